From an optimization exercise on the open Yosys and OpenROAD flow, aimed at small area; shortcuts taken in it are not production practice.
At most, simulation tests tie the RTL to the original design; equivalence was not proved.
Order is by start time. A run may have started before the one above it ended, and the first run may already hold edits.
The series may have gaps, and a smaller design here may also do less where the tests do not look.
Only the layout flow was run in run 2; the RTL was not checked for function there.
Power figures rest on the tool's default switching activity, not on a simulated workload.

==> flow/design.v <==
module edge_detect (
   clk,
   rst,
   data_in,
   pos_edge,
   neg_edge 
   );
input      clk;
input      rst;
input      data_in;
output     pos_edge;
output     neg_edge;
reg        data_in_d1;
reg        data_in_d2; 
assign pos_edge =  data_in_d1 & ~data_in_d2;
assign neg_edge =  ~data_in_d1 & data_in_d2;
always@(posedge clk or negedge rst) 
begin
  if (!rst)
  begin
    data_in_d1 <= 1'b0;
    data_in_d2 <= 1'b0;
  end
  else 
  begin
    data_in_d1 <= ~data_in;
    data_in_d2 <= data_in_d1;   
  end
end
endmodule
module state(
	clk,
	rst,
	key0,
	run_stop
);
input clk;
input rst;
input key0;
output run_stop;
reg run_stop;
always@(posedge clk or negedge rst)
begin
	if(!rst)
		run_stop<=1'b0;
	else
	begin
	if(key0)
		if(run_stop)
			run_stop<=0;
		else
			run_stop<=1;
	else
		run_stop<=run_stop;
	end
end
endmodule
module  stopwatch	(
	clk,
	rst,
	run_stop,
	min,
	sec,
	ms
);
input	clk;
input	rst;
input run_stop;
output [6:0]min;
output [6:0]sec;
output [6:0]ms;
reg	[18:0]min_counter;
reg	[12:0]sec_counter;
reg	[5:0]ms_counter;
reg	[6:0]ms;
reg	[6:0]sec;
reg	[6:0]min;
always@(posedge clk or negedge rst)
begin
	if(!rst)
		ms_counter <=6'b1;
	else 
	begin
		if(ms_counter==6'd50)
			ms_counter <=6'b0;
		else
		begin
			if(run_stop)
				ms_counter <=ms_counter+1;
			else
				ms_counter <=ms_counter;
		end			
	end
end
always@(posedge clk or negedge rst)
begin
	if(!rst)
		ms<=7'd0;
	else
	begin
		if(run_stop)
			if(ms_counter==6'd0)
				if(ms==7'd99)
					ms<=7'd0;
				else
					ms<=ms+1;
			else
				ms<=ms;
		else
			ms<=ms;
	end
end
always@(posedge clk or negedge rst)
begin
	if(!rst)
		sec_counter<=13'b1;
	else
	begin
		if(sec_counter==13'd5000)
			sec_counter <= 13'b0;
		else
		begin
			if(run_stop)
				sec_counter <=sec_counter+1;
			else
				sec_counter <=sec_counter;
		end
	end
end
always@(posedge clk or negedge rst)
begin
	if(!rst)
		sec<=7'd0;
	else
	begin
		if(run_stop)
			if(sec_counter==13'd0)
				if(sec==7'd59)
					sec<=7'd0;
				else
					sec<=sec+1;
			else
				sec<=sec;
		else
			sec<=sec;
	end
end
always@(posedge clk or negedge rst)
begin
	if(!rst)
		min_counter<=19'b1;
	else
	begin
		if(min_counter==19'd300000)
			min_counter <= 19'b0;
		else
		begin
			if(run_stop)
				min_counter <=min_counter+1;
			else
				min_counter <=min_counter;
		end
	end
end
always@(posedge clk or negedge rst)
begin
	if(!rst)
		min<=7'd0;
	else
	begin
		if(run_stop)
			if(min_counter==19'd0)
				if(min==7'd59)
					min<=7'd0;
				else
					min<=min+1;
			else
				min<=min;
		else
			min<=min;
	end
end
endmodule
module seg(
	clk,
	rst,
	number_in,
	code_out
);
input clk;
input rst;
input [3:0]number_in;
output [6:0]code_out;
reg [6:0]code_out;
always@(posedge clk or negedge rst)
begin
	if(!rst)
		code_out<=7'b1000000;
	else
		begin
			case(number_in)
			4'h0: code_out <= 7'b1000000;  
			4'h1: code_out <= 7'b1111001;  
			4'h2: code_out <= 7'b0100100;  
			4'h3: code_out <= 7'b0110000;  
			4'h4: code_out <= 7'b0011001;  
			4'h5: code_out <= 7'b0010010;  
			4'h6: code_out <= 7'b0000010;  
			4'h7: code_out <= 7'b1111000;  
			4'h8: code_out <= 7'b0000000;  
			4'h9: code_out <= 7'b0011000;  
			4'ha: code_out <= 7'b0001000;  
			4'hb: code_out <= 7'b0000011;  
			4'hc: code_out <= 7'b1000110;  
			4'hd: code_out <= 7'b0100001;  
			4'he: code_out <= 7'b0000110;  
			4'hf: code_out <= 7'b0001110;  
	     default: code_out <= 7'b0111111;  
		  endcase
		end
end
endmodule
module  Lab1	(
	clk,
	rst,
	key0_in,
	min1,
	min2,
	sec1,
	sec2,
	ms1,
	ms2
);
input clk;
input rst;
input key0_in;
output [6:0]min1;
output [6:0]min2;
output [6:0]sec1;
output [6:0]sec2;
output [6:0]ms1;
output [6:0]ms2;
wire	run_stop;
wire	[6:0]min;
wire	[6:0]sec;
wire	[6:0]ms;
wire	posed_key0;
wire	neged_key0;
wire	[3:0]min_units;
wire	[3:0]min_tens;
wire	[3:0]sec_units;
wire	[3:0]sec_tens;
wire	[3:0]ms_units;
wire	[3:0]ms_tens;
edge_detect edge_detect0(
	.clk(clk),
   .rst(rst),
   .data_in(key0_in),
   .pos_edge(posed_key0),
   .neg_edge(neged_key0) 
);
state state1(
	.clk(clk),
	.rst(rst),
	.key0(neged_key0),
	.run_stop(run_stop)
);
stopwatch stopwatch1(
	.clk(clk),
	.rst(rst),
	.run_stop(run_stop),
	.min(min),
	.sec(sec),
	.ms(ms)
);
assign min_units=min%10;
assign min_tens=min/10;
assign sec_units=sec%10;
assign sec_tens=sec/10;
assign ms_units=ms%10;
assign ms_tens=ms/10;
seg	min_uni(
	.clk(clk),
	.rst(rst),
	.number_in(min_units),
	.code_out(min1)
);
seg	min_ten(
	.clk(clk),
	.rst(rst),
	.number_in(min_tens),
	.code_out(min2)
);
seg	sec_uni(
	.clk(clk),
	.rst(rst),
	.number_in(sec_units),
	.code_out(sec1)
);
seg	sec_ten(
	.clk(clk),
	.rst(rst),
	.number_in(sec_tens),
	.code_out(sec2)
);
seg	ms_uni(
	.clk(clk),
	.rst(rst),
	.number_in(ms_units),
	.code_out(ms1)
);
seg	ms_ten(
	.clk(clk),
	.rst(rst),
	.number_in(ms_tens),
	.code_out(ms2)
);
endmodule		
==> flow/run.sh <==
#!/bin/bash
# synth_recipe.tcl (not shown) runs the flow's synth.tcl, then flattens the netlist and writes it again
# the make line also repeats each setting of config.mk as NAME=value (left out here)
make -C /OpenROAD-flow-scripts/flow DESIGN_CONFIG=/design/flow/config.mk WORK_HOME=/design/flow/orfs CLKGATE_MAP_FILE= SYNTH_SCRIPT=/design/flow/synth_recipe.tcl finish
==> flow/config.mk <==
export PLATFORM = sky130hd
export DESIGN_NAME = Lab1
export DESIGN_NICKNAME = Lab1
export VERILOG_FILES = /design/flow/design.v
export SDC_FILE = /design/flow/constraint.sdc
export NUM_CORES = 4
export LEC_CHECK = 0
export CAP_MARGIN = 20
export CORE_MARGIN = 2
export CORE_UTILIZATION = 40
export SLEW_MARGIN = 20
==> flow/constraint.sdc <==
create_clock -name core_clock -period 10.0 [get_ports {clk}]
set_input_delay 2.0000 -clock core_clock [delete_from_list [all_inputs] [get_ports {clk}]]
set_output_delay 2.0000 -clock core_clock [all_outputs]
set_load 0.01 [all_outputs]
==> run_results.csv, run 1 <==
group,metric,value,unit
grt,grt_max_degree,66,
final_layout,top_register,"stopwatch1.min_counter",
grt,grt_pass1_wl,26100,µm
final_layout,final_common_cell,"dfrtp_1",
synth,yosysUniqueCellTypes,77,
place,place_ws,5.12,ns
timing,rsz0062_at_grt,"no",
synth,syn_avg_cell_area,8.73,µm²
floorplan,die_w,140,µm
place,dp.final_hpwl,10600,µm
synth,synth_edf_count,0,
hold_path,hold_path.class,"register to register",
cts,htree_levels,3,
floorplan,fp.dieH,140,µm
final_layout,reg_top3,"stopwatch1.min_counter: 19 flops, stopwatch1.sec_counter: 13 flops",
final_layout,final_nets,917,
setup_path,cp_cell_sequence,"nor2_1 -> inv_1 -> ha_1 -> nor2b_1 -> nand2_1 -> a22oi_1 -> a21oi_1 -> o21ai_0 -> nand3_1 -> xnor2_1 -> inv_1 -> ha_1 -> mux2i_1 -> a221oi_1",
timing,min_period,4.95,ns
cts,root_buffer,"clkbuf_16",
detailed_routing,dr.pass1.iters,5,
timing,finalSetupViolCount,0,
cts,cts_buffer_depth,2,
synth,syn_area,7370,µm²
power_and_ir_drop,leakage,0.00349,µW
setup_path,slowest_delay,0.73,ns
grt,grt_pass1_vias,5497,
final_layout,fin_cells,1091,
detailed_routing,routed_wl,15000,µm
synth,ys.flop_type,"dfrtp_1",
grt,antenna_found_initial,0,
cts,cts.repair.resized,0,
place,dp_cells,1076,
cts,clock_latency,0.36,ns
setup_path,cp-start-kind,"register",
setup_path,endpoint_kind,"register",
timing,final_max_slew_viol_count,0,
detailed_routing,route.detailed.drc,0,
synth,synth-warning-count,4,
timing,finalSetupTns,0,ns
timing,clock_skew,0.00454,ns
synth,async_flop_share,100,%
floorplan,dieArea,19500,µm²
cts,cts_tree,"done",
timing,setup_slack,5.05,ns
cts,cts_sinks,104,
detailed_routing,num_vias,5938,
final_layout,diodes,0,
final_layout,drive_above_1_share,5.34,%
floorplan,start_util,40.9,%
setup_path,crit_fanout,20,
synth,synth_seq_cells,104,
floorplan,core-area,18000,µm²
cts,post_cts_buffers,0,
setup_path,crit_required,10.26,ns
synth,synth_nets,902,
cts,cts_hold_buf,0,
run_status,status,"no timing/DRC/antenna violations",
synth,netlist_instances,844,
detailed_routing,drt_iter0_markers,430,
grt,grtUsageTotal,15.8,%
final_layout,largest_reg_flops,19,
setup_path,critical_path_class,"register to register",
place,portBuffers,44,
cts,cts.clk_slew.worst_paths,0.07,ns
final_layout,final_core_util,45.5,%
final_layout,most-common-layout-cells,"dfrtp_1, nand2_1, nor2_1",
setup_path,critical_path_arrival,5.21,ns
setup_path,slowest_stage,"a22oi_1",
job,max_cap_viol_count,0,
power_and_ir_drop,power_density,232,nW/µm²
cts,cts_buffers,9,
floorplan,io_pins,45,
final_layout,nFillCells,1793,
detailed_routing,wl_per_cell,13.7,µm
timing,slew_headroom,34.4,%
floorplan,rows,49,
detailed_routing,postRouteAntennaNets,0,
timing,max_clock_freq,202,MHz
timing,hold_viol_final,0,
grt,grt_overflow,0,
detailed_routing,avgViaCountPerCell,5.44,
place,finalWeightedCongestion,0.915,
timing,worst_pin_slew,0.977,ns
timing,period_share,49.5,%
power_and_ir_drop,vdd_ir_drop_max,0.148,mV
synth,synth.yosys.seq_area_share,35.5,%
final_layout,area.growth.synth_to_final,11.2,%
## kinds of logic after synthesis
logic type	synth area share [%]
AOI/OAI and AO/OA	18.4
xor gates and xnor gates	6.40
adders and majority gates	9.62
buffers and inverters	5.09
DFF	35.5
muxes	3.38
and+or+nand+nor	21.6
## synthesized netlist by cell type (19+ instances only)
cell,number,area share (%)
nand3_1,33,2.2
nor2_1,72,3.7
inv_1,40,2.0
dfrtp_1,95,32
mux2i_1,19,2.6
nand4_1,21,1.8
nor3_1,21,1.4
ha_1,55,9.3
a21oi_1,39,2.6
xnor2_1,34,4.0
nand2_1,76,3.9
clkbuf_1,29,1.5
o21ai_0,56,3.8
## critical path: cells and delay by family (launching register included)
family                   cells  cell delay (ns)
buffers and inverters        2             0.27
adder cells (fa/ha/maj)      2             0.71
AND/OR/NAND/NOR              4             1.24
XOR/XNOR                     1             0.50
AO/OA/AOI/OAI                4             1.43
flip-flops                   1             0.58
multiplexers                 1             0.14
## cell type report
cell class              count  area (µm²)  share of cell area [%]
flip-flops and latches    104        2610                    31.9
well taps                 229         287                    3.50
clock buffers               9         225                    2.75
inverters                  45         169                    2.06
multi-input cells         652        4390                    53.5
repair buffers             47         458                    5.59
clock inverters             5        57.6                   0.702
## metal layers
layer | global-route usage [%] | routed length, µm
met5 | 0 | 0
met4 | 5.00 | 250
met3 | 3.10 | 491
met2 | 25.6 | 6990
met1 | 21.4 | 7230
## path summary, 6_finish.rpt
check / start / endpoint / depth (start not counted) / slack (ns)
setup / recovery: stopwatch1.sec[4]$_DFFE_PN0P_ / sec_uni.code_out[3]$_DFF_PN0_ / 14 / 5.05
hold / removal: edge_detect0.data_in_d1$_DFF_PN0_ / edge_detect0.data_in_d2$_DFF_PN0_ / 0 / 0.37
setup reg to reg: stopwatch1.sec[4]$_DFFE_PN0P_ / sec_uni.code_out[3]$_DFF_PN0_ / 14 / 5.05
hold reg to reg: edge_detect0.data_in_d1$_DFF_PN0_ / edge_detect0.data_in_d2$_DFF_PN0_ / 0 / 0.37
max in group asynchronous: rst / stopwatch1.ms[1]$_DFFE_PN0P_ / 2 / 7.20
min in group asynchronous: rst / ms_ten.code_out[3]$_DFF_PN0_ / 1 / 1.61
## metrics by stage
| step | area, µm² | power [µW] | hold WS [ns] |
|---|---|---|---|
| final | 8200 | 1900 | 0.369 |
| after global routing | 8200 | 2070 | 0.395 |
| after CTS | 8190 | 1920 | 0.373 |
| after detailed placement | 7910 | 1560 | 0.357 |
| after global placement | 7910 | 1550 | 0.358 |
| after floorplan | 7370 | 1330 | 0.346 |
## where the power goes
group	internal, µW	switching, µW
clock network	192	158
registers	546	141
logic	411	451
==> run 2, diff against run 1 <==
==> flow/design.v (replaced) <==
module Lab1 (
	input        clk,
	input        rst,
	input        key0_in,
	output [6:0] min1,
	output [6:0] min2,
	output [6:0] sec1,
	output [6:0] sec2,
	output [6:0] ms1,
	output [6:0] ms2
);
reg k1, k2, k3;
always @(posedge clk or negedge rst)
	if (!rst) begin
		k1 <= 1'b0;
		k2 <= 1'b0;
		k3 <= 1'b0;
	end else begin
		k1 <= ~key0_in;
		k2 <= k1;
		k3 <= k2;
	end
reg run;
always @(posedge clk or negedge rst)
	if (!rst)
		run <= 1'b0;
	else if (~k2 & k3)
		run <= ~run;
reg  [5:0] pc;
wire tc = (pc == 6'h38);
wire zc = (pc == 6'h31);
wire fc = ^(pc & 6'h30) ^ 1'b0 ^ tc;
always @(posedge clk or negedge rst)
	if (!rst)
		pc <= 6'h22;
	else if (run | tc)
		pc <= {pc[4:0], fc};
wire inc_c = run & zc;
reg  [12:0] ps;
wire ts = (ps == 13'h1c40);
wire zs = (ps == 13'h1880);
wire fs = ^(ps & 13'h1004) ^ 1'b0 ^ ts;
always @(posedge clk or negedge rst)
	if (!rst)
		ps <= 13'h1101;
	else if (run | ts)
		ps <= {ps[11:0], fs};
wire inc_s = run & zs;
reg  [18:0] pm;
wire tm = (pm == 19'h1834);
wire zm = (pm == 19'h3069);
wire fm = ^(pm & 19'h48000) ^ 1'b0 ^ tm;
always @(posedge clk or negedge rst)
	if (!rst)
		pm <= 19'h60d2;
	else if (run | tm)
		pm <= {pm[17:0], fm};
wire inc_m = run & zm;
reg [3:0] c1, c2;
reg [3:0] s1, m1;
reg [2:0] s2, m2;
always @(posedge clk or negedge rst)
	if (!rst) begin
		c1 <= 4'd0; c2 <= 4'd0;
		s1 <= 4'd0; s2 <= 3'd0;
		m1 <= 4'd0; m2 <= 3'd0;
	end else begin
		if (inc_c) begin
			if (c1 == 4'd9) begin
				c1 <= 4'd0;
				c2 <= (c2 == 4'd9) ? 4'd0 : c2 + 4'd1;
			end else
				c1 <= c1 + 4'd1;
		end
		if (inc_s) begin
			if (s1 == 4'd9) begin
				s1 <= 4'd0;
				s2 <= (s2 == 3'd5) ? 3'd0 : s2 + 3'd1;
			end else
				s1 <= s1 + 4'd1;
		end
		if (inc_m) begin
			if (m1 == 4'd9) begin
				m1 <= 4'd0;
				m2 <= (m2 == 3'd5) ? 3'd0 : m2 + 3'd1;
			end else
				m1 <= m1 + 4'd1;
		end
	end
function [6:0] seg;
	input [3:0] d;
	case (d)
	4'd0: seg = 7'b1000000;
	4'd1: seg = 7'b1111001;
	4'd2: seg = 7'b0100100;
	4'd3: seg = 7'b0110000;
	4'd4: seg = 7'b0011001;
	4'd5: seg = 7'b0010010;
	4'd6: seg = 7'b0000010;
	4'd7: seg = 7'b1111000;
	4'd8: seg = 7'b0000000;
	default: seg = 7'b0011000;
	endcase
endfunction
assign ms1  = seg(c1);
assign ms2  = seg(c2);
assign sec1 = seg(s1);
assign sec2 = seg({1'b0, s2});
assign min1 = seg(m1);
assign min2 = seg({1'b0, m2});
endmodule
==> flow/flow/run.sh (new file) <==
#!/bin/bash
# Own layout flow: the standard ORFS flow with three changes:
#  - synthesis uses an area-oriented ABC script and skips Yosys's full/half-adder
#    extraction (everything else, including register naming, is the standard flow's synthesis);
#  - ports are buffered with the smallest buffer cell;
#  - clock tree built from small clock buffers, without dummy loads.
set -euo pipefail
W=$PWD
F=$W/flow
# synthesis script: synth_recipe.tcl, with ORFS's synth.tcl patched to use flow/area.abc
sed -e "s#^source \$::env(SCRIPTS_DIR)/synth_preamble.tcl\$#&\nset abc_args [lreplace \$abc_args 1 1 $F/area.abc]#" \
  "$FLOW_HOME/scripts/synth.tcl" > "$W/synth_body.tcl"
grep -q "area.abc" "$W/synth_body.tcl"
sed -e "s#^source \$::env(SCRIPTS_DIR)/synth.tcl\$#source $W/synth_body.tcl#" "$W/synth_recipe.tcl" > "$W/own_synth.tcl"
grep -q "synth_body.tcl" "$W/own_synth.tcl"
CTS="-sink_clustering_enable -repair_clock_nets -dont_use_dummy_load -buf_list $(cat $F/cts_bufs.txt)"
bash standard.sh \
  SYNTH_SCRIPT="$W/own_synth.tcl" \
  ADDER_MAP_FILE= \
  "BUFFER_PORTS_ARGS=-buffer_cell sky130_fd_sc_hd__buf_1" \
  "CTS_ARGS=$CTS" \
  finish > "$W/orfs_make.log" 2>&1
==> flow/flow/area.abc (new file) <==
strash
refactor
rewrite
balance
dch -f
amap
topo
dnsize -c
==> flow/flow/cts_bufs.txt (new file) <==
sky130_fd_sc_hd__clkbuf_4
==> flow/standard.sh (new file) <==
#!/bin/bash
# synth_recipe.tcl (not shown) runs the flow's synth.tcl, then flattens the netlist and writes it again
# the make line also repeats each setting of config.mk as NAME=value (left out here)
make -C /OpenROAD-flow-scripts/flow DESIGN_CONFIG=/design/flow/config.mk WORK_HOME=/design/flow/orfs CLKGATE_MAP_FILE= SYNTH_SCRIPT=/design/flow/synth_recipe.tcl "${@:-finish}"
removed: flow/run.sh
==> run_results.csv, run 2 <==
group,metric,value,unit
synth,synth-warning-count,1,
timing,finalSetupViolCount,0,
timing,final_max_slew_viol_count,0,
synth,synth_nets,352,
setup_path,r2r_slack,6.83,ns
grt,grtUsageTotal,15.0,%
detailed_routing,drt_iter0_markers,135,
final_layout,nFillCells,701,
synth,syn_area,3060,µm²
grt,grt_overflow,0,
detailed_routing,route.detailed.drc,0,
timing,slew_headroom,43.6,%
cts,htree_levels,3,
synth,synth_top_area_share,43.3,%
setup_path,cp_cell_sequence,"clkinv_1 -> nor2_1 -> o21ai_0 -> o22ai_1 -> buf_1",
final_layout,top_register,"pm",
cts,cts.clk_slew.worst_paths,0.10,ns
power_and_ir_drop,p_clk_share,16.8,%
timing,rsz0062_at_grt,"no",
hold_path,min_to,"k2$_DFF_PN0_",
detailed_routing,dr.pass1.iters,5,
detailed_routing,routed_wl,5810,µm
setup_path,crit_family,"flip-flops",
floorplan,io_pins,45,
synth,synthTopCellsByCount,"nor2_1, dfrtp_1, clkinv_1, a21oi_1, nor3_1",
final_layout,final_core_util,46.9,%
setup_path,r2r_cells,10,
timing,worst_pin_slew,0.844,ns
cts,clock_latency,0.40,ns
power_and_ir_drop,power_frac_seq,59.2,%
cts,cts_buffer_depth,2,
floorplan,start_util,41.8,%
place,portBuffers,44,
place,finalWeightedCongestion,0.857,
final_layout,fin_area,3430,µm²
cts,post_cts_buffers,0,
place,place_area,3370,µm²
detailed_routing,avgViaCountPerCell,5.18,
final_layout,most-common-layout-cells,"nor2_1, dfrtp_1, clkinv_1",
setup_path,endpoint_kind,"output pin",
timing,period_share,36.8,%
floorplan,fp.dieH,91.5,µm
final_layout,drive_above_1_share,5.69,%
synth,synth.yosys.seq_area_share,52.8,%
final_layout,reg_top3,"pm: 19 flops, ps: 13 flops, pc: 6 flops",
power_and_ir_drop,net-switching-power,232,µW
detailed_routing,postRouteAntennaNets,0,
detailed_routing,num_vias,2606,
cts,root_buffer,"clkbuf_4",
setup_path,critical_path_class,"register to output pin",
timing,min_period,3.68,ns
setup_path,crit_fanout,5,
synth,netlist_instances,349,
synth,yosysUniqueCellTypes,33,
synth,yosysMostFrequentCell,"nor2_1",
cts,cts_buffers,9,
power_and_ir_drop,pwr-share-comb,24.0,%
power_and_ir_drop,leakage,0.00127,µW
final_layout,area.growth.synth_to_final,12.2,%
cts,cts_sinks,64,
power_and_ir_drop,internal-power,464,µW
final_layout,final_common_cell,"nor2_1",
setup_path,r2r-start,"ps[3]$_DFFE_PN0P_",
floorplan,core-area,7330,µm²
job,max_cap_viol_count,0,
cts,cts_hold_buf,0,
place,dp.final_hpwl,4190,µm
power_and_ir_drop,switching_share,33.3,%
hold_path,min_path_cells,0,
grt,grt_pass1_vias,2397,
synth,synth_seq_cells,64,
cts,cts.repair.resized,0,
setup_path,timing.rr.end,"s1[3]$_DFFE_PN0P_",
timing,hold_viol_final,0,
setup_path,crit_required,8.00,ns
grt,grt_max_degree,65,
synth,synth_edf_count,0,
detailed_routing,wl_per_cell,11.6,µm
final_layout,final_nets,409,
timing,finalSetupTns,0,ns
synth,synth_largest_area_cell,"dfrtp_1",
setup_path,critical_path_arrival,1.68,ns
synth,ys.flop_type,"dfrtp_1",
cts,cts_tree,"done",
final_layout,largest_reg_flops,19,
hold_path,hp-start,"k1$_DFF_PN0_",
setup_path,path_buf_inv,2,
timing,max_clock_freq,272,MHz
hold_path,hold_path.class,"register to register",
synth,ys_top_cells_by_area,"dfrtp_1, nor2_1, dfstp_2",
run_status,status,"no timing/DRC/antenna violations",
setup_path,cp-start-kind,"register",
timing,clock_skew,0.0184,ns
setup_path,slowest_stage,"dfrtp_1",
floorplan,dieArea,8370,µm²
synth,syn_avg_cell_area,8.77,µm²
grt,antenna_found_initial,0,
power_and_ir_drop,power_density,203,nW/µm²
final_layout,diodes,0,
synth,async_flop_share,100,%
power_and_ir_drop,vdd_ir_drop_max,0.0883,mV
grt,grt_pass1_wl,10400,µm
setup_path,slowest_delay,0.43,ns
floorplan,rows,31,
floorplan,die_w,91.5,µm
## run 2: logic make-up after synthesis
kind of cell / synth area share [%]
and+or+nand+nor: 22.5
AOI/OAI and AO/OA: 18.9
DFF: 52.8
buffers and inverters: 5.88
## run 2: worst max path at each step
stage                 startpoint  slack, ns       to  depth (start not counted)
4_1_cts        c2[0]$_DFFE_PN0P_       6.30   ms2[3]                          7
6_report       m1[0]$_DFFE_PN0P_       6.32  min1[3]                          5
5_1_grt        c2[0]$_DFFE_PN0P_       6.13   ms2[3]                          7
2_1_floorplan  s2[2]$_DFFE_PN0P_       6.77  sec2[3]                          4
3_3_place_gp   s1[0]$_DFFE_PN0P_       6.76  sec1[3]                          7
3_5_place_dp   c2[0]$_DFFE_PN0P_       6.75   ms2[3]                          7
## run 2: power groups by stage
stage	combinational, µW	clock, µW	sequential, µW
final	167	117	412
after global routing	193	137	425
after CTS	171	126	412
after detailed placement	170	0	417
after global placement	166	0	416
after floorplan	132	0	399
## run 2: per-layer routing
layer,vias up,part of all wire [%],GRT usage [%],wire [µm]
met2,56,44,22.7,2530
met3,11,3.6,2.82,210
met5,-,0,0,0
li1,1356,-,-,-
met1,1183,51,20.6,2950
met4,0,2.1,7.70,124
## run 2: final cells by class
type	count	area [µm²]	area share, %
sequential	64	1620	47.0
multi-input combinational	237	1270	36.9
timing repair buffer	46	181	5.28
clock buffer	9	67.6	1.97
tap	99	124	3.61
inverter	48	180	5.25
## run 2: worst register-to-register path, stage by stage (launching register included)
cell	delay [ns]
dfrtp_1	0.41
or4_1	0.54
nor3_1	0.25
nor2_1	0.24
clkinv_1	0.27
nand2_1	0.11
nor4_1	0.63
nand2_1	0.16
nor2_1	0.20
nor2_1	0.06
a211oi_1	0.20
## run 2: per-stage QoR
step	std cells	hold WS, ns	setup WS [ns]	total power, µW
finish	503	0.357	6.32	696
global route	503	0.369	6.13	756
floorplan	349	0.331	6.77	531
CTS	503	0.359	6.30	708
detailed placement	494	0.337	6.75	587
global placement	494	0.332	6.76	582
==> run 3, diff against run 2 <==
==> flow/design.v (replaced) <==
module Lab1 (
	input        clk,
	input        rst,
	input        key0_in,
	output [6:0] min1,
	output [6:0] min2,
	output [6:0] sec1,
	output [6:0] sec2,
	output [6:0] ms1,
	output [6:0] ms2
);
reg k1, k2, k3;
always @(posedge clk or negedge rst)
	if (!rst) begin
		k1 <= 1'b0;
		k2 <= 1'b0;
		k3 <= 1'b0;
	end else begin
		k1 <= ~key0_in;
		k2 <= k1;
		k3 <= k2;
	end
reg run;
always @(posedge clk or negedge rst)
	if (!rst)
		run <= 1'b0;
	else if (~k2 & k3)
		run <= ~run;
reg  [5:0] pc;
wire tc = (pc == 6'h38);
wire zc = (pc == 6'h31);
wire fc = ^(pc & 6'h30) ^ 1'b0 ^ tc;
always @(posedge clk or negedge rst)
	if (!rst)
		pc <= 6'h22;
	else if (run | tc)
		pc <= {pc[4:0], fc};
wire inc_c = run & zc;
reg  [12:0] ps;
wire ts = (ps == 13'h1c40);
wire zs = (ps == 13'h1880);
wire fs = ^(ps & 13'h1004) ^ 1'b0 ^ ts;
always @(posedge clk or negedge rst)
	if (!rst)
		ps <= 13'h1101;
	else if (run | ts)
		ps <= {ps[11:0], fs};
wire inc_s = run & zs;
reg  [18:0] pm;
wire tm = (pm == 19'h1834);
wire zm = (pm == 19'h3069);
wire fm = ^(pm & 19'h48000) ^ 1'b0 ^ tm;
always @(posedge clk or negedge rst)
	if (!rst)
		pm <= 19'h60d2;
	else if (run | tm)
		pm <= {pm[17:0], fm};
wire inc_m = run & zm;
reg [3:0] c1;
wire c1_n0 = (c1[2]) | (~c1[0]);
wire c1_n1 = (~c1[1] & c1[2]) | (c1[3]);
wire c1_n2 = (~c1[0] & c1[2]) | (c1[0] & ~c1[1] & ~c1[2]);
wire c1_n3 = (c1[0] & c1[1] & ~c1[3]) | (~c1[0] & c1[3]) | (c1[1] & c1[2]);
always @(posedge clk or negedge rst)
	if (!rst)
		c1 <= 4'd2;
	else if (inc_c)
		c1 <= {c1_n3, c1_n2, c1_n1, c1_n0};
wire c1_co = inc_c & ((c1[1] & c1[3]));
reg [3:0] c2;
wire c2_n0 = (~c2[2] & c2[3]) | (~c2[0]);
wire c2_n1 = (~c2[0] & c2[1]) | (c2[1] & ~c2[3]) | (~c2[0] & ~c2[3]);
wire c2_n2 = (~c2[0] & ~c2[1]) | (~c2[1] & c2[2]);
wire c2_n3 = (~c2[0] & ~c2[2] & ~c2[3]) | (c2[1]);
always @(posedge clk or negedge rst)
	if (!rst)
		c2 <= 4'd4;
	else if (c1_co)
		c2 <= {c2_n3, c2_n2, c2_n1, c2_n0};
reg [3:0] s1;
wire s1_n0 = (s1[2]) | (~s1[0]);
wire s1_n1 = (~s1[1] & s1[2]) | (s1[3]);
wire s1_n2 = (~s1[0] & s1[2]) | (s1[0] & ~s1[1] & ~s1[2]);
wire s1_n3 = (s1[0] & s1[1] & ~s1[3]) | (~s1[0] & s1[3]) | (s1[1] & s1[2]);
always @(posedge clk or negedge rst)
	if (!rst)
		s1 <= 4'd2;
	else if (inc_s)
		s1 <= {s1_n3, s1_n2, s1_n1, s1_n0};
wire s1_co = inc_s & ((s1[1] & s1[3]));
reg [2:0] s2;
wire s2_n0 = (~s2[2]);
wire s2_n1 = (~s2[0]);
wire s2_n2 = (~s2[1]);
always @(posedge clk or negedge rst)
	if (!rst)
		s2 <= 3'd4;
	else if (s1_co)
		s2 <= {s2_n2, s2_n1, s2_n0};
reg [3:0] m1;
wire m1_n0 = (m1[2]) | (~m1[0]);
wire m1_n1 = (~m1[1] & m1[2]) | (m1[3]);
wire m1_n2 = (~m1[0] & m1[2]) | (m1[0] & ~m1[1] & ~m1[2]);
wire m1_n3 = (m1[0] & m1[1] & ~m1[3]) | (~m1[0] & m1[3]) | (m1[1] & m1[2]);
always @(posedge clk or negedge rst)
	if (!rst)
		m1 <= 4'd2;
	else if (inc_m)
		m1 <= {m1_n3, m1_n2, m1_n1, m1_n0};
wire m1_co = inc_m & ((m1[1] & m1[3]));
reg [2:0] m2;
wire m2_n0 = (~m2[2]);
wire m2_n1 = (~m2[0]);
wire m2_n2 = (~m2[1]);
always @(posedge clk or negedge rst)
	if (!rst)
		m2 <= 3'd4;
	else if (m1_co)
		m2 <= {m2_n2, m2_n1, m2_n0};
assign ms1[0] = (c1[0] & ~c1[1] & ~c1[2]);
assign ms1[1] = (~c1[0] & c1[1] & c1[2]) | (c1[2] & c1[3]);
assign ms1[2] = (~c1[0] & ~c1[1] & ~c1[3]);
assign ms1[3] = (c1[0] & ~c1[2]);
assign ms1[4] = (c1[0] & ~c1[2]) | (c1[1] & c1[2]);
assign ms1[5] = (~c1[1] & ~c1[3]) | (c1[0] & ~c1[3]);
assign ms1[6] = (~c1[2] & ~c1[3]);
assign ms2[0] = (c2[1] & ~c2[3]) | (c2[0] & ~c2[1] & c2[3]);
assign ms2[1] = (~c2[2] & ~c2[3]);
assign ms2[2] = (~c2[0] & c2[1]);
assign ms2[3] = (c2[0] & c2[2]) | (c2[0] & ~c2[1] & c2[3]);
assign ms2[4] = (c2[0]);
assign ms2[5] = (c2[1]);
assign ms2[6] = (~c2[0] & c2[2]) | (c2[1] & c2[2]);
assign sec1[0] = (s1[0] & ~s1[1] & ~s1[2]);
assign sec1[1] = (~s1[0] & s1[1] & s1[2]) | (s1[2] & s1[3]);
assign sec1[2] = (~s1[0] & ~s1[1] & ~s1[3]);
assign sec1[3] = (s1[0] & ~s1[2]);
assign sec1[4] = (s1[0] & ~s1[2]) | (s1[1] & s1[2]);
assign sec1[5] = (~s1[1] & ~s1[3]) | (s1[0] & ~s1[3]);
assign sec1[6] = (~s1[2] & ~s1[3]);
assign sec2[0] = (~s2[1] & ~s2[2]) | (s2[1] & s2[2]);
assign sec2[1] = (s2[0] & s2[2]);
assign sec2[2] = (~s2[0] & ~s2[2]);
assign sec2[3] = (~s2[1] & ~s2[2]) | (s2[1] & s2[2]);
assign sec2[4] = (s2[1] & s2[2]) | (s2[0]);
assign sec2[5] = (s2[1]);
assign sec2[6] = (~s2[0] & s2[2]);
assign min1[0] = (m1[0] & ~m1[1] & ~m1[2]);
assign min1[1] = (~m1[0] & m1[1] & m1[2]) | (m1[2] & m1[3]);
assign min1[2] = (~m1[0] & ~m1[1] & ~m1[3]);
assign min1[3] = (m1[0] & ~m1[2]);
assign min1[4] = (m1[0] & ~m1[2]) | (m1[1] & m1[2]);
assign min1[5] = (~m1[1] & ~m1[3]) | (m1[0] & ~m1[3]);
assign min1[6] = (~m1[2] & ~m1[3]);
assign min2[0] = (~m2[1] & ~m2[2]) | (m2[1] & m2[2]);
assign min2[1] = (m2[0] & m2[2]);
assign min2[2] = (~m2[0] & ~m2[2]);
assign min2[3] = (~m2[1] & ~m2[2]) | (m2[1] & m2[2]);
assign min2[4] = (m2[1] & m2[2]) | (m2[0]);
assign min2[5] = (m2[1]);
assign min2[6] = (~m2[0] & m2[2]);
endmodule
==> flow/flow/area.abc (replaced) <==
strash
&get -n
&deepsyn -T 60
&put
dch -f
amap
topo
dnsize -c
==> run_results.csv, run 3 <==
group,metric,value,unit
run_status,status,"no timing/DRC/antenna violations",
setup_path,crit_required,8.00,ns
grt,antenna_found_initial,0,
synth,synthTopCellsByCount,"clkinv_1, nor2_1, dfrtp_1, o22ai_1, a21oi_1",
detailed_routing,postRouteAntennaNets,0,
grt,grt_pass1_vias,2070,
timing,finalSetupTns,0,ns
hold_path,hold_path.class,"register to register",
timing,rsz0062_at_grt,"no",
final_layout,multi_input_area,885,µm²
synth,ys_top_cells_by_area,"dfrtp_1, dfstp_2, clkinv_1",
cts,cts_sinks,64,
final_layout,most-common-layout-cells,"clkinv_1, nor2_1, dfrtp_1",
floorplan,fp.dieH,87.4,µm
detailed_routing,num_vias,2212,
floorplan,die_w,87.4,µm
floorplan,core-area,6760,µm²
synth,synth_nets,306,
final_layout,nFillCells,644,
final_layout,largest_reg_flops,19,
grt,grt_overflow,0,
synth,yosysUniqueCellTypes,23,
setup_path,r2r_slack,7.26,ns
cts,cts_hold_buf,0,
power_and_ir_drop,leakage,0.00116,µW
floorplan,start_util,41.2,%
setup_path,cp-start-kind,"register",
timing,finalSetupViolCount,0,
place,finalWeightedCongestion,0.781,
final_layout,final_common_cell,"clkinv_1",
cts,cts.repair.resized,0,
synth,synth_largest_area_cell,"dfrtp_1",
synth,synth-simple-area-share,14.4,%
synth,synth.yosys.seq_area_share,58.3,%
detailed_routing,route.detailed.drc,0,
synth,synth_top_area_share,42.2,%
final_layout,fin_area,3080,µm²
grt,grt_pass1_wl,8780,µm
final_layout,drive_above_1_share,7.98,%
grt,grt_max_degree,65,
floorplan,dieArea,7650,µm²
synth,synthAdderAreaFrac,0,%
timing,hold_viol_final,0,
final_layout,top_register,"pm",
place,portBuffers,44,
synth,netlist_instances,303,
synth,yosysMostFrequentCell,"clkinv_1",
cts,cts.clk_slew.worst_paths,0.08,ns
timing,final_max_slew_viol_count,0,
power_and_ir_drop,power_density,200,nW/µm²
synth,synth_top_family_by_area,"compound AO/OA/AOI/OAI gates",
final_layout,diodes,0,
final_layout,area.growth.synth_to_final,10.6,%
cts,cts_buffers,9,
setup_path,endpoint_kind,"output pin",
timing,min_period,3.60,ns
synth,synth-warning-count,1,
synth,synth_edf_count,0,
power_and_ir_drop,vdd_ir_drop_max,0.0747,mV
final_layout,final_nets,356,
synth,synthXorXnorAreaFrac,0,%
detailed_routing,routed_wl,5080,µm
grt,grtUsageTotal,14.6,%
cts,cts_tree,"done",
place,place_area,3010,µm²
synth,syn_area,2790,µm²
timing,period_share,36.0,%
detailed_routing,dr.pass1.iters,4,
place,dp_cells,422,
detailed_routing,avgViaCountPerCell,5.13,
setup_path,critical_path_arrival,1.60,ns
floorplan,io_pins,45,
timing,worst_pin_slew,0.908,ns
synth,synth_seq_cells,64,
detailed_routing,wl_per_cell,11.8,µm
setup_path,critical_path_class,"register to output pin",
cts,clock_latency,0.39,ns
cts,cts_buffer_depth,2,
synth,async_flop_share,100,%
cts,root_buffer,"clkbuf_4",
detailed_routing,drt_iter0_markers,133,
final_layout,reg_top3,"pm: 19 flops, ps: 13 flops, pc: 6 flops",
timing,clock_skew,0.0277,ns
place,dp.final_hpwl,3490,µm
timing,max_clock_freq,278,MHz
synth,synthMuxAreaShare,0,%
cts,post_cts_buffers,0,
job,max_cap_viol_count,0,
synth,syn_avg_cell_area,9.19,µm²
timing,slew_headroom,39.2,%
final_layout,fin_cells,431,
cts,htree_levels,3,
synth,ys.flop_type,"dfrtp_1",
setup_path,crit_fanout,4,
power_and_ir_drop,power,616,µW
synth,synth_compound_area_share,17.3,%
final_layout,regArea,1620,µm²
floorplan,rows,30,
==> run 3: changes by cell type after synthesis, sizes merged, moves of 4 or more <==
cell    previous run  this run
a21oi             27        19
or2                5         1
nand3              6         2
dfstp             11        17
nor3              20         3
a211oi             6         0
buf                0         6
clkinv            48        62
dfrtp             53        47
o22a              16         8
o21ai             10        16
nor2              80        56
o22ai             11        27
==> run 3: worst paths after layout <==
| kind | from | endpoint | depth (start not counted) |
|---|---|---|---|
| min in group asynchronous | rst | c2[0]$_DFFE_PN0P_ | 2 |
| max | s1[1]$_DFFE_PN1P_ | sec1[1] | 5 |
| min reg2reg | k1$_DFF_PN0_ | k2$_DFF_PN0_ | 0 |
| max reg2reg | run$_DFFE_PN0P_ | c2[1]$_DFFE_PN0P_ | 8 |
| min | k1$_DFF_PN0_ | k2$_DFF_PN0_ | 0 |
| max in group asynchronous | rst | ps[10]$_DFFE_PN0P_ | 2 |
==> run 3: cell type report <==
class | count | share of cell area [%]
Clock buffer | 9 | 2.19
Inverter | 62 | 7.55
Multi-Input combinational cell | 171 | 28.7
Sequential cell | 64 | 52.7
Tap cell | 80 | 3.25
Timing Repair Buffer | 45 | 5.64
==> run 3: stage by stage <==
step           worst slack, ns  hold slack, ns  util [%]
2_1_floorplan             6.83           0.331         -
3_3_place_gp              6.82           0.334      44.6
3_5_place_dp              6.78           0.337      44.6
4_1_cts                   6.36           0.354      45.6
5_1_grt                   6.26           0.371      45.6
6_report                  6.40           0.351      45.6
==> run 3: where the power goes <==
part	internal, µW	switching, µW	total (µW)
registers	333	46.5	379
clock network	41.8	76.7	119
logic	47.5	70.9	118
total	422	194	616
==> run 3: critical path, stage by stage, from the launching register on <==
cell,delay (ns)
dfstp_2,0.56
clkinv_1,0.07
o21ai_0,0.21
clkinv_1,0.14
nor2_1,0.10
buf_1,0.15
==> run 3: cell families (layout without fill, tap and decap cells) <==
| group | after synthesis | after routing |
|---|---|---|
| buffers and inverters | 68 | 116 |
| AND/OR/NAND/NOR | 93 | 93 |
| AO/OA/AOI/OAI | 78 | 78 |
| flip-flops | 64 | 64 |
==> run 3: per-layer routing <==
metal / up-vias / GRT usage [%] / routed length (µm)
li1: 1128 / - / -
met1: 1036 / 18.5 / 2500
met3: 10 / 3.22 / 152
met2: 38 / 23.1 / 2320
met4: 0 / 8.11 / 106
met5: - / 0 / 0
==> run 4, diff against run 3 <==
--- a/flow/design.v
+++ b/flow/design.v
@@ -21,4 +21,10 @@
 		k3 <= k2;
 	end
+reg go;
+always @(posedge clk or negedge rst)
+	if (!rst)
+		go <= 1'b0;
+	else
+		go <= 1'b1;
 reg run;
 always @(posedge clk or negedge rst)
@@ -31,6 +37,6 @@
 wire zc = (pc == 6'h31);
 wire fc = ^(pc & 6'h30) ^ 1'b0 ^ tc;
-always @(posedge clk or negedge rst)
-	if (!rst)
+always @(posedge clk)
+	if (!go)
 		pc <= 6'h22;
 	else if (run | tc)
@@ -41,6 +47,6 @@
 wire zs = (ps == 13'h1880);
 wire fs = ^(ps & 13'h1004) ^ 1'b0 ^ ts;
-always @(posedge clk or negedge rst)
-	if (!rst)
+always @(posedge clk)
+	if (!go)
 		ps <= 13'h1101;
 	else if (run | ts)
@@ -51,6 +57,6 @@
 wire zm = (pm == 19'h3069);
 wire fm = ^(pm & 19'h48000) ^ 1'b0 ^ tm;
-always @(posedge clk or negedge rst)
-	if (!rst)
+always @(posedge clk)
+	if (!go)
 		pm <= 19'h60d2;
 	else if (run | tm)
==> run_results.csv, run 4 <==
group,metric,value,unit
floorplan,io_pins,45,
synth,async_flop_share,41.5,%
setup_path,critical_path_arrival,1.64,ns
grt,grt_max_degree,28,
cts,cts_buffers,9,
timing,hold-worst-slack,0.352,ns
setup_path,worstSetupStartpoint,"c1[1]$_DFFE_PN1P_",
cts,cts_sinks,65,
job,max_cap_viol_count,0,
cts,post_cts_buffers,0,
cts,cts_tree,"done",
setup_path,r2r-start,"run$_DFFE_PN0P_",
synth,ys.flop_type,"dfxtp_1",
grt,antenna_found_initial,0,
setup_path,crit_path_end,"ms1[1]",
synth,synth_seq_cells,65,
setup_path,critical_path_class,"register to output pin",
power_and_ir_drop,power,460,µW
timing,finalSetupTns,0,ns
detailed_routing,drt_iter0_markers,98,
place,dp.final_hpwl,3580,µm
power_and_ir_drop,leakage,0.00105,µW
cts,cts_hold_buf,0,
grt,grtUsageTotal,14.6,%
synth,yosysUniqueCellTypes,23,
setup_path,path_buf_inv,3,
power_and_ir_drop,pwr-share-comb,11.2,%
synth,syn_area,2640,µm²
setup_path,slowest_delay,0.56,ns
detailed_routing,postRouteAntennaNets,0,
place,finalWeightedCongestion,0.781,
synth,ys_top_cells_by_area,"dfxtp_1, dfrtp_1, clkinv_1",
timing,clock_skew,0.0316,ns
setup_path,crit_cells,5,
synth,synthTopCellsByCount,"clkinv_1, nor2_1, o22ai_1, dfxtp_1, dfrtp_1",
cts,htree_levels,3,
timing,rsz0062_at_grt,"no",
grt,grt_use_met3,4.38,%
synth,synth_largest_area_cell,"dfxtp_1",
cts,root_buffer,"clkbuf_4",
detailed_routing,routed_wl,4880,µm
timing,finalSetupViolCount,0,
power_and_ir_drop,p_clk_share,25.2,%
cts,cts.repair.resized,0,
grt,grt_util_met2,23.4,%
synth,synth-warning-count,1,
floorplan,core-area,6350,µm²
setup_path,cp_cell_sequence,"clkinv_1 -> o21ai_0 -> clkinv_1 -> nor2_1 -> buf_1",
timing,max_clock_freq,274,MHz
final_layout,top_register,"pm",
synth,yosysMostFrequentCell,"clkinv_1",
setup_path,slowest_stage,"dfstp_2",
final_layout,area.growth.synth_to_final,11.1,%
setup_path,r2r_slack,7.94,ns
detailed_routing,avgViaCountPerCell,5.04,
final_layout,final_common_cell,"clkinv_1",
timing,worst_pin_slew,0.987,ns
floorplan,dieArea,7260,µm²
detailed_routing,wl_per_cell,11.2,µm
synth,synth_nets,313,
final_layout,largest_reg_flops,19,
power_and_ir_drop,power_frac_seq,63.6,%
detailed_routing,num_vias,2192,
floorplan,start_util,41.5,%
synth,synth_edf_count,0,
final_layout,final_nets,363,
detailed_routing,dr.pass1.iters,4,
synth,synth.yosys.seq_area_share,54.8,%
grt,use_met1,17.6,%
grt,grt_overflow,0,
timing,slew_headroom,34.0,%
setup_path,timing.rr.end,"c2[0]$_DFFE_PN0P_",
setup_path,crit_top_cell,"clkinv_1",
setup_path,crit_fanout,3,
power_and_ir_drop,power_density,157,nW/µm²
floorplan,fp.dieH,85.2,µm
run_status,status,"no timing/DRC/antenna violations",
setup_path,crit_required,8.00,ns
power_and_ir_drop,internal-power,341,µW
hold_path,hold_path.class,"register to register",
cts,clock_latency,0.39,ns
final_layout,reg_top3,"pm: 19 flops, ps: 13 flops, pc: 6 flops",
synth,syn_avg_cell_area,8.50,µm²
power_and_ir_drop,switching_share,26.0,%
place,portBuffers,44,
grt,grt_pass1_vias,1969,
setup_path,cp-start-kind,"register",
final_layout,most-common-layout-cells,"clkinv_1, nor2_1, buf_1",
setup_path,crit_family,"flip-flops",
cts,cts.clk_slew.worst_paths,0.10,ns
timing,final_max_slew_viol_count,0,
power_and_ir_drop,vdd_ir_drop_max,0.0894,mV
floorplan,die_w,85.2,µm
timing,hold_viol_final,0,
grt,grt-busiest-layer,"met2",
final_layout,drive_above_1_share,4.47,%
synth,synth_top_area_share,28.9,%
cts,cts_buffer_depth,2,
setup_path,r2r_cells,8,
synth,netlist_instances,310,
timing,min_period,3.64,ns
floorplan,rows,29,
power_and_ir_drop,net-switching-power,120,µW
grt,grt_pass1_wl,8400,µm
setup_path,endpoint_kind,"output pin",
final_layout,diodes,0,
detailed_routing,route.detailed.drc,0,
timing,period_share,36.4,%
==> run 4: changes by cell type in the layout (fill, tap and decap cells not counted), sizes merged, moves of 2 or more <==
cell / delta
o22ai: +12
nor2: -5
dfrtp: -26
dfstp: -11
clkinv: +11
a22oi: -2
a21oi: -11
dfxtp: +38
nor4: -2
nand2: -2
or4: -4
o221ai: -2
o32ai: +2
nand4: +5
==> run 4: per-stage QoR <==
stage	utilization (%)	area (µm²)	setup slack [ns]	cells
final	46.1	2930	6.36	435
after detailed placement	45.0	2860	6.78	426
after CTS	46.1	2930	6.32	435
after global placement	45.0	2860	6.81	426
after floorplan	-	2640	6.83	310
after global routing	46.1	2930	6.13	435
==> run 4: final cells by class <==
cell class	count	area [µm²]
fill	655	3420
tap	77	96.3
clock buffer	9	67.6
sequential	65	1440
timing repair buffer	45	173
inverter	73	274
multi-input combinational	166	873
==> run 4: worst min path at each step <==
stage	from	endpoint	slack, ns	depth (start not counted)
2_1_floorplan	k1$_DFF_PN0_	k2$_DFF_PN0_	0.33	0
3_3_place_gp	k1$_DFF_PN0_	k2$_DFF_PN0_	0.34	0
3_5_place_dp	k1$_DFF_PN0_	k2$_DFF_PN0_	0.34	0
4_1_cts	k1$_DFF_PN0_	k2$_DFF_PN0_	0.36	0
5_1_grt	k1$_DFF_PN0_	k2$_DFF_PN0_	0.38	0
6_report	k1$_DFF_PN0_	k2$_DFF_PN0_	0.35	0
==> run 4: kinds of logic (layout without fill, tap and decap cells) <==
group,Yosys count,in the layout,synth area share (%)
flip-flops,65,65,54.8
AND/OR/NAND/NOR,86,86,14.0
other,1,1,0.142
AO/OA/AOI/OAI,79,79,18.9
buffers and inverters,79,127,12.1
==> run 4: worst register-to-register path: cells and delay by family, from the launching register on <==
family | cells | cell delay (ns)
buffers and inverters | 2 | 0.36
DFF | 1 | 0.46
AOI/OAI and AO/OA | 3 | 0.41
and+or+nand+nor | 3 | 0.70
==> run 4: power by group through the flow <==
stage	combinational, µW	sequential (µW)	clock (µW)
after floorplan	39.1	296	0
after global placement	51.8	298	0
after detailed placement	52.1	299	0
after CTS	52.3	293	122
after global routing	58.9	296	135
final	51.5	293	116
==> run 4: per-layer routing <==
layer	routed length, µm	up-vias
met1	2330	993
li1	-	1152
met3	185	11
met2	2260	36
met5	0	-
met4	102	0
==> run 5, diff against run 4 <==
--- a/flow/flow/run.sh
+++ b/flow/flow/run.sh
@@ -14,5 +14,5 @@
 sed -e "s#^source \$::env(SCRIPTS_DIR)/synth.tcl\$#source $W/synth_body.tcl#" "$W/synth_recipe.tcl" > "$W/own_synth.tcl"
 grep -q "synth_body.tcl" "$W/own_synth.tcl"
-CTS="-sink_clustering_enable -repair_clock_nets -dont_use_dummy_load -buf_list $(cat $F/cts_bufs.txt)"
+CTS="$(cat $F/cts_args.txt)"
 bash standard.sh \
   SYNTH_SCRIPT="$W/own_synth.tcl" \
==> flow/flow/cts_args.txt (new file) <==
-sink_clustering_enable -repair_clock_nets -dont_use_dummy_load -buf_list sky130_fd_sc_hd__clkbuf_8 -sink_clustering_size 35 -sink_clustering_max_diameter 300
removed: flow/flow/cts_bufs.txt
==> run_results.csv, run 5 <==
group,metric,value,unit
detailed_routing,drt_iter0_markers,133,
setup_path,r2r_cells,8,
cts,cts_tree,"done",
hold_path,hp-start,"k1$_DFF_PN0_",
cts,cts_buffer_depth,2,
floorplan,start_util,41.5,%
grt,grt_overflow,0,
final_layout,most-common-layout-cells,"clkinv_1, nor2_1, buf_1",
timing,hold_viol_final,0,
grt,grt_pass1_vias,1947,
setup_path,crit_fanout,6,
timing,min_period,3.58,ns
run_status,status,"no timing/DRC/antenna violations",
timing,finalSetupViolCount,0,
synth,synth_edf_count,0,
setup_path,crit_required,8.00,ns
setup_path,crit_top_cell,"clkinv_1",
synth,synth-warning-count,1,
setup_path,r2r_slack,7.94,ns
final_layout,final_common_cell,"clkinv_1",
setup_path,crit_cells,5,
floorplan,dieArea,7260,µm²
grt,grt_pass1_wl,8320,µm
detailed_routing,dr.pass1.iters,4,
setup_path,timing.rr.end,"c2[0]$_DFFE_PN0P_",
setup_path,path_buf_inv,3,
cts,htree_levels,3,
grt,grt_max_degree,28,
cts,clock_latency,0.34,ns
cts,root_buffer,"clkbuf_8",
synth,syn_area,2640,µm²
hold_path,min_to,"k2$_DFF_PN0_",
timing,max_clock_freq,279,MHz
detailed_routing,routed_wl,4880,µm
setup_path,r2r-start,"run$_DFFE_PN0P_",
synth,syn_avg_cell_area,8.50,µm²
synth,synth_seq_cells,65,
final_layout,diodes,0,
setup_path,cp_cell_sequence,"clkinv_1 -> nor2_1 -> clkinv_1 -> o22ai_1 -> buf_1",
detailed_routing,postRouteAntennaNets,0,
synth,netlist_instances,310,
final_layout,final_nets,363,
synth,yosysUniqueCellTypes,23,
final_layout,largest_reg_flops,19,
place,portBuffers,44,
synth,synthTopCellsByCount,"clkinv_1, nor2_1, o22ai_1, dfxtp_1, dfrtp_1",
cts,cts.clk_slew.worst_paths,0.06,ns
timing,period_share,35.8,%
timing,finalSetupTns,0,ns
cts,cts_sinks,65,
power_and_ir_drop,vdd_ir_drop_max,0.101,mV
detailed_routing,num_vias,2179,
setup_path,endpoint_kind,"output pin",
place,place_ws,6.78,ns
floorplan,rows,29,
setup_path,worstSetupStartpoint,"c2[0]$_DFFE_PN0P_",
timing,clock_skew,0.0183,ns
final_layout,top_register,"pm",
timing,rsz0062_at_grt,"no",
setup_path,critical_path_class,"register to output pin",
floorplan,die_w,85.2,µm
power_and_ir_drop,power_density,170,nW/µm²
timing,worst_pin_slew,0.969,ns
final_layout,final_core_util,47.0,%
detailed_routing,wl_per_cell,11.2,µm
final_layout,reg_top3,"pm: 19 flops, ps: 13 flops, pc: 6 flops",
place,finalWeightedCongestion,0.781,
setup_path,slowest_stage,"dfrtp_1",
synth,synth_largest_area_cell,"dfxtp_1",
hold_path,min_path_cells,0,
cts,cts.repair.resized,0,
grt,grtUsageTotal,14.5,%
setup_path,critical_path_arrival,1.58,ns
synth,yosysMostFrequentCell,"clkinv_1",
floorplan,io_pins,45,
synth,ys.flop_type,"dfxtp_1",
synth,synth_top_area_share,28.9,%
floorplan,fp.dieH,85.2,µm
setup_path,slowest_delay,0.44,ns
hold_path,hold_path.class,"register to register",
detailed_routing,avgViaCountPerCell,5.01,
cts,post_cts_buffers,0,
timing,slew_headroom,35.2,%
final_layout,drive_above_1_share,4.47,%
place,dp.final_hpwl,3580,µm
setup_path,crit_family,"flip-flops",
synth,synth.yosys.seq_area_share,54.8,%
timing,setup_slack,6.42,ns
synth,ys_top_cells_by_area,"dfxtp_1, dfrtp_1, clkinv_1",
synth,async_flop_share,41.5,%
job,max_cap_viol_count,0,
timing,final_max_slew_viol_count,0,
detailed_routing,route.detailed.drc,0,
floorplan,core-area,6350,µm²
setup_path,cp-start-kind,"register",
power_and_ir_drop,leakage,0.00107,µW
cts,cts_hold_buf,0,
final_layout,area.growth.synth_to_final,13.2,%
grt,antenna_found_initial,0,
synth,synth_nets,313,
cts,cts_buffers,9,
run 5: cell counts after synthesis:
Identical to the previous run, type by type.
run 5: where the power goes:
group | internal, µW | leakage [µW] | switching, µW
logic | 18.1 | 0.000350 | 33.3
registers | 281 | 0.000656 | 12.1
clock network | 79.9 | 0.0000647 | 82.2
total | 379 | 0.00107 | 128
run 5: final cells by class:
cell class,count,area [µm²]
Fill cell,655,3370
Sequential cell,65,1440
Multi-Input combinational cell,166,873
Inverter,73,274
Timing Repair Buffer,45,173
Clock buffer,9,124
Tap cell,77,96.3
run 5: worst max path at each step:
stage                          to  slack (ns)
final                      ms2[0]        6.42
after global routing      sec1[1]        6.21
after CTS                  ms1[1]        6.40
after detailed placement   ms1[1]        6.78
after global placement     ms1[1]        6.81
after floorplan            ms1[1]        6.83
run 5: logic make-up (layout without fill, tap and decap cells):
group	count (synthesis)	in the layout	synth area share (%)
flops	65	65	54.8
buf+inv	79	127	12.1
compound gates	79	79	18.9
other cells	1	1	0.142
simple gates	86	86	14.0
run 5: layer usage:
metal / part of all wire, % / routed length [µm] / global-route usage, % / vias up
met5: 0 / 0 / 0 / -
met4: 1.8 / 87 / 6.93 / 0
met3: 4.0 / 195 / 4.67 / 9
met2: 46 / 2230 / 22.7 / 31
met1: 49 / 2370 / 18.0 / 995
li1: - / - / - / 1144
run 5: metrics by stage:
| stage | instance area [µm²] | hold slack, ns | power (µW) | cells |
|---|---|---|---|---|
| after global routing | 2980 | 0.369 | 536 | 435 |
| after global placement | 2860 | 0.336 | 350 | 426 |
| after detailed placement | 2860 | 0.336 | 351 | 426 |
| final | 2980 | 0.346 | 507 | 435 |
| after CTS | 2980 | 0.350 | 513 | 435 |
| after floorplan | 2640 | 0.331 | 335 | 310 |
==> run 6, diff against run 5 <==
==> flow/flow/cts_args.txt (replaced) <==
-sink_clustering_enable -repair_clock_nets -dont_use_dummy_load -buf_list sky130_fd_sc_hd__clkbuf_16 -sink_clustering_size 100 -sink_clustering_max_diameter 500
==> run_results.csv, run 6 <==
group,metric,value,unit
run_status,status,"no timing/DRC/antenna violations",
timing,max_clock_freq,282,MHz
cts,cts_sinks,65,
setup_path,crit_fanout,3,
power_and_ir_drop,net-switching-power,135,µW
setup_path,cp-start-kind,"register",
detailed_routing,dr.pass1.iters,4,
final_layout,drive_above_1_share,4.47,%
final_layout,most-common-layout-cells,"clkinv_1, nor2_1, buf_1",
final_layout,area.growth.synth_to_final,17.0,%
setup_path,worstSetupStartpoint,"c1[1]$_DFFE_PN1P_",
synth,yosysUniqueCellTypes,23,
power_and_ir_drop,power_frac_seq,49.7,%
floorplan,die_w,85.2,µm
cts,cts_tree,"done",
timing,hold_viol_final,0,
detailed_routing,route.detailed.drc,0,
synth,ys_top_cells_by_area,"dfxtp_1, dfrtp_1, clkinv_1",
power_and_ir_drop,leakage,0.00112,µW
floorplan,rows,29,
cts,cts_buffer_depth,2,
final_layout,top_register,"pm",
synth,syn_avg_cell_area,8.50,µm²
timing,finalSetupTns,0,ns
power_and_ir_drop,switching_share,22.9,%
timing,finalSetupViolCount,0,
place,portBuffers,44,
cts,cts_buffers,9,
cts,cts_hold_buf,0,
setup_path,cp_cell_sequence,"clkinv_1 -> o21ai_0 -> clkinv_1 -> nor2_1 -> buf_1",
grt,antenna_found_initial,0,
detailed_routing,avgViaCountPerCell,5.03,
cts,root_buffer,"clkbuf_16",
grt,grt_pass1_wl,8420,µm
setup_path,slowest_delay,0.54,ns
synth,netlist_instances,310,
power_and_ir_drop,vdd_ir_drop_max,0.114,mV
timing,min_period,3.55,ns
timing,worst_pin_slew,0.983,ns
detailed_routing,routed_wl,4870,µm
final_layout,diodes,0,
power_and_ir_drop,p_clk_share,41.6,%
timing,period_share,35.5,%
place,finalWeightedCongestion,0.781,
detailed_routing,wl_per_cell,11.2,µm
synth,ys.flop_type,"dfxtp_1",
cts,cts.clk_slew.worst_paths,0.05,ns
setup_path,crit_top_cell,"clkinv_1",
setup_path,crit_required,8.00,ns
final_layout,final_common_cell,"clkinv_1",
cts,cts.repair.resized,0,
synth,synth_edf_count,0,
setup_path,slowest_stage,"dfstp_2",
floorplan,dieArea,7260,µm²
hold_path,hold_path.class,"register to register",
synth,synthTopCellsByCount,"clkinv_1, nor2_1, o22ai_1, dfxtp_1, dfrtp_1",
synth,async_flop_share,41.5,%
final_layout,fin_area,3090,µm²
detailed_routing,num_vias,2186,
synth,yosysMostFrequentCell,"clkinv_1",
place,place_ws,6.78,ns
synth,synth.yosys.seq_area_share,54.8,%
grt,grtUsageTotal,14.5,%
cts,post_cts_buffers,0,
place,dp.final_hpwl,3580,µm
floorplan,start_util,41.5,%
floorplan,core-area,6350,µm²
synth,synth_seq_cells,65,
timing,final_max_slew_viol_count,0,
job,max_cap_viol_count,0,
setup_path,critical_path_arrival,1.55,ns
timing,clock_skew,0.0134,ns
floorplan,io_pins,45,
place,place_area,2860,µm²
timing,rsz0062_at_grt,"no",
detailed_routing,postRouteAntennaNets,0,
final_layout,final_nets,363,
power_and_ir_drop,power,592,µW
grt,grt_pass1_vias,1960,
cts,htree_levels,3,
synth,synth-warning-count,1,
timing,slew_headroom,34.2,%
floorplan,fp.dieH,85.2,µm
synth,synth_top_area_share,28.9,%
timing,hold-worst-slack,0.343,ns
timing,setup_slack,6.45,ns
setup_path,critical_path_class,"register to output pin",
setup_path,r2r-start,"run$_DFFE_PN0P_",
power_and_ir_drop,pwr-share-comb,8.7,%
final_layout,largest_reg_flops,19,
setup_path,r2r_slack,7.94,ns
synth,synth_nets,313,
grt,grt_overflow,0,
synth,syn_area,2640,µm²
final_layout,reg_top3,"pm: 19 flops, ps: 13 flops, pc: 6 flops",
hold_path,hp-start,"k1$_DFF_PN0_",
cts,clock_latency,0.32,ns
synth,synth_largest_area_cell,"dfxtp_1",
detailed_routing,drt_iter0_markers,89,
setup_path,endpoint_kind,"output pin",
power_and_ir_drop,power_density,192,nW/µm²
power_and_ir_drop,internal-power,456,µW
grt,grt_max_degree,28,
==> run 6: stage by stage <==
| step | utilization, % | std cells |
|---|---|---|
| 6_report | 48.6 | 435 |
| 5_1_grt | 48.6 | 435 |
| 4_1_cts | 48.6 | 435 |
| 3_5_place_dp | 45.0 | 426 |
| 3_3_place_gp | 45.0 | 426 |
| 2_1_floorplan | - | 310 |
==> run 6: path summary, 6_finish.rpt <==
kind | end | cells after the start
worst max-delay path | ms1[1] | 5
worst min-delay path | k2$_DFF_PN0_ | 0
worst max register to register | c2[0]$_DFFE_PN0P_ | 8
worst min register to register | k2$_DFF_PN0_ | 0
max in group asynchronous | c2[2]$_DFFE_PN1P_ | 2
min in group asynchronous | s1[2]$_DFFE_PN0P_ | 2
==> run 6: cell type report <==
| type | instances | area [µm²] |
|---|---|---|
| multi-input combinational | 166 | 873 |
| fill | 638 | 3260 |
| sequential | 65 | 1440 |
| clock buffer | 9 | 225 |
| timing repair buffer | 45 | 173 |
| inverter | 73 | 274 |
| tap | 77 | 96.3 |
==> run 6: worst max-delay path: cells and delay by family (launching register included) <==
| kind | cells | cell delay [ns] |
|---|---|---|
| simple gates | 1 | 0.10 |
| compound gates | 1 | 0.22 |
| flops | 1 | 0.54 |
| buf+inv | 3 | 0.37 |
==> run 6: layer usage <==
layer  wire, µm  vias to the layer above  GRT usage (%)
met2       2290                       36           23.2
met5          0                        -              0
li1           -                     1153              -
met3        188                        7           4.67
met1       2320                      990           17.9
met4         71                        0           6.49
==> run 6: power by group through the flow <==
stage / registers [µW] / logic (µW) / clock network (µW)
2_1_floorplan: 296 / 39.1 / 0
3_3_place_gp: 298 / 51.8 / 0
3_5_place_dp: 299 / 52.1 / 0
4_1_cts: 294 / 52.2 / 254
5_1_grt: 297 / 58.8 / 269
6_report: 294 / 51.5 / 246
==> run 6: cell families after synthesis <==
logic type	count (synthesis)	synth area share, %
other cells	1	0.142
buf+inv	79	12.1
simple gates	86	14.0
flops	65	54.8
compound gates	79	18.9
==> run 7, diff against run 6 <==
==> flow/flow/cts_args.txt (replaced) <==
-repair_clock_nets -dont_use_dummy_load -buf_list sky130_fd_sc_hd__clkbuf_4
==> run_results.csv, run 7 <==
group,metric,value,unit
run_status,status,"no timing/DRC/antenna violations",
place,finalWeightedCongestion,0.781,
final_layout,fin_area,2930,µm²
setup_path,crit_required,8.00,ns
setup_path,crit_fanout,3,
synth,synth-warning-count,1,
grt,grt_overflow,0,
floorplan,start_util,41.5,%
setup_path,critical_path_class,"register to output pin",
floorplan,fp.dieH,85.2,µm
final_layout,diodes,0,
setup_path,critical_path_arrival,1.64,ns
detailed_routing,postRouteAntennaNets,0,
synth,synth_edf_count,0,
final_layout,nFillCells,655,
detailed_routing,avgViaCountPerCell,5.04,
place,place_area,2860,µm²
cts,clock_latency,0.39,ns
detailed_routing,route.detailed.drc,0,
grt,antenna_found_initial,0,
cts,cts_hold_buf,0,
synth,ys_top_cells_by_area,"dfxtp_1, dfrtp_1, clkinv_1",
synth,syn_avg_cell_area,8.50,µm²
final_layout,top_register,"pm",
cts,cts_buffer_depth,2,
grt,grt_pass1_vias,1969,
place,dp.final_hpwl,3580,µm
timing,period_share,36.4,%
floorplan,core-area,6350,µm²
detailed_routing,routed_wl,4880,µm
detailed_routing,wl_per_cell,11.2,µm
synth,syn_area,2640,µm²
timing,slew_headroom,34.0,%
cts,cts_tree,"done",
timing,rsz0062_at_grt,"no",
synth,synthTopCellsByCount,"clkinv_1, nor2_1, o22ai_1, dfxtp_1, dfrtp_1",
final_layout,drive_above_1_share,4.47,%
synth,synth_top_area_share,28.9,%
grt,grt_pass1_wl,8400,µm
power_and_ir_drop,leakage,0.00105,µW
timing,finalSetupViolCount,0,
detailed_routing,num_vias,2192,
detailed_routing,dr.pass1.iters,4,
cts,cts.clk_slew.worst_paths,0.10,ns
timing,finalSetupTns,0,ns
power_and_ir_drop,vdd_ir_drop_max,0.0894,mV
synth,yosysMostFrequentCell,"clkinv_1",
synth,ys.flop_type,"dfxtp_1",
timing,hold-worst-slack,0.352,ns
grt,grt_max_degree,28,
final_layout,area.growth.synth_to_final,11.1,%
final_layout,final_nets,363,
timing,min_period,3.64,ns
cts,htree_levels,3,
synth,yosysUniqueCellTypes,23,
floorplan,die_w,85.2,µm
final_layout,final_common_cell,"clkinv_1",
power_and_ir_drop,power_density,157,nW/µm²
grt,grtUsageTotal,14.6,%
floorplan,rows,29,
power_and_ir_drop,power,460,µW
timing,max_clock_freq,274,MHz
final_layout,reg_top3,"pm: 19 flops, ps: 13 flops, pc: 6 flops",
timing,final_max_slew_viol_count,0,
synth,synth_nets,313,
timing,hold_viol_final,0,
cts,post_cts_buffers,0,
final_layout,most-common-layout-cells,"clkinv_1, nor2_1, buf_1",
synth,netlist_instances,310,
cts,cts_sinks,65,
synth,synth_largest_area_cell,"dfxtp_1",
place,portBuffers,44,
cts,cts.repair.resized,0,
synth,synth.yosys.seq_area_share,54.8,%
floorplan,dieArea,7260,µm²
synth,async_flop_share,41.5,%
cts,root_buffer,"clkbuf_4",
timing,clock_skew,0.0316,ns
timing,worst_pin_slew,0.987,ns
job,max_cap_viol_count,0,
cts,cts_buffers,9,
hold_path,hold_path.class,"register to register",
synth,synth_seq_cells,65,
setup_path,endpoint_kind,"output pin",
detailed_routing,drt_iter0_markers,98,
floorplan,io_pins,45,
setup_path,cp-start-kind,"register",
final_layout,largest_reg_flops,19,
-- run 7: worst max-delay path, cell delays in order (launching register included) --
cell	delay, ns
dfstp_2	0.56
clkinv_1	0.08
o21ai_0	0.22
clkinv_1	0.14
nor2_1	0.10
buf_1	0.15
-- run 7: final timing paths --
path	startpoint	to	slack, ns	cells past startpoint
max	c1[1]$_DFFE_PN1P_	ms1[1]	6.36	5
min	k1$_DFF_PN0_	k2$_DFF_PN0_	0.35	0
max reg2reg	run$_DFFE_PN0P_	c2[0]$_DFFE_PN0P_	7.94	8
min reg2reg	k1$_DFF_PN0_	k2$_DFF_PN0_	0.35	0
max in group asynchronous	rst	s2[2]$_DFFE_PN1P_	8.09	2
min in group asynchronous	rst	s1[2]$_DFFE_PN0P_	1.58	2
-- run 7: where the power goes --
part           switching, µW  leakage [µW]  internal, µW
Combinational           33.4      0.000350          18.1
Clock                   74.3     0.0000414          41.8
Sequential              12.2      0.000656           281
-- run 7: cell type report --
type	count	area, µm²	area share (%)
sequential	65	1440	49.3
clock buffer	9	67.6	2.31
timing repair buffer	45	173	5.90
inverter	73	274	9.36
multi-input combinational	166	873	29.8
tap	77	96.3	3.29
-- run 7: per-stage QoR --
stage               instances  utilization [%]  worst slack (ns)
finish                    435             46.1              6.36
global route              435             46.1              6.13
detailed placement        426             45.0              6.78
CTS                       435             46.1              6.32
floorplan                 310                -              6.83
global placement          426             45.0              6.81
-- run 7: layer usage --
metal / vias up / wire length, µm / global-route usage, %
li1: 1152 / - / -
met1: 993 / 2330 / 17.6
met4: 0 / 102 / 8.23
met3: 11 / 185 / 4.38
met2: 36 / 2260 / 23.4
met5: - / 0 / 0
-- run 7: kinds of logic (layout without fill, tap and decap cells) --
family,Yosys count,in the layout,synth area share (%)
AND/OR/NAND/NOR,86,86,14.0
other,1,1,0.142
buffers and inverters,79,127,12.1
AO/OA/AOI/OAI,79,79,18.9
flip-flops,65,65,54.8
==> run 8, diff against run 7 <==
==> flow/flow/cts_args.txt (replaced) <==
-sink_clustering_enable -repair_clock_nets -dont_use_dummy_load -buf_list sky130_fd_sc_hd__clkbuf_4 -sink_buffer_max_cap_derate 0.1
==> run_results.csv, run 8 <==
group,metric,value,unit
run_status,status,"no timing/DRC/antenna violations",
synth,yosysUniqueCellTypes,23,
place,place_area,2860,µm²
place,dp_cells,426,
floorplan,core-area,6350,µm²
cts,cts_sinks,65,
floorplan,dieArea,7260,µm²
timing,finalSetupViolCount,0,
timing,finalSetupTns,0,ns
cts,clock_latency,0.39,ns
synth,synth_edf_count,0,
synth,synth_top_area_share,28.9,%
setup_path,cp_cell_sequence,"clkinv_1 -> o21ai_0 -> clkinv_1 -> nor2_1 -> buf_1",
setup_path,critical_path_class,"register to output pin",
detailed_routing,postRouteAntennaNets,0,
timing,final_max_slew_viol_count,0,
floorplan,die_w,85.2,µm
final_layout,fin_area,2930,µm²
setup_path,crit_top_cell,"clkinv_1",
synth,ys.flop_type,"dfxtp_1",
job,max_cap_viol_count,0,
power_and_ir_drop,power,460,µW
synth,syn_area,2640,µm²
power_and_ir_drop,power_density,157,nW/µm²
timing,min_period,3.64,ns
detailed_routing,avgViaCountPerCell,5.04,
grt,grt_max_degree,28,
final_layout,final_nets,363,
grt,grtUsageTotal,14.6,%
final_layout,top_register,"pm",
setup_path,slowest_stage,"dfstp_2",
synth,synth_seq_cells,65,
grt,antenna_found_initial,0,
hold_path,hold_path.class,"register to register",
detailed_routing,num_vias,2192,
detailed_routing,dr.pass1.iters,4,
power_and_ir_drop,leakage,0.00105,µW
synth,synthTopCellsByCount,"clkinv_1, nor2_1, o22ai_1, dfxtp_1, dfrtp_1",
floorplan,start_util,41.5,%
power_and_ir_drop,vdd_ir_drop_max,0.0894,mV
cts,cts_buffers,9,
timing,clock_skew,0.0316,ns
final_layout,fin_cells,435,
setup_path,crit_required,8.00,ns
cts,cts_hold_buf,0,
synth,async_flop_share,41.5,%
place,portBuffers,44,
setup_path,endpoint_kind,"output pin",
synth,synth_nets,313,
final_layout,area.growth.synth_to_final,11.1,%
detailed_routing,wl_per_cell,11.2,µm
synth,netlist_instances,310,
cts,htree_levels,3,
detailed_routing,route.detailed.drc,0,
synth,synth_largest_area_cell,"dfxtp_1",
cts,cts_tree,"done",
setup_path,slowest_delay,0.56,ns
setup_path,cp-start-kind,"register",
timing,rsz0062_at_grt,"no",
grt,grt_overflow,0,
floorplan,rows,29,
detailed_routing,routed_wl,4880,µm
cts,cts_buffer_depth,2,
final_layout,diodes,0,
cts,cts.repair.resized,0,
timing,worst_pin_slew,0.987,ns
final_layout,final_common_cell,"clkinv_1",
floorplan,io_pins,45,
grt,grt_pass1_wl,8400,µm
timing,hold_viol_final,0,
detailed_routing,drt_iter0_markers,98,
place,dp.final_hpwl,3580,µm
cts,post_cts_buffers,0,
synth,syn_avg_cell_area,8.50,µm²
timing,period_share,36.4,%
final_layout,drive_above_1_share,4.47,%
final_layout,final_core_util,46.1,%
final_layout,reg_top3,"pm: 19 flops, ps: 13 flops, pc: 6 flops",
final_layout,nFillCells,655,
cts,cts.clk_slew.worst_paths,0.10,ns
synth,synth.yosys.seq_area_share,54.8,%
final_layout,largest_reg_flops,19,
place,finalWeightedCongestion,0.781,
timing,max_clock_freq,274,MHz
setup_path,crit_fanout,3,
floorplan,fp.dieH,85.2,µm
timing,slew_headroom,34.0,%
grt,grt_pass1_vias,1969,
synth,ys_top_cells_by_area,"dfxtp_1, dfrtp_1, clkinv_1",
final_layout,most-common-layout-cells,"clkinv_1, nor2_1, buf_1",
synth,synth-warning-count,1,
setup_path,critical_path_arrival,1.64,ns
synth,yosysMostFrequentCell,"clkinv_1",
cts,root_buffer,"clkbuf_4",
-- run 8: cell counts after synthesis --
No cell type changed its count.
-- run 8: per-stage QoR --
| step | setup WS (ns) | hold slack, ns |
|---|---|---|
| 2_1_floorplan | 6.83 | 0.331 |
| 3_3_place_gp | 6.81 | 0.336 |
| 3_5_place_dp | 6.78 | 0.336 |
| 4_1_cts | 6.32 | 0.357 |
| 5_1_grt | 6.13 | 0.376 |
| 6_report | 6.36 | 0.352 |
-- run 8: cell families (layout without fill, tap and decap cells) --
family	after synthesis	count (layout)	synth area share (%)
DFF	65	65	54.8
other	1	1	0.142
AOI/OAI and AO/OA	79	79	18.9
and+or+nand+nor	86	86	14.0
buffers and inverters	79	127	12.1
-- run 8: worst paths after layout --
| check | start | to | slack (ns) | cells after the start |
|---|---|---|---|---|
| setup / recovery | c1[1]$_DFFE_PN1P_ | ms1[1] | 6.36 | 5 |
| hold / removal | k1$_DFF_PN0_ | k2$_DFF_PN0_ | 0.35 | 0 |
| setup reg to reg | run$_DFFE_PN0P_ | c2[0]$_DFFE_PN0P_ | 7.94 | 8 |
| hold reg to reg | k1$_DFF_PN0_ | k2$_DFF_PN0_ | 0.35 | 0 |
| max in group asynchronous | rst | s2[2]$_DFFE_PN1P_ | 8.09 | 2 |
| min in group asynchronous | rst | s1[2]$_DFFE_PN0P_ | 1.58 | 2 |
-- run 8: power by group --
| part | internal (µW) | switching [µW] |
|---|---|---|
| clock network | 41.8 | 74.3 |
| registers | 281 | 12.2 |
| logic | 18.1 | 33.4 |
| total | 341 | 120 |
-- run 8: cell type report --
cell class              count  area [µm²]  area share, %
flip-flops and latches     65        1440           49.3
repair buffers             45         173           5.90
inverters                  73         274           9.36
clock buffers               9        67.6           2.31
well taps                  77        96.3           3.29
multi-input cells         166         873           29.8
-- run 8: metal layers --
| metal | global-route usage [%] | vias up | wire (µm) |
|---|---|---|---|
| met5 | 0 | - | 0 |
| met4 | 8.23 | 0 | 102 |
| met3 | 4.38 | 11 | 185 |
| met2 | 23.4 | 36 | 2260 |
| met1 | 17.6 | 993 | 2330 |
| li1 | - | 1152 | - |
-- run 8: critical path, delay by kind of cell (launching register included) --
family                 cells  cell delay, ns
buffers and inverters      3            0.37
and+or+nand+nor            1            0.10
DFF                        1            0.56
AOI/OAI and AO/OA          1            0.22
==> run 9, diff against run 8 <==
==> flow/flow/cts_args.txt (replaced) <==
-sink_clustering_enable -repair_clock_nets -dont_use_dummy_load -buf_list sky130_fd_sc_hd__clkbuf_8 -sink_clustering_buffer sky130_fd_sc_hd__clkbuf_8 -sink_buffer_max_cap_derate 0.1 -sink_clustering_size 40 -sink_clustering_max_diameter 400
==> run_results.csv, run 9 <==
group,metric,value,unit
setup_path,timing.rr.end,"c2[0]$_DFFE_PN0P_",
grt,grt_pass1_vias,1947,
power_and_ir_drop,vdd_ir_drop_max,0.101,mV
job,max_cap_viol_count,0,
detailed_routing,route.detailed.drc,0,
setup_path,crit_top_cell,"clkinv_1",
floorplan,rows,29,
setup_path,r2r-start,"run$_DFFE_PN0P_",
cts,cts_hold_buf,0,
synth,ys.flop_type,"dfxtp_1",
setup_path,cp-start-kind,"register",
timing,final_max_slew_viol_count,0,
final_layout,diodes,0,
floorplan,core-area,6350,µm²
run_status,status,"no timing/DRC/antenna violations",
final_layout,largest_reg_flops,19,
power_and_ir_drop,power_density,170,nW/µm²
power_and_ir_drop,leakage,0.00107,µW
cts,cts_buffer_depth,2,
timing,min_period,3.58,ns
timing,period_share,35.8,%
cts,root_buffer,"clkbuf_8",
cts,cts.clk_slew.worst_paths,0.06,ns
cts,clock_latency,0.34,ns
detailed_routing,drt_iter0_markers,133,
final_layout,nFillCells,655,
timing,finalSetupViolCount,0,
place,portBuffers,44,
setup_path,crit_fanout,6,
power_and_ir_drop,power_frac_seq,57.9,%
detailed_routing,avgViaCountPerCell,5.01,
setup_path,critical_path_class,"register to output pin",
setup_path,crit_required,8.00,ns
setup_path,critical_path_arrival,1.58,ns
floorplan,dieArea,7260,µm²
synth,ys_top_cells_by_area,"dfxtp_1, dfrtp_1, clkinv_1",
power_and_ir_drop,switching_share,25.2,%
grt,grt_max_degree,28,
cts,cts.repair.resized,0,
setup_path,r2r_slack,7.94,ns
final_layout,top_register,"pm",
synth,synth-warning-count,1,
synth,syn_avg_cell_area,8.50,µm²
synth,synth_nets,313,
synth,synth.yosys.seq_area_share,54.8,%
detailed_routing,num_vias,2179,
timing,setup_slack,6.42,ns
setup_path,path_buf_inv,3,
timing,finalSetupTns,0,ns
timing,clock_skew,0.0183,ns
synth,synth_seq_cells,65,
floorplan,die_w,85.2,µm
setup_path,crit_cells,5,
detailed_routing,dr.pass1.iters,4,
detailed_routing,routed_wl,4880,µm
synth,yosysUniqueCellTypes,23,
power_and_ir_drop,net-switching-power,128,µW
floorplan,start_util,41.5,%
setup_path,r2r_cells,8,
cts,htree_levels,3,
grt,grtUsageTotal,14.5,%
hold_path,hold_path.class,"register to register",
synth,synth_largest_area_cell,"dfxtp_1",
power_and_ir_drop,p_clk_share,32.0,%
final_layout,area.growth.synth_to_final,13.2,%
cts,cts_buffers,9,
setup_path,cp_cell_sequence,"clkinv_1 -> nor2_1 -> clkinv_1 -> o22ai_1 -> buf_1",
final_layout,most-common-layout-cells,"clkinv_1, nor2_1, buf_1",
timing,max_clock_freq,279,MHz
grt,antenna_found_initial,0,
final_layout,fin_cells,435,
synth,synth_edf_count,0,
cts,cts_sinks,65,
setup_path,endpoint_kind,"output pin",
synth,synth_top_area_share,28.9,%
place,dp_cells,426,
cts,cts_tree,"done",
setup_path,worstSetupStartpoint,"c2[0]$_DFFE_PN0P_",
timing,worst_pin_slew,0.969,ns
setup_path,crit_path_end,"ms2[0]",
synth,netlist_instances,310,
floorplan,fp.dieH,85.2,µm
power_and_ir_drop,pwr-share-comb,10.1,%
final_layout,final_nets,363,
synth,yosysMostFrequentCell,"clkinv_1",
synth,synthTopCellsByCount,"clkinv_1, nor2_1, o22ai_1, dfxtp_1, dfrtp_1",
setup_path,slowest_delay,0.44,ns
timing,rsz0062_at_grt,"no",
final_layout,final_core_util,47.0,%
detailed_routing,postRouteAntennaNets,0,
final_layout,reg_top3,"pm: 19 flops, ps: 13 flops, pc: 6 flops",
grt,grt_pass1_wl,8320,µm
synth,async_flop_share,41.5,%
floorplan,io_pins,45,
setup_path,slowest_stage,"dfrtp_1",
grt,grt_overflow,0,
detailed_routing,wl_per_cell,11.2,µm
place,dp.final_hpwl,3580,µm
timing,slew_headroom,35.2,%
synth,syn_area,2640,µm²
setup_path,crit_family,"flip-flops",
final_layout,drive_above_1_share,4.47,%
cts,post_cts_buffers,0,
power_and_ir_drop,internal-power,379,µW
place,finalWeightedCongestion,0.781,
place,place_ws,6.78,ns
final_layout,final_common_cell,"clkinv_1",
timing,hold_viol_final,0,
==> run 9: cell counts after synthesis <==
Identical to the previous run, type by type.
==> run 9: cells by family (layout without fill, tap and decap cells) <==
kind of cell	after synthesis	count (layout)	share of synthesized area (%)
simple gates	86	86	14.0
other cells	1	1	0.142
flops	65	65	54.8
buf+inv	79	127	12.1
compound gates	79	79	18.9
==> run 9: final cells by class <==
| class | count | area [µm²] | area share [%] |
|---|---|---|---|
| repair buffers | 45 | 173 | 5.79 |
| multi-input cells | 166 | 873 | 29.3 |
| clock buffers | 9 | 124 | 4.15 |
| well taps | 77 | 96.3 | 3.23 |
| inverters | 73 | 274 | 9.18 |
| flip-flops and latches | 65 | 1440 | 48.4 |
==> run 9: how the worst min path moves through the flow <==
stage	startpoint	endpoint	slack (ns)	cells after the start
after floorplan	k1$_DFF_PN0_	k2$_DFF_PN0_	0.33	0
after global placement	k1$_DFF_PN0_	k2$_DFF_PN0_	0.34	0
after detailed placement	k1$_DFF_PN0_	k2$_DFF_PN0_	0.34	0
after CTS	k1$_DFF_PN0_	k2$_DFF_PN0_	0.35	0
after global routing	k1$_DFF_PN0_	k2$_DFF_PN0_	0.37	0
final	k1$_DFF_PN0_	k2$_DFF_PN0_	0.35	0
==> run 9: routing by layer <==
metal  track usage, %  vias to the layer above  share of wire (%)  wire [µm]
met5                0                        -                  0          0
met4             6.93                        0                1.8         87
met3             4.67                        9                4.0        195
met2             22.7                       31                 46       2230
met1             18.0                      995                 49       2370
li1                 -                     1144                  -          -
==> run 9: stage by stage <==
step	cell area, µm²	hold slack, ns	total power (µW)
final	2980	0.346	507
after floorplan	2640	0.331	335
after global placement	2860	0.336	350
after detailed placement	2860	0.336	351
after global routing	2980	0.369	536
after CTS	2980	0.350	513
==> run 9: power groups by stage <==
stage               clock network (µW)  registers (µW)  logic (µW)
finish                             162             293        51.4
global route                       181             296        58.8
CTS                                167             294        52.2
detailed placement                   0             299        52.1
global placement                     0             298        51.8
floorplan                            0             296        39.1
==> run 9: worst register-to-register path, stage by stage, from the launching register on <==
cell and delay, ns:
dfrtp_1 0.44, clkinv_1 0.16, o22ai_1 0.12, nor3_1 0.34, clkinv_1 0.20, nor2_1 0.19
nand2_1 0.19, o21ai_0 0.19, o21ai_0 0.10
==> run 10, diff against run 9 <==
==> flow/flow/area.abc (replaced) <==
strash
&get -n
&deepsyn -T 90
&put
&get -n
&dch -f
&nf -R 10000 -p -C 32
&put
topo
dnsize -c
==> flow/flow/cts_args.txt (replaced) <==
-sink_clustering_enable -repair_clock_nets -dont_use_dummy_load -buf_list sky130_fd_sc_hd__clkbuf_4
==> run_results.csv, run 10 <==
group,metric,value,unit
setup_path,worstSetupStartpoint,"s1[1]$_DFFE_PN1P_",
setup_path,critical_path_arrival,1.39,ns
final_layout,nFillCells,617,
job,max_cap_viol_count,0,
cts,clock_latency,0.39,ns
floorplan,fp.dieH,85.0,µm
timing,worst_pin_slew,0.936,ns
final_layout,reg_top3,"pm: 19 flops, ps: 13 flops, pc: 6 flops",
synth,ys_top_cells_by_area,"dfxtp_1, dfrtp_1, a22o_1",
synth,synth-warning-count,1,
power_and_ir_drop,vdd_ir_drop_max,0.0902,mV
synth,syn_avg_cell_area,9.90,µm²
power_and_ir_drop,power_density,195,nW/µm²
cts,root_buffer,"clkbuf_4",
detailed_routing,route.detailed.drc,0,
run_status,status,"no timing/DRC/antenna violations",
cts,cts.clk_slew.worst_paths,0.11,ns
synth,yosysUniqueCellTypes,33,
synth,synth_compound_area_share,20.4,%
place,portBuffers,44,
cts,post_cts_buffers,0,
timing,rsz0062_at_grt,"no",
setup_path,slowest_stage,"dfstp_2",
detailed_routing,dr.pass1.iters,4,
place,dp.final_hpwl,3410,µm
power_and_ir_drop,switching_share,30.2,%
power_and_ir_drop,leakage,0.00116,µW
final_layout,drive_above_1_share,5.41,%
power_and_ir_drop,power_frac_seq,62.3,%
timing,hold_viol_final,0,
timing,slew_headroom,37.0,%
grt,grt_pass1_vias,1815,
timing,max_clock_freq,295,MHz
setup_path,crit_fanout,7,
final_layout,area.growth.synth_to_final,11.4,%
synth,ys.flop_type,"dfxtp_1",
detailed_routing,avgViaCountPerCell,5.22,
synth,yosysMostFrequentCell,"dfxtp_1",
setup_path,endpoint_kind,"output pin",
floorplan,die_w,85.0,µm
cts,cts_hold_buf,0,
place,finalWeightedCongestion,0.797,
synth,synth_top_family_by_area,"compound AO/OA/AOI/OAI gates",
synth,synthXorXnorAreaFrac,1.34,%
cts,cts_tree,"done",
floorplan,core-area,6350,µm²
synth,syn_area,2620,µm²
final_layout,most-common-layout-cells,"buf_1, dfxtp_1, nand2_1",
setup_path,cp_cell_sequence,"a21oi_1 -> nor2b_1 -> buf_1",
detailed_routing,routed_wl,4880,µm
power_and_ir_drop,internal-power,399,µW
grt,grt_max_degree,28,
synth,synthAdderAreaFrac,0,%
timing,final_max_slew_viol_count,0,
synth,netlist_instances,265,
final_layout,final_core_util,46.0,%
detailed_routing,postRouteAntennaNets,0,
synth,synth-simple-area-share,19.3,%
detailed_routing,wl_per_cell,12.5,µm
cts,cts_sinks,65,
hold_path,hp-start,"k1$_DFF_PN0_",
timing,clock_skew,0.0389,ns
floorplan,dieArea,7220,µm²
final_layout,largest_reg_flops,19,
final_layout,diodes,0,
grt,grtUsageTotal,14.2,%
setup_path,path_buf_inv,1,
cts,cts_buffers,9,
setup_path,r2r-start,"pm[18]$_SDFFE_PN0P_",
synth,synth_top_area_share,29.0,%
setup_path,crit_required,8.00,ns
synth,synth_largest_area_cell,"dfxtp_1",
synth,synthTopCellsByCount,"dfxtp_1, nand2_1, nor2_1, a22o_1, dfrtp_1",
setup_path,crit_family,"flip-flops",
floorplan,io_pins,45,
timing,finalSetupViolCount,0,
cts,htree_levels,3,
floorplan,rows,29,
floorplan,start_util,41.3,%
setup_path,cp-start-kind,"register",
hold_path,hold_path.class,"register to register",
setup_path,critical_path_class,"register to output pin",
power_and_ir_drop,net-switching-power,172,µW
timing,min_period,3.39,ns
synth,async_flop_share,41.5,%
power_and_ir_drop,p_clk_share,20.5,%
timing,finalSetupTns,0,ns
synth,synth_nets,268,
final_layout,final_nets,319,
synth,synth_edf_count,0,
timing,hold-worst-slack,0.368,ns
grt,grt_pass1_wl,8140,µm
cts,cts_buffer_depth,2,
grt,antenna_found_initial,0,
synth,synthMuxAreaShare,0.763,%
final_layout,top_register,"pm",
grt,grt_overflow,0,
detailed_routing,num_vias,2042,
cts,cts.repair.resized,0,
setup_path,slowest_delay,0.60,ns
synth,synth.yosys.seq_area_share,55.0,%
synth,synth_seq_cells,65,
detailed_routing,drt_iter0_markers,138,
timing,period_share,33.9,%
power_and_ir_drop,pwr-share-comb,17.2,%
final_layout,final_common_cell,"buf_1",
[run 10: metrics by stage]
stage / cell area [µm²] / worst slack (ns) / instances / power [µW]
after floorplan: 2620 / 7.07 / 265 / 424
after global placement: 2860 / 7.05 / 382 / 461
after detailed placement: 2860 / 7.03 / 382 / 461
after CTS: 2920 / 6.57 / 391 / 583
after global routing: 2920 / 6.51 / 391 / 612
final: 2920 / 6.61 / 391 / 571
[run 10: area by class of cell]
| type | instances | area (µm²) | share of cell area [%] |
|---|---|---|---|
| clock buffers | 9 | 67.6 | 2.31 |
| flip-flops and latches | 65 | 1440 | 49.4 |
| repair buffers | 46 | 180 | 6.16 |
| inverters | 9 | 33.8 | 1.16 |
| well taps | 77 | 96.3 | 3.30 |
| multi-input cells | 185 | 1100 | 37.7 |
[run 10: final timing paths]
| path | to | slack (ns) | depth (start not counted) |
|---|---|---|---|
| max | sec1[1] | 6.61 | 3 |
| min | k2$_DFF_PN0_ | 0.37 | 0 |
| max reg2reg | m2[0]$_DFFE_PN0P_ | 7.74 | 6 |
| min reg2reg | k2$_DFF_PN0_ | 0.37 | 0 |
| max in group asynchronous | c1[1]$_DFFE_PN1P_ | 8.06 | 2 |
| min in group asynchronous | k2$_DFF_PN0_ | 1.59 | 2 |
[run 10: logic make-up (layout without fill, tap and decap cells)]
family	after synthesis	after routing
XOR/XNOR	4	4
AND/OR/NAND/NOR	105	105
buffers and inverters	15	64
multiplexers	2	2
other	1	1
flip-flops	65	65
AO/OA/AOI/OAI	73	73
[run 10: routing by layer]
metal,track usage (%),wire length [µm]
met1,19.1,2470
met5,0,0
met2,21.0,2140
met4,8.23,60
met3,3.21,206
[run 10: power groups by stage]
stage | Sequential [µW] | Clock [µW] | Combinational (µW)
finish | 356 | 117 | 98.1
global route | 365 | 135 | 112
CTS | 356 | 127 | 100
detailed placement | 361 | 0 | 100
global placement | 361 | 0 | 99.4
floorplan | 347 | 0 | 77.1
==> run 11, diff against run 10 <==
==> flow/flow/area.abc (replaced) <==
strash
&get -n
&deepsyn -T 30
&put
&get -n
&dch -f
&nf -R 10000 -F 8 -A 8 -p
&put
topo
dnsize -c
==> run_results.csv, run 11 <==
group,metric,value,unit
synth,async_flop_share,41.5,%
power_and_ir_drop,power_frac_seq,62.4,%
synth,yosysUniqueCellTypes,32,
grt,grt_max_degree,28,
timing,min_period,3.35,ns
synth,synth_top_area_share,29.0,%
synth,synth_seq_cells,65,
synth,synth-warning-count,1,
final_layout,top_register,"pm",
setup_path,critical_path_class,"register to output pin",
detailed_routing,routed_wl,4730,µm
detailed_routing,dr.pass1.iters,4,
floorplan,dieArea,7210,µm²
cts,cts_tree,"done",
synth,syn_area,2620,µm²
grt,grt_pass1_vias,1792,
detailed_routing,num_vias,2032,
floorplan,fp.dieH,84.9,µm
place,dp.final_hpwl,3320,µm
grt,grt_pass1_wl,8000,µm
cts,clock_latency,0.38,ns
synth,netlist_instances,263,
synth,syn_avg_cell_area,9.96,µm²
hold_path,hp-start,"k1$_DFF_PN0_",
power_and_ir_drop,net-switching-power,173,µW
timing,hold_viol_final,0,
synth,synth_nets,266,
run_status,status,"no timing/DRC/antenna violations",
final_layout,nFillCells,605,
hold_path,min_path_cells,0,
final_layout,largest_reg_flops,19,
synth,ys_top_cells_by_area,"dfxtp_1, dfrtp_1, a22o_1",
setup_path,r2r-start,"pm[8]$_SDFFE_PN0P_",
cts,cts_sinks,65,
synth,synthTopCellsByCount,"dfxtp_1, nand2_1, nor2_1, a22o_1, dfrtp_1",
power_and_ir_drop,leakage,0.00116,µW
floorplan,die_w,84.9,µm
setup_path,crit_required,8.00,ns
timing,final_max_slew_viol_count,0,
power_and_ir_drop,p_clk_share,20.4,%
setup_path,cp-start-kind,"register",
floorplan,rows,29,
setup_path,endpoint_kind,"output pin",
final_layout,final_nets,316,
setup_path,worstSetupStartpoint,"s1[1]$_DFFE_PN1P_",
final_layout,most-common-layout-cells,"buf_1, dfxtp_1, nand2_1",
place,portBuffers,44,
cts,cts.repair.resized,0,
grt,grt_overflow,0,
setup_path,crit_fanout,7,
detailed_routing,route.detailed.drc,0,
floorplan,io_pins,45,
timing,hold-worst-slack,0.370,ns
final_layout,final_common_cell,"buf_1",
synth,synth.yosys.seq_area_share,55.1,%
power_and_ir_drop,pwr-share-comb,17.2,%
synth,ys.flop_type,"dfxtp_1",
detailed_routing,drt_iter0_markers,124,
place,dp_cells,379,
timing,worst_pin_slew,1.01,ns
setup_path,critical_path_arrival,1.35,ns
detailed_routing,wl_per_cell,12.2,µm
detailed_routing,postRouteAntennaNets,0,
detailed_routing,avgViaCountPerCell,5.24,
cts,post_cts_buffers,0,
cts,cts_buffers,9,
power_and_ir_drop,vdd_ir_drop_max,0.0942,mV
final_layout,diodes,0,
floorplan,start_util,41.3,%
setup_path,r2r_cells,6,
synth,yosysMostFrequentCell,"dfxtp_1",
final_layout,area.growth.synth_to_final,11.2,%
cts,htree_levels,3,
timing,clock_skew,0.0333,ns
grt,antenna_found_initial,0,
grt,grtUsageTotal,14.0,%
place,finalWeightedCongestion,0.807,
power_and_ir_drop,switching_share,30.3,%
timing,max_clock_freq,298,MHz
final_layout,reg_top3,"pm: 19 flops, ps: 13 flops, pc: 6 flops",
hold_path,hold_path.class,"register to register",
timing,finalSetupTns,0,ns
power_and_ir_drop,power_density,196,nW/µm²
cts,cts_hold_buf,0,
power_and_ir_drop,power,571,µW
floorplan,core-area,6350,µm²
timing,period_share,33.5,%
timing,rsz0062_at_grt,"no",
timing,finalSetupViolCount,0,
cts,root_buffer,"clkbuf_4",
cts,cts_buffer_depth,2,
synth,synth_edf_count,0,
final_layout,fin_cells,388,
final_layout,drive_above_1_share,5.47,%
synth,synth_largest_area_cell,"dfxtp_1",
power_and_ir_drop,internal-power,398,µW
timing,slew_headroom,31.9,%
cts,cts.clk_slew.worst_paths,0.11,ns
job,max_cap_viol_count,0,
-- run 11: layer usage --
| layer | up-vias | routed length [µm] | global-route usage (%) |
|---|---|---|---|
| met5 | - | 0 | 0 |
| met2 | 45 | 2030 | 20.6 |
| met4 | 0 | 77 | 7.79 |
| li1 | 1037 | - | - |
| met3 | 7 | 221 | 3.50 |
| met1 | 943 | 2400 | 19.0 |
-- run 11: layout make-up --
| cell class | instances | area [µm²] | share of cell area [%] |
|---|---|---|---|
| inverter | 8 | 30.0 | 1.03 |
| clock buffer | 9 | 67.6 | 2.32 |
| timing repair buffer | 45 | 173 | 5.93 |
| sequential | 65 | 1440 | 49.5 |
| multi-input combinational | 184 | 1100 | 37.9 |
| tap | 77 | 96.3 | 3.31 |
-- run 11: critical path, cell delays in order, from the launching register on --
cell,delay (ns)
dfstp_2,0.60
a21oi_1,0.11
nor2b_1,0.11
buf_1,0.15
-- run 11: final timing paths --
| path | slack (ns) | end |
|---|---|---|
| setup / recovery | 6.65 | sec1[1] |
| hold / removal | 0.37 | k2$_DFF_PN0_ |
| setup reg to reg | 7.61 | m2[1]$_DFFE_PN0P_ |
| hold reg to reg | 0.37 | k2$_DFF_PN0_ |
| max in group asynchronous | 8.06 | c1[1]$_DFFE_PN1P_ |
| min in group asynchronous | 1.58 | s1[0]$_DFFE_PN0P_ |
-- run 11: power by group through the flow --
stage	logic (µW)	registers (µW)	clock network, µW
global placement	98.2	361	0
floorplan	78.4	347	0
global route	111	365	135
detailed placement	98.8	360	0
CTS	99.1	356	125
finish	98.1	356	117
-- run 11: metrics by stage --
| step | worst slack (ns) | utilization, % | instance area (µm²) |
|---|---|---|---|
| global placement | 7.08 | 44.8 | 2840 |
| floorplan | 7.07 | - | 2620 |
| CTS | 6.60 | 45.9 | 2910 |
| finish | 6.65 | 45.9 | 2910 |
| global route | 6.52 | 45.9 | 2910 |
| detailed placement | 7.06 | 44.8 | 2840 |
-- run 11: cells by family (layout without fill, tap and decap cells) --
logic type                count (synthesis)  count (layout)  share of synthesized area, %
AOI/OAI and AO/OA                        73              73                          20.5
muxes                                     2               2                         0.764
and+or+nand+nor                         104             104                          19.2
other                                     1               1                         0.143
DFF                                      65              65                          55.1
xor gates and xnor gates                  4               4                          1.34
buffers and inverters                    14              62                          2.87
==> run 12, diff against run 11 <==
==> flow/flow/cts_args.txt (replaced) <==
-sink_clustering_enable -repair_clock_nets -dont_use_dummy_load -buf_list sky130_fd_sc_hd__clkbuf_4 -sink_buffer_max_cap_derate 1.0
==> run_results.csv, run 12 <==
group,metric,value,unit
synth,synth_top_family_by_area,"compound AO/OA/AOI/OAI gates",
setup_path,cp-start-kind,"register",
cts,cts_hold_buf,0,
cts,htree_levels,3,
synth,synth_edf_count,0,
setup_path,path_buf_inv,1,
final_layout,fin_cells,388,
setup_path,critical_path_arrival,1.35,ns
final_layout,final_nets,316,
detailed_routing,drt_iter0_markers,124,
setup_path,critical_path_class,"register to output pin",
timing,rsz0062_at_grt,"no",
power_and_ir_drop,power_density,196,nW/µm²
timing,hold_viol_final,0,
timing,period_share,33.5,%
setup_path,crit_fanout,7,
floorplan,dieArea,7210,µm²
timing,worst_pin_slew,1.01,ns
grt,grt_pass1_wl,8000,µm
cts,cts.clk_slew.worst_paths,0.11,ns
final_layout,diodes,0,
final_layout,most-common-layout-cells,"buf_1, dfxtp_1, nand2_1",
setup_path,cp_cell_sequence,"a21oi_1 -> nor2b_1 -> buf_1",
floorplan,fp.dieH,84.9,µm
timing,slew_headroom,31.9,%
cts,cts_buffer_depth,2,
timing,finalSetupViolCount,0,
detailed_routing,postRouteAntennaNets,0,
grt,grt_max_degree,28,
grt,grt_overflow,0,
synth,syn_area,2620,µm²
synth,synthMuxAreaShare,0.764,%
final_layout,final_common_cell,"buf_1",
final_layout,fin_area,2910,µm²
final_layout,area.growth.synth_to_final,11.2,%
setup_path,crit_family,"flip-flops",
synth,synth-simple-area-share,19.2,%
final_layout,multi_input_area,1100,µm²
grt,antenna_found_initial,0,
synth,netlist_instances,263,
synth,synthXorXnorAreaFrac,1.34,%
floorplan,core-area,6350,µm²
final_layout,largest_reg_flops,19,
timing,min_period,3.35,ns
grt,grt_pass1_vias,1792,
place,dp_cells,379,
detailed_routing,num_vias,2032,
timing,clock_skew,0.0333,ns
final_layout,nFillCells,605,
detailed_routing,routed_wl,4730,µm
detailed_routing,wl_per_cell,12.2,µm
place,place_area,2840,µm²
floorplan,start_util,41.3,%
synth,synth_seq_cells,65,
floorplan,io_pins,45,
synth,async_flop_share,41.5,%
synth,synth_top_area_share,29.0,%
synth,yosysUniqueCellTypes,32,
cts,root_buffer,"clkbuf_4",
cts,cts_tree,"done",
synth,ys.flop_type,"dfxtp_1",
synth,synth_compound_area_share,20.5,%
final_layout,reg_top3,"pm: 19 flops, ps: 13 flops, pc: 6 flops",
final_layout,regArea,1440,µm²
timing,max_clock_freq,298,MHz
floorplan,die_w,84.9,µm
place,dp.final_hpwl,3320,µm
grt,grtUsageTotal,14.0,%
synth,synthAdderAreaFrac,0,%
synth,synthTopCellsByCount,"dfxtp_1, nand2_1, nor2_1, a22o_1, dfrtp_1",
cts,clock_latency,0.38,ns
synth,ys_top_cells_by_area,"dfxtp_1, dfrtp_1, a22o_1",
timing,final_max_slew_viol_count,0,
setup_path,crit_required,8.00,ns
synth,synth_nets,266,
detailed_routing,avgViaCountPerCell,5.24,
setup_path,slowest_stage,"dfstp_2",
detailed_routing,dr.pass1.iters,4,
setup_path,endpoint_kind,"output pin",
synth,yosysMostFrequentCell,"dfxtp_1",
cts,cts_sinks,65,
final_layout,top_register,"pm",
hold_path,hold_path.class,"register to register",
cts,cts.repair.resized,0,
floorplan,rows,29,
run_status,status,"no timing/DRC/antenna violations",
cts,post_cts_buffers,0,
detailed_routing,route.detailed.drc,0,
synth,synth-warning-count,1,
place,finalWeightedCongestion,0.807,
setup_path,slowest_delay,0.60,ns
power_and_ir_drop,leakage,0.00116,µW
final_layout,drive_above_1_share,5.47,%
cts,cts_buffers,9,
job,max_cap_viol_count,0,
place,portBuffers,44,
timing,finalSetupTns,0,ns
synth,synth.yosys.seq_area_share,55.1,%
power_and_ir_drop,power,571,µW
power_and_ir_drop,vdd_ir_drop_max,0.0942,mV
synth,synth_largest_area_cell,"dfxtp_1",
synth,syn_avg_cell_area,9.96,µm²
run 12: cell counts after synthesis:
No cell type changed its count.
run 12: path summary, 6_finish.rpt:
kind / end / cells after the start / start / slack (ns)
setup / recovery: sec1[1] / 3 / s1[1]$_DFFE_PN1P_ / 6.65
max in group asynchronous: c1[1]$_DFFE_PN1P_ / 2 / rst / 8.06
setup reg to reg: m2[1]$_DFFE_PN0P_ / 6 / pm[8]$_SDFFE_PN0P_ / 7.61
min in group asynchronous: s1[0]$_DFFE_PN0P_ / 2 / rst / 1.58
hold reg to reg: k2$_DFF_PN0_ / 0 / k1$_DFF_PN0_ / 0.37
hold / removal: k2$_DFF_PN0_ / 0 / k1$_DFF_PN0_ / 0.37
run 12: metrics by stage:
stage | hold slack, ns | util [%] | worst slack [ns]
after floorplan | 0.331 | - | 7.07
after detailed placement | 0.336 | 44.8 | 7.06
after global routing | 0.383 | 45.9 | 6.52
final | 0.370 | 45.9 | 6.65
after global placement | 0.338 | 44.8 | 7.08
after CTS | 0.364 | 45.9 | 6.60
run 12: final cells by class:
| type | instances | area share, % |
|---|---|---|
| sequential | 65 | 49.5 |
| multi-input combinational | 184 | 37.9 |
| tap | 77 | 3.31 |
| inverter | 8 | 1.03 |
| clock buffer | 9 | 2.32 |
| timing repair buffer | 45 | 5.93 |
run 12: logic make-up after synthesis:
logic type,after synthesis
XOR/XNOR,4
buffers and inverters,14
multiplexers,2
AND/OR/NAND/NOR,104
other,1
flip-flops,65
AO/OA/AOI/OAI,73
run 12: where the power goes:
part / switching, µW / total (µW) / leakage, µW / internal, µW
Clock: 74.9 / 117 / 0.0000414 / 41.8
Sequential: 47.5 / 356 / 0.000656 / 308
Combinational: 50.3 / 98.1 / 0.000459 / 47.8
Total: 173 / 571 / 0.00116 / 398
run 12: metal layers:
metal  up-vias  track usage [%]  routed length [µm]
met5         -                0                   0
met4         0             7.79                  77
met3         7             3.50                 221
met2        45             20.6                2030
met1       943             19.0                2400
li1       1037                -                   -
==> run 13, diff against run 12 <==
==> flow/flow/cts_args.txt (replaced) <==
-sink_clustering_enable -repair_clock_nets -dont_use_dummy_load -buf_list sky130_fd_sc_hd__clkbuf_2 sky130_fd_sc_hd__clkbuf_4 -sink_clustering_size 10
==> run_results.csv, run 13 <==
group,metric,value,unit
synth,synth-warning-count,1,
synth,synth_nets,266,
place,dp_cells,379,
floorplan,die_w,84.9,µm
floorplan,rows,29,
synth,synth_largest_area_cell,"dfxtp_1",
floorplan,fp.dieH,84.9,µm
floorplan,io_pins,45,
synth,yosysUniqueCellTypes,32,
synth,synth_top_area_share,29.0,%
run_status,firstError,"[ERROR STA-0564] clock_tree_synthesis positional arguments not supported.",
synth,yosysMostFrequentCell,"dfxtp_1",
synth,ys.flop_type,"dfxtp_1",
synth,syn_avg_cell_area,9.96,µm²
synth,synth.yosys.seq_area_share,55.1,%
synth,async_flop_share,41.5,%
run_status,lastStage,"clock tree synthesis (4_1_cts)",
place,finalWeightedCongestion,0.807,
synth,ys_top_cells_by_area,"dfxtp_1, dfrtp_1, a22o_1",
place,portBuffers,44,
place,dp.final_hpwl,3320,µm
synth,synthTopCellsByCount,"dfxtp_1, nand2_1, nor2_1, a22o_1, dfrtp_1",
synth,syn_area,2620,µm²
floorplan,start_util,41.3,%
run_status,status,"aborted with a tool error",
synth,synth_seq_cells,65,
synth,synth_edf_count,0,
synth,netlist_instances,263,
==> run 13: per-stage QoR <==
stage | utilization, % | setup WS, ns | power, µW | cell area (µm²)
2_1_floorplan | - | 7.07 | 425 | 2620
3_3_place_gp | 44.8 | 7.08 | 460 | 2840
3_5_place_dp | 44.8 | 7.06 | 459 | 2840
==> run 13: worst max-delay path by stage <==
stage,start,end,slack (ns),cells after the start
3_5_place_dp,c1[1]$_DFFE_PN1P_,ms1[1],7.06,3
3_3_place_gp,c1[1]$_DFFE_PN1P_,ms1[1],7.08,3
2_1_floorplan,s2[2]$_DFFE_PN1P_,sec2[3],7.07,2
==> run 13: power groups by stage <==
| stage | combinational (µW) | sequential [µW] | clock [µW] |
|---|---|---|---|
| after floorplan | 78.4 | 347 | 0 |
| after global placement | 98.2 | 361 | 0 |
| after detailed placement | 98.8 | 360 | 0 |
==> run 13: logic make-up after synthesis <==
| group | after synthesis | share of synthesized area, % |
|---|---|---|
| simple gates | 104 | 19.2 |
| flops | 65 | 55.1 |
| mux | 2 | 0.764 |
| xor+xnor | 4 | 1.34 |
| other cells | 1 | 0.143 |
| compound gates | 73 | 20.5 |
| buf+inv | 14 | 2.87 |
==> run 14, diff against run 13 <==
==> flow/flow/cts_args.txt (replaced) <==
-sink_clustering_enable -repair_clock_nets -dont_use_dummy_load -buf_list {sky130_fd_sc_hd__clkbuf_2 sky130_fd_sc_hd__clkbuf_4}
==> run_results.csv, run 14 <==
group,metric,value,unit
run_status,status,"no timing/DRC/antenna violations",
timing,final_max_slew_viol_count,0,
final_layout,nFillCells,605,
synth,synth_largest_area_cell,"dfxtp_1",
grt,grtUsageTotal,14.0,%
timing,max_clock_freq,298,MHz
timing,hold_viol_final,0,
final_layout,top_register,"pm",
synth,synth_seq_cells,65,
final_layout,final_common_cell,"buf_1",
grt,antenna_found_initial,0,
place,portBuffers,44,
synth,syn_area,2620,µm²
cts,post_cts_buffers,0,
synth,syn_avg_cell_area,9.96,µm²
final_layout,area.growth.synth_to_final,11.2,%
cts,cts_buffers,9,
setup_path,critical_path_arrival,1.35,ns
synth,yosysMostFrequentCell,"dfxtp_1",
timing,slew_headroom,31.9,%
synth,async_flop_share,41.5,%
floorplan,io_pins,45,
cts,cts_sinks,65,
final_layout,diodes,0,
detailed_routing,postRouteAntennaNets,0,
power_and_ir_drop,power_density,196,nW/µm²
hold_path,min_path_cells,0,
synth,ys.flop_type,"dfxtp_1",
cts,cts.clk_slew.worst_paths,0.11,ns
synth,synth_edf_count,0,
power_and_ir_drop,vdd_ir_drop_max,0.0942,mV
cts,cts_hold_buf,0,
final_layout,drive_above_1_share,5.47,%
floorplan,dieArea,7210,µm²
synth,synth-warning-count,1,
floorplan,rows,29,
grt,grt_pass1_vias,1792,
place,finalWeightedCongestion,0.807,
setup_path,crit_required,8.00,ns
hold_path,hp-start,"k1$_DFF_PN0_",
cts,clock_latency,0.38,ns
setup_path,crit_fanout,7,
grt,grt_pass1_wl,8000,µm
detailed_routing,route.detailed.drc,0,
setup_path,r2r_cells,6,
detailed_routing,avgViaCountPerCell,5.24,
final_layout,fin_cells,388,
final_layout,largest_reg_flops,19,
timing,worst_pin_slew,1.01,ns
timing,clock_skew,0.0333,ns
final_layout,final_core_util,45.9,%
synth,yosysUniqueCellTypes,32,
setup_path,r2r-start,"pm[8]$_SDFFE_PN0P_",
detailed_routing,num_vias,2032,
synth,ys_top_cells_by_area,"dfxtp_1, dfrtp_1, a22o_1",
timing,finalSetupViolCount,0,
cts,htree_levels,3,
floorplan,fp.dieH,84.9,µm
cts,cts.repair.resized,0,
floorplan,start_util,41.3,%
floorplan,core-area,6350,µm²
place,dp_cells,379,
cts,cts_tree,"done",
timing,period_share,33.5,%
timing,rsz0062_at_grt,"no",
detailed_routing,routed_wl,4730,µm
hold_path,hold_path.class,"register to register",
detailed_routing,dr.pass1.iters,4,
final_layout,most-common-layout-cells,"buf_1, dfxtp_1, nand2_1",
setup_path,worstSetupStartpoint,"s1[1]$_DFFE_PN1P_",
synth,synth.yosys.seq_area_share,55.1,%
synth,synth_top_area_share,29.0,%
setup_path,endpoint_kind,"output pin",
power_and_ir_drop,power,571,µW
synth,synthTopCellsByCount,"dfxtp_1, nand2_1, nor2_1, a22o_1, dfrtp_1",
cts,cts_buffer_depth,2,
timing,finalSetupTns,0,ns
grt,grt_max_degree,28,
setup_path,cp-start-kind,"register",
setup_path,critical_path_class,"register to output pin",
detailed_routing,wl_per_cell,12.2,µm
job,max_cap_viol_count,0,
cts,root_buffer,"clkbuf_4",
detailed_routing,drt_iter0_markers,124,
place,dp.final_hpwl,3320,µm
final_layout,final_nets,316,
floorplan,die_w,84.9,µm
timing,min_period,3.35,ns
synth,netlist_instances,263,
timing,hold-worst-slack,0.370,ns
synth,synth_nets,266,
final_layout,reg_top3,"pm: 19 flops, ps: 13 flops, pc: 6 flops",
grt,grt_overflow,0,
power_and_ir_drop,leakage,0.00116,µW
-- run 14: cell counts after synthesis --
No cell type changed its count.
-- run 14: final timing paths --
| kind | to | slack, ns |
|---|---|---|
| max reg2reg | m2[1]$_DFFE_PN0P_ | 7.61 |
| min in group asynchronous | s1[0]$_DFFE_PN0P_ | 1.58 |
| max in group asynchronous | c1[1]$_DFFE_PN1P_ | 8.06 |
| max | sec1[1] | 6.65 |
| min | k2$_DFF_PN0_ | 0.37 |
| min reg2reg | k2$_DFF_PN0_ | 0.37 |
-- run 14: final cells by class --
cell class | count | area (µm²) | area share, %
tap | 77 | 96.3 | 3.31
timing repair buffer | 45 | 173 | 5.93
clock buffer | 9 | 67.6 | 2.32
sequential | 65 | 1440 | 49.5
multi-input combinational | 184 | 1100 | 37.9
inverter | 8 | 30.0 | 1.03
-- run 14: logic make-up (layout without fill, tap and decap cells) --
family,Yosys count,in the layout,synth area share (%)
xor+xnor,4,4,1.34
flops,65,65,55.1
mux,2,2,0.764
buf+inv,14,62,2.87
compound gates,73,73,20.5
other cells,1,1,0.143
simple gates,104,104,19.2
-- run 14: power by group --
group | total, µW | switching [µW] | internal (µW)
logic | 98.1 | 50.3 | 47.8
registers | 356 | 47.5 | 308
clock network | 117 | 74.9 | 41.8
-- run 14: metrics by stage --
| step | area, µm² | setup slack [ns] |
|---|---|---|
| after floorplan | 2620 | 7.07 |
| after global placement | 2840 | 7.08 |
| after detailed placement | 2840 | 7.06 |
| after CTS | 2910 | 6.60 |
| after global routing | 2910 | 6.52 |
| final | 2910 | 6.65 |
-- run 14: layer usage --
layer  track usage [%]  up-vias  wire, µm
li1                  -     1037         -
met1              19.0      943      2400
met2              20.6       45      2030
met3              3.50        7       221
met4              7.79        0        77
met5                 0        -         0
-- run 14: critical path, cell delays in order, from the launching register on --
cell     delay (ns)
dfstp_2        0.60
a21oi_1        0.11
nor2b_1        0.11
buf_1          0.15
==> run 15, diff against run 14 <==
--- a/flow/design.v
+++ b/flow/design.v
@@ -34,16 +34,16 @@
 		run <= ~run;
 reg  [5:0] pc;
-wire tc = (pc == 6'h38);
-wire zc = (pc == 6'h31);
-wire fc = ^(pc & 6'h30) ^ 1'b0 ^ tc;
+wire tc = ((pc & 6'h3f) == 6'h23);
+wire zc = ((pc & 6'h3f) == 6'h7);
+wire fc = ^(pc & 6'h21) ^ 1'b0 ^ tc;
 always @(posedge clk)
 	if (!go)
-		pc <= 6'h22;
+		pc <= 6'hf;
 	else if (run | tc)
 		pc <= {pc[4:0], fc};
 wire inc_c = run & zc;
 reg  [12:0] ps;
-wire ts = (ps == 13'h1c40);
-wire zs = (ps == 13'h1880);
+wire ts = ((ps & 13'h1fff) == 13'h1c40);
+wire zs = ((ps & 13'h1fff) == 13'h1880);
 wire fs = ^(ps & 13'h1004) ^ 1'b0 ^ ts;
 always @(posedge clk)
@@ -54,10 +54,10 @@
 wire inc_s = run & zs;
 reg  [18:0] pm;
-wire tm = (pm == 19'h1834);
-wire zm = (pm == 19'h3069);
-wire fm = ^(pm & 19'h48000) ^ 1'b0 ^ tm;
+wire tm = ((pm & 19'h7ffff) == 19'he010);
+wire zm = ((pm & 19'h7ffff) == 19'h1c020);
+wire fm = ^(pm & 19'h41080) ^ 1'b1 ^ tm;
 always @(posedge clk)
 	if (!go)
-		pm <= 19'h60d2;
+		pm <= 19'h38041;
 	else if (run | tm)
 		pm <= {pm[17:0], fm};
==> flow/flow/cts_args.txt (replaced) <==
-sink_clustering_enable -repair_clock_nets -dont_use_dummy_load -buf_list sky130_fd_sc_hd__clkbuf_4
==> run_results.csv, run 15 <==
group,metric,value,unit
final_layout,fin_cells,393,
final_layout,drive_above_1_share,5.06,%
timing,worst_pin_slew,0.934,ns
timing,slew_headroom,37.6,%
cts,cts_hold_buf,0,
final_layout,top_register,"pm",
power_and_ir_drop,vdd_ir_drop_max,0.116,mV
setup_path,r2r_slack,7.15,ns
detailed_routing,drt_iter0_markers,95,
setup_path,critical_path_class,"register to output pin",
detailed_routing,avgViaCountPerCell,5.36,
final_layout,area.growth.synth_to_final,11.0,%
timing,hold_viol_final,0,
place,finalWeightedCongestion,0.838,
detailed_routing,postRouteAntennaNets,0,
cts,cts_sinks,65,
cts,clock_latency,0.40,ns
floorplan,die_w,85.3,µm
final_layout,most-common-layout-cells,"buf_1, dfxtp_1, nand2_1",
timing,setup_slack,6.60,ns
timing,clock_skew,0.0296,ns
synth,synthTopCellsByCount,"dfxtp_1, nand2_1, a22o_1, nor2_1, dfrtp_1",
synth,synth_seq_cells,65,
final_layout,final_core_util,46.0,%
floorplan,start_util,41.4,%
place,dp_cells,384,
timing,min_period,3.40,ns
synth,ys_top_cells_by_area,"dfxtp_1, dfrtp_1, a22o_1",
floorplan,io_pins,45,
detailed_routing,dr.pass1.iters,4,
setup_path,crit_required,8.00,ns
power_and_ir_drop,leakage,0.00116,µW
cts,htree_levels,3,
setup_path,r2r-start,"pm[0]$_SDFFE_PN1P_",
cts,cts.clk_slew.worst_paths,0.11,ns
synth,yosysUniqueCellTypes,32,
grt,antenna_found_initial,0,
hold_path,hold_path.class,"register to register",
cts,cts_buffer_depth,2,
cts,post_cts_buffers,0,
setup_path,r2r_cells,6,
final_layout,reg_top3,"pm: 19 flops, ps: 13 flops, pc: 6 flops",
job,max_cap_viol_count,0,
synth,syn_area,2640,µm²
power_and_ir_drop,power_density,219,nW/µm²
timing,rsz0062_at_grt,"no",
setup_path,timing.rr.end,"pm[10]$_SDFFE_PN0P_",
grt,grt_pass1_vias,1916,
grt,grtUsageTotal,15.3,%
final_layout,final_nets,321,
synth,synth_edf_count,0,
cts,cts_buffers,9,
timing,hold-worst-slack,0.353,ns
synth,synth_top_area_share,28.8,%
setup_path,critical_path_arrival,1.40,ns
timing,max_clock_freq,294,MHz
synth,synth.yosys.seq_area_share,54.6,%
synth,synth-warning-count,1,
cts,cts.repair.resized,0,
timing,final_max_slew_viol_count,0,
place,dp.final_hpwl,3510,µm
synth,async_flop_share,41.5,%
final_layout,nFillCells,634,
final_layout,largest_reg_flops,19,
timing,period_share,34.0,%
detailed_routing,routed_wl,5060,µm
final_layout,final_common_cell,"buf_1",
floorplan,core-area,6390,µm²
synth,yosysMostFrequentCell,"dfxtp_1",
floorplan,dieArea,7280,µm²
synth,synth_nets,271,
synth,ys.flop_type,"dfxtp_1",
timing,finalSetupViolCount,0,
place,portBuffers,44,
grt,grt_max_degree,28,
setup_path,cp-start-kind,"register",
synth,synth_largest_area_cell,"dfxtp_1",
grt,grt_pass1_wl,8860,µm
detailed_routing,num_vias,2105,
synth,syn_avg_cell_area,9.86,µm²
setup_path,crit_fanout,8,
cts,cts_tree,"done",
timing,finalSetupTns,0,ns
floorplan,fp.dieH,85.3,µm
cts,root_buffer,"clkbuf_4",
setup_path,worstSetupStartpoint,"c2[0]$_DFFE_PN0P_",
setup_path,crit_path_end,"ms2[3]",
grt,grt_overflow,0,
synth,netlist_instances,268,
place,place_ws,7.03,ns
run_status,status,"no timing/DRC/antenna violations",
setup_path,endpoint_kind,"output pin",
detailed_routing,wl_per_cell,12.9,µm
detailed_routing,route.detailed.drc,0,
floorplan,rows,29,
final_layout,diodes,0,
-- run 15: changes by cell type after synthesis, sizes merged, moves of 2 or more --
cell / change
and3: -2
o21ai: +2
clkinv: +2
a22o: +2
nor4: +5
o22a: -7
nand2b: -4
nor4b: -2
xor2: +2
o32a: +5
-- run 15: where the power goes --
group,switching [µW],internal [µW],leakage (µW)
Clock,77.3,41.8,0.0000414
Sequential,61.3,313,0.000651
Combinational,82.6,66.6,0.000469
Total,221,422,0.00116
-- run 15: worst min path at each step --
stage          depth (start not counted)            to          from  slack (ns)
4_1_cts                                0  k2$_DFF_PN0_  k1$_DFF_PN0_        0.36
2_1_floorplan                          0  k2$_DFF_PN0_  k1$_DFF_PN0_        0.33
6_report                               0  k2$_DFF_PN0_  k1$_DFF_PN0_        0.35
5_1_grt                                0  k2$_DFF_PN0_  k1$_DFF_PN0_        0.37
3_3_place_gp                           0  k2$_DFF_PN0_  k1$_DFF_PN0_        0.34
3_5_place_dp                           0  k2$_DFF_PN0_  k1$_DFF_PN0_        0.34
-- run 15: cell families (layout without fill, tap and decap cells) --
group	after synthesis	count (layout)	synth area share, %
compound gates	74	74	20.5
other cells	1	1	0.142
flops	65	65	54.6
simple gates	104	104	18.9
mux	2	2	0.757
xor+xnor	6	6	1.99
buf+inv	16	64	3.12
-- run 15: routing by layer --
layer  track usage [%]  share of wire, %  vias up
li1                  -                 -     1068
met1              20.6                52      987
met2              23.2                43       42
met3              2.92               3.4        8
met4              8.66               1.9        0
met5                 0                 0        -
-- run 15: area by class of cell --
cell class | instances | area [µm²] | share of cell area, %
repair buffers | 45 | 173 | 5.88
flip-flops and latches | 65 | 1440 | 49.2
well taps | 77 | 96.3 | 3.28
multi-input cells | 187 | 1120 | 38.1
clock buffers | 9 | 67.6 | 2.30
inverters | 10 | 37.5 | 1.28
-- run 15: worst max-delay path, cell delays in order, from the launching register on --
cell	delay, ns
dfrtp_1	0.48
nand2_1	0.14
o21ai_0	0.20
buf_1	0.18
-- run 15: through the flow --
stage                     instance area (µm²)  power (µW)
after floorplan                          2640         478
after global placement                   2870         526
after detailed placement                 2870         529
after CTS                                2940         650
after global routing                     2940         692
final                                    2940         643
==> run 16, diff against run 15 <==
==> flow/flow/area.abc (replaced) <==
strash
&get -n
&deepsyn -I 3 -J 500
&put
dch -f
amap
topo
dnsize -c
==> run_results.csv, run 16 <==
group,metric,value,unit
synth,yosysUniqueCellTypes,26,
grt,grtUsageTotal,14.2,%
timing,min_period,3.63,ns
synth,syn_area,2610,µm²
timing,period_share,36.3,%
cts,cts_sinks,65,
cts,root_buffer,"clkbuf_4",
final_layout,diodes,0,
setup_path,r2r_slack,7.23,ns
detailed_routing,drt_iter0_markers,88,
hold_path,hp-start,"k1$_DFF_PN0_",
detailed_routing,avgViaCountPerCell,5.04,
grt,grt_pass1_vias,1886,
final_layout,multi_input_area,870,µm²
timing,hold_viol_final,0,
power_and_ir_drop,leakage,0.00106,µW
synth,synthTopCellsByCount,"clkinv_1, nor2_1, dfxtp_1, o22ai_1, o21ai_0",
place,portBuffers,44,
synth,synthAdderAreaFrac,0,%
setup_path,timing.rr.end,"c2[3]$_DFFE_PN0P_",
place,place_ws,6.78,ns
cts,cts_buffer_depth,2,
place,place_area,2840,µm²
detailed_routing,dr.pass1.iters,6,
synth,synthMuxAreaShare,0,%
timing,worst_pin_slew,0.805,ns
floorplan,die_w,84.8,µm
final_layout,nFillCells,628,
setup_path,crit_required,8.00,ns
final_layout,final_nets,356,
grt,grt_overflow,0,
place,dp.final_hpwl,3430,µm
timing,final_max_slew_viol_count,0,
cts,htree_levels,3,
setup_path,critical_path_class,"register to output pin",
floorplan,core-area,6310,µm²
timing,slew_headroom,45.9,%
synth,synth_compound_area_share,20.1,%
synth,synth-warning-count,1,
synth,synth_largest_area_cell,"dfxtp_1",
floorplan,io_pins,45,
floorplan,start_util,41.3,%
cts,cts_tree,"done",
setup_path,crit_fanout,4,
hold_path,min_path_cells,0,
final_layout,reg_top3,"pm: 19 flops, ps: 13 flops, pc: 6 flops",
synth,async_flop_share,41.5,%
timing,clock_skew,0.0322,ns
grt,grt_max_degree,28,
final_layout,fin_area,2910,µm²
cts,post_cts_buffers,0,
synth,synth-simple-area-share,13.0,%
final_layout,top_register,"pm",
place,finalWeightedCongestion,0.865,
timing,setup_slack,6.37,ns
setup_path,cp-start-kind,"register",
setup_path,r2r_cells,7,
final_layout,area.growth.synth_to_final,11.5,%
grt,grt_pass1_wl,8140,µm
cts,cts_buffers,9,
timing,max_clock_freq,275,MHz
synth,synthXorXnorAreaFrac,0,%
setup_path,critical_path_arrival,1.63,ns
cts,cts.repair.resized,0,
detailed_routing,postRouteAntennaNets,0,
floorplan,dieArea,7190,µm²
cts,cts_hold_buf,0,
job,max_cap_viol_count,0,
cts,cts.clk_slew.worst_paths,0.10,ns
synth,synth_seq_cells,65,
synth,synth.yosys.seq_area_share,55.3,%
detailed_routing,num_vias,2158,
setup_path,endpoint_kind,"output pin",
setup_path,worstSetupStartpoint,"c1[1]$_DFFE_PN1P_",
grt,antenna_found_initial,0,
final_layout,final_common_cell,"clkinv_1",
floorplan,fp.dieH,84.8,µm
detailed_routing,route.detailed.drc,0,
timing,rsz0062_at_grt,"no",
detailed_routing,wl_per_cell,11.2,µm
synth,synth_top_family_by_area,"compound AO/OA/AOI/OAI gates",
synth,ys.flop_type,"dfxtp_1",
final_layout,most-common-layout-cells,"clkinv_1, buf_1, nor2_1",
power_and_ir_drop,vdd_ir_drop_max,0.0945,mV
hold_path,min_to,"k2$_DFF_PN0_",
synth,yosysMostFrequentCell,"clkinv_1",
hold_path,hold_path.class,"register to register",
synth,synth_nets,305,
final_layout,drive_above_1_share,4.84,%
synth,synth_top_area_share,29.1,%
synth,syn_avg_cell_area,8.64,µm²
synth,ys_top_cells_by_area,"dfxtp_1, dfrtp_1, clkinv_1",
final_layout,largest_reg_flops,19,
power_and_ir_drop,power_density,179,nW/µm²
detailed_routing,routed_wl,4780,µm
setup_path,r2r-start,"run$_DFFE_PN0P_",
synth,netlist_instances,302,
run_status,status,"no timing/DRC/antenna violations",
final_layout,regArea,1440,µm²
timing,finalSetupViolCount,0,
floorplan,rows,29,
timing,finalSetupTns,0,ns
cts,clock_latency,0.39,ns
synth,synth_edf_count,0,
## run 16: changes by cell type in the layout (fill, tap and decap cells not counted), sizes merged, moves of 9 or more
cell | before | now
a22o | 28 | 0
nor2 | 26 | 40
clkinv | 10 | 67
nor2b | 11 | 2
nand2 | 32 | 20
o22ai | 0 | 38
## run 16: per-stage QoR
| stage | power (µW) | utilization (%) | std cells | hold WS, ns |
|---|---|---|---|---|
| after floorplan | 377 | - | 302 | 0.331 |
| after global placement | 406 | 45.0 | 419 | 0.346 |
| after detailed placement | 408 | 45.0 | 419 | 0.344 |
| after CTS | 528 | 46.1 | 428 | 0.368 |
| after global routing | 556 | 46.1 | 428 | 0.387 |
| final | 521 | 46.1 | 428 | 0.361 |
## run 16: critical path: stages (launching register included)
cell and delay, ns:
dfstp_2 0.57, clkinv_1 0.07, o21ai_0 0.21, clkinv_1 0.14, nor2_1 0.10, buf_1 0.15
## run 16: logic make-up after synthesis
family,after synthesis
flops,65
buf+inv,73
other cells,1
simple gates,79
compound gates,84
## run 16: final cells by class
type                       count  share of cell area, %
clock buffer                   9                   2.32
inverter                      67                   8.65
multi-input combinational    164                   29.9
sequential                    65                   49.6
tap                           77                   3.31
timing repair buffer          46                   6.19
## run 16: how the worst max path moves through the flow
stage	end	slack, ns
5_1_grt	sec1[1]	6.14
2_1_floorplan	sec1[1]	6.82
3_5_place_dp	sec1[1]	6.78
4_1_cts	ms1[1]	6.33
6_report	ms1[1]	6.37
3_3_place_gp	sec1[1]	6.80
## run 16: where the power goes
group	switching [µW]	internal (µW)	total, µW
Clock	77.4	41.8	119
Sequential	17.4	288	305
Combinational	62.6	33.8	96.5
## run 16: per-layer routing
metal | up-vias | part of all wire [%] | global-route usage [%]
met1 | 959 | 51 | 19.5
met5 | - | 0 | 0
met4 | 0 | 1.8 | 7.50
met3 | 9 | 5.4 | 4.62
li1 | 1135 | - | -
met2 | 55 | 41 | 19.8
==> run 17, diff against run 16 <==
--- a/flow/config.mk
+++ b/flow/config.mk
@@ -8,4 +8,4 @@
 export CAP_MARGIN = 20
 export CORE_MARGIN = 2
-export CORE_UTILIZATION = 40
+export CORE_UTILIZATION = 65
 export SLEW_MARGIN = 20
==> run_results.csv, run 17 <==
group,metric,value,unit
cts,cts_hold_buf,0,
hold_path,hold_path.class,"register to register",
setup_path,cp-start-kind,"register",
timing,max_clock_freq,273,MHz
synth,synth.yosys.seq_area_share,55.3,%
timing,final_max_slew_viol_count,0,
final_layout,drive_above_1_share,4.84,%
synth,yosysUniqueCellTypes,26,
timing,rsz0062_at_grt,"no",
detailed_routing,num_vias,2166,
cts,cts_sinks,65,
detailed_routing,postRouteAntennaNets,0,
grt,grt_pass1_vias,1812,
hold_path,hp-start,"k1$_DFF_PN0_",
detailed_routing,routed_wl,4670,µm
cts,cts.clk_slew.worst_paths,0.09,ns
synth,synth_nets,305,
cts,cts.repair.resized,0,
detailed_routing,route.detailed.drc,0,
final_layout,fin_area,2880,µm²
power_and_ir_drop,net-switching-power,155,µW
final_layout,nFillCells,310,
timing,min_period,3.66,ns
setup_path,r2r_slack,7.33,ns
place,portBuffers,44,
setup_path,timing.rr.end,"c2[3]$_DFFE_PN0P_",
synth,synth-warning-count,1,
timing,finalSetupTns,0,ns
synth,syn_area,2610,µm²
setup_path,r2r-start,"run$_DFFE_PN0P_",
grt,grt_overflow,0,
floorplan,fp.dieH,67.4,µm
final_layout,diodes,0,
final_layout,final_nets,356,
detailed_routing,wl_per_cell,11.6,µm
final_layout,top_register,"pm",
synth,synthTopCellsByCount,"clkinv_1, nor2_1, dfxtp_1, o22ai_1, o21ai_0",
hold_path,min_to,"k2$_DFF_PN0_",
final_layout,most-common-layout-cells,"clkinv_1, buf_1, nor2_1",
timing,worst_pin_slew,0.698,ns
setup_path,endpoint_kind,"output pin",
cts,cts_buffer_depth,2,
cts,htree_levels,3,
grt,grtUsageTotal,22.7,%
place,finalWeightedCongestion,0.805,
synth,synth_edf_count,0,
final_layout,fin_cells,401,
setup_path,critical_path_class,"register to output pin",
cts,post_cts_buffers,0,
setup_path,worstSetupStartpoint,"s1[1]$_DFFE_PN1P_",
setup_path,critical_path_arrival,1.66,ns
power_and_ir_drop,leakage,0.00106,µW
final_layout,largest_reg_flops,19,
power_and_ir_drop,vdd_ir_drop_max,0.116,mV
final_layout,final_core_util,72.9,%
setup_path,r2r_cells,7,
synth,synth_top_area_share,29.1,%
cts,root_buffer,"clkbuf_4",
synth,async_flop_share,41.5,%
power_and_ir_drop,p_clk_share,22.3,%
hold_path,min_path_cells,0,
synth,synth_seq_cells,65,
floorplan,rows,23,
synth,synth_largest_area_cell,"dfxtp_1",
run_status,status,"no timing/DRC/antenna violations",
detailed_routing,drt_iter0_markers,50,
power_and_ir_drop,power,518,µW
setup_path,crit_fanout,3,
place,dp_cells,392,
grt,grt_pass1_wl,7670,µm
floorplan,core-area,3940,µm²
power_and_ir_drop,switching_share,29.9,%
synth,syn_avg_cell_area,8.64,µm²
place,dp.final_hpwl,3460,µm
timing,finalSetupViolCount,0,
timing,clock_skew,0.0150,ns
power_and_ir_drop,power_density,180,nW/µm²
final_layout,final_common_cell,"clkinv_1",
grt,grt_max_degree,28,
grt,antenna_found_initial,0,
detailed_routing,dr.pass1.iters,4,
power_and_ir_drop,power_frac_seq,58.8,%
final_layout,reg_top3,"pm: 19 flops, ps: 13 flops, pc: 6 flops",
timing,period_share,36.6,%
cts,cts_tree,"done",
final_layout,area.growth.synth_to_final,10.2,%
power_and_ir_drop,pwr-share-comb,18.9,%
cts,cts_buffers,9,
floorplan,dieArea,4540,µm²
synth,ys.flop_type,"dfxtp_1",
setup_path,crit_required,8.00,ns
detailed_routing,avgViaCountPerCell,5.40,
floorplan,die_w,67.4,µm
power_and_ir_drop,internal-power,363,µW
job,max_cap_viol_count,0,
timing,hold_viol_final,0,
synth,ys_top_cells_by_area,"dfxtp_1, dfrtp_1, clkinv_1",
synth,yosysMostFrequentCell,"clkinv_1",
place,place_area,2810,µm²
floorplan,start_util,66.2,%
floorplan,io_pins,45,
synth,netlist_instances,302,
cts,clock_latency,0.38,ns
timing,slew_headroom,53.1,%
==> run 17: stage by stage <==
step,hold slack [ns],worst slack [ns]
2_1_floorplan,0.331,6.82
3_3_place_gp,0.339,6.81
3_5_place_dp,0.351,6.75
4_1_cts,0.379,6.32
5_1_grt,0.394,6.14
6_report,0.374,6.34
==> run 17: worst max-delay path, cell delays in order (launching register included) <==
cell	delay (ns)
dfstp_2	0.55
clkinv_1	0.08
o21ai_0	0.24
clkinv_1	0.14
nor2_1	0.11
buf_1	0.16
==> run 17: layer usage <==
metal  vias to the layer above  global-route usage (%)  share of wire [%]
li1                       1133                       -                  -
met2                        54                    35.8                 45
met5                         -                       0                  0
met4                         0                    11.5                1.4
met3                         8                    5.00                4.7
met1                       971                    29.6                 49
==> run 17: cells by family after synthesis <==
group                  count (synthesis)  synth area share [%]
other                                  1                 0.144
buffers and inverters                 73                  11.4
and+or+nand+nor                       79                  13.0
AOI/OAI and AO/OA                     84                  20.1
DFF                                   65                  55.3
==> run 17: final cells by class <==
cell class,count,area (µm²),share of cell area [%]
inverters,67,251,8.75
well taps,50,62.6,2.18
repair buffers,46,180,6.27
clock buffers,9,67.6,2.35
flip-flops and latches,65,1440,50.2
multi-input cells,164,870,30.2
==> run 17: worst max-delay path by stage <==
stage | end | slack (ns)
2_1_floorplan | sec1[1] | 6.82
3_3_place_gp | sec1[1] | 6.81
3_5_place_dp | sec1[1] | 6.75
4_1_cts | sec1[1] | 6.32
5_1_grt | ms1[1] | 6.14
6_report | sec1[1] | 6.34
==> run 17: power groups by stage <==
stage	combinational (µW)	sequential, µW	clock [µW]
floorplan	71.4	306	0
global placement	95.5	310	0
detailed placement	97.6	310	0
CTS	97.9	305	119
global route	111	308	128
finish	97.8	305	115
==> run 18, diff against run 17 <==
--- a/flow/config.mk
+++ b/flow/config.mk
@@ -8,4 +8,4 @@
 export CAP_MARGIN = 20
 export CORE_MARGIN = 2
-export CORE_UTILIZATION = 65
+export CORE_UTILIZATION = 85
 export SLEW_MARGIN = 20
==> run_results.csv, run 18 <==
group,metric,value,unit
run_status,status,"aborted with a tool error",
run_status,lastStage,"global placement (3_3_place_gp)",
run_status,firstError,"[ERROR GPL-0301] Utilization 100.884 % exceeds 100%.",
synth,syn_area,2610,µm²
floorplan,start_util,87.6,%
synth,synthTopCellsByCount,"clkinv_1, nor2_1, dfxtp_1, o22ai_1, o21ai_0",
synth,syn_avg_cell_area,8.64,µm²
synth,yosysUniqueCellTypes,26,
floorplan,rows,20,
synth,synth_nets,305,
floorplan,die_w,59.4,µm
synth,synth_largest_area_cell,"dfxtp_1",
floorplan,io_pins,45,
synth,yosysMostFrequentCell,"clkinv_1",
synth,ys_top_cells_by_area,"dfxtp_1, dfrtp_1, clkinv_1",
place,portBuffers,44,
synth,netlist_instances,302,
synth,synth_seq_cells,65,
synth,ys.flop_type,"dfxtp_1",
synth,synth-warning-count,1,
synth,synth_edf_count,0,
synth,async_flop_share,41.5,%
synth,synth.yosys.seq_area_share,55.3,%
floorplan,fp.dieH,59.4,µm
synth,synth_top_area_share,29.1,%
## run 18: cell counts after synthesis
Identical to the previous run, type by type.
## run 18: cell families after synthesis
| family | after synthesis | share of synthesized area [%] |
|---|---|---|
| buf+inv | 73 | 11.4 |
| flops | 65 | 55.3 |
| compound gates | 84 | 20.1 |
| other cells | 1 | 0.144 |
| simple gates | 79 | 13.0 |
==> run 19, diff against run 18 <==
--- a/flow/config.mk
+++ b/flow/config.mk
@@ -6,6 +6,6 @@
 export NUM_CORES = 4
 export LEC_CHECK = 0
-export CAP_MARGIN = 20
+export CAP_MARGIN = 0
 export CORE_MARGIN = 2
-export CORE_UTILIZATION = 85
-export SLEW_MARGIN = 20
+export CORE_UTILIZATION = 40
+export SLEW_MARGIN = 0
==> run_results.csv, run 19 <==
group,metric,value,unit
synth,synth_seq_cells,65,
timing,clock_skew,0.0322,ns
floorplan,start_util,41.3,%
synth,ys.flop_type,"dfxtp_1",
setup_path,slowest_stage,"dfstp_2",
final_layout,top_register,"pm",
power_and_ir_drop,power,521,µW
place,portBuffers,44,
cts,cts_hold_buf,0,
timing,min_period,3.63,ns
floorplan,fp.dieH,84.8,µm
cts,root_buffer,"clkbuf_4",
synth,synth.yosys.seq_area_share,55.3,%
cts,cts_buffer_depth,2,
timing,finalSetupViolCount,0,
timing,hold-worst-slack,0.361,ns
detailed_routing,routed_wl,4780,µm
power_and_ir_drop,internal-power,363,µW
final_layout,final_nets,356,
setup_path,crit_family,"flip-flops",
grt,grtUsageTotal,14.2,%
synth,yosysUniqueCellTypes,26,
synth,synthXorXnorAreaFrac,0,%
final_layout,nFillCells,628,
synth,synth_top_area_share,29.1,%
power_and_ir_drop,p_clk_share,22.9,%
detailed_routing,postRouteAntennaNets,0,
detailed_routing,avgViaCountPerCell,5.04,
job,max_cap_viol_count,0,
floorplan,io_pins,45,
detailed_routing,wl_per_cell,11.2,µm
power_and_ir_drop,vdd_ir_drop_max,0.0945,mV
detailed_routing,dr.pass1.iters,6,
grt,antenna_found_initial,0,
final_layout,largest_reg_flops,19,
setup_path,critical_path_class,"register to output pin",
timing,rsz0062_at_grt,"no",
place,dp.final_hpwl,3430,µm
cts,htree_levels,3,
synth,synth_largest_area_cell,"dfxtp_1",
detailed_routing,route.detailed.drc,0,
setup_path,crit_fanout,4,
detailed_routing,num_vias,2158,
hold_path,hold_path.class,"register to register",
synth,synth_edf_count,0,
power_and_ir_drop,net-switching-power,157,µW
synth,synth_compound_area_share,20.1,%
synth,syn_area,2610,µm²
setup_path,cp_cell_sequence,"clkinv_1 -> o21ai_0 -> clkinv_1 -> nor2_1 -> buf_1",
setup_path,critical_path_arrival,1.63,ns
setup_path,slowest_delay,0.57,ns
cts,cts_buffers,9,
final_layout,final_common_cell,"clkinv_1",
power_and_ir_drop,pwr-share-comb,18.5,%
synth,netlist_instances,302,
cts,cts.clk_slew.worst_paths,0.10,ns
power_and_ir_drop,leakage,0.00106,µW
synth,synth_top_family_by_area,"compound AO/OA/AOI/OAI gates",
place,finalWeightedCongestion,0.865,
power_and_ir_drop,power_frac_seq,58.6,%
synth,synthTopCellsByCount,"clkinv_1, nor2_1, dfxtp_1, o22ai_1, o21ai_0",
floorplan,rows,29,
final_layout,diodes,0,
timing,max_clock_freq,275,MHz
synth,synth-warning-count,1,
setup_path,crit_required,8.00,ns
timing,finalSetupTns,0,ns
run_status,status,"no timing/DRC/antenna violations",
floorplan,dieArea,7190,µm²
setup_path,cp-start-kind,"register",
final_layout,most-common-layout-cells,"clkinv_1, buf_1, nor2_1",
synth,async_flop_share,41.5,%
power_and_ir_drop,power_density,179,nW/µm²
setup_path,crit_top_cell,"clkinv_1",
grt,grt_pass1_wl,8140,µm
cts,cts_tree,"done",
synth,synthAdderAreaFrac,0,%
cts,clock_latency,0.39,ns
setup_path,endpoint_kind,"output pin",
synth,syn_avg_cell_area,8.64,µm²
final_layout,reg_top3,"pm: 19 flops, ps: 13 flops, pc: 6 flops",
timing,slew_headroom,45.9,%
cts,cts_sinks,65,
timing,period_share,36.3,%
final_layout,drive_above_1_share,4.84,%
cts,post_cts_buffers,0,
floorplan,core-area,6310,µm²
floorplan,die_w,84.8,µm
grt,grt_pass1_vias,1886,
synth,ys_top_cells_by_area,"dfxtp_1, dfrtp_1, clkinv_1",
synth,synth_nets,305,
synth,synthMuxAreaShare,0,%
synth,synth-simple-area-share,13.0,%
cts,cts.repair.resized,0,
final_layout,area.growth.synth_to_final,11.5,%
power_and_ir_drop,switching_share,30.2,%
setup_path,path_buf_inv,3,
timing,hold_viol_final,0,
timing,worst_pin_slew,0.805,ns
detailed_routing,drt_iter0_markers,88,
grt,grt_max_degree,28,
synth,yosysMostFrequentCell,"clkinv_1",
grt,grt_overflow,0,
timing,final_max_slew_viol_count,0,
run 19: power groups by stage:
stage,logic (µW),registers [µW],clock network [µW]
after floorplan,71.4,306,0
after global placement,96.2,310,0
after detailed placement,97.6,310,0
after CTS,97.6,305,126
after global routing,111,308,137
final,96.5,305,119
run 19: area by class of cell:
type / instances / area, µm² / area share [%]
sequential: 65 / 1440 / 49.6
multi-input combinational: 164 / 870 / 29.9
tap: 77 / 96.3 / 3.31
clock buffer: 9 / 67.6 / 2.32
timing repair buffer: 46 / 180 / 6.19
inverter: 67 / 251 / 8.65
run 19: metrics by stage:
step | utilization, % | instances | instance area (µm²) | setup WS, ns
after floorplan | - | 302 | 2610 | 6.82
after global placement | 45.0 | 419 | 2840 | 6.80
after detailed placement | 45.0 | 419 | 2840 | 6.78
after CTS | 46.1 | 428 | 2910 | 6.33
after global routing | 46.1 | 428 | 2910 | 6.14
final | 46.1 | 428 | 2910 | 6.37
run 19: path summary, 6_finish.rpt:
kind | slack [ns] | start | endpoint | cells past startpoint
setup / recovery | 6.37 | c1[1]$_DFFE_PN1P_ | ms1[1] | 5
max in group asynchronous | 8.10 | rst | s1[1]$_DFFE_PN1P_ | 2
hold / removal | 0.36 | k1$_DFF_PN0_ | k2$_DFF_PN0_ | 0
min in group asynchronous | 1.58 | rst | m2[0]$_DFFE_PN0P_ | 2
hold reg to reg | 0.36 | k1$_DFF_PN0_ | k2$_DFF_PN0_ | 0
setup reg to reg | 7.23 | run$_DFFE_PN0P_ | c2[3]$_DFFE_PN0P_ | 7
run 19: layer usage:
metal | vias up | share of wire [%] | track usage [%]
met4 | 0 | 1.8 | 7.50
met1 | 959 | 51 | 19.5
met5 | - | 0 | 0
met2 | 55 | 41 | 19.8
met3 | 9 | 5.4 | 4.62
li1 | 1135 | - | -
run 19: logic make-up (layout without fill, tap and decap cells):
group,Yosys count,after routing
buffers and inverters,73,122
other,1,1
AND/OR/NAND/NOR,79,79
AO/OA/AOI/OAI,84,84
flip-flops,65,65
==> run 20, diff against run 19 <==
==> flow/flow/area.abc (replaced) <==
strash
&get -n
&deepsyn -I 3 -J 500
&put
dch -f
amap -F 8 -A 16
topo
dnsize -c
--- a/flow/config.mk
+++ b/flow/config.mk
@@ -6,6 +6,6 @@
 export NUM_CORES = 4
 export LEC_CHECK = 0
-export CAP_MARGIN = 0
+export CAP_MARGIN = 20
 export CORE_MARGIN = 2
 export CORE_UTILIZATION = 40
-export SLEW_MARGIN = 0
+export SLEW_MARGIN = 20
==> run_results.csv, run 20 <==
group,metric,value,unit
synth,synthTopCellsByCount,"clkinv_1, o22ai_1, nor2_1, dfxtp_1, o21ai_0",
timing,worst_pin_slew,0.547,ns
timing,final_max_slew_viol_count,0,
final_layout,regArea,1440,µm²
synth,synth.yosys.seq_area_share,55.6,%
synth,yosysMostFrequentCell,"clkinv_1",
setup_path,critical_path_arrival,1.64,ns
timing,min_period,3.64,ns
synth,syn_avg_cell_area,8.69,µm²
timing,clock_skew,0.0255,ns
final_layout,top_register,"pm",
setup_path,endpoint_kind,"output pin",
timing,max_clock_freq,275,MHz
cts,cts.clk_slew.worst_paths,0.10,ns
power_and_ir_drop,power_density,179,nW/µm²
setup_path,crit_top_cell,"clkinv_1",
synth,synth_largest_area_cell,"dfxtp_1",
hold_path,min_path_cells,0,
final_layout,reg_top3,"pm: 19 flops, ps: 13 flops, pc: 6 flops",
grt,grt_overflow,0,
cts,cts_tree,"done",
detailed_routing,wl_per_cell,11.5,µm
timing,rsz0062_at_grt,"no",
grt,antenna_found_initial,0,
final_layout,nFillCells,634,
detailed_routing,drt_iter0_markers,74,
floorplan,core-area,6310,µm²
floorplan,rows,29,
place,dp.final_hpwl,3510,µm
setup_path,crit_required,8.00,ns
detailed_routing,routed_wl,4890,µm
grt,grt_max_degree,28,
cts,cts_buffer_depth,2,
cts,clock_latency,0.39,ns
setup_path,crit_family,"flip-flops",
timing,finalSetupViolCount,0,
cts,cts_hold_buf,0,
detailed_routing,route.detailed.drc,0,
final_layout,area.growth.synth_to_final,11.2,%
floorplan,start_util,41.1,%
synth,ys_top_cells_by_area,"dfxtp_1, dfrtp_1, o22ai_1",
hold_path,min_to,"k2$_DFF_PN0_",
final_layout,final_nets,352,
final_layout,multi_input_area,861,µm²
detailed_routing,num_vias,2214,
floorplan,io_pins,45,
final_layout,fin_cells,424,
setup_path,slowest_stage,"dfstp_2",
cts,cts_buffers,9,
job,max_cap_viol_count,0,
setup_path,r2r-start,"run$_DFFE_PN0P_",
hold_path,hp-start,"k1$_DFF_PN0_",
synth,synth_top_area_share,29.3,%
final_layout,diodes,0,
power_and_ir_drop,vdd_ir_drop_max,0.0890,mV
synth,synth-warning-count,1,
grt,grt_pass1_wl,8330,µm
timing,slew_headroom,63.3,%
place,finalWeightedCongestion,0.856,
grt,grt_pass1_vias,1887,
setup_path,path_buf_inv,3,
detailed_routing,avgViaCountPerCell,5.22,
synth,ys.flop_type,"dfxtp_1",
detailed_routing,dr.pass1.iters,4,
timing,hold_viol_final,0,
final_layout,final_core_util,45.8,%
synth,async_flop_share,41.5,%
setup_path,cp_cell_sequence,"clkinv_1 -> o21ai_0 -> clkinv_1 -> nor2_1 -> buf_1",
floorplan,fp.dieH,84.6,µm
cts,cts.repair.resized,0,
cts,htree_levels,3,
grt,grtUsageTotal,14.3,%
place,dp_cells,415,
setup_path,critical_path_class,"register to output pin",
setup_path,r2r_slack,7.47,ns
detailed_routing,postRouteAntennaNets,0,
cts,root_buffer,"clkbuf_4",
timing,finalSetupTns,0,ns
setup_path,timing.rr.end,"c2[3]$_DFFE_PN0P_",
setup_path,crit_fanout,3,
power_and_ir_drop,power,519,µW
final_layout,largest_reg_flops,19,
cts,post_cts_buffers,0,
synth,syn_area,2600,µm²
timing,hold-worst-slack,0.361,ns
synth,netlist_instances,299,
final_layout,most-common-layout-cells,"clkinv_1, buf_1, o22ai_1",
power_and_ir_drop,leakage,0.00105,µW
floorplan,die_w,84.6,µm
setup_path,cp-start-kind,"register",
timing,period_share,36.4,%
place,portBuffers,44,
synth,synth_nets,302,
hold_path,hold_path.class,"register to register",
final_layout,final_common_cell,"clkinv_1",
cts,cts_sinks,65,
synth,synth_edf_count,0,
synth,yosysUniqueCellTypes,27,
run_status,status,"no timing/DRC/antenna violations",
setup_path,worstSetupStartpoint,"s1[1]$_DFFE_PN1P_",
floorplan,dieArea,7150,µm²
setup_path,r2r_cells,7,
synth,synth_seq_cells,65,
final_layout,drive_above_1_share,4.61,%
setup_path,slowest_delay,0.55,ns
## run 20: changes by cell type after synthesis, moves of 2 or more
cell	previous run	this run
nand2_1	20	16
o22ai_1	38	41
nand4_1	4	6
or3_1	0	2
## run 20: report_power, final
group          leakage [µW]  internal [µW]  switching (µW)
logic              0.000356           31.9            63.5
registers          0.000653            288            16.8
clock network     0.0000414           41.8            76.9
total               0.00105            361             157
## run 20: routing by layer
metal	track usage (%)	share of wire, %	up-vias
met5	0	0	-
met4	7.79	1.9	0
met3	3.54	4.2	10
met2	21.3	44	43
met1	19.3	50	1031
li1	-	-	1130
## run 20: final cells by class
type,count,area share (%)
Multi-Input combinational cell,162,29.8
Sequential cell,65,50.0
Inverter,66,8.58
Tap cell,77,3.33
Timing Repair Buffer,45,5.98
Clock buffer,9,2.34
## run 20: how the worst max path moves through the flow
stage	end	cells past startpoint	slack, ns
floorplan	sec1[1]	4	6.82
global placement	sec1[1]	5	6.81
detailed placement	ms1[1]	5	6.76
CTS	ms1[1]	5	6.33
global route	ms1[1]	5	6.13
finish	sec1[1]	5	6.36
## run 20: stage by stage
step / instance area [µm²] / worst slack (ns)
2_1_floorplan: 2600 / 6.82
3_3_place_gp: 2820 / 6.81
3_5_place_dp: 2820 / 6.76
4_1_cts: 2890 / 6.33
5_1_grt: 2890 / 6.13
6_report: 2890 / 6.36
## run 20: cell families (layout without fill, tap and decap cells)
logic type             after synthesis  after routing  share of synthesized area (%)
buffers and inverters               72            120                           11.3
AO/OA/AOI/OAI                       84             84                           20.1
other                                1              1                          0.144
flip-flops                          65             65                           55.6
AND/OR/NAND/NOR                     77             77                           12.9

==> separate check: timing with driven ports <==
In the flow no input, the clock included, has a driving cell. The finished layouts below were timed again as built, in two steps.
Step 1, drivers: a clkbuf_16 drives clk and a buf_2 each remaining input, both assumed.
Step 2 also shifts input and output timing later by t, the mid clock arrival at the registers, as if the neighbouring blocks saw the same clock.
Three values: ideal ports, drivers, drivers and shift; two values: the first two.
run	t (ns)	setup WS [ns]	hold WS [ns]	worst setup path after step 2	slew at the worst register clock pin (ns)
run 1	0.394	5.048 / 5.048 / 5.048	0.369 / 0.369 / 0.369	register to register	0.07 / 0.07
run 2	0.415	6.319 / 6.292 / 6.708	0.357 / 0.357 / 0.357	register to output	0.10 / 0.10
run 3	0.402	6.398 / 6.372 / 6.774	0.351 / 0.351 / 0.351	register to output	0.10 / 0.10
run 4	0.401	6.355 / 6.328 / 6.730	0.352 / 0.352 / 0.352	register to output	0.10 / 0.10
run 5	0.355	6.420 / 6.393 / 6.748	0.346 / 0.346 / 0.346	register to output	0.07 / 0.07
run 6	0.344	6.449 / 6.416 / 6.760	0.343 / 0.343 / 0.343	register to output	0.05 / 0.05
run 7	0.401	6.355 / 6.328 / 6.730	0.352 / 0.352 / 0.352	register to output	0.10 / 0.10
run 8	0.401	6.355 / 6.328 / 6.730	0.352 / 0.352 / 0.352	register to output	0.10 / 0.10
run 9	0.355	6.420 / 6.393 / 6.748	0.346 / 0.346 / 0.346	register to output	0.07 / 0.07
run 10	0.397	6.605 / 6.580 / 6.977	0.368 / 0.368 / 0.368	register to output	0.11 / 0.11
run 11	0.398	6.649 / 6.622 / 7.020	0.370 / 0.370 / 0.370	register to output	0.11 / 0.11
run 12	0.398	6.649 / 6.622 / 7.020	0.370 / 0.370 / 0.370	register to output	0.11 / 0.11
run 14	0.398	6.649 / 6.622 / 7.020	0.370 / 0.370 / 0.370	register to output	0.11 / 0.11
run 15	0.411	6.600 / 6.572 / 6.983	0.353 / 0.353 / 0.353	register to output	0.11 / 0.11
run 16	0.402	6.367 / 6.342 / 6.744	0.361 / 0.361 / 0.361	register to output	0.10 / 0.10
run 17	0.397	6.340 / 6.317 / 6.714	0.374 / 0.374 / 0.374	register to output	0.09 / 0.09
run 19	0.402	6.367 / 6.342 / 6.744	0.361 / 0.361 / 0.361	register to output	0.10 / 0.10
run 20	0.403	6.363 / 6.336 / 6.740	0.361 / 0.361 / 0.361	register to output	0.10 / 0.10
After both steps every run listed still meets setup and hold.
